Background: an optimization exercise with open tools, aiming at small area. Do not read the settings as production practice. RTL that was checked went through simulation tests only; none was proved equivalent to the original. Order is by start time. A run may have started before the one above it ended, and the first run may already hold edits. The series may have gaps, and a smaller design here may also do less where the tests do not look. No functional check of the RTL was part of runs 3 and 5. No driver is modelled on the clock port, so clocking that relies on it looks cheaper here than on a real chip. Power and IR drop assume default switching activity.

==> design/flow/design.v <==
module decoder(digit, seg);
  input [3:0] digit;
  output [6:0] seg;
  reg [6:0] seg;
  always@(digit) begin  
    case(digit)
     4'b0000 : seg = 7'b1000000;
     4'b0001 : seg = 7'b1111001;
     4'b0010 : seg = 7'b0100100;
     4'b0011 : seg = 7'b0110000;
     4'b0100 : seg = 7'b0011001;
     4'b0101 : seg = 7'b0010010;
     4'b0110 : seg = 7'b0000010;
     4'b0111 : seg = 7'b1111000;
     4'b1000 : seg = 7'b0000000;
     4'b1001 : seg = 7'b0010000;
     default : seg = 7'b1111111;
    endcase
  end
endmodule
module digits_small(value, out100, out10, out1, len);
    input [6:0] value;
    output [3:0] out100, out10, out1;
    output [1:0] len;
    assign out100 = value / 100;
    assign out10 = (value % 100) / 10;
    assign out1 = value % 10;
    assign len = (out100 == 4'b0000) ? ( (out10 == 4'b0000) ? 2'b01 : 2'b10 ) : 2'b11;
endmodule
module digits_large(value, out1000, out100, out10, out1, len);
    input [9:0] value;
    output [3:0] out1000, out100, out10, out1;
    output [2:0] len;
    assign out1000 = value / 1000;
    assign out100 = (value % 1000) / 100;
    assign out10 = (value % 100) / 10;
    assign out1 = value % 10;
    assign len = (out1000 == 4'b0000) ? ( (out100 == 4'b0000) ? ( (out10 == 4'b0000) ? 3'b001 : 3'b010 ) : 3'b011 ) : 3'b100;
endmodule
module digits_immense(value, out100000, out10000, out1000, out100, out10, out1, len);
    input [16:0] value;
    output [3:0] out100000, out10000, out1000, out100, out10, out1;
    output [2:0] len;
    assign out100000 = value / 100000;
    assign out10000 = (value % 100000) / 10000;
    assign out1000 = (value % 10000) / 1000;
    assign out100 = (value % 1000) / 100;
    assign out10 = (value % 100) / 10;
    assign out1 = value % 10;
    assign len = (out100000 == 4'b0000) ? ( (out10000 == 4'b0000) ? ( (out1000 == 4'b0000) ? ( (out100 == 4'b0000) ? ( (out10 == 4'b0000) ? 3'b001 : 3'b010 ) : 3'b011 ) : 3'b100 ) : 3'b101 ) : 3'b110;
endmodule
module display_mux(mode, cn_now, qty_now, total_sum, seg5, seg4, seg3, seg2, seg1, seg0);
    input [2:0] mode;
    input [9:0] cn_now;
    input [6:0] qty_now;
    input [16:0] total_sum;
    wire [3:0] num_q100, num_q10, num_q1;
    wire [3:0] num_c1000, num_c100, num_c10, num_c1;
    wire [3:0] num_t100000, num_t10000, num_t1000, num_t100, num_t10, num_t1;
    wire [6:0] seg_q100, seg_q10, seg_q1;
    wire [6:0] seg_c1000, seg_c100, seg_c10, seg_c1;
    wire [6:0] seg_t100000, seg_t10000, seg_t1000, seg_t100, seg_t10, seg_t1;
    wire [1:0] len_qty;
    wire [2:0] len_cn, len_total;
    output [6:0] seg5, seg4, seg3, seg2, seg1, seg0;
    parameter [6:0] disp_bar = 7'b0111111,
                    disp_c = 7'b0100111,
                    disp_f = 7'b0001110,
                    disp_h = 7'b0001001,
                    disp_i = 7'b1111001,
                    disp_small_n = 7'b0101011,
                    disp_big_n = 7'b1001000,
                    disp_q = 7'b0011000,
                    disp_s = 7'b0010010,
                    disp_t = 7'b0000111,
                    disp_y = 7'b0010001,
                    disp_null = 7'b1111111;
    digits_small digits_qty(qty_now, num_q100, num_q10, num_q1, len_qty);
    digits_large digits_cn(cn_now, num_c1000, num_c100, num_c10, num_c1, len_cn);
    digits_immense digits_ts(total_sum, num_t100000, num_t10000, num_t1000, num_t100, num_t10, num_t1, len_total);
    decoder dc_q100(num_q100, seg_q100);
    decoder dc_q10(num_q10, seg_q10);
    decoder dc_q1(num_q1, seg_q1);
    decoder dc_c1000(num_c1000, seg_c1000);
    decoder dc_c100(num_c100, seg_c100);
    decoder dc_c10(num_c10, seg_c10);
    decoder dc_c1(num_c1, seg_c1);
    decoder dc_t100000(num_t100000, seg_t100000);
    decoder dc_t10000(num_t10000, seg_t10000);
    decoder dc_t1000(num_t1000, seg_t1000);
    decoder dc_t100(num_t100, seg_t100);
    decoder dc_t10(num_t10, seg_t10);
    decoder dc_t1(num_t1, seg_t1);
    assign seg5 = (mode[2] == 1'b1) ? disp_f
                                    : ( (mode[1] == 1'b1) ? ( (mode[0] == 1'b1) ? ( (len_total == 3'b110) ? seg_t100000 : disp_null ) : disp_q)
                                                        : ( (mode[0] == 1'b1) ? disp_c : disp_bar ) );
    assign seg4 = (mode[2] == 1'b1) ? disp_i
                                    : ( (mode[1] == 1'b1) ? ( (mode[0] == 1'b1) ? ( (len_total == 3'b101 || len_total == 3'b110) ? seg_t10000 : disp_null ) : disp_t)
                                                        : ( (mode[0] == 1'b1) ? disp_small_n : disp_bar ) );
    assign seg3 = (mode[2] == 1'b1) ? disp_big_n
                                    : ( (mode[1] == 1'b1) ? ( (mode[0] == 1'b1) ? ( (len_total == 3'b100 || len_total == 3'b101 || len_total == 3'b110) ? seg_t1000 : disp_null ) : disp_y)
                                                        : ( (mode[0] == 1'b1) ? ( (len_cn == 3'b100) ? seg_c1000 : disp_null ) : disp_bar ) );
    assign seg2 = (mode[2] == 1'b1) ? disp_i
                                    : ( (mode[1] == 1'b1) ? ( (mode[0] == 1'b1) ? ( (len_total == 3'b011 || len_total == 3'b100 || len_total == 3'b101 || len_total == 3'b110) ? seg_t100 : disp_null ) : ( (len_qty == 2'b11) ? seg_q100 : disp_null ) )
                                                        : ( (mode[0] == 1'b1) ? ( (len_cn == 3'b011 || len_cn == 3'b100) ? seg_c100 : disp_null ) : disp_bar ) );
    assign seg1 = (mode[2] == 1'b1) ? disp_s
                                    : ( (mode[1] == 1'b1) ? ( (mode[0] == 1'b1) ? ( (len_total == 3'b010 || len_total == 3'b011 || len_total == 3'b100 || len_total == 3'b101 || len_total == 3'b110) ? seg_t10 : disp_null ) : ( (len_qty == 2'b10 || len_qty == 2'b11) ? seg_q10 : disp_null ) )
                                                        : ( (mode[0] == 1'b1) ? ( (len_cn == 3'b010 || len_cn == 3'b011 || len_cn == 3'b100) ? seg_c10 : disp_null ) : disp_bar ) );
    assign seg0 = (mode[2] == 1'b1) ? disp_h
                                    : ( (mode[1] == 1'b1) ? ( (mode[0] == 1'b1) ? seg_t1 : seg_q1)
                                                        : ( (mode[0] == 1'b1) ? seg_c1 : disp_bar ) );
endmodule
module item_dic(cn, price);
    input [9:0] cn;
    output [16:0] price;
    reg [16:0] price;
    always@(cn) begin
        if(cn < 256) price <= 100;
        else if(cn < 512) price <= 500;
        else price <= 1000;
    end
endmodule
module vud_small(clk, ctrl, value);
    input clk;
    input [3:0] ctrl;
    parameter [3:0] idx_upper_bound = 6;
    parameter [idx_upper_bound:0] min = 0, max = 127;
    output [idx_upper_bound:0] value;
    reg [idx_upper_bound:0] value;
    wire rst, lock, flag_dir;
    wire flag_delta;
    assign {rst, lock, flag_dir, flag_delta} = ctrl;
    reg [idx_upper_bound:0] delta;
    always@(*) begin
        if(flag_delta == 1'b1) delta = 10;
        else delta = 1;
    end
    always@(posedge clk) begin
        if(!lock) ;
        else begin
            if(!rst) begin
                value <= 0;
            end
            else begin
                if(flag_dir == 1'b1) begin
                    if(value <= max - delta)
						      value <= value + delta;
                end
                else begin
                    if(value >= min + delta)
						      value <= value - delta;
                end
            end
        end
    end
endmodule
module vud_large(clk, ctrl, value);
    input clk;
    input [4:0] ctrl;
    parameter [3:0] idx_upper_bound = 9;
    parameter [idx_upper_bound:0] min = 0, max = 1023;
    output [idx_upper_bound:0] value;
    reg [idx_upper_bound:0] value;
    wire rst, lock, flag_dir;
    wire [1:0] flag_delta;
    assign {rst, lock, flag_dir, flag_delta} = ctrl;
    reg [idx_upper_bound:0] delta;
    always@(*) begin
        if(flag_delta == 2'b11) delta = 1000;
        else if(flag_delta == 2'b10) delta = 100;
        else if(flag_delta == 2'b01) delta = 10;
        else delta = 1;
    end
    always@(posedge clk) begin
        if(!lock) ;
        else begin
            if(!rst) begin
                value <= 0;
            end
            else begin
                if(flag_dir == 1'b1) begin
                    if(value > max - delta) ;
                    else value <= value + delta;
                end
                else begin
                    if(value < min + delta) ;
                    else value <= value - delta;
                end
            end
        end
    end
endmodule
module vm_control(clk, ctrl_cn, ctrl_qty, fix, switches, cn_now, qty_now, total_sum, mode);
    input clk;
    input [4:0] ctrl_cn;
    input [3:0] ctrl_qty;
    input fix;
    input [3:0] switches;
    output [2:0] mode;
    assign mode = m;
    wire [9:0] c;
    wire [16:0] item_price;
    output [9:0] cn_now;
    assign cn_now = c;
    output [6:0] qty_now;
    output [16:0] total_sum;
    reg [16:0] total_sum;
    reg [2:0] m;
    reg [3:0] switches_prev;
    always@(posedge clk) begin
        switches_prev <= switches;
        if(switches == 4'b0111) m <= 3'b000;
        else if(switches == 4'b1011) m <= 3'b001;
        else if(switches == 4'b1101) m <= 3'b010;
        else if(switches == 4'b1110) begin
            if(fix == 1'b1) m <= 3'b100;
            else begin
                if(switches_prev != 4'b1110) total_sum <= total_sum + (item_price * qty_now);
                m <= 3'b011;
            end
        end
		  if(m == 3'b000) total_sum <= 0;
    end
    vud_large vud_cn(clk, ctrl_cn, c);
    vud_small vud_qty(clk, ctrl_qty, qty_now);
    item_dic dic(c, item_price);
endmodule
module top_book_vending(clk, sw9, sw8, sw7, sw6, sw5, sw4, sw3, sw2, sw1 , sw0, btn3, btn2, btn1, btn0 , seg5, seg4, seg3, seg2, seg1, seg0);
    input sw0, sw1, sw2, sw3, sw4, sw5, sw6, sw7, sw8, sw9;
    input btn0, btn1, btn2, btn3;
    input clk;
    output [6:0] seg0, seg1, seg2, seg3, seg4, seg5;
    wire [9:0] cn_now;
    wire [6:0] qty_now;
    wire [16:0] total_sum;
    wire [2:0] mode;
    vm_control ctrl(clk, { sw9, sw8, sw7, sw6, sw5 }, { sw4, sw3, sw2, sw1 }, sw0, { btn3, btn2, btn1, btn0 }, cn_now, qty_now, total_sum, mode);
    display_mux mux(mode, cn_now, qty_now, total_sum, seg5, seg4, seg3, seg2, seg1, seg0);
endmodule
==> design/flow/run.sh <==
#!/bin/bash
# synth_recipe.tcl (not shown) runs the flow's synth.tcl, then flattens the netlist and writes it again
# the make line also repeats each setting of config.mk as NAME=value (left out here)
make -C /OpenROAD-flow-scripts/flow DESIGN_CONFIG=/design/flow/config.mk WORK_HOME=/design/flow/orfs CLKGATE_MAP_FILE= SYNTH_SCRIPT=/design/flow/synth_recipe.tcl finish
==> design/flow/config.mk <==
export PLATFORM = sky130hd
export DESIGN_NAME = top_book_vending
export DESIGN_NICKNAME = top_book_vending
export VERILOG_FILES = /design/flow/design.v
export SDC_FILE = /design/flow/constraint.sdc
export NUM_CORES = 4
export LEC_CHECK = 0
export CAP_MARGIN = 20
export CORE_MARGIN = 2
export CORE_UTILIZATION = 40
export SLEW_MARGIN = 20
==> design/flow/constraint.sdc <==
create_clock -name core_clock -period 20.0 [get_ports {clk}]
set_input_delay 4.0000 -clock core_clock [delete_from_list [all_inputs] [get_ports {clk}]]
set_output_delay 4.0000 -clock core_clock [all_outputs]
set_load 0.01 [all_outputs]
==> results of run 1 <==
==> metal layers <==
layer  routed length [um]  part of all wire [%]  up-vias
li1                     -                     -    11009
met1                30400                    46    10712
met2                30200                    46      761
met3                 3770                   5.7      118
met4                 1540                   2.3        4
met5                   22                 0.033        -
==> sequential cells by signal (all words and copies together), names as in the netlist <==
signal,count
ctrl.vud_cn.value,10
ctrl.vud_qty.value,7
ctrl.m,3
ctrl.switches_prev,4
ctrl.total_sum,15
==> cell type report <==
type	instances	area [um2]	area share (%)
Multi-Input combinational cell	2622	18200	84.5
Sequential cell	39	951	4.42
Tap cell	672	841	3.91
Timing Repair Buffer	92	831	3.86
Inverter	147	552	2.57
Clock buffer	6	150	0.698
Clock inverter	2	13.8	0.0640
==> worst max-delay path by stage <==
| stage | from | end |
|---|---|---|
| final | ctrl.total_sum[8]$_SDFFE_PN0P_ | seg2[2] |
| after global routing | ctrl.total_sum[8]$_SDFFE_PN0P_ | seg2[2] |
| after CTS | ctrl.total_sum[8]$_SDFFE_PN0P_ | seg2[2] |
| after detailed placement | ctrl.total_sum[8]$_SDFFE_PN0P_ | seg2[2] |
| after floorplan | ctrl.total_sum[5]$_SDFFE_PN0P_ | seg2[2] |
| after global placement | ctrl.total_sum[8]$_SDFFE_PN0P_ | seg2[2] |
==> critical path, delay by kind of cell (launching register included) <==
family,cells,cell delay (ns)
fa+ha+maj,2,0.60
simple gates,7,1.95
compound gates,22,6.85
flops,1,0.34
mux,2,0.53
xor+xnor,2,0.56
buf+inv,4,1.73
==> placed cells by master, fill, tap and decap left out, types with 18 or more instances in the layout <==
cell / instances
sky130_fd_sc_hd__o22ai_1: 32
sky130_fd_sc_hd__o2111ai_1: 18
sky130_fd_sc_hd__a211o_1: 23
sky130_fd_sc_hd__o211ai_1: 47
sky130_fd_sc_hd__nand2b_1: 27
sky130_fd_sc_hd__mux2_2: 34
sky130_fd_sc_hd__nand2_1: 254
sky130_fd_sc_hd__mux2i_1: 47
sky130_fd_sc_hd__nor2_1: 304
sky130_fd_sc_hd__o21ai_1: 27
sky130_fd_sc_hd__buf_4: 36
sky130_fd_sc_hd__and3_1: 28
sky130_fd_sc_hd__or2_2: 24
sky130_fd_sc_hd__and2_1: 66
sky130_fd_sc_hd__fa_1: 44
sky130_fd_sc_hd__dfxtp_1: 22
sky130_fd_sc_hd__inv_1: 135
sky130_fd_sc_hd__ha_1: 128
sky130_fd_sc_hd__a211oi_1: 26
sky130_fd_sc_hd__nor3_1: 94
sky130_fd_sc_hd__maj3_1: 18
sky130_fd_sc_hd__o31ai_1: 32
sky130_fd_sc_hd__o21ai_0: 194
sky130_fd_sc_hd__o21a_1: 34
sky130_fd_sc_hd__xor2_1: 31
sky130_fd_sc_hd__or3_1: 27
sky130_fd_sc_hd__o21bai_1: 33
sky130_fd_sc_hd__nor2b_1: 41
sky130_fd_sc_hd__nand3_1: 90
sky130_fd_sc_hd__nand4_1: 26
sky130_fd_sc_hd__a21oi_1: 226
sky130_fd_sc_hd__a31oi_1: 64
sky130_fd_sc_hd__clkdlybuf4s50_1: 56
sky130_fd_sc_hd__a22oi_1: 19
sky130_fd_sc_hd__o211a_1: 20
sky130_fd_sc_hd__nor4_1: 24
sky130_fd_sc_hd__xnor2_1: 122
sky130_fd_sc_hd__a21o_1: 42
==> cell families (layout without fill, tap and decap cells) <==
| logic type | Yosys count | in the layout | share of synthesized area [%] |
|---|---|---|---|
| other cells | 1 | 2 | 0.0184 |
| buf+inv | 309 | 247 | 6.20 |
| mux | 87 | 87 | 4.75 |
| compound gates | 1102 | 1102 | 38.1 |
| xor+xnor | 155 | 155 | 6.77 |
| simple gates | 1085 | 1085 | 26.4 |
| fa+ha+maj | 191 | 191 | 13.1 |
| flops | 39 | 39 | 4.67 |
==> through the flow <==
stage,util [%],instances
floorplan,-,2970
global placement,42.5,3572
detailed placement,42.5,3572
CTS,42.8,3580
global route,42.9,3580
finish,42.9,3580
==> flow_metrics.tcl, run 1 <==
set metrics [dict create \
    outcome "finished clean" \
    tritoncts "done" \
    synthDominantAreaCellType "sky130_fd_sc_hd__ha_1" \
    synth-async-reset-ratio_pct 0 \
    clock_latency_ns 0.31 \
    syn2layout_area_growth_pct 5.58 \
    post_cts_resized 0 \
    critical_path.most_common_cell "sky130_fd_sc_hd__a21oi_1" \
    drt-vias-per-instance 6.31 \
    post_drt_wl_per_cell_um 18.4 \
    worst_stage_delay_on_the_critical_path_ns 0.77 \
    detail-route-antenna-nets 0 \
    netlist.area_leader.share_pct 7.86 \
    kind_of_launch_point_of_the_worst_setup_path "register" \
    num_rows 82 \
    syn-instance-count 2969 \
    worst_setup_path_end_kind "output pin" \
    antenna_found_initial 3 \
    ff2ff_setup_slack_ns 13.91 \
    grt_setup_unrepaired "no" \
    place_ws_ns 3.57 \
    source_of_the_worst_hold_timing_path "ctrl.total_sum[15]$_SDFFE_PN0P_" \
    io_pins 57 \
    detailedRoute.firstIterationViolations 2068 \
    synth_cell_types 134 \
    floorplan.initialDensity_pct 40.6 \
    fin_clk_skew_ns 0.0153 \
    yosys-top-cells-count "sky130_fd_sc_hd__nor2_1 (304), sky130_fd_sc_hd__nand2_1 (254), sky130_fd_sc_hd__a21oi_1 (227), sky130_fd_sc_hd__o21ai_0 (194), sky130_fd_sc_hd__inv_1 (135)" \
    cts_max_level 2 \
    ys_ff_latch 39 \
    grt_start_max_net_pins 48 \
    mappedNetlistArea_um2 20400 \
    grt.total_usage_pct 24.2 \
    first_pass_iters 6 \
    use_met1_pct 32.4 \
    r2r_cells 23 \
    worstReg2RegStart "ctrl.vud_cn.value[8]$_SDFFCE_PN0P_" \
    setup_viol 0 \
    met2_usage_pct 40.9 \
    hold_buffers 0 \
    routed-via-count 22604 \
    post_layout_inst_area_um2 21500 \
    layout-drive-gt1-share_pct 7.02 \
    max-cap-violations 0 \
    worst_hold_path_type "register to register" \
    ys_dominant_reg_cell "sky130_fd_sc_hd__dfxtp_1" \
    cp.arrival_ns 12.91 \
    grt_util_met3_pct 2.55 \
    clk_root_buffer_cell "sky130_fd_sc_hd__clkbuf_16" \
    maxSlewViolCount 0 \
    synth_sequential_area_ratio_pct 4.67 \
    fp.dieArea_um2 52700 \
    hold_path_end "ctrl.total_sum[15]$_SDFFE_PN0P_" \
    max_freq_mhz 59.1 \
    final_hold_fails 0 \
    remaining_global_route_overflow 0 \
    ys_warn_count 5 \
    port-buffer-count 56 \
    synth_edf_count 17 \
    post_syn_area_per_cell_um2 6.86 \
    cts-buffers-inserted 5 \
    grt_busiest_layer "met2" \
    clock_sinks 39 \
    period_share_pct 84.6 \
    n_antenna_cell 0 \
    cp_data_required_time_ns 16.00 \
    totalWireLength_mm 66.0 \
    clkTransAtPathRegs_ns 0.07 \
    fin_nets 3094 \
    holdPathStages 2 \
    final.setup.tns_ns 0 \
    critPathMaxFanout 25 \
    filler_cell_count 5223 \
    die_height_um 230 \
    synth_most_common_cell "sky130_fd_sc_hd__nor2_1" \
    synth.top_cells.by_area "sky130_fd_sc_hd__ha_1 (7.9%), sky130_fd_sc_hd__nor2_1 (5.6%), sky130_fd_sc_hd__a21oi_1 (5.6%), sky130_fd_sc_hd__xnor2_1 (5.2%), sky130_fd_sc_hd__o21ai_0 (4.8%)" \
    worstReg2RegEnd "ctrl.total_sum[16]$_SDFFE_PN0P_" \
    first_global_vias 21356 \
    critical_path_class "register to output pin" \
    cts.repair_timing.setup_buffer_count 0 \
    core-area_um2 50200 \
    tightest_slew_ns 1.12 \
    grt_pass1_wl_mm 108 \
    total_half_perimeter_wirelength_after_legalization_and_detailed_placement_mm 50.9 \
    setup_slack_ns 3.09 \
    worst_slew_margin_rel_pct 25.5 \
    die_w_um 230 \
    drc 0 \
    worst_path_max_delay_cell "sky130_fd_sc_hd__clkinv_1" \
    post_dp_cell_area_um2 21300 \
    period_needed_ns 16.91 \
    clk_path_buf_depth 2 \
    place.gp.congestion 0.904 \
    hold_ws_ns 0.548 \
]
Power of run 1 is not shown: the default activity estimate is doubtful for this run.
==> run 2, diff against run 1 <==
==> design/flow/design.v (replaced) <==
module top_book_vending(clk, sw9, sw8, sw7, sw6, sw5, sw4, sw3, sw2, sw1 , sw0, btn3, btn2, btn1, btn0 , seg5, seg4, seg3, seg2, seg1, seg0);
    input sw0, sw1, sw2, sw3, sw4, sw5, sw6, sw7, sw8, sw9;
    input btn0, btn1, btn2, btn3;
    input clk;
    output [6:0] seg0, seg1, seg2, seg3, seg4, seg5;
    reg       c3;             
    reg [3:0] c2, c1, c0;
    reg       q2;             
    reg [3:0] q1, q0;
    reg       t5;             
    reg [3:0] t4, t3, t2, t1, t0;
    reg [2:0] m;              
    reg       prev_buy;       
    wire [3:0] B = {btn3, btn2, btn1, btn0};
    wire [1:0] ck = {sw6, sw5};
    wire c_up = sw7;
    reg c_blk;
    always @* begin
        if (c_up) begin
            case (ck)
                2'd0: c_blk = c3 & c1[1] & (c0 == 4'd3);                        
                2'd1: c_blk = c3 & (c1[1] | (c1[0] & (c0 >= 4'd4)));            
                2'd2: c_blk = c3 | ((c2 == 4'd9) & ((c1 >= 4'd3) | ((c1 == 4'd2) & (c0 >= 4'd4))));  
                default: c_blk = c3 | (c2 != 4'd0) | (c1 >= 4'd3) | ((c1 == 4'd2) & (c0 >= 4'd4));  
            endcase
        end else begin
            case (ck)
                2'd0: c_blk = ~c3 & (c2 == 4'd0) & (c1 == 4'd0) & (c0 == 4'd0);
                2'd1: c_blk = ~c3 & (c2 == 4'd0) & (c1 == 4'd0);
                2'd2: c_blk = ~c3 & (c2 == 4'd0);
                default: c_blk = ~c3;
            endcase
        end
    end
    wire [3:0] cw = c_up ? 4'd9 : 4'd0;       
    wire ca0 = (ck == 2'd0);
    wire ca1 = (ck == 2'd1) | (ca0 & (c0 == cw));
    wire ca2 = (ck == 2'd2) | (ca1 & (c1 == cw));
    wire ca3 = (ck == 2'd3) | (ca2 & (c2 == cw));
    wire [3:0] c0s = c_up ? ((c0 == 4'd9) ? 4'd0 : c0 + 4'd1) : ((c0 == 4'd0) ? 4'd9 : c0 - 4'd1);
    wire [3:0] c1s = c_up ? ((c1 == 4'd9) ? 4'd0 : c1 + 4'd1) : ((c1 == 4'd0) ? 4'd9 : c1 - 4'd1);
    wire [3:0] c2s = c_up ? ((c2 == 4'd9) ? 4'd0 : c2 + 4'd1) : ((c2 == 4'd0) ? 4'd9 : c2 - 4'd1);
    always @(posedge clk) begin
        if (sw8) begin
            if (!sw9) begin
                c3 <= 1'b0; c2 <= 4'd0; c1 <= 4'd0; c0 <= 4'd0;
            end else if (!c_blk) begin
                if (ca0) c0 <= c0s;
                if (ca1) c1 <= c1s;
                if (ca2) c2 <= c2s;
                if (ca3) c3 <= ~c3;
            end
        end
    end
    wire qk = sw1;
    wire q_up = sw2;
    reg q_blk;
    always @* begin
        if (q_up) begin
            if (!qk) q_blk = q2 & q1[1] & (q0 == 4'd7);                        
            else     q_blk = q2 & (q1[1] | (q1[0] & (q0 >= 4'd8)));             
        end else begin
            if (!qk) q_blk = ~q2 & (q1 == 4'd0) & (q0 == 4'd0);
            else     q_blk = ~q2 & (q1 == 4'd0);
        end
    end
    wire [3:0] qw = q_up ? 4'd9 : 4'd0;
    wire qa0 = ~qk;
    wire qa1 = qk | (q0 == qw);
    wire qa2 = (qa1 & (q1 == qw));
    wire [3:0] q0s = q_up ? ((q0 == 4'd9) ? 4'd0 : q0 + 4'd1) : ((q0 == 4'd0) ? 4'd9 : q0 - 4'd1);
    wire [3:0] q1s = q_up ? ((q1 == 4'd9) ? 4'd0 : q1 + 4'd1) : ((q1 == 4'd0) ? 4'd9 : q1 - 4'd1);
    always @(posedge clk) begin
        if (sw3) begin
            if (!sw4) begin
                q2 <= 1'b0; q1 <= 4'd0; q0 <= 4'd0;
            end else if (!q_blk) begin
                if (qa0) q0 <= q0s;
                if (qa1) q1 <= q1s;
                if (qa2) q2 <= ~q2;
            end
        end
    end
    wire lt256 = ~c3 & ((c2 <= 4'd1) | ((c2 == 4'd2) & ((c1 <= 4'd4) | ((c1 == 4'd5) & (c0 <= 4'd5)))));
    wire lt512 = ~c3 & ((c2 <= 4'd4) | ((c2 == 4'd5) & ((c1 == 4'd0) | ((c1 == 4'd1) & (c0 <= 4'd1)))));
    reg [3:0] a2, a3, a4;
    reg       a5;
    always @* begin
        if (lt256) begin             
            a2 = q0; a3 = q1; a4 = {3'd0, q2}; a5 = 1'b0;
        end else if (lt512) begin    
            a2 = q0[0] ? 4'd5 : 4'd0;
            a3 = {1'b0, q0[3:1]} + (q1[0] ? 4'd5 : 4'd0);
            a4 = {1'b0, q1[3:1]} + (q2 ? 4'd5 : 4'd0);
            a5 = 1'b0;
        end else begin               
            a2 = 4'd0; a3 = q0; a4 = q1; a5 = q2;
        end
    end
    wire [4:0] z2 = t2 + a2;
    wire k2 = z2 > 5'd9;
    wire [3:0] s2 = k2 ? z2 - 5'd10 : z2;
    wire [4:0] z3 = t3 + a3 + k2;
    wire k3 = z3 > 5'd9;
    wire [3:0] s3 = k3 ? z3 - 5'd10 : z3;
    wire [4:0] z4 = t4 + a4 + k3;
    wire k4 = z4 > 5'd9;
    wire [3:0] s4 = k4 ? z4 - 5'd10 : z4;
    wire [1:0] s5 = t5 + a5 + k4;             
    wire [4:0] d0x = {1'b0, t0} - 5'd2;
    wire b0 = d0x[4];
    wire [3:0] d0 = b0 ? d0x + 5'd10 : d0x;
    wire [4:0] d1x = {1'b0, t1} - 5'd7 - b0;
    wire b1 = d1x[4];
    wire [3:0] d1 = b1 ? d1x + 5'd10 : d1x;
    wire [4:0] d2x = {1'b0, s2} - 5'd0 - b1;
    wire b2 = d2x[4];
    wire [3:0] d2 = b2 ? d2x + 5'd10 : d2x;
    wire [4:0] d3x = {1'b0, s3} - 5'd1 - b2;
    wire b3 = d3x[4];
    wire [3:0] d3 = b3 ? d3x + 5'd10 : d3x;
    wire [4:0] d4x = {1'b0, s4} - 5'd3 - b3;
    wire b4 = d4x[4];
    wire [3:0] d4 = b4 ? d4x + 5'd10 : d4x;
    wire [2:0] d5x = {1'b0, s5} - 3'd1 - b4;
    wire wrap = ~d5x[2];                      
    wire buy = (B == 4'b1110) & ~sw0 & ~prev_buy;
    always @(posedge clk) begin
        prev_buy <= (B == 4'b1110);
        if (B == 4'b0111) m <= 3'd0;
        else if (B == 4'b1011) m <= 3'd1;
        else if (B == 4'b1101) m <= 3'd2;
        else if (B == 4'b1110) m <= sw0 ? 3'd4 : 3'd3;
        if (m == 3'd0) begin
            t5 <= 1'b0; t4 <= 4'd0; t3 <= 4'd0; t2 <= 4'd0; t1 <= 4'd0; t0 <= 4'd0;
        end else if (buy) begin
            if (wrap) begin
                t5 <= d5x[0]; t4 <= d4; t3 <= d3; t2 <= d2; t1 <= d1; t0 <= d0;
            end else begin
                t5 <= s5[0]; t4 <= s4; t3 <= s3; t2 <= s2;
            end
        end
    end
    localparam [111:0] DEC7 = {7'b1111111, 7'b1111111, 7'b1111111, 7'b1111111, 7'b1111111, 7'b1111111, 7'b0010000, 7'b0000000, 7'b1111000, 7'b0000010, 7'b0010010, 7'b0011001, 7'b0110000, 7'b0100100, 7'b1111001, 7'b1000000};
    localparam [6:0] BAR = 7'b0111111, BLANK = 7'b1111111,
                     L_C = 7'b0100111, L_N = 7'b0101011, L_Q = 7'b0011000,
                     L_T = 7'b0000111, L_Y = 7'b0010001, L_F = 7'b0001110,
                     L_I = 7'b1111001, L_BN = 7'b1001000, L_S = 7'b0010010,
                     L_H = 7'b0001001;
    wire m1 = (m == 3'd1), m2 = (m == 3'd2), m3 = (m == 3'd3), m0 = (m == 3'd0), m4 = m[2];
    wire cz2 = ~c3 & (c2 == 4'd0);
    wire cz1 = cz2 & (c1 == 4'd0);
    wire qz1 = ~q2 & (q1 == 4'd0);
    wire tz4 = ~t5 & (t4 == 4'd0);
    wire tz3 = tz4 & (t3 == 4'd0);
    wire tz2 = tz3 & (t2 == 4'd0);
    wire tz1 = tz2 & (t1 == 4'd0);
    wire [3:0] dd0 = m1 ? c0 : m2 ? q0 : t0;
    wire [3:0] dd1 = m1 ? (cz1 ? 4'd10 : c1) : m2 ? (qz1 ? 4'd10 : q1) : (tz1 ? 4'd10 : t1);
    wire [3:0] dd2 = m1 ? (cz2 ? 4'd10 : c2) : m2 ? (q2 ? 4'd1 : 4'd10) : (tz2 ? 4'd10 : t2);
    wire [3:0] dd3 = m1 ? (c3 ? 4'd1 : 4'd10) : (tz3 ? 4'd10 : t3);
    wire [3:0] dd4 = tz4 ? 4'd10 : t4;
    wire [3:0] dd5 = t5 ? 4'd1 : 4'd10;
    assign seg0 = m0 ? BAR : m4 ? L_H : DEC7[7*dd0 +: 7];
    assign seg1 = m0 ? BAR : m4 ? L_S : DEC7[7*dd1 +: 7];
    assign seg2 = m0 ? BAR : m4 ? L_I : DEC7[7*dd2 +: 7];
    assign seg3 = m0 ? BAR : m4 ? L_BN : m2 ? L_Y : DEC7[7*dd3 +: 7];
    assign seg4 = m0 ? BAR : m4 ? L_I : m2 ? L_T : m1 ? L_N : DEC7[7*dd4 +: 7];
    assign seg5 = m0 ? BAR : m4 ? L_F : m2 ? L_Q : m1 ? L_C : DEC7[7*dd5 +: 7];
endmodule
--- a/design/flow/config.mk
+++ b/design/flow/config.mk
@@ -6,6 +6,7 @@
 export NUM_CORES = 4
 export LEC_CHECK = 0
+export ABC_AREA = 1
 export CAP_MARGIN = 20
 export CORE_MARGIN = 2
-export CORE_UTILIZATION = 40
+export CORE_UTILIZATION = 60
 export SLEW_MARGIN = 20
==> flow_metrics.tcl, run 2 <==
set metrics [dict create \
    outcome "finished clean" \
    clock_latency_ns 0.30 \
    die_height_um 103 \
    detailedRoute.firstIterationViolations 363 \
    worst_path_max_delay_cell "sky130_fd_sc_hd__edfxtp_1" \
    totalWireLength_mm 16.0 \
    critical_path.most_common_cell "sky130_fd_sc_hd__nand2_1" \
    grt_busiest_layer "met2" \
    synthDominantAreaCellType "sky130_fd_sc_hd__ha_1" \
    detail-route-antenna-nets 0 \
    final_common_cell "sky130_fd_sc_hd__nand2_1" \
    maxSlewViolCount 0 \
    synth_cell_types 61 \
    remaining_global_route_overflow 0 \
    setup_slack_ns 12.05 \
    met2_usage_pct 53.6 \
    fin_cells 1095 \
    num_rows 36 \
    fin_clk_skew_ns 0.00761 \
    grt_pass1_wl_mm 25.9 \
    worstReg2RegEnd "t0[1]$_SDFFE_PP0P_" \
    n_antenna_cell 0 \
    mappedNetlistArea_um2 5900 \
    kind_of_launch_point_of_the_worst_setup_path "register" \
    syn-instance-count 917 \
    adder_cell_fraction_of_synth_area_pct 14.3 \
    clk_root_buffer_cell "sky130_fd_sc_hd__clkbuf_8" \
    ys_ff_latch 46 \
    clock_sinks 46 \
    synth.top_cells.by_area "sky130_fd_sc_hd__ha_1 (12%), sky130_fd_sc_hd__edfxtp_1 (11%), sky130_fd_sc_hd__nand2_1 (11%), sky130_fd_sc_hd__inv_1 (9.4%), sky130_fd_sc_hd__dfxtp_1 (8.1%)" \
    clkTransAtPathRegs_ns 0.09 \
    setup_viol 0 \
    cp_data_required_time_ns 20.17 \
    final_hold_fails 0 \
    core-area_um2 9640 \
    netlist.area_leader.share_pct 12.3 \
    leakagePower_nw 3.22 \
    hold_ws_ns 0.516 \
    sw_frac_of_total_pct 52.0 \
    final.setup.tns_ns 0 \
    layout.core_utilization_pct 68.7 \
    post_drt_wl_per_cell_um 14.6 \
    drc 0 \
    die_w_um 103 \
    cts_max_level 2 \
    combinational_family_with_the_most_area_after_synthesis "simple AND/OR/NAND/NOR gates" \
    worst_stage_delay_on_the_critical_path_ns 0.49 \
    post_syn_area_per_cell_um2 6.43 \
    placed_cells 1087 \
    drt-vias-per-instance 5.69 \
    critPathMaxFanout 14 \
    source_of_the_worst_hold_timing_path "t1[1]$_SDFFE_PP0P_" \
    mux_cell_area_share_after_synthesis_pct 0 \
    period_share_pct 39.8 \
    holdPathStages 2 \
    worst_setup_path_end_kind "register" \
    synthXorXnorAreaFrac_pct 2.48 \
    grt.total_usage_pct 30.7 \
    synth_most_common_cell "sky130_fd_sc_hd__nand2_1" \
    ys_warn_count 1 \
    first_global_vias 5547 \
    grt_setup_unrepaired "no" \
    critical_path_class "register to register" \
    synth-async-reset-ratio_pct 0 \
    antenna_found_initial 0 \
    place.gp.congestion 0.927 \
    post_cts_resized 0 \
    synth_compound_area_share_pct 21.0 \
    period_needed_ns 7.95 \
    syn2layout_area_growth_pct 12.2 \
    ff2ff_setup_slack_ns 12.05 \
    cp.arrival_ns 8.12 \
    tritoncts "done" \
    worst_slew_margin_rel_pct 49.2 \
    tightest_slew_ns 0.761 \
    place_ws_ns 12.15 \
    cts-buffers-inserted 5 \
    synth_edf_count 22 \
    fp.dieArea_um2 10600 \
    hold_buffers 0 \
    grt_start_max_net_pins 27 \
    clk_path_buf_depth 2 \
    routed-via-count 6234 \
    max-cap-violations 0 \
    total_half_perimeter_wirelength_after_legalization_and_detailed_placement_mm 12.8 \
    ys_dominant_reg_cell "sky130_fd_sc_hd__dfxtp_1" \
    worst_hold_path_type "register to register" \
    synth_sequential_area_ratio_pct 19.3 \
    clock_power_share_pct 8.0 \
    max_freq_mhz 126 \
    worstReg2RegStart "c1[1]$_SDFFCE_PN0P_" \
    r2r_cells 43 \
    most-common-layout-cells "sky130_fd_sc_hd__nand2_1 (174), sky130_fd_sc_hd__inv_1 (148), sky130_fd_sc_hd__nor2_1 (104)" \
    layout-drive-gt1-share_pct 7.48 \
    vdd_drop_max_v 0.000113 \
    use_met1_pct 40.0 \
    total_switching_power_mw 0.403 \
    first_pass_iters 5 \
    yosys-top-cells-count "sky130_fd_sc_hd__nand2_1 (174), sky130_fd_sc_hd__inv_1 (148), sky130_fd_sc_hd__nor2_1 (104), sky130_fd_sc_hd__o21ai_0 (73), sky130_fd_sc_hd__a21oi_1 (66)" \
    seqPwrFrac_pct 16.1 \
    post_synth_simple_gate_area_pct 30.2 \
    io_pins 57 \
    filler_cell_count 873 \
    cts.repair_timing.setup_buffer_count 0 \
    fin_nets 1040 \
    hold_path_end "t1[1]$_SDFFE_PP0P_" \
    port-buffer-count 56 \
    power.combinational.fraction_pct 75.9 \
    floorplan.initialDensity_pct 61.2 \
    power_per_cell_area_nw_per_um2 117 \
    grt_util_met3_pct 2.51 \
    p_int_mw 0.373 \
]
[run 2: cell count changes after synthesis, moves of 41 or more]
cell / before / now
sky130_fd_sc_hd__xnor2_1: 122 / 6
sky130_fd_sc_hd__a21o_1: 42 / 0
sky130_fd_sc_hd__nor3_1: 94 / 9
sky130_fd_sc_hd__nor2_1: 304 / 104
sky130_fd_sc_hd__ha_1: 128 / 58
sky130_fd_sc_hd__and2_1: 66 / 1
sky130_fd_sc_hd__nand2_1: 254 / 174
sky130_fd_sc_hd__clkbuf_1: 105 / 10
sky130_fd_sc_hd__nor2b_1: 41 / 0
sky130_fd_sc_hd__mux2i_1: 47 / 0
sky130_fd_sc_hd__a31oi_1: 64 / 15
sky130_fd_sc_hd__o21ai_0: 194 / 73
sky130_fd_sc_hd__a21oi_1: 227 / 66
[run 2: through the flow]
stage	instance area (um2)	power [mW]
2_1_floorplan	5900	0.531
3_3_place_gp	6530	0.690
3_5_place_dp	6530	0.710
4_1_cts	6620	0.774
5_1_grt	6620	0.861
6_report	6620	0.776
[run 2: worst max-delay path, delay by kind of cell (launching register included)]
kind                     cells  cell delay, ns
AND/OR/NAND/NOR             20            2.76
buffers and inverters        7            0.73
AO/OA/AOI/OAI                4            0.49
adder cells (fa/ha/maj)      9            2.81
flip-flops                   1            0.49
XOR/XNOR                     3            0.52
[run 2: cells by family (layout without fill, tap and decap cells)]
| group | Yosys count | in the layout |
|---|---|---|
| fa+ha+maj | 64 | 64 |
| buf+inv | 190 | 235 |
| xor+xnor | 15 | 15 |
| flops | 46 | 46 |
| simple gates | 392 | 392 |
| compound gates | 210 | 210 |
[run 2: metal layers]
metal | up-vias | share of wire [%]
met3 | 26 | 5.5
met2 | 203 | 49
met1 | 2902 | 42
li1 | 3103 | -
met5 | - | 0
met4 | 0 | 2.7
[run 2: power by group through the flow]
stage	sequential (mW)	combinational, mW	clock, mW
2_1_floorplan	0.119	0.412	0
3_3_place_gp	0.126	0.564	0
3_5_place_dp	0.126	0.584	0
4_1_cts	0.124	0.587	0.0631
5_1_grt	0.126	0.669	0.0664
6_report	0.125	0.589	0.0624
[run 2: worst max path at each step]
stage	startpoint	endpoint	cells after the start
after floorplan	c1[1]$_SDFFCE_PN0P_	t2[3]$_SDFFE_PP0P_	43
after global placement	c1[1]$_SDFFCE_PN0P_	t0[1]$_SDFFE_PP0P_	42
after detailed placement	c1[1]$_SDFFCE_PN0P_	t0[1]$_SDFFE_PP0P_	42
after CTS	c1[1]$_SDFFCE_PN0P_	t0[1]$_SDFFE_PP0P_	42
after global routing	c1[1]$_SDFFCE_PN0P_	t0[1]$_SDFFE_PP0P_	44
final	c1[1]$_SDFFCE_PN0P_	t0[1]$_SDFFE_PP0P_	43
[run 2: layout make-up]
class                   instances  area, um2  share of cell area (%)
well taps                     133        166                    2.51
repair buffers                 57        568                    8.58
inverters                     170        643                    9.71
flip-flops and latches         46       1140                    17.2
multi-input cells             681       4010                    60.6
clock buffers                   7       87.6                    1.32
clock inverters                 1       5.00                  0.0756
==> run 3, diff against run 2 <==
==> design/flow/design.v (replaced) <==
module bcd_step(d, up, n);
    input [3:0] d;
    input up;
    output [3:0] n;
    wire nz = d[3] | d[2] | d[1];
    assign n[0] = ~d[0];
    assign n[1] = up ? ((d[1] ^ d[0]) & ~d[3]) : ((d[1] ^ ~d[0]) & nz);
    assign n[2] = up ? (d[2] ^ (d[1] & d[0])) : (d[2] ? (d[1] | d[0]) : (d[3] & ~d[0]));
    assign n[3] = up ? ((d[3] & ~d[0]) | (d[2] & d[1] & d[0])) : ((d[3] & d[0]) | ~(nz | d[0]));
endmodule
module seg7(d, s);
    input [3:0] d;
    output [6:0] s;
    assign s[0] = (d[0] & ~d[1] & ~d[2] & ~d[3]) | (d[2] & d[3]) | (~d[0] & ~d[1] & d[2]);
    assign s[1] = (~d[0] & d[1] & d[2]) | (d[1] & d[3]) | (d[0] & ~d[1] & d[2]);
    assign s[2] = (d[1] & d[3]) | (~d[0] & d[1] & ~d[2]);
    assign s[3] = (~d[0] & ~d[1] & d[2]) | (d[0] & ~d[1] & ~d[2] & ~d[3]) | (d[0] & d[1] & d[2]);
    assign s[4] = (~d[1] & d[2]) | d[0];
    assign s[5] = (d[1] & ~d[2]) | (d[0] & ~d[2] & ~d[3]) | (d[0] & d[1]);
    assign s[6] = (~d[1] & ~d[2] & ~d[3]) | (d[0] & d[1] & d[2]);
endmodule
module bcd_add(t, a, ci, s, co);
    input [3:0] t, a;
    input ci;
    output [3:0] s;
    output co;
    wire [4:0] z = t + a + ci;
    assign co = z[4] | (z[3] & (z[2] | z[1]));
    assign s = z[3:0] + {1'b0, co, co, 1'b0};
endmodule
module top_book_vending(clk, sw9, sw8, sw7, sw6, sw5, sw4, sw3, sw2, sw1 , sw0, btn3, btn2, btn1, btn0 , seg5, seg4, seg3, seg2, seg1, seg0);
    input sw0, sw1, sw2, sw3, sw4, sw5, sw6, sw7, sw8, sw9;
    input btn0, btn1, btn2, btn3;
    input clk;
    output [6:0] seg0, seg1, seg2, seg3, seg4, seg5;
    reg       c3;             
    reg [3:0] c2, c1, c0;
    reg       q2;             
    reg [3:0] q1, q0;
    reg       t5;             
    reg [3:0] t4, t3, t2, t1, t0;
    reg [2:0] m;              
    reg       prev_buy;       
    wire [3:0] B = {btn3, btn2, btn1, btn0};
    wire [1:0] ck = {sw6, sw5};
    wire c_up = sw7;
    wire cz2 = ~c3 & (c2 == 4'd0);
    wire cz1 = cz2 & (c1 == 4'd0);
    wire c1ge24 = (c1 >= 4'd3) | ((c1 == 4'd2) & (c0 >= 4'd4));
    reg c_blk;
    always @* begin
        if (c_up) begin
            case (ck)
                2'd0: c_blk = c3 & c1[1] & (c0 == 4'd3);                        
                2'd1: c_blk = c3 & (c1[1] | (c1[0] & (c0 >= 4'd4)));            
                2'd2: c_blk = c3 | ((c2 == 4'd9) & c1ge24);                     
                default: c_blk = ~cz2 | c1ge24;                                 
            endcase
        end else begin
            case (ck)
                2'd0: c_blk = cz1 & (c0 == 4'd0);
                2'd1: c_blk = cz1;
                2'd2: c_blk = cz2;
                default: c_blk = ~c3;
            endcase
        end
    end
    wire [3:0] cw = c_up ? 4'd9 : 4'd0;       
    wire ca0 = (ck == 2'd0);
    wire ca1 = (ck == 2'd1) | (ca0 & (c0 == cw));
    wire ca2 = (ck == 2'd2) | (ca1 & (c1 == cw));
    wire ca3 = (ck == 2'd3) | (ca2 & (c2 == cw));
    wire [3:0] c0s, c1s, c2s;
    bcd_step st_c0(c0, c_up, c0s);
    bcd_step st_c1(c1, c_up, c1s);
    bcd_step st_c2(c2, c_up, c2s);
    wire c_go = ~sw9 | ~c_blk;
    always @(posedge clk) begin
        if (sw8 & c_go & (~sw9 | ca0)) c0 <= sw9 ? c0s : 4'd0;
        if (sw8 & c_go & (~sw9 | ca1)) c1 <= sw9 ? c1s : 4'd0;
        if (sw8 & c_go & (~sw9 | ca2)) c2 <= sw9 ? c2s : 4'd0;
        if (sw8 & c_go & (~sw9 | ca3)) c3 <= sw9 & ~c3;
    end
    wire qk = sw1;
    wire q_up = sw2;
    wire qz1 = ~q2 & (q1 == 4'd0);
    reg q_blk;
    always @* begin
        if (q_up) begin
            if (!qk) q_blk = q2 & q1[1] & (q0 == 4'd7);                        
            else     q_blk = q2 & (q1[1] | (q1[0] & (q0 >= 4'd8)));             
        end else begin
            if (!qk) q_blk = qz1 & (q0 == 4'd0);
            else     q_blk = qz1;
        end
    end
    wire [3:0] qw = q_up ? 4'd9 : 4'd0;
    wire qa0 = ~qk;
    wire qa1 = qk | (q0 == qw);
    wire qa2 = qa1 & (q1 == qw);
    wire [3:0] q0s, q1s;
    bcd_step st_q0(q0, q_up, q0s);
    bcd_step st_q1(q1, q_up, q1s);
    wire q_go = ~sw4 | ~q_blk;
    always @(posedge clk) begin
        if (sw3 & q_go & (~sw4 | qa0)) q0 <= sw4 ? q0s : 4'd0;
        if (sw3 & q_go & (~sw4 | qa1)) q1 <= sw4 ? q1s : 4'd0;
        if (sw3 & q_go & (~sw4 | qa2)) q2 <= sw4 & ~q2;
    end
    wire lt256 = ~c3 & ((c2 <= 4'd1) | ((c2 == 4'd2) & ((c1 <= 4'd4) | ((c1 == 4'd5) & (c0 <= 4'd5)))));
    wire lt512 = ~c3 & ((c2 <= 4'd4) | ((c2 == 4'd5) & ((c1 == 4'd0) | ((c1 == 4'd1) & (c0 <= 4'd1)))));
    reg [3:0] a2, a3, a4;
    reg       a5;
    always @* begin
        if (lt256) begin             
            a2 = q0; a3 = q1; a4 = {3'd0, q2}; a5 = 1'b0;
        end else if (lt512) begin    
            a2 = {1'b0, q0[0], 1'b0, q0[0]};
            a3 = {1'b0, q0[3:1]} + {1'b0, q1[0], 1'b0, q1[0]};
            a4 = {1'b0, q1[3:1]} + {1'b0, q2, 1'b0, q2};
            a5 = 1'b0;
        end else begin               
            a2 = 4'd0; a3 = q0; a4 = q1; a5 = q2;
        end
    end
    wire [3:0] s2, s3, s4;
    wire k2, k3, k4;
    bcd_add ad2(t2, a2, 1'b0, s2, k2);
    bcd_add ad3(t3, a3, k2, s3, k3);
    bcd_add ad4(t4, a4, k3, s4, k4);
    wire [1:0] s5 = t5 + a5 + k4;             
    wire lge72 = (t1 >= 4'd8) | ((t1 == 4'd7) & (t0 >= 4'd2));
    wire wrap = s5[1] | (s5[0] & ((s4 >= 4'd4) | ((s4 == 4'd3) & ((s3 >= 4'd2) | ((s3 == 4'd1) & ((s2 != 4'd0) | lge72))))));
    wire [3:0] w0 = (t0 >= 4'd2) ? t0 - 4'd2 : t0 + 4'd8;
    wire [3:0] w1x = t1 + 4'd2 + (t0 >= 4'd2);
    wire [3:0] w1 = (w1x >= 4'd10) ? w1x - 4'd10 : w1x;
    wire b2 = ~lge72;
    wire [4:0] w2x = {1'b0, s2} - b2;
    wire b3 = w2x[4];
    wire [3:0] w2 = b3 ? w2x + 5'd10 : w2x;
    wire [4:0] w3x = {1'b0, s3} - 5'd1 - b3;
    wire b4 = w3x[4];
    wire [3:0] w3 = b4 ? w3x + 5'd10 : w3x;
    wire [4:0] w4x = {1'b0, s4} - 5'd3 - b4;
    wire b5 = w4x[4];
    wire [3:0] w4 = b5 ? w4x + 5'd10 : w4x;
    wire w5 = s5[1] & ~s5[0] & ~b5;            
    wire m0 = (m == 3'd0);
    wire buy = (B == 4'b1110) & ~sw0 & ~prev_buy;
    always @(posedge clk) begin
        prev_buy <= (B == 4'b1110);
        if (B == 4'b0111) m <= 3'd0;
        else if (B == 4'b1011) m <= 3'd1;
        else if (B == 4'b1101) m <= 3'd2;
        else if (B == 4'b1110) m <= sw0 ? 3'd4 : 3'd3;
        if (m0 | buy) begin
            t5 <= ~m0 & (wrap ? w5 : s5[0]);
            t4 <= m0 ? 4'd0 : wrap ? w4 : s4;
            t3 <= m0 ? 4'd0 : wrap ? w3 : s3;
            t2 <= m0 ? 4'd0 : wrap ? w2 : s2;
        end
        if (m0 | (buy & wrap)) begin
            t1 <= m0 ? 4'd0 : w1;
            t0 <= m0 ? 4'd0 : w0;
        end
    end
    localparam [6:0] BAR = 7'b0111111,
                     L_C = 7'b0100111, L_N = 7'b0101011, L_Q = 7'b0011000,
                     L_T = 7'b0000111, L_Y = 7'b0010001, L_F = 7'b0001110,
                     L_I = 7'b1111001, L_BN = 7'b1001000, L_S = 7'b0010010,
                     L_H = 7'b0001001;
    wire m1 = ~m[2] & ~m[1] & m[0];
    wire m2 = ~m[2] & m[1] & ~m[0];
    wire m4 = m[2];
    wire tz4 = ~t5 & (t4 == 4'd0);
    wire tz3 = tz4 & (t3 == 4'd0);
    wire tz2 = tz3 & (t2 == 4'd0);
    wire tz1 = tz2 & (t1 == 4'd0);
    wire [3:0] dd0 = m1 ? c0 : m2 ? q0 : t0;
    wire [3:0] dd1 = m1 ? (cz1 ? 4'd15 : c1) : m2 ? (qz1 ? 4'd15 : q1) : (tz1 ? 4'd15 : t1);
    wire [3:0] dd2 = m1 ? (cz2 ? 4'd15 : c2) : m2 ? (q2 ? 4'd1 : 4'd15) : (tz2 ? 4'd15 : t2);
    wire [3:0] dd3 = m1 ? (c3 ? 4'd1 : 4'd15) : (tz3 ? 4'd15 : t3);
    wire [3:0] dd4 = tz4 ? 4'd15 : t4;
    wire [3:0] dd5 = t5 ? 4'd1 : 4'd15;
    wire [6:0] e0, e1, e2, e3, e4, e5;
    seg7 dc0(dd0, e0);
    seg7 dc1(dd1, e1);
    seg7 dc2(dd2, e2);
    seg7 dc3(dd3, e3);
    seg7 dc4(dd4, e4);
    seg7 dc5(dd5, e5);
    assign seg0 = m0 ? BAR : m4 ? L_H : e0;
    assign seg1 = m0 ? BAR : m4 ? L_S : e1;
    assign seg2 = m0 ? BAR : m4 ? L_I : e2;
    assign seg3 = m0 ? BAR : m4 ? L_BN : m2 ? L_Y : e3;
    assign seg4 = m0 ? BAR : m4 ? L_I : m2 ? L_T : m1 ? L_N : e4;
    assign seg5 = m0 ? BAR : m4 ? L_F : m2 ? L_Q : m1 ? L_C : e5;
endmodule
==> design/flow/flow/run.sh (new file) <==
#!/bin/bash
# Own layout flow: the standard ORFS flow (standard.sh) with three changes that
# only change how the layout is made:
#  1. synthesis maps the logic with a stronger ABC area script (flow/area.abc);
#     everything else in synthesis, registers included, is the standard synthesis;
#  2. every input and output port is buffered with the smallest buffer (buf_1);
#  3. the clock tree uses small clock buffers and no dummy loads.
# Each tool's output goes to a log file of its own in this folder and in orfs/logs.
set -euo pipefail
W=$(pwd)
F=$W/flow

# 1. synthesis: ORFS's synth.tcl with our ABC script in place of the area/speed one
sed 's#log_cmd abc {\*}$abc_args#log_cmd abc {*}[lreplace $abc_args 1 1 '"$F"'/area.abc]#' \
    "$FLOW_HOME/scripts/synth.tcl" > "$W/own_synth_core.tcl"
grep -q "$F/area.abc" "$W/own_synth_core.tcl"
sed 's#$::env(SCRIPTS_DIR)/synth.tcl#'"$W"'/own_synth_core.tcl#' "$W/synth_recipe.tcl" > "$W/own_synth.tcl"
grep -q own_synth_core "$W/own_synth.tcl"
sed 's#SYNTH_SCRIPT=[^ ]*#SYNTH_SCRIPT='"$W"'/own_synth.tcl#' "$W/standard.sh" > "$W/own_standard.sh"
grep -q own_synth.tcl "$W/own_standard.sh"

# 2. and 3. through ORFS's own variables
export BUFFER_PORTS_ARGS="-buffer_cell sky130_fd_sc_hd__buf_1"
export CTS_ARGS="-sink_clustering_enable -repair_clock_nets -dont_use_dummy_load -buf_list {sky130_fd_sc_hd__clkbuf_2 sky130_fd_sc_hd__clkbuf_4 sky130_fd_sc_hd__clkbuf_8}"

bash "$W/own_standard.sh" finish > "$W/flow_make.log" 2>&1
==> design/flow/flow/area.abc (new file) <==
strash
&get -n
&deepsyn -T 30
&put
dch -f
amap
strash
&get -n
&deepsyn -T 30
&put
dch -f
amap
topo
==> design/flow/standard.sh (new file) <==
#!/bin/bash
# synth_recipe.tcl (not shown) runs the flow's synth.tcl, then flattens the netlist and writes it again
# the make line also repeats each setting of config.mk as NAME=value (left out here)
make -C /OpenROAD-flow-scripts/flow DESIGN_CONFIG=/design/flow/config.mk WORK_HOME=/design/flow/orfs CLKGATE_MAP_FILE= SYNTH_SCRIPT=/design/flow/synth_recipe.tcl "${@:-finish}"
removed: design/flow/run.sh
==> flow_metrics.tcl, run 3 <==
set metrics [dict create \
    synthXorXnorAreaFrac_pct 0.546 \
    totalWireLength_mm 13.6 \
    max-cap-violations 0 \
    clkTransAtPathRegs_ns 0.09 \
    synth.top_cells.by_area "sky130_fd_sc_hd__edfxtp_1 (26%), sky130_fd_sc_hd__ha_1 (13%), sky130_fd_sc_hd__nor2_1 (10%), sky130_fd_sc_hd__clkinv_1 (8.6%), sky130_fd_sc_hd__o21ai_0 (5.8%)" \
    adder_cell_fraction_of_synth_area_pct 16.5 \
    post_syn_area_per_cell_um2 7.42 \
    first_global_vias 4594 \
    netlist.area_leader.share_pct 26.2 \
    die_w_um 93.6 \
    outcome "finished clean" \
    place.gp.congestion 0.937 \
    core-area_um2 7770 \
    critical_path_class "register to register" \
    setup_slack_ns 10.38 \
    clk_root_buffer_cell "sky130_fd_sc_hd__clkbuf_8" \
    placed_cells 807 \
    max_freq_mhz 104 \
    clock_latency_ns 0.30 \
    port-buffer-count 56 \
    drt-vias-per-instance 6.19 \
    setup_viol 0 \
    cts_max_level 2 \
    cts.repair_timing.setup_buffer_count 0 \
    ys_dominant_reg_cell "sky130_fd_sc_hd__edfxtp_1" \
    cp.arrival_ns 9.78 \
    grt_setup_unrepaired "no" \
    worst_slew_margin_rel_pct 48.7 \
    cp_num_cells 40 \
    syn-instance-count 649 \
    mux_cell_area_share_after_synthesis_pct 0 \
    critical-path-top-delay-family "compound AO/OA/AOI/OAI gates" \
    synth-async-reset-ratio_pct 0 \
    synth_cell_types 50 \
    critical_path.most_common_cell "sky130_fd_sc_hd__clkinv_1" \
    combinational_family_with_the_most_area_after_synthesis "compound AO/OA/AOI/OAI gates" \
    period_needed_ns 9.62 \
    antenna_found_initial 0 \
    clock_sinks 46 \
    post_drt_wl_per_cell_um 16.8 \
    total_half_perimeter_wirelength_after_legalization_and_detailed_placement_mm 11.1 \
    detailedRoute.firstIterationViolations 394 \
    syn2layout_area_growth_pct 8.55 \
    fin_nets 785 \
    layout-drive-gt1-share_pct 1.13 \
    detail-route-antenna-nets 0 \
    hold_ws_ns 0.582 \
    drc 0 \
    place_ws_ns 10.60 \
    first_pass_iters 5 \
    n_antenna_cell 0 \
    tritoncts "done" \
    yosys-top-cells-count "sky130_fd_sc_hd__nor2_1 (130), sky130_fd_sc_hd__clkinv_1 (110), sky130_fd_sc_hd__o21ai_0 (56), sky130_fd_sc_hd__ha_1 (49), sky130_fd_sc_hd__nand2_1 (46)" \
    kind_of_launch_point_of_the_worst_setup_path "register" \
    synth_compound_area_share_pct 25.0 \
    final_common_cell "sky130_fd_sc_hd__nor2_1" \
    cp_data_required_time_ns 20.16 \
    grt_start_max_net_pins 17 \
    worst_stage_delay_on_the_critical_path_ns 0.55 \
    floorplan.initialDensity_pct 62.0 \
    cts-buffers-inserted 5 \
    critPathMaxFanout 8 \
    path_buf_inv 10 \
    clk_path_buf_depth 2 \
    num_rows 32 \
    tightest_slew_ns 0.766 \
    worst_path_max_delay_cell "sky130_fd_sc_hd__o21ai_0" \
    maxSlewViolCount 0 \
    worst_hold_path_type "register to register" \
    worst_setup_path_end_kind "register" \
    final.setup.tns_ns 0 \
    fp.dieArea_um2 8750 \
    fin_clk_skew_ns 0.0158 \
    grt_pass1_wl_mm 21.9 \
    die_height_um 93.6 \
    hold_buffers 0 \
    mappedNetlistArea_um2 4810 \
    ys_ff_latch 46 \
    period_share_pct 48.1 \
    ys_warn_count 1 \
    routed-via-count 5029 \
    remaining_global_route_overflow 0 \
    synth_edf_count 42 \
    most-common-layout-cells "sky130_fd_sc_hd__nor2_1 (130), sky130_fd_sc_hd__clkinv_1 (110), sky130_fd_sc_hd__o21ai_0 (56), sky130_fd_sc_hd__buf_1 (56), sky130_fd_sc_hd__ha_1 (49)" \
    synth_sequential_area_ratio_pct 27.9 \
    final_hold_fails 0 \
    synthDominantAreaCellType "sky130_fd_sc_hd__edfxtp_1" \
    fin_cells 812 \
    post_synth_simple_gate_area_pct 21.2 \
    synth_most_common_cell "sky130_fd_sc_hd__nor2_1" \
    io_pins 57 \
    r2r_cells 40 \
    grt.total_usage_pct 31.8 \
    post_cts_resized 0 \
    holdPathStages 1 \
]
-- run 3: routing by layer --
layer	share of wire [%]	global-route usage [%]	wire length, um	vias up
met3	8.8	5.72	1200	33
li1	-	-	-	2444
met1	44	43.9	5980	2300
met5	0	0	0	-
met2	44	49.8	6000	252
met4	3.1	12.1	422	0
-- run 3: area by class of cell --
cell class | count | area, um2
inverters | 110 | 413
well taps | 102 | 128
clock buffers | 5 | 68.8
flip-flops and latches | 46 | 1340
multi-input cells | 491 | 3050
fillers | 666 | 2540
repair buffers | 58 | 225
-- run 3: kinds of logic after synthesis --
family / Yosys count
AND/OR/NAND/NOR: 240
AO/OA/AOI/OAI: 190
buffers and inverters: 112
adder cells (fa/ha/maj): 58
flip-flops: 46
XOR/XNOR: 3
-- run 3: worst reg2reg max path: cells and delay by family (launching register included) --
family	cells	cell delay (ns)
AO/OA/AOI/OAI	14	3.33
adder cells (fa/ha/maj)	8	2.77
buffers and inverters	10	1.44
AND/OR/NAND/NOR	8	1.41
flip-flops	1	0.51
-- run 3: final timing paths --
kind	end	start	slack, ns
setup reg to reg	t2[3]$_SDFFCE_PP0P_	c0[0]$_SDFFCE_PN0P_	10.38
hold / removal	t0[1]$_SDFFCE_PP0P_	t0[1]$_SDFFCE_PP0P_	0.58
setup / recovery	t2[3]$_SDFFCE_PP0P_	c0[0]$_SDFFCE_PN0P_	10.38
hold reg to reg	t0[1]$_SDFFCE_PP0P_	t0[1]$_SDFFCE_PP0P_	0.58
-- run 3: per-stage QoR --
stage               util, %  area, um2
floorplan                 -       4810
global placement       66.4       5160
detailed placement     66.4       5160
CTS                    67.3       5230
global route           67.3       5230
finish                 67.3       5230
Power of run 3 is not shown: the default activity estimate is doubtful for this run.
==> run 4, diff against run 3 <==
--- a/design/flow/design.v
+++ b/design/flow/design.v
@@ -39,5 +39,7 @@
     reg [3:0] q1, q0;
     reg       t5;             
-    reg [3:0] t4, t3, t2, t1, t0;
+    reg [3:0] t4, t3, t2, t1;
+    reg [1:0] t0h;            
+    wire [3:0] t0 = {t0h, t1[0], 1'b0};
     reg [2:0] m;              
     reg       prev_buy;       
@@ -47,12 +49,13 @@
     wire cz2 = ~c3 & (c2 == 4'd0);
     wire cz1 = cz2 & (c1 == 4'd0);
-    wire c1ge24 = (c1 >= 4'd3) | ((c1 == 4'd2) & (c0 >= 4'd4));
+    wire c0ge4 = c0[3] | c0[2];
+    wire c1ge24 = c1[3] | c1[2] | (c1[1] & (c1[0] | c0ge4));
     reg c_blk;
     always @* begin
         if (c_up) begin
             case (ck)
-                2'd0: c_blk = c3 & c1[1] & (c0 == 4'd3);                        
-                2'd1: c_blk = c3 & (c1[1] | (c1[0] & (c0 >= 4'd4)));            
-                2'd2: c_blk = c3 | ((c2 == 4'd9) & c1ge24);                     
+                2'd0: c_blk = c3 & c1[1] & c0[1] & c0[0];                       
+                2'd1: c_blk = c3 & (c1[1] | (c1[0] & c0ge4));           
+                2'd2: c_blk = c3 | (c2[3] & c2[0] & c1ge24);                    
                 default: c_blk = ~cz2 | c1ge24;                                 
             endcase
@@ -66,9 +69,8 @@
         end
     end
-    wire [3:0] cw = c_up ? 4'd9 : 4'd0;       
     wire ca0 = (ck == 2'd0);
-    wire ca1 = (ck == 2'd1) | (ca0 & (c0 == cw));
-    wire ca2 = (ck == 2'd2) | (ca1 & (c1 == cw));
-    wire ca3 = (ck == 2'd3) | (ca2 & (c2 == cw));
+    wire ca1 = (ck == 2'd1) | (ca0 & (c_up ? c0[3] & c0[0] : c0 == 4'd0));
+    wire ca2 = (ck == 2'd2) | (ca1 & (c_up ? c1[3] & c1[0] : c1 == 4'd0));
+    wire ca3 = (ck == 2'd3) | (ca2 & (c_up ? c2[3] & c2[0] : c2 == 4'd0));
     wire [3:0] c0s, c1s, c2s;
     bcd_step st_c0(c0, c_up, c0s);
@@ -88,6 +90,6 @@
     always @* begin
         if (q_up) begin
-            if (!qk) q_blk = q2 & q1[1] & (q0 == 4'd7);                        
-            else     q_blk = q2 & (q1[1] | (q1[0] & (q0 >= 4'd8)));             
+            if (!qk) q_blk = q2 & q1[1] & q0[2] & q0[1] & q0[0];                       
+            else     q_blk = q2 & (q1[1] | (q1[0] & q0[3]));            
         end else begin
             if (!qk) q_blk = qz1 & (q0 == 4'd0);
@@ -95,8 +97,7 @@
         end
     end
-    wire [3:0] qw = q_up ? 4'd9 : 4'd0;
     wire qa0 = ~qk;
-    wire qa1 = qk | (q0 == qw);
-    wire qa2 = qa1 & (q1 == qw);
+    wire qa1 = qk | (q_up ? q0[3] & q0[0] : q0 == 4'd0);
+    wire qa2 = qa1 & (q_up ? q1[3] & q1[0] : q1 == 4'd0);
     wire [3:0] q0s, q1s;
     bcd_step st_q0(q0, q_up, q0s);
@@ -108,6 +109,7 @@
         if (sw3 & q_go & (~sw4 | qa2)) q2 <= sw4 & ~q2;
     end
-    wire lt256 = ~c3 & ((c2 <= 4'd1) | ((c2 == 4'd2) & ((c1 <= 4'd4) | ((c1 == 4'd5) & (c0 <= 4'd5)))));
-    wire lt512 = ~c3 & ((c2 <= 4'd4) | ((c2 == 4'd5) & ((c1 == 4'd0) | ((c1 == 4'd1) & (c0 <= 4'd1)))));
+    wire c1le4 = ~c1[3] & ~(c1[2] & (c1[1] | c1[0]));
+    wire lt256 = ~c3 & ~c2[3] & ~c2[2] & (~c2[1] | (~c2[0] & (c1le4 | (c1 == 4'd5) & ~c0[3] & ~(c0[2] & c0[1]))));
+    wire lt512 = ~c3 & ~c2[3] & (~c2[2] | (~c2[1] & (~c2[0] | ((c1 == 4'd0) | ((c1 == 4'd1) & ~c0[3] & ~c0[2] & ~c0[1])))));
     reg [3:0] a2, a3, a4;
     reg       a5;
@@ -130,9 +132,14 @@
     bcd_add ad4(t4, a4, k3, s4, k4);
     wire [1:0] s5 = t5 + a5 + k4;             
-    wire lge72 = (t1 >= 4'd8) | ((t1 == 4'd7) & (t0 >= 4'd2));
+    wire lge72 = t1[3] | (t1[0] & t1[1] & t1[2]);
     wire wrap = s5[1] | (s5[0] & ((s4 >= 4'd4) | ((s4 == 4'd3) & ((s3 >= 4'd2) | ((s3 == 4'd1) & ((s2 != 4'd0) | lge72))))));
-    wire [3:0] w0 = (t0 >= 4'd2) ? t0 - 4'd2 : t0 + 4'd8;
-    wire [3:0] w1x = t1 + 4'd2 + (t0 >= 4'd2);
-    wire [3:0] w1 = (w1x >= 4'd10) ? w1x - 4'd10 : w1x;
+    wire [1:0] w0h;
+    wire [3:0] w1;
+    assign w0h[0] = t0h[1] | (t1[0] & t0h[0]);
+    assign w0h[1] = ~t1[0] & ~t0h[0] & ~t0h[1];
+    assign w1[0] = t0h[1] | (~t1[0] & t0h[0]);
+    assign w1[1] = (~t1[0] & ~t1[1] & ~t1[3]) | (t1[0] & t1[3]) | (t1[0] & t1[1] & ~t1[2]);
+    assign w1[2] = (t1[0] & ~t1[2] & ~t1[3]) | (t1[1] & ~t1[2]) | (~t1[0] & ~t1[1] & t1[2]);
+    assign w1[3] = (t1[0] & ~t1[1] & t1[2]) | (~t1[0] & t1[1] & t1[2]);
     wire b2 = ~lge72;
     wire [4:0] w2x = {1'b0, s2} - b2;
@@ -162,5 +169,5 @@
         if (m0 | (buy & wrap)) begin
             t1 <= m0 ? 4'd0 : w1;
-            t0 <= m0 ? 4'd0 : w0;
+            t0h <= m0 ? 2'd0 : w0h;
         end
     end
--- a/design/flow/flow/run.sh
+++ b/design/flow/flow/run.sh
@@ -2,5 +2,5 @@
 # Own layout flow: the standard ORFS flow (standard.sh) with three changes that
 # only change how the layout is made:
-#  1. synthesis maps the logic with a stronger ABC area script (flow/area.abc);
+#  1. synthesis maps all the logic with a stronger ABC area script (flow/area.abc);
 #     everything else in synthesis, registers included, is the standard synthesis;
 #  2. every input and output port is buffered with the smallest buffer (buf_1);
@@ -17,10 +17,11 @@
 sed 's#$::env(SCRIPTS_DIR)/synth.tcl#'"$W"'/own_synth_core.tcl#' "$W/synth_recipe.tcl" > "$W/own_synth.tcl"
 grep -q own_synth_core "$W/own_synth.tcl"
-sed 's#SYNTH_SCRIPT=[^ ]*#SYNTH_SCRIPT='"$W"'/own_synth.tcl#' "$W/standard.sh" > "$W/own_standard.sh"
+# (ADDER_MAP_FILE empty: no full/half-adder cells are extracted before ABC, so ABC maps all the logic)
+sed 's#SYNTH_SCRIPT=[^ ]*#SYNTH_SCRIPT='"$W"'/own_synth.tcl ADDER_MAP_FILE=#' "$W/standard.sh" > "$W/own_standard.sh"
 grep -q own_synth.tcl "$W/own_standard.sh"
 
 # 2. and 3. through ORFS's own variables
 export BUFFER_PORTS_ARGS="-buffer_cell sky130_fd_sc_hd__buf_1"
-export CTS_ARGS="-sink_clustering_enable -repair_clock_nets -dont_use_dummy_load -buf_list {sky130_fd_sc_hd__clkbuf_2 sky130_fd_sc_hd__clkbuf_4 sky130_fd_sc_hd__clkbuf_8}"
+export CTS_ARGS="-sink_clustering_enable -repair_clock_nets -dont_use_dummy_load -sink_clustering_size 50 -sink_clustering_max_diameter 300 -root_buf sky130_fd_sc_hd__clkbuf_8 -buf_list {sky130_fd_sc_hd__clkbuf_8 sky130_fd_sc_hd__clkbuf_16}"
 
 bash "$W/own_standard.sh" finish > "$W/flow_make.log" 2>&1
==> flow_metrics.tcl, run 4 <==
set metrics [dict create \
    die_w_um 86.5 \
    cp_data_required_time_ns 20.05 \
    path_buf_inv 5 \
    port-buffer-count 56 \
    num_rows 30 \
    detail-route-antenna-nets 0 \
    synth-async-reset-ratio_pct 0 \
    worst_slew_margin_rel_pct 33.2 \
    floorplan.initialDensity_pct 61.1 \
    setup_slack_ns 10.41 \
    tightest_slew_ns 0.991 \
    clk_path_buf_depth 2 \
    critPathMaxFanout 10 \
    syn2layout_area_growth_pct 9.10 \
    n_antenna_cell 0 \
    antenna_found_initial 0 \
    remaining_global_route_overflow 0 \
    first_global_vias 4109 \
    io_pins 57 \
    mappedNetlistArea_um2 4080 \
    grt_start_max_net_pins 18 \
    totalWireLength_mm 11.5 \
    p_total_mw 0.470 \
    synth_cell_types 42 \
    drc 0 \
    detailedRoute.firstIterationViolations 409 \
    final.setup.tns_ns 0 \
    post_drt_wl_per_cell_um 15.3 \
    syn-instance-count 612 \
    ys_ff_latch 45 \
    layout-drive-gt1-share_pct 0.893 \
    total_half_perimeter_wirelength_after_legalization_and_detailed_placement_mm 9.17 \
    drt-vias-per-instance 6.26 \
    grt_pass1_wl_mm 19.0 \
    critical-path-top-delay-family "compound AO/OA/AOI/OAI gates" \
    place_ws_ns 10.71 \
    most-common-layout-cells "sky130_fd_sc_hd__nor2_1 (151), sky130_fd_sc_hd__clkinv_1 (81), sky130_fd_sc_hd__o21ai_0 (72)" \
    clk_root_buffer_cell "sky130_fd_sc_hd__clkbuf_8" \
    yosys-top-cells-count "sky130_fd_sc_hd__nor2_1 (151), sky130_fd_sc_hd__clkinv_1 (81), sky130_fd_sc_hd__o21ai_0 (73), sky130_fd_sc_hd__nand2_1 (69), sky130_fd_sc_hd__edfxtp_1 (41)" \
    worst_hold_path_type "register to register" \
    routed-via-count 4711 \
    cts.repair_timing.setup_buffer_count 0 \
    die_height_um 86.5 \
    clkTransAtPathRegs_ns 0.09 \
    synth_sequential_area_ratio_pct 32.1 \
    fin_nets 689 \
    setup_viol 0 \
    worst_setup_path_end_kind "register" \
    ys_warn_count 1 \
    grt_setup_unrepaired "no" \
    filler_cell_count 607 \
    critical_path.most_common_cell "sky130_fd_sc_hd__o21ai_0" \
    netlist.area_leader.share_pct 30.2 \
    power_per_cell_area_nw_per_um2 106 \
    kind_of_launch_point_of_the_worst_setup_path "register" \
    final_common_cell "sky130_fd_sc_hd__nor2_1" \
    leakagePower_nw 1.50 \
    synthDominantAreaCellType "sky130_fd_sc_hd__edfxtp_1" \
    fin_cells 752 \
    outcome "finished clean" \
    post_syn_area_per_cell_um2 6.67 \
    tritoncts "done" \
    grt.total_usage_pct 31.5 \
    clock_latency_ns 0.31 \
    max-cap-violations 0 \
    clock_sinks 45 \
    synth_edf_count 41 \
    cts_max_level 2 \
    vdd_drop_max_v 0.0000463 \
    place.gp.congestion 0.979 \
    fin_clk_skew_ns 0.0137 \
    maxSlewViolCount 0 \
    critical_path_class "register to register" \
    worst_path_max_delay_cell "sky130_fd_sc_hd__o21ai_0" \
    cp.arrival_ns 9.65 \
    ys_dominant_reg_cell "sky130_fd_sc_hd__edfxtp_1" \
    core-area_um2 6680 \
    hold_buffers 0 \
    max_freq_mhz 104 \
    cts-buffers-inserted 5 \
    placed_cells 747 \
    fp.dieArea_um2 7480 \
    first_pass_iters 6 \
    period_needed_ns 9.59 \
    post_cts_resized 0 \
    synth.top_cells.by_area "sky130_fd_sc_hd__edfxtp_1 (30%), sky130_fd_sc_hd__nor2_1 (14%), sky130_fd_sc_hd__o21ai_0 (9.0%), sky130_fd_sc_hd__clkinv_1 (7.4%), sky130_fd_sc_hd__nand2_1 (6.3%)" \
    period_share_pct 48.0 \
    final_hold_fails 0 \
    synth_most_common_cell "sky130_fd_sc_hd__nor2_1" \
    worst_stage_delay_on_the_critical_path_ns 0.79 \
]
==> run 4: layout make-up <==
cell class | instances | area (um2) | area share [%]
clock buffers | 5 | 68.8 | 1.55
flip-flops and latches | 45 | 1310 | 29.4
multi-input cells | 484 | 2450 | 55.0
inverters | 81 | 304 | 6.83
well taps | 80 | 100 | 2.25
repair buffers | 57 | 218 | 4.89
==> run 4: through the flow <==
step / utilization, % / hold WS [ns] / cell area (um2)
final: 66.6 / 0.588 / 4450
after global routing: 66.6 / 0.638 / 4450
after CTS: 66.6 / 0.583 / 4450
after detailed placement: 65.6 / 0.566 / 4380
after global placement: 65.6 / 0.570 / 4380
after floorplan: - / 0.532 / 4080
==> run 4: kinds of logic (layout without fill, tap and decap cells) <==
family	Yosys count	count (layout)	share of synthesized area, %
simple gates	275	275	27.8
compound gates	209	209	32.3
buf+inv	83	143	7.82
flops	45	45	32.1
==> run 4: routing by layer <==
layer | vias up | GRT usage (%) | wire length, um
met4 | 0 | 10.1 | 272
met1 | 2109 | 43.7 | 5080
met5 | - | 0 | 0
li1 | 2337 | - | -
met3 | 29 | 5.24 | 956
met2 | 236 | 50.5 | 5220
==> run 4: worst paths after layout <==
check | startpoint | end | slack [ns] | cells after the start
worst max-delay path | c2[0]$_SDFFCE_PN0P_ | t4[3]$_SDFFCE_PP0P_ | 10.41 | 41
worst min-delay path | m[0]$_SDFFE_PP0P_ | m[0]$_SDFFE_PP0P_ | 0.59 | 2
worst max register to register | c2[0]$_SDFFCE_PN0P_ | t4[3]$_SDFFCE_PP0P_ | 10.41 | 41
worst min register to register | m[0]$_SDFFE_PP0P_ | m[0]$_SDFFE_PP0P_ | 0.59 | 2
==> run 4: where the power goes <==
group          total, mW  internal (mW)  switching, mW
Clock             0.0520         0.0226         0.0294
Sequential         0.147          0.128         0.0196
Combinational      0.271         0.0906          0.180
Total              0.470          0.241          0.229
==> run 4: tightest hold or removal path: stages, from the launching register on <==
cell                       delay, ns
sky130_fd_sc_hd__dfxtp_1        0.38
sky130_fd_sc_hd__nor2_1         0.12
sky130_fd_sc_hd__a211oi_1       0.05
==> run 5, diff against run 4 <==
--- a/design/flow/design.v
+++ b/design/flow/design.v
@@ -45,4 +45,13 @@
     reg       prev_buy;       
     wire [3:0] B = {btn3, btn2, btn1, btn0};
+    function [3:0] hold4(input e, input [3:0] n, input [3:0] q);
+        hold4 = ({4{e}} & n) | ({4{~e}} & q);
+    endfunction
+    function [1:0] hold2(input e, input [1:0] n, input [1:0] q);
+        hold2 = ({2{e}} & n) | ({2{~e}} & q);
+    endfunction
+    function hold1(input e, input n, input q);
+        hold1 = (e & n) | (~e & q);
+    endfunction
     wire [1:0] ck = {sw6, sw5};
     wire c_up = sw7;
@@ -79,8 +88,8 @@
     wire c_go = ~sw9 | ~c_blk;
     always @(posedge clk) begin
-        if (sw8 & c_go & (~sw9 | ca0)) c0 <= sw9 ? c0s : 4'd0;
-        if (sw8 & c_go & (~sw9 | ca1)) c1 <= sw9 ? c1s : 4'd0;
-        if (sw8 & c_go & (~sw9 | ca2)) c2 <= sw9 ? c2s : 4'd0;
-        if (sw8 & c_go & (~sw9 | ca3)) c3 <= sw9 & ~c3;
+        c0 <= hold4(sw8 & c_go & (~sw9 | ca0), {4{sw9}} & c0s, c0);
+        c1 <= hold4(sw8 & c_go & (~sw9 | ca1), {4{sw9}} & c1s, c1);
+        c2 <= hold4(sw8 & c_go & (~sw9 | ca2), {4{sw9}} & c2s, c2);
+        c3 <= hold1(sw8 & c_go & (~sw9 | ca3), sw9 & ~c3, c3);
     end
     wire qk = sw1;
@@ -105,7 +114,7 @@
     wire q_go = ~sw4 | ~q_blk;
     always @(posedge clk) begin
-        if (sw3 & q_go & (~sw4 | qa0)) q0 <= sw4 ? q0s : 4'd0;
-        if (sw3 & q_go & (~sw4 | qa1)) q1 <= sw4 ? q1s : 4'd0;
-        if (sw3 & q_go & (~sw4 | qa2)) q2 <= sw4 & ~q2;
+        q0 <= hold4(sw3 & q_go & (~sw4 | qa0), {4{sw4}} & q0s, q0);
+        q1 <= hold4(sw3 & q_go & (~sw4 | qa1), {4{sw4}} & q1s, q1);
+        q2 <= hold1(sw3 & q_go & (~sw4 | qa2), sw4 & ~q2, q2);
     end
     wire c1le4 = ~c1[3] & ~(c1[2] & (c1[1] | c1[0]));
@@ -153,22 +162,18 @@
     wire [3:0] w4 = b5 ? w4x + 5'd10 : w4x;
     wire w5 = s5[1] & ~s5[0] & ~b5;            
-    wire m0 = (m == 3'd0);
+    wire m0 = m[2] & ~m[0];
     wire buy = (B == 4'b1110) & ~sw0 & ~prev_buy;
     always @(posedge clk) begin
         prev_buy <= (B == 4'b1110);
-        if (B == 4'b0111) m <= 3'd0;
-        else if (B == 4'b1011) m <= 3'd1;
-        else if (B == 4'b1101) m <= 3'd2;
-        else if (B == 4'b1110) m <= sw0 ? 3'd4 : 3'd3;
-        if (m0 | buy) begin
-            t5 <= ~m0 & (wrap ? w5 : s5[0]);
-            t4 <= m0 ? 4'd0 : wrap ? w4 : s4;
-            t3 <= m0 ? 4'd0 : wrap ? w3 : s3;
-            t2 <= m0 ? 4'd0 : wrap ? w2 : s2;
-        end
-        if (m0 | (buy & wrap)) begin
-            t1 <= m0 ? 4'd0 : w1;
-            t0h <= m0 ? 2'd0 : w0h;
-        end
+        if (B == 4'b0111) m <= 3'b100;
+        else if (B == 4'b1011) m <= 3'b001;
+        else if (B == 4'b1101) m <= 3'b010;
+        else if (B == 4'b1110) m <= {sw0, 1'b0, sw0};
+        t5 <= hold1(m0 | buy, ~m0 & (wrap ? w5 : s5[0]), t5);
+        t4 <= hold4(m0 | buy, {4{~m0}} & (wrap ? w4 : s4), t4);
+        t3 <= hold4(m0 | buy, {4{~m0}} & (wrap ? w3 : s3), t3);
+        t2 <= hold4(m0 | buy, {4{~m0}} & (wrap ? w2 : s2), t2);
+        t1 <= hold4(m0 | (buy & wrap), {4{~m0}} & w1, t1);
+        t0h <= hold2(m0 | (buy & wrap), {2{~m0}} & w0h, t0h);
     end
     localparam [6:0] BAR = 7'b0111111,
@@ -177,7 +182,7 @@
                      L_I = 7'b1111001, L_BN = 7'b1001000, L_S = 7'b0010010,
                      L_H = 7'b0001001;
-    wire m1 = ~m[2] & ~m[1] & m[0];
-    wire m2 = ~m[2] & m[1] & ~m[0];
-    wire m4 = m[2];
+    wire m1 = m[0];              
+    wire m2 = m[1];
+    wire m4 = m[2];              
     wire tz4 = ~t5 & (t4 == 4'd0);
     wire tz3 = tz4 & (t3 == 4'd0);
==> flow_metrics.tcl, run 5 <==
set metrics [dict create \
    placed_cells 762 \
    core-area_um2 6760 \
    fp.dieArea_um2 7600 \
    most-common-layout-cells "sky130_fd_sc_hd__nor2_1 (145), sky130_fd_sc_hd__clkinv_1 (93), sky130_fd_sc_hd__o21ai_0 (73)" \
    power.combinational.fraction_pct 61.5 \
    cts_max_level 2 \
    clock_sinks 45 \
    port-buffer-count 56 \
    clkTransAtPathRegs_ns 0.09 \
    drc 0 \
    routed-via-count 4812 \
    worst_slew_margin_rel_pct 40.7 \
    remaining_global_route_overflow 0 \
    post_cts_resized 0 \
    power_per_cell_area_nw_per_um2 127 \
    ys_warn_count 1 \
    synth-async-reset-ratio_pct 0 \
    ys_ff_latch 45 \
    antenna_found_initial 0 \
    clk_root_buffer_cell "sky130_fd_sc_hd__clkbuf_8" \
    total_half_perimeter_wirelength_after_legalization_and_detailed_placement_mm 9.34 \
    filler_cell_count 604 \
    num_rows 30 \
    cts.repair_timing.setup_buffer_count 0 \
    fin_clk_skew_ns 0.0197 \
    first_global_vias 4303 \
    period_share_pct 42.5 \
    cp_num_cells 40 \
    synthDominantAreaCellType "sky130_fd_sc_hd__edfxtp_1" \
    worst_stage_delay_on_the_critical_path_ns 0.61 \
    period_needed_ns 8.50 \
    adder_cell_fraction_of_synth_area_pct 0 \
    synth_compound_area_share_pct 32.1 \
    total_switching_power_mw 0.294 \
    seqPwrFrac_pct 29.4 \
    synth.top_cells.by_area "sky130_fd_sc_hd__edfxtp_1 (30%), sky130_fd_sc_hd__nor2_1 (13%), sky130_fd_sc_hd__o21ai_0 (8.8%), sky130_fd_sc_hd__clkinv_1 (8.4%), sky130_fd_sc_hd__nand2_1 (5.4%)" \
    yosys-top-cells-count "sky130_fd_sc_hd__nor2_1 (145), sky130_fd_sc_hd__clkinv_1 (93), sky130_fd_sc_hd__o21ai_0 (73), sky130_fd_sc_hd__nand2_1 (60), sky130_fd_sc_hd__edfxtp_1 (41)" \
    clock_power_share_pct 9.2 \
    mappedNetlistArea_um2 4150 \
    syn2layout_area_growth_pct 9.13 \
    outcome "finished clean" \
    post_synth_simple_gate_area_pct 27.6 \
    register_area_um2 1310 \
    first_pass_iters 5 \
    drt-vias-per-instance 6.27 \
    critical_path_class "register to register" \
    cp_data_required_time_ns 20.06 \
    n_antenna_cell 0 \
    ys_dominant_reg_cell "sky130_fd_sc_hd__edfxtp_1" \
    holdPathStages 1 \
    worst_path_max_delay_cell "sky130_fd_sc_hd__a2111oi_0" \
    synth_most_common_cell "sky130_fd_sc_hd__nor2_1" \
    path_buf_inv 6 \
    maxSlewViolCount 0 \
    die_w_um 87.2 \
    detailedRoute.firstIterationViolations 388 \
    place.gp.congestion 0.955 \
    grt_pass1_wl_mm 19.5 \
    post_drt_wl_per_cell_um 15.6 \
    tritoncts "done" \
    fin_cells 767 \
    totalWireLength_mm 11.9 \
    die_height_um 87.2 \
    mux_cell_area_share_after_synthesis_pct 0 \
    floorplan.initialDensity_pct 61.5 \
    synth_cell_types 45 \
    combinational_family_with_the_most_area_after_synthesis "compound AO/OA/AOI/OAI gates" \
    fin_nets 704 \
    sw_frac_of_total_pct 51.3 \
    worst_setup_path_end_kind "register" \
    critPathMaxFanout 8 \
    detail-route-antenna-nets 0 \
    max-cap-violations 0 \
    synthXorXnorAreaFrac_pct 0 \
    io_pins 57 \
    tightest_slew_ns 0.880 \
    source_of_the_worst_hold_timing_path "m[1]$_SDFFE_PP0P_" \
    critical-path-top-delay-family "compound AO/OA/AOI/OAI gates" \
    synth_edf_count 41 \
    synth_sequential_area_ratio_pct 31.6 \
    final_hold_fails 0 \
    p_int_mw 0.279 \
    syn-instance-count 626 \
    grt.total_usage_pct 32.0 \
    critical_path.most_common_cell "sky130_fd_sc_hd__nor2_1" \
    leakagePower_nw 1.53 \
    grt_setup_unrepaired "no" \
    layout-drive-gt1-share_pct 1.02 \
    setup_viol 0 \
    layout.core_utilization_pct 67.1 \
    r2r_cells 40 \
    grt_start_max_net_pins 19 \
    clock_latency_ns 0.30 \
    hold_buffers 0 \
    worst_hold_path_type "register to register" \
    final.setup.tns_ns 0 \
    final_common_cell "sky130_fd_sc_hd__nor2_1" \
    vdd_drop_max_v 0.0000581 \
    post_syn_area_per_cell_um2 6.64 \
    clk_path_buf_depth 2 \
    cts-buffers-inserted 5 \
    cp.arrival_ns 8.55 \
    kind_of_launch_point_of_the_worst_setup_path "register" \
    area_taken_by_multi_input_logic_gates_um2 2480 \
    netlist.area_leader.share_pct 29.6 \
    max_freq_mhz 118 \
]
-- run 5: final timing paths --
check | end | slack [ns]
worst max-delay path | register | 11.50
worst min register to register | m[1]$_SDFFE_PP0P_ | 0.51
worst max register to register | register | 11.50
worst min-delay path | m[1]$_SDFFE_PP0P_ | 0.51
-- run 5: cells by family after synthesis --
family                 Yosys count
AND/OR/NAND/NOR                272
AO/OA/AOI/OAI                  214
buffers and inverters           95
flip-flops                      45
-- run 5: area by class of cell --
type / instances / area share (%)
multi-input combinational: 486 / 54.7
inverter: 93 / 7.70
sequential: 45 / 28.9
clock buffer: 5 / 1.52
timing repair buffer: 58 / 4.97
tap: 80 / 2.21
-- run 5: power groups by stage --
stage               clock network [mW]  logic (mW)  registers, mW
finish                          0.0526       0.353          0.168
global route                    0.0553       0.401          0.171
CTS                             0.0529       0.346          0.167
detailed placement                   0       0.344          0.169
global placement                     0       0.338          0.168
floorplan                            0       0.264          0.157
-- run 5: stage by stage --
step                      total power [mW]  cell area [um2]  setup slack, ns  hold slack [ns]
after floorplan                      0.422             4150            12.44            0.471
after global placement               0.506             4460            12.29            0.486
after detailed placement             0.513             4460            11.69            0.494
after CTS                            0.566             4530            11.73            0.511
after global routing                 0.627             4530            10.45            0.533
final                                0.574             4530            11.50            0.507
-- run 5: per-layer routing --
layer	vias to the layer above	GRT usage, %	wire, um
met5	-	0	0
met4	0	10.9	261
met3	20	4.08	934
met2	246	53.3	5670
met1	2159	43.0	5070
li1	2387	-	-
-- run 5: worst reg2reg max path, delay by kind of cell (launching register included) --
| kind | cells | cell delay, ns |
|---|---|---|
| AOI/OAI and AO/OA | 16 | 4.08 |
| buffers and inverters | 6 | 0.93 |
| DFF | 1 | 0.49 |
| and+or+nand+nor | 18 | 2.77 |
==> run 6, diff against run 5 <==
==> design/flow/design.v (replaced) <==
module bcd_step(d, up, n);
    input [3:0] d;
    input up;
    output [3:0] n;
    wire nz = d[3] | d[2] | d[1];
    assign n[0] = ~d[0];
    assign n[1] = up ? ((d[1] ^ d[0]) & ~d[3]) : ((d[1] ^ ~d[0]) & nz);
    assign n[2] = up ? (d[2] ^ (d[1] & d[0])) : (d[2] ? (d[1] | d[0]) : (d[3] & ~d[0]));
    assign n[3] = up ? ((d[3] & ~d[0]) | (d[2] & d[1] & d[0])) : ((d[3] & d[0]) | ~(nz | d[0]));
endmodule
module seg7(d, s);
    input [3:0] d;
    output [6:0] s;
    assign s[0] = (d[0] & ~d[1] & ~d[2] & ~d[3]) | (d[2] & d[3]) | (~d[0] & ~d[1] & d[2]);
    assign s[1] = (~d[0] & d[1] & d[2]) | (d[1] & d[3]) | (d[0] & ~d[1] & d[2]);
    assign s[2] = (d[1] & d[3]) | (~d[0] & d[1] & ~d[2]);
    assign s[3] = (~d[0] & ~d[1] & d[2]) | (d[0] & ~d[1] & ~d[2] & ~d[3]) | (d[0] & d[1] & d[2]);
    assign s[4] = (~d[1] & d[2]) | d[0];
    assign s[5] = (d[1] & ~d[2]) | (d[0] & ~d[2] & ~d[3]) | (d[0] & d[1]);
    assign s[6] = (~d[1] & ~d[2] & ~d[3]) | (d[0] & d[1] & d[2]);
endmodule
module seg7_p0(d, s);
    input [3:0] d;
    output [6:0] s;
    assign s[0] = (d[0] & ~d[1] & ~d[2] & ~d[3]) | (d[2] & d[3]) | (~d[0] & ~d[1] & d[2]);
    assign s[1] = ~((~d[0] & ~d[1]) | (d[0] & d[1] & ~d[3]) | (~d[2]));
    assign s[2] = (d[1] & d[3]) | (~d[0] & d[1] & ~d[2]);
    assign s[3] = (~d[0] & ~d[1] & d[2]) | (d[0] & ~d[1] & ~d[2] & ~d[3]) | (d[0] & d[1] & d[2]);
    assign s[4] = (d[0]) | (~d[1] & d[2] & ~d[3]);
    assign s[5] = (d[1] & ~d[2]) | (d[0] & ~d[2] & ~d[3]) | (d[0] & d[1]);
    assign s[6] = (~d[1] & ~d[2] & ~d[3]) | (d[0] & d[1] & d[2] & ~d[3]);
endmodule
module seg7_p1(d, s);
    input [3:0] d;
    output [6:0] s;
    assign s[0] = (d[0] & ~d[1] & ~d[2] & ~d[3]) | (d[1] & d[3]) | (~d[0] & ~d[1] & d[2]);
    assign s[1] = (~d[0] & d[1] & d[2]) | (d[1] & d[3]) | (d[0] & ~d[1] & d[2]);
    assign s[2] = (d[1] & d[3]) | (~d[0] & d[1] & ~d[2]);
    assign s[3] = (d[1] & d[3]) | (~d[0] & ~d[1] & d[2]) | (d[0] & ~d[1] & ~d[2] & ~d[3]) | (d[0] & d[1] & d[2]);
    assign s[4] = (~d[1] & d[2]) | (d[0]);
    assign s[5] = (d[1] & ~d[2]) | (d[0] & ~d[2] & ~d[3]) | (d[0] & d[1]);
    assign s[6] = (~d[1] & ~d[2] & ~d[3]) | (d[0] & d[1] & d[2]);
endmodule
module seg7_p2(d, s);
    input [3:0] d;
    output [6:0] s;
    assign s[0] = (d[0] & ~d[1] & ~d[2] & ~d[3]) | (d[1] & d[3]) | (~d[0] & ~d[1] & d[2]);
    assign s[1] = (~d[0] & d[1] & d[2]) | (d[1] & d[3]) | (d[0] & ~d[1] & d[2]);
    assign s[2] = (d[1] & d[3]) | (~d[0] & d[1] & ~d[2]);
    assign s[3] = (d[1] & d[3]) | (~d[0] & ~d[1] & d[2]) | (d[0] & ~d[1] & ~d[2] & ~d[3]) | (d[0] & d[1] & d[2]);
    assign s[4] = (~d[1] & d[2]) | (d[0]);
    assign s[5] = (d[1] & ~d[2]) | (d[0] & ~d[2] & ~d[3]) | (d[0] & d[1]);
    assign s[6] = (~d[1] & ~d[2] & ~d[3]) | (d[0] & d[1] & d[2]);
endmodule
module seg7_p3(d, s);
    input [3:0] d;
    output [6:0] s;
    assign s[0] = (~d[0] & ~d[1] & d[2]) | (d[0] & ~d[1] & ~d[2] & ~d[3]) | (d[0] & d[1] & d[3]);
    assign s[1] = (d[0] & ~d[1] & d[2]) | (~d[0] & d[1] & d[2] & ~d[3]) | (d[0] & d[1] & d[3]);
    assign s[2] = (d[0] & d[1] & d[3]) | (~d[0] & d[1] & ~d[2]);
    assign s[3] = (d[1] & d[3]) | (~d[0] & ~d[1] & d[2] & ~d[3]) | (d[0] & ~d[1] & ~d[2] & ~d[3]) | (d[0] & d[1] & d[2]);
    assign s[4] = (~d[1] & d[2]) | (d[0]);
    assign s[5] = (d[1] & ~d[2]) | (d[0] & ~d[2] & ~d[3]) | (d[0] & d[1]);
    assign s[6] = (~d[1] & ~d[2] & ~d[3]) | (d[1] & d[2] & d[3]) | (d[0] & d[1] & d[2]);
endmodule
module seg7_p4(d, s);
    input [3:0] d;
    output [6:0] s;
    assign s[0] = (d[0] & ~d[1] & ~d[2] & ~d[3]) | (d[1] & d[3]) | (~d[0] & ~d[1] & d[2]);
    assign s[1] = (~d[0] & d[1] & d[2]) | (d[1] & d[3]) | (d[0] & ~d[1] & d[2]);
    assign s[2] = (~d[0] & d[1] & ~d[2] & ~d[3]) | (d[0] & d[1] & d[3]) | (d[2] & d[3]);
    assign s[3] = (~d[0] & ~d[1] & d[2]) | (d[0] & ~d[1] & ~d[2] & ~d[3]) | (d[1] & ~d[2] & d[3]) | (d[0] & d[1] & d[2]);
    assign s[4] = (~d[1] & d[2]) | (d[0]);
    assign s[5] = (d[1] & ~d[2]) | (d[0] & ~d[2] & ~d[3]) | (d[0] & d[1]);
    assign s[6] = (~d[1] & ~d[2] & ~d[3]) | (d[0] & d[1] & d[2]);
endmodule
module bcd_add(t, a, ci, s, co);
    input [3:0] t, a;
    input ci;
    output [3:0] s;
    output co;
    wire [4:0] z = t + a + ci;
    assign co = z[4] | (z[3] & (z[2] | z[1]));
    assign s = z[3:0] + {1'b0, co, co, 1'b0};
endmodule
module top_book_vending(clk, sw9, sw8, sw7, sw6, sw5, sw4, sw3, sw2, sw1 , sw0, btn3, btn2, btn1, btn0 , seg5, seg4, seg3, seg2, seg1, seg0);
    input sw0, sw1, sw2, sw3, sw4, sw5, sw6, sw7, sw8, sw9;
    input btn0, btn1, btn2, btn3;
    input clk;
    output [6:0] seg0, seg1, seg2, seg3, seg4, seg5;
    reg [3:0] ch;             
    reg [3:0] c1, c0;         
    reg [3:0] qh;             
    reg [3:0] q0;             
    reg [3:0] th;             
    reg [3:0] t3, t2, t1;     
    reg [1:0] t0h;            
    wire [3:0] t0 = {t0h, t1[0], 1'b0};
    reg [2:0] m;              
    reg       prev_buy;       
    wire [3:0] B = {btn3, btn2, btn1, btn0};
    wire c3 = ch[3] & ch[1];                                     
    wire [3:0] c2 = {ch[3] & ~ch[1], ch[2], ch[1] & ~ch[3], ch[0]};
    wire q2 = qh[3] & (qh[2] | qh[1]);                           
    wire [3:0] q1 = q2 ? {2'b00, qh[2], qh[0]} : qh;
    wire t5 = th[3] & (th[2] | th[1]);                           
    wire [3:0] t4 = t5 ? {2'b00, th[2], th[0]} : th;
    wire [1:0] ck = {sw6, sw5};
    wire c_up = sw7;
    wire cz2 = (ch == 4'd0);
    wire cz1 = cz2 & (c1 == 4'd0);
    wire c0ge4 = c0[3] | c0[2];
    wire c1ge24 = c1[3] | c1[2] | (c1[1] & (c1[0] | c0ge4));
    reg c_blk;
    always @* begin
        if (c_up) begin
            case (ck)
                2'd0: c_blk = c3 & c1[1] & c0[1] & c0[0];                   
                2'd1: c_blk = c3 & (c1[1] | (c1[0] & c0ge4));               
                2'd2: c_blk = c3 | (ch[3] & ch[0] & c1ge24);                
                default: c_blk = ~cz2 | c1ge24;                             
            endcase
        end else begin
            case (ck)
                2'd0: c_blk = cz1 & (c0 == 4'd0);
                2'd1: c_blk = cz1;
                2'd2: c_blk = cz2;
                default: c_blk = ~c3;
            endcase
        end
    end
    wire ca0 = (ck == 2'd0);
    wire ca1 = (ck == 2'd1) | (ca0 & (c_up ? c0[3] & c0[0] : c0 == 4'd0));
    wire cah = ck[1] | (ca1 & (c_up ? c1[3] & c1[0] : c1 == 4'd0));
    wire [3:0] c0s, c1s;
    bcd_step st_c0(c0, c_up, c0s);
    bcd_step st_c1(c1, c_up, c1s);
    wire [3:0] chs = (ck == 2'd3) ? {c_up, 1'b0, c_up, 1'b0} : c_up ? ch + 4'd1 : ch - 4'd1;
    wire c_go = ~sw9 | ~c_blk;
    always @(posedge clk) begin
        if (sw8 & c_go & (~sw9 | ca0)) c0 <= sw9 ? c0s : 4'd0;
        if (sw8 & c_go & (~sw9 | ca1)) c1 <= sw9 ? c1s : 4'd0;
        if (sw8 & c_go & (~sw9 | cah)) ch <= sw9 ? chs : 4'd0;
    end
    wire qk = sw1;
    wire q_up = sw2;
    wire qz1 = (qh == 4'd0);
    wire qh12 = qh[3] & qh[2];
    wire qh11 = qh[3] & qh[1] & qh[0];
    reg q_blk;
    always @* begin
        if (q_up) begin
            if (!qk) q_blk = qh12 & q0[2] & q0[1] & q0[0];                 
            else     q_blk = qh12 | (qh11 & q0[3]);                        
        end else begin
            if (!qk) q_blk = qz1 & (q0 == 4'd0);
            else     q_blk = qz1;
        end
    end
    wire qa0 = ~qk;
    wire qah = qk | (q_up ? q0[3] & q0[0] : q0 == 4'd0);
    wire [3:0] q0s;
    bcd_step st_q0(q0, q_up, q0s);
    wire [3:0] qhs = q_up ? qh + 4'd1 : qh - 4'd1;
    wire q_go = ~sw4 | ~q_blk;
    always @(posedge clk) begin
        if (sw3 & q_go & (~sw4 | qa0)) q0 <= sw4 ? q0s : 4'd0;
        if (sw3 & q_go & (~sw4 | qah)) qh <= sw4 ? qhs : 4'd0;
    end
    wire c1le4 = ~c1[3] & ~(c1[2] & (c1[1] | c1[0]));
    wire lt256 = (ch <= 4'd1) | ((ch == 4'd2) & (c1le4 | (c1 == 4'd5) & ~c0[3] & ~(c0[2] & c0[1])));
    wire lt512 = (ch <= 4'd4) | ((ch == 4'd5) & ((c1 == 4'd0) | ((c1 == 4'd1) & ~c0[3] & ~c0[2] & ~c0[1])));
    reg [3:0] a2, a3, ah;
    always @* begin
        if (lt256) begin             
            a2 = q0; a3 = q1; ah = {3'd0, q2};
        end else if (lt512) begin    
            a2 = {1'b0, q0[0], 1'b0, q0[0]};
            a3 = {1'b0, q0[3:1]} + {1'b0, qh[0], 1'b0, qh[0]};
            ah = {1'b0, qh[3:1]};
        end else begin               
            a2 = 4'd0; a3 = q0; ah = qh;
        end
    end
    wire [3:0] s2, s3;
    wire k2, k3;
    bcd_add ad2(t2, a2, 1'b0, s2, k2);
    bcd_add ad3(t3, a3, k2, s3, k3);
    wire [4:0] sh = th + ah + k3;             
    wire lge72 = t1[3] | (t1[0] & t1[1] & t1[2]);
    wire wrap = (sh >= 5'd14) | ((sh == 5'd13) & ((s3 >= 4'd2) | ((s3 == 4'd1) & ((s2 != 4'd0) | lge72))));
    wire [1:0] w0h;
    wire [3:0] w1;
    assign w0h[0] = t0h[1] | (t1[0] & t0h[0]);
    assign w0h[1] = ~t1[0] & ~t0h[0] & ~t0h[1];
    assign w1[0] = t0h[1] | (~t1[0] & t0h[0]);
    assign w1[1] = (~t1[0] & ~t1[1] & ~t1[3]) | (t1[0] & t1[3]) | (t1[0] & t1[1] & ~t1[2]);
    assign w1[2] = (t1[0] & ~t1[2] & ~t1[3]) | (t1[1] & ~t1[2]) | (~t1[0] & ~t1[1] & t1[2]);
    assign w1[3] = (t1[0] & ~t1[1] & t1[2]) | (~t1[0] & t1[1] & t1[2]);
    wire b2 = ~lge72;
    wire [4:0] w2x = {1'b0, s2} - b2;
    wire b3 = w2x[4];
    wire [3:0] w2 = b3 ? w2x + 5'd10 : w2x;
    wire [4:0] w3x = {1'b0, s3} - 5'd1 - b3;
    wire b4 = w3x[4];
    wire [3:0] w3 = b4 ? w3x + 5'd10 : w3x;
    wire [3:0] wh = sh - 5'd13 - b4;           
    wire m0 = m[2] & ~m[0];
    wire buy = (B == 4'b1110) & ~sw0 & ~prev_buy;
    always @(posedge clk) begin
        prev_buy <= (B == 4'b1110);
        if (B == 4'b0111) m <= 3'b100;
        else if (B == 4'b1011) m <= 3'b001;
        else if (B == 4'b1101) m <= 3'b010;
        else if (B == 4'b1110) m <= {sw0, 1'b0, sw0};
        if (m0 | buy) begin
            th <= m0 ? 4'd0 : wrap ? wh : sh[3:0];
            t3 <= m0 ? 4'd0 : wrap ? w3 : s3;
            t2 <= m0 ? 4'd0 : wrap ? w2 : s2;
        end
        if (m0 | (buy & wrap)) begin
            t1 <= m0 ? 4'd0 : w1;
            t0h <= m0 ? 2'd0 : w0h;
        end
    end
    localparam [6:0] BAR = 7'b0111111,
                     L_C = 7'b0100111, L_N = 7'b0101011, L_Q = 7'b0011000,
                     L_T = 7'b0000111, L_Y = 7'b0010001, L_F = 7'b0001110,
                     L_I = 7'b1111001, L_BN = 7'b1001000, L_S = 7'b0010010,
                     L_H = 7'b0001001;
    wire m1 = m[0];              
    wire m2 = m[1];
    wire m4 = m[2];              
    wire tz4 = (th == 4'd0);
    wire tz3 = tz4 & (t3 == 4'd0);
    wire tz2 = tz3 & (t2 == 4'd0);
    wire tz1 = tz2 & (t1 == 4'd0);
    wire [3:0] dd0 = m0 ? 4'd15 : m4 ? 4'd12 : m1 ? c0 : m2 ? q0 : t0;
    wire [3:0] dd1 = m0 ? 4'd11 : m4 ? 4'd5 : m1 ? (cz1 ? 4'd15 : c1) : m2 ? (qz1 ? 4'd15 : q1) : (tz1 ? 4'd15 : t1);
    wire [3:0] dd2 = m0 ? 4'd11 : m4 ? 4'd1 : m1 ? (cz2 ? 4'd15 : c2) : m2 ? (q2 ? 4'd1 : 4'd15) : (tz2 ? 4'd15 : t2);
    wire [3:0] dd3 = m0 ? 4'd11 : m4 ? 4'd14 : m2 ? 4'd12 : m1 ? (c3 ? 4'd1 : 4'd15) : (tz3 ? 4'd15 : t3);
    wire [3:0] dd4 = m0 ? 4'd11 : m4 ? 4'd1 : m2 ? 4'd14 : m1 ? 4'd10 : (tz4 ? 4'd15 : t4);
    seg7_p0 dc0(dd0, seg0);
    seg7_p1 dc1(dd1, seg1);
    seg7_p2 dc2(dd2, seg2);
    seg7_p3 dc3(dd3, seg3);
    seg7_p4 dc4(dd4, seg4);
    assign seg5 = m0 ? BAR : m4 ? L_F : m2 ? L_Q : m1 ? L_C : t5 ? 7'b1111001 : 7'b1111111;
endmodule
==> flow_metrics.tcl, run 6 <==
set metrics [dict create \
    netlist.area_leader.share_pct 30.2 \
    final.setup.tns_ns 0 \
    synth_most_common_cell "sky130_fd_sc_hd__nor2_1" \
    core-area_um2 5990 \
    clk_root_buffer_cell "sky130_fd_sc_hd__clkbuf_8" \
    drt-vias-per-instance 6.36 \
    grt.total_usage_pct 32.9 \
    yosys-top-cells-count "sky130_fd_sc_hd__nor2_1 (126), sky130_fd_sc_hd__clkinv_1 (85), sky130_fd_sc_hd__nand2_1 (67), sky130_fd_sc_hd__o21ai_0 (62), sky130_fd_sc_hd__a21oi_1 (48)" \
    post_drt_wl_per_cell_um 15.8 \
    synthDominantAreaCellType "sky130_fd_sc_hd__edfxtp_1" \
    vdd_drop_max_v 0.000120 \
    detail-route-antenna-nets 0 \
    floorplan.initialDensity_pct 63.0 \
    post_syn_area_per_cell_um2 6.59 \
    cts.repair_timing.setup_buffer_count 0 \
    fp.dieArea_um2 6940 \
    worst_setup_path_end_kind "output pin" \
    ys_warn_count 1 \
    clk_path_buf_depth 2 \
    max_freq_mhz 132 \
    remaining_global_route_overflow 0 \
    clock_latency_ns 0.30 \
    cts_max_level 2 \
    cp.arrival_ns 3.57 \
    first_global_vias 4066 \
    final_hold_fails 0 \
    ys_dominant_reg_cell "sky130_fd_sc_hd__edfxtp_1" \
    leakagePower_nw 1.37 \
    synth-async-reset-ratio_pct 0 \
    setup_viol 0 \
    synth.top_cells.by_area "sky130_fd_sc_hd__edfxtp_1 (30%), sky130_fd_sc_hd__nor2_1 (13%), sky130_fd_sc_hd__clkinv_1 (8.4%), sky130_fd_sc_hd__o21ai_0 (8.2%), sky130_fd_sc_hd__nand2_1 (6.7%)" \
    outcome "finished clean" \
    grt_start_max_net_pins 17 \
    detailedRoute.firstIterationViolations 471 \
    die_w_um 83.3 \
    n_antenna_cell 0 \
    fin_nets 651 \
    mappedNetlistArea_um2 3780 \
    final_common_cell "sky130_fd_sc_hd__nor2_1" \
    worst_slew_margin_rel_pct 50.8 \
    filler_cell_count 539 \
    synth_edf_count 38 \
    tritoncts "done" \
    hold_ws_ns 0.506 \
    most-common-layout-cells "sky130_fd_sc_hd__nor2_1 (126), sky130_fd_sc_hd__clkinv_1 (85), sky130_fd_sc_hd__nand2_1 (67)" \
    period_share_pct 37.9 \
    cts-buffers-inserted 5 \
    layout-drive-gt1-share_pct 1.10 \
    post_cts_resized 0 \
    total_half_perimeter_wirelength_after_legalization_and_detailed_placement_mm 8.99 \
    syn2layout_area_growth_pct 9.87 \
    port-buffer-count 56 \
    tightest_slew_ns 0.735 \
    ys_ff_latch 42 \
    place.gp.congestion 0.954 \
    syn-instance-count 573 \
    cp_data_required_time_ns 16.00 \
    critical_path_class "register to output pin" \
    num_rows 28 \
    routed-via-count 4511 \
    clkTransAtPathRegs_ns 0.07 \
    antenna_found_initial 0 \
    synth_cell_types 36 \
    max-cap-violations 0 \
    maxSlewViolCount 0 \
    period_needed_ns 7.57 \
    power_per_cell_area_nw_per_um2 121 \
    io_pins 57 \
    synth_sequential_area_ratio_pct 32.3 \
    grt_pass1_wl_mm 18.8 \
    die_height_um 83.3 \
    grt_setup_unrepaired "no" \
    drc 0 \
    first_pass_iters 5 \
    layout.core_utilization_pct 69.3 \
    critPathMaxFanout 9 \
    clock_sinks 42 \
    totalWireLength_mm 11.2 \
    hold_buffers 0 \
    worst_hold_path_type "register to register" \
    fin_clk_skew_ns 0.0115 \
    kind_of_launch_point_of_the_worst_setup_path "register" \
]
-- run 6: worst max-delay path: stages, from the launching register on --
cell                       delay (ns)
sky130_fd_sc_hd__edfxtp_1        0.53
sky130_fd_sc_hd__nor3_1          0.31
sky130_fd_sc_hd__clkinv_1        0.14
sky130_fd_sc_hd__nor3_1          0.30
sky130_fd_sc_hd__nand3_1         0.18
sky130_fd_sc_hd__o31ai_1         0.34
sky130_fd_sc_hd__o221a_1         0.25
sky130_fd_sc_hd__o32ai_1         0.13
sky130_fd_sc_hd__nor3_1          0.30
sky130_fd_sc_hd__nor2_1          0.11
sky130_fd_sc_hd__o21ai_0         0.26
sky130_fd_sc_hd__or2_0           0.19
sky130_fd_sc_hd__o21ai_0         0.08
sky130_fd_sc_hd__buf_1           0.15
-- run 6: per-stage QoR --
stage / instance area [um2] / power (mW) / setup slack [ns] / std cells
after floorplan: 3780 / 0.364 / 13.16 / 573
after global placement: 4080 / 0.439 / 12.95 / 704
after detailed placement: 4080 / 0.445 / 12.84 / 704
after CTS: 4150 / 0.496 / 12.51 / 709
after global routing: 4150 / 0.546 / 11.82 / 709
final: 4150 / 0.503 / 12.43 / 709
-- run 6: final timing paths --
kind | cells past startpoint | start | slack, ns | end
hold / removal | 1 | m[1]$_SDFFE_PP0P_ | 0.51 | m[1]$_SDFFE_PP0P_
setup / recovery | 13 | t3[1]$_SDFFCE_PP0P_ | 12.43 | seg1[1]
hold reg to reg | 1 | m[1]$_SDFFE_PP0P_ | 0.51 | m[1]$_SDFFE_PP0P_
setup reg to reg | 39 | c1[1]$_SDFFCE_PN0P_ | 12.78 | t2[2]$_SDFFCE_PP0P_
-- run 6: power breakdown --
group          leakage [nW]  internal (mW)  total (mW)  switching (mW)
registers             0.399          0.124       0.148          0.0244
clock network        0.0359         0.0226      0.0508          0.0282
logic                 0.933         0.0980       0.303           0.205
total                  1.37          0.245       0.503           0.258
-- run 6: cells by family (layout without fill, tap and decap cells) --
logic type | after synthesis | in the layout | synth area share (%)
AOI/OAI and AO/OA | 196 | 196 | 31.6
and+or+nand+nor | 248 | 248 | 27.2
DFF | 42 | 42 | 32.3
buffers and inverters | 87 | 148 | 8.85
-- run 6: layout make-up --
| cell class | count | area [um2] | share of cell area, % |
|---|---|---|---|
| Sequential cell | 42 | 1220 | 29.4 |
| Tap cell | 75 | 93.8 | 2.26 |
| Multi-Input combinational cell | 444 | 2220 | 53.5 |
| Timing Repair Buffer | 58 | 225 | 5.43 |
| Clock buffer | 5 | 68.8 | 1.66 |
| Inverter | 85 | 319 | 7.69 |
-- run 6: per-layer routing --
layer / part of all wire [%] / wire length (um) / GRT usage [%] / up-vias
li1: - / - / - / 2185
met1: 42 / 4700 / 45.0 / 2024
met2: 44 / 4940 / 50.4 / 271
met3: 11 / 1220 / 7.26 / 31
met4: 2.8 / 318 / 13.4 / 0
met5: 0 / 0 / 0 / -
==> run 7, diff against run 6 <==
--- a/design/flow/design.v
+++ b/design/flow/design.v
@@ -97,6 +97,6 @@
     reg [1:0] t0h;            
     wire [3:0] t0 = {t0h, t1[0], 1'b0};
-    reg [2:0] m;              
-    reg       prev_buy;       
+    reg [2:0] m;
+    wire prev_buy = m[2] & m[1];
     wire [3:0] B = {btn3, btn2, btn1, btn0};
     wire c3 = ch[3] & ch[1];                                     
@@ -206,12 +206,12 @@
     wire [3:0] w3 = b4 ? w3x + 5'd10 : w3x;
     wire [3:0] wh = sh - 5'd13 - b4;           
-    wire m0 = m[2] & ~m[0];
+    wire m0 = m[2] & ~m[1] & ~m[0];
     wire buy = (B == 4'b1110) & ~sw0 & ~prev_buy;
     always @(posedge clk) begin
-        prev_buy <= (B == 4'b1110);
         if (B == 4'b0111) m <= 3'b100;
         else if (B == 4'b1011) m <= 3'b001;
         else if (B == 4'b1101) m <= 3'b010;
-        else if (B == 4'b1110) m <= {sw0, 1'b0, sw0};
+        else if (B == 4'b1110) m <= {2'b11, sw0};
+        else if (prev_buy) m <= {m[0], 1'b0, m[0]};
         if (m0 | buy) begin
             th <= m0 ? 4'd0 : wrap ? wh : sh[3:0];
@@ -230,6 +230,6 @@
                      L_H = 7'b0001001;
     wire m1 = m[0];              
-    wire m2 = m[1];
-    wire m4 = m[2];              
+    wire m2 = m[1] & ~m[2];
+    wire m4 = m[2] & m[0];
     wire tz4 = (th == 4'd0);
     wire tz3 = tz4 & (t3 == 4'd0);
==> flow_metrics.tcl, run 7 <==
set metrics [dict create \
    outcome "finished clean" \
    post_syn_area_per_cell_um2 6.47 \
    clock_latency_ns 0.30 \
    p_total_mw 0.665 \
    max_freq_mhz 123 \
    mux_cell_area_share_after_synthesis_pct 0 \
    num_rows 29 \
    grt_start_max_net_pins 17 \
    kind_of_launch_point_of_the_worst_setup_path "register" \
    worstSetupStartpoint "c1[1]$_SDFFCE_PN0P_" \
    totalWireLength_mm 11.0 \
    synthXorXnorAreaFrac_pct 0 \
    holdPathStages 1 \
    synth_edf_count 38 \
    post_drt_wl_per_cell_um 15.0 \
    ys_dominant_reg_cell "sky130_fd_sc_hd__edfxtp_1" \
    floorplan.initialDensity_pct 61.7 \
    combinational_family_with_the_most_area_after_synthesis "simple AND/OR/NAND/NOR gates" \
    fin_nets 675 \
    period_share_pct 40.6 \
    setup_viol 0 \
    worstReg2RegStart "c1[1]$_SDFFCE_PN0P_" \
    remaining_global_route_overflow 0 \
    ys_warn_count 1 \
    ff2ff_setup_slack_ns 11.88 \
    routed-via-count 4525 \
    critPathMaxFanout 8 \
    clk_root_buffer_cell "sky130_fd_sc_hd__clkbuf_8" \
    ys_ff_latch 41 \
    syn2layout_area_growth_pct 9.50 \
    grt_setup_unrepaired "no" \
    placed_cells 730 \
    clkTransAtPathRegs_ns 0.09 \
    max-cap-violations 0 \
    tightest_slew_ns 0.895 \
    worst_slew_margin_rel_pct 39.7 \
    setup.worst_path.end "t2[2]$_SDFFCE_PP0P_" \
    drc 0 \
    detailedRoute.firstIterationViolations 402 \
    n_antenna_cell 0 \
    cp_num_cells 44 \
    cts-buffers-inserted 5 \
    period_needed_ns 8.12 \
    critical-path-top-delay-family "compound AO/OA/AOI/OAI gates" \
    fin_clk_skew_ns 0.0195 \
    worst_hold_path_type "register to register" \
    synth-async-reset-ratio_pct 0 \
    io_pins 57 \
    die_w_um 84.3 \
    yosys-top-cells-count "sky130_fd_sc_hd__nor2_1 (142), sky130_fd_sc_hd__clkinv_1 (90), sky130_fd_sc_hd__nand2_1 (79), sky130_fd_sc_hd__o21ai_0 (71), sky130_fd_sc_hd__edfxtp_1 (38)" \
    grt.total_usage_pct 30.8 \
    port-buffer-count 56 \
    cts_max_level 2 \
    syn-instance-count 598 \
    synth_compound_area_share_pct 29.8 \
    tritoncts "done" \
    core-area_um2 6280 \
    die_height_um 84.3 \
    worst_stage_delay_on_the_critical_path_ns 0.70 \
    detail-route-antenna-nets 0 \
    final_hold_fails 0 \
    synth_most_common_cell "sky130_fd_sc_hd__nor2_1" \
    leakagePower_nw 1.44 \
    critical_path_class "register to register" \
    drt-vias-per-instance 6.16 \
    worst_path_max_delay_cell "sky130_fd_sc_hd__o21ai_0" \
    synth_cell_types 41 \
    layout-drive-gt1-share_pct 0.912 \
    antenna_found_initial 0 \
    path_buf_inv 4 \
    place.gp.congestion 0.971 \
    synthDominantAreaCellType "sky130_fd_sc_hd__edfxtp_1" \
    synth_sequential_area_ratio_pct 31.0 \
    mappedNetlistArea_um2 3870 \
    worst_setup_path_end_kind "register" \
    cts.repair_timing.setup_buffer_count 0 \
    synth.top_cells.by_area "sky130_fd_sc_hd__edfxtp_1 (29%), sky130_fd_sc_hd__nor2_1 (14%), sky130_fd_sc_hd__o21ai_0 (9.2%), sky130_fd_sc_hd__clkinv_1 (8.7%), sky130_fd_sc_hd__nand2_1 (7.7%)" \
    final.setup.tns_ns 0 \
    adder_cell_fraction_of_synth_area_pct 0 \
    post_cts_resized 0 \
    cp.arrival_ns 8.25 \
    netlist.area_leader.share_pct 29.5 \
    post_synth_simple_gate_area_pct 30.1 \
    total_half_perimeter_wirelength_after_legalization_and_detailed_placement_mm 8.83 \
    most-common-layout-cells "sky130_fd_sc_hd__nor2_1 (142), sky130_fd_sc_hd__clkinv_1 (90), sky130_fd_sc_hd__nand2_1 (79)" \
    power_per_cell_area_nw_per_um2 157 \
    fin_cells 735 \
    first_pass_iters 6 \
    clk_path_buf_depth 2 \
    clock_sinks 41 \
    vdd_drop_max_v 0.000156 \
    critical_path.most_common_cell "sky130_fd_sc_hd__nand2_1" \
    hold_buffers 0 \
    maxSlewViolCount 0 \
    worstReg2RegEnd "t2[2]$_SDFFCE_PP0P_" \
    fp.dieArea_um2 7110 \
    cp_data_required_time_ns 20.13 \
    final_common_cell "sky130_fd_sc_hd__nor2_1" \
    grt_pass1_wl_mm 18.1 \
    r2r_cells 44 \
    first_global_vias 3979 \
]
-- run 7: changes by cell type in the layout (fill, tap and decap cells not counted), moves of 9 or more --
cell,previous run,this run
sky130_fd_sc_hd__a21oi_1,48,30
sky130_fd_sc_hd__nor2_1,126,142
sky130_fd_sc_hd__nand2_1,67,79
sky130_fd_sc_hd__a211oi_1,17,7
sky130_fd_sc_hd__o21ai_0,61,71
sky130_fd_sc_hd__a31oi_1,14,5
-- run 7: layout make-up --
cell class | instances | area [um2]
clock buffers | 5 | 68.8
repair buffers | 57 | 218
inverters | 90 | 338
well taps | 77 | 96.3
multi-input cells | 465 | 2320
flip-flops and latches | 41 | 1200
fillers | 567 | 2040
-- run 7: worst reg2reg max path, delay by kind of cell, from the launching register on --
kind                   cells  cell delay (ns)
AO/OA/AOI/OAI             17             4.06
AND/OR/NAND/NOR           23             2.72
buffers and inverters      4             0.72
flip-flops                 1             0.42
-- run 7: power breakdown --
group          internal (mW)  total (mW)  switching (mW)
clock network         0.0226      0.0510          0.0284
registers              0.135       0.165          0.0307
logic                  0.149       0.449           0.300
total                  0.306       0.665           0.359
-- run 7: stage by stage --
| step | util, % | hold WS (ns) | setup slack (ns) | area [um2] |
|---|---|---|---|---|
| global route | 67.5 | 0.667 | 10.96 | 4240 |
| floorplan | - | 0.581 | 13.05 | 3870 |
| finish | 67.5 | 0.636 | 11.88 | 4240 |
| CTS | 67.5 | 0.637 | 12.13 | 4240 |
| detailed placement | 66.4 | 0.625 | 12.16 | 4170 |
| global placement | 66.4 | 0.623 | 12.71 | 4170 |
-- run 7: per-layer routing --
| metal | part of all wire [%] | global-route usage (%) |
|---|---|---|
| met3 | 8.0 | 5.51 |
| met5 | 0 | 0 |
| met1 | 43 | 40.8 |
| met4 | 2.3 | 10.3 |
| met2 | 47 | 51.0 |
-- run 7: logic make-up after synthesis --
logic type,after synthesis
buf+inv,92
flops,41
compound gates,185
simple gates,280
-- run 7: worst min path at each step --
| stage | from | slack [ns] | to |
|---|---|---|---|
| finish | ch[0]$_SDFFCE_PP0P_ | 0.64 | ch[0]$_SDFFCE_PP0P_ |
| detailed placement | ch[0]$_SDFFCE_PP0P_ | 0.62 | ch[0]$_SDFFCE_PP0P_ |
| CTS | ch[0]$_SDFFCE_PP0P_ | 0.64 | ch[0]$_SDFFCE_PP0P_ |
| global placement | ch[0]$_SDFFCE_PP0P_ | 0.62 | ch[0]$_SDFFCE_PP0P_ |
| floorplan | ch[0]$_SDFFCE_PP0P_ | 0.58 | ch[0]$_SDFFCE_PP0P_ |
| global route | ch[0]$_SDFFCE_PP0P_ | 0.67 | ch[0]$_SDFFCE_PP0P_ |
==> run 8, diff against run 7 <==
--- a/design/flow/design.v
+++ b/design/flow/design.v
@@ -137,9 +137,12 @@
     bcd_step st_c1(c1, c_up, c1s);
     wire [3:0] chs = (ck == 2'd3) ? {c_up, 1'b0, c_up, 1'b0} : c_up ? ch + 4'd1 : ch - 4'd1;
-    wire c_go = ~sw9 | ~c_blk;
+    wire c_step = sw8 & sw9 & ~c_blk;    
+    wire c_clr = sw8 & ~sw9;             
     always @(posedge clk) begin
-        if (sw8 & c_go & (~sw9 | ca0)) c0 <= sw9 ? c0s : 4'd0;
-        if (sw8 & c_go & (~sw9 | ca1)) c1 <= sw9 ? c1s : 4'd0;
-        if (sw8 & c_go & (~sw9 | cah)) ch <= sw9 ? chs : 4'd0;
+        c0[2:0] <= (c_step & ca0) ? c0s[2:0] : c0[2:0] & {3{~c_clr}};
+        c1[2:0] <= (c_step & ca1) ? c1s[2:0] : c1[2:0] & {3{~c_clr}};
+        if ((c_step & ca0) | c_clr) c0[3] <= c0s[3] & ~c_clr;
+        if ((c_step & ca1) | c_clr) c1[3] <= c1s[3] & ~c_clr;
+        ch <= (c_step & cah) ? chs : ch & {4{~c_clr}};
     end
     wire qk = sw1;
@@ -163,8 +166,10 @@
     bcd_step st_q0(q0, q_up, q0s);
     wire [3:0] qhs = q_up ? qh + 4'd1 : qh - 4'd1;
-    wire q_go = ~sw4 | ~q_blk;
+    wire q_step = sw3 & sw4 & ~q_blk;    
+    wire q_clr = sw3 & ~sw4;             
     always @(posedge clk) begin
-        if (sw3 & q_go & (~sw4 | qa0)) q0 <= sw4 ? q0s : 4'd0;
-        if (sw3 & q_go & (~sw4 | qah)) qh <= sw4 ? qhs : 4'd0;
+        q0[2:0] <= (q_step & qa0) ? q0s[2:0] : q0[2:0] & {3{~q_clr}};
+        if ((q_step & qa0) | q_clr) q0[3] <= q0s[3] & ~q_clr;
+        qh <= (q_step & qah) ? qhs : qh & {4{~q_clr}};
     end
     wire c1le4 = ~c1[3] & ~(c1[2] & (c1[1] | c1[0]));
@@ -208,4 +213,5 @@
     wire m0 = m[2] & ~m[1] & ~m[0];
     wire buy = (B == 4'b1110) & ~sw0 & ~prev_buy;
+    wire buy_add = buy & ~m0;
     always @(posedge clk) begin
         if (B == 4'b0111) m <= 3'b100;
@@ -213,14 +219,10 @@
         else if (B == 4'b1101) m <= 3'b010;
         else if (B == 4'b1110) m <= {2'b11, sw0};
-        else if (prev_buy) m <= {m[0], 1'b0, m[0]};
-        if (m0 | buy) begin
-            th <= m0 ? 4'd0 : wrap ? wh : sh[3:0];
-            t3 <= m0 ? 4'd0 : wrap ? w3 : s3;
-            t2 <= m0 ? 4'd0 : wrap ? w2 : s2;
-        end
-        if (m0 | (buy & wrap)) begin
-            t1 <= m0 ? 4'd0 : w1;
-            t0h <= m0 ? 2'd0 : w0h;
-        end
+        else m <= m & {~prev_buy | m[0], ~prev_buy, 1'b1};    
+        th <= buy_add ? (wrap ? wh : sh[3:0]) : th & {4{~m0}};
+        t3 <= buy_add ? (wrap ? w3 : s3) : t3 & {4{~m0}};
+        t2 <= buy_add ? (wrap ? w2 : s2) : t2 & {4{~m0}};
+        t1 <= (buy_add & wrap) ? w1 : t1 & {4{~m0}};
+        t0h <= (buy_add & wrap) ? w0h : t0h & {2{~m0}};
     end
     localparam [6:0] BAR = 7'b0111111,
==> design/flow/flow/area.abc (replaced) <==
strash
&get -n
&deepsyn -J 100
&put
dch -f
amap
strash
&get -n
&deepsyn -J 100
&put
dch -f
amap
topo
==> flow_metrics.tcl, run 8 <==
set metrics [dict create \
    leakagePower_nw 1.35 \
    final_common_cell "sky130_fd_sc_hd__nor2_1" \
    drc 0 \
    synth_most_common_cell "sky130_fd_sc_hd__nor2_1" \
    clk_root_buffer_cell "sky130_fd_sc_hd__clkbuf_8" \
    first_pass_iters 8 \
    hold_ws_ns 0.517 \
    layout-drive-gt1-share_pct 0.740 \
    synth_sequential_area_ratio_pct 23.1 \
    ys_warn_count 1 \
    ys_dominant_reg_cell "sky130_fd_sc_hd__dfxtp_1" \
    worst_path_max_delay_cell "sky130_fd_sc_hd__o31ai_1" \
    post_drt_wl_per_cell_um 15.5 \
    drt-vias-per-instance 6.35 \
    cts-buffers-inserted 5 \
    core-area_um2 5920 \
    yosys-top-cells-count "sky130_fd_sc_hd__nor2_1 (150), sky130_fd_sc_hd__clkinv_1 (99), sky130_fd_sc_hd__o21ai_0 (68), sky130_fd_sc_hd__nand2_1 (50), sky130_fd_sc_hd__dfxtp_1 (38)" \
    post_layout_inst_area_um2 4040 \
    max-cap-violations 0 \
    worst_stage_delay_on_the_critical_path_ns 0.65 \
    syn2layout_area_growth_pct 9.71 \
    cp.arrival_ns 8.70 \
    die_w_um 82.4 \
    cts.repair_timing.setup_buffer_count 0 \
    first_global_vias 3964 \
    total_half_perimeter_wirelength_after_legalization_and_detailed_placement_mm 9.34 \
    hold_buffers 0 \
    detail-route-antenna-nets 0 \
    synth_edf_count 3 \
    ys_ff_latch 41 \
    clk_path_buf_depth 2 \
    post_cts_resized 0 \
    critPathMaxFanout 7 \
    period_needed_ns 8.47 \
    grt_setup_unrepaired "no" \
    period_share_pct 42.4 \
    setup_viol 0 \
    outcome "finished clean" \
    routed-via-count 4769 \
    post_dp_cell_area_um2 3980 \
    io_pins 57 \
    final.setup.tns_ns 0 \
    die_height_um 82.4 \
    clkTransAtPathRegs_ns 0.09 \
    tritoncts "done" \
    place.gp.congestion 1.03 \
    worst_slew_margin_rel_pct 42.7 \
    grt_start_max_net_pins 13 \
    totalWireLength_mm 11.7 \
    synthDominantAreaCellType "sky130_fd_sc_hd__dfxtp_1" \
    most-common-layout-cells "sky130_fd_sc_hd__nor2_1 (150), sky130_fd_sc_hd__clkinv_1 (99), sky130_fd_sc_hd__o21ai_0 (68)" \
    final_hold_fails 0 \
    fin_nets 693 \
    floorplan.initialDensity_pct 62.3 \
    netlist.area_leader.share_pct 20.6 \
    remaining_global_route_overflow 0 \
    clock_latency_ns 0.31 \
    fin_clk_skew_ns 0.0193 \
    num_rows 28 \
    detailedRoute.firstIterationViolations 461 \
    kind_of_launch_point_of_the_worst_setup_path "register" \
    synth.top_cells.by_area "sky130_fd_sc_hd__dfxtp_1 (21%), sky130_fd_sc_hd__nor2_1 (15%), sky130_fd_sc_hd__clkinv_1 (10%), sky130_fd_sc_hd__o21ai_0 (9.2%), sky130_fd_sc_hd__nand2_1 (5.1%)" \
    clock_sinks 41 \
    fp.dieArea_um2 6790 \
    n_antenna_cell 0 \
    syn-instance-count 617 \
    grt_pass1_wl_mm 18.2 \
    grt.total_usage_pct 34.1 \
    power_per_cell_area_nw_per_um2 142 \
    antenna_found_initial 0 \
    post_syn_area_per_cell_um2 5.97 \
    worst_hold_path_type "register to register" \
    port-buffer-count 56 \
    worst_setup_path_end_kind "register" \
    critical_path_class "register to register" \
    vdd_drop_max_v 0.000107 \
    synth-async-reset-ratio_pct 0 \
    critical_path.most_common_cell "sky130_fd_sc_hd__clkinv_1" \
    cp_data_required_time_ns 20.23 \
    layout.core_utilization_pct 68.3 \
    mappedNetlistArea_um2 3690 \
    cts_max_level 2 \
    maxSlewViolCount 0 \
    tightest_slew_ns 0.857 \
    max_freq_mhz 118 \
    synth_cell_types 48 \
]
## run 8: changes by cell type after synthesis, sizes merged, moves of 5 or more
cell	previous run	this run
a31oi	5	15
dfxtp	3	38
clkinv	90	99
o32ai	8	13
nor2b	2	10
o22ai	16	24
nor2	142	150
nand2	79	50
edfxtp	38	3
## run 8: cell families after synthesis
family	synth area share [%]
flops	23.1
buf+inv	10.5
simple gates	30.7
compound gates	35.7
## run 8: per-layer routing
metal	vias up	part of all wire [%]	global-route usage (%)
met5	-	0	0
li1	2299	-	-
met2	307	43	52.4
met3	37	11	8.48
met1	2126	43	46.4
met4	0	2.5	11.8
## run 8: final cells by class
| type | count | area [um2] |
|---|---|---|
| repair buffers | 56 | 210 |
| fillers | 549 | 1880 |
| well taps | 75 | 93.8 |
| multi-input cells | 475 | 2450 |
| clock buffers | 5 | 68.8 |
| flip-flops and latches | 41 | 851 |
| inverters | 99 | 372 |
## run 8: report_power, final
part	internal [mW]	switching (mW)
Sequential	0.0954	0.0179
Clock	0.0226	0.0293
Combinational	0.132	0.279
Total	0.250	0.326
## run 8: critical path: cells and delay by family (launching register included)
kind	cells	cell delay, ns
AO/OA/AOI/OAI	17	3.81
AND/OR/NAND/NOR	18	2.56
flip-flops	1	0.46
buffers and inverters	9	1.51
## run 8: worst paths after layout
check                       from        endpoint  slack (ns)  cells after the start
setup / recovery   c1[0]$_DFF_P_   t3[2]$_DFF_P_       11.53                     44
hold / removal    t0h[0]$_DFF_P_  t0h[0]$_DFF_P_        0.52                      2
setup reg to reg   c1[0]$_DFF_P_   t3[2]$_DFF_P_       11.53                     44
hold reg to reg   t0h[0]$_DFF_P_  t0h[0]$_DFF_P_        0.52                      2
## run 8: per-stage QoR
| step | power [mW] | setup slack (ns) | instances |
|---|---|---|---|
| 6_report | 0.576 | 11.53 | 751 |
| 2_1_floorplan | 0.403 | 13.18 | 617 |
| 4_1_cts | 0.564 | 11.74 | 751 |
| 5_1_grt | 0.626 | 10.68 | 751 |
| 3_5_place_dp | 0.513 | 11.79 | 746 |
| 3_3_place_gp | 0.505 | 12.14 | 746 |
==> run 9, diff against run 8 <==
==> design/flow/flow/area.abc (replaced) <==
strash
&get -n
&deepsyn -J 100
&put
dch -f
amap
strash
&get -n
&deepsyn -J 100
&put
dch -f
amap
mfs3 -aez -H 6
mfs3 -ae -H 6
mfs3 -aez -H 6
mfs3 -ae -H 6
topo
==> flow_metrics.tcl, run 9 <==
set metrics [dict create \
    outcome "aborted with a tool error" \
    ys_warn_count 1 \
    outcome.stop_stage "synthesis" \
    tool.error "ERROR: ABC failed with status 6" \
]
==> run 10, diff against run 9 <==
==> design/flow/flow/run.sh (replaced) <==
#!/bin/bash
# Own layout flow: the standard ORFS flow (standard.sh) with three changes that
# only change how the layout is made:
#  1. synthesis maps all the logic with a stronger ABC area script (flow/area.abc,
#     or flow/safe.abc if ABC fails on it); everything before that step,
#     registers and their names included, is the standard synthesis;
#  2. every input and output port is buffered with the smallest buffer (buf_1);
#  3. the clock tree uses no dummy loads.
# Each tool's output goes to a log file of its own in this folder and in orfs/logs.
set -euo pipefail
W=$(pwd)
F=$W/flow

# 1. synthesis: ORFS's synth.tcl with our ABC script in place of the area/speed one
# (ADDER_MAP_FILE empty: no full/half-adder cells are extracted before ABC, so ABC maps all the logic)
core() {
  sed 's#log_cmd abc {\*}$abc_args#log_cmd abc {*}[lreplace $abc_args 1 1 '"$F/$1"']#' \
      "$FLOW_HOME/scripts/synth.tcl" > "$W/own_synth_core.tcl"
  grep -q "$F/$1" "$W/own_synth_core.tcl"
}
core area.abc
sed 's#$::env(SCRIPTS_DIR)/synth.tcl#'"$W"'/own_synth_core.tcl#' "$W/synth_recipe.tcl" > "$W/own_synth.tcl"
grep -q own_synth_core "$W/own_synth.tcl"
sed 's#SYNTH_SCRIPT=[^ ]*#SYNTH_SCRIPT='"$W"'/own_synth.tcl ADDER_MAP_FILE=#' "$W/standard.sh" > "$W/own_standard.sh"
grep -q own_synth.tcl "$W/own_standard.sh"

# 2. and 3. through ORFS's own variables
export BUFFER_PORTS_ARGS="-buffer_cell sky130_fd_sc_hd__buf_1"
export CTS_ARGS="-sink_clustering_enable -repair_clock_nets -dont_use_dummy_load -sink_clustering_size 50 -sink_clustering_max_diameter 300 -root_buf sky130_fd_sc_hd__clkbuf_8 -buf_list {sky130_fd_sc_hd__clkbuf_8 sky130_fd_sc_hd__clkbuf_16}"

if ! bash "$W/own_standard.sh" synth > "$W/flow_synth.log" 2>&1; then
  core safe.abc
  bash "$W/own_standard.sh" synth > "$W/flow_synth_safe.log" 2>&1
fi
bash "$W/own_standard.sh" finish > "$W/flow_make.log" 2>&1
==> design/flow/flow/area.abc (replaced) <==
strash
&get -n
&deepsyn -J 100
&put
dch -f
amap
strash
&get -n
&deepsyn -J 100
&put
dch -f
amap
mfs3 -ae -H 6
mfs3 -ae -H 6
topo
==> design/flow/flow/safe.abc (new file) <==
strash
&get -n
&deepsyn -J 100
&put
dch -f
amap
strash
&get -n
&deepsyn -J 100
&put
dch -f
amap
topo
==> flow_metrics.tcl, run 10 <==
set metrics [dict create \
    worst_stage_delay_on_the_critical_path_ns 0.57 \
    ff2ff_setup_slack_ns 11.75 \
    path_buf_inv 7 \
    clock_sinks 41 \
    hold_buffers 0 \
    most-common-layout-cells "sky130_fd_sc_hd__nor2_1 (134), sky130_fd_sc_hd__clkinv_1 (80), sky130_fd_sc_hd__o21ai_0 (64)" \
    post_syn_area_per_cell_um2 6.13 \
    synth_most_common_cell "sky130_fd_sc_hd__nor2_1" \
    r2r_cells 43 \
    setup_viol 0 \
    cp_data_required_time_ns 20.21 \
    cp.arrival_ns 8.46 \
    n_antenna_cell 0 \
    synth_cell_types 46 \
    post_cts_resized 0 \
    clock_power_share_pct 10.2 \
    core-area_um2 5920 \
    netlist.area_leader.share_pct 20.8 \
    antenna_found_initial 0 \
    die_height_um 82.0 \
    fin_nets 673 \
    totalWireLength_mm 11.3 \
    synth_sequential_area_ratio_pct 23.3 \
    routed-via-count 4582 \
    critPathMaxFanout 8 \
    vdd_drop_max_v 0.000104 \
    io_pins 57 \
    p_int_mw 0.231 \
    ys_warn_count 1 \
    placed_cells 726 \
    worstReg2RegEnd "t3[2]$_DFF_P_" \
    syn2layout_area_growth_pct 10.0 \
    layout-drive-gt1-share_pct 0.915 \
    synth_edf_count 3 \
    fp.dieArea_um2 6730 \
    grt_setup_unrepaired "no" \
    synth.top_cells.by_area "sky130_fd_sc_hd__dfxtp_1 (21%), sky130_fd_sc_hd__nor2_1 (14%), sky130_fd_sc_hd__o21ai_0 (8.8%), sky130_fd_sc_hd__clkinv_1 (8.2%), sky130_fd_sc_hd__nand2_1 (5.5%)" \
    drc 0 \
    grt_pass1_wl_mm 17.9 \
    clk_path_buf_depth 2 \
    clk_root_buffer_cell "sky130_fd_sc_hd__clkbuf_8" \
    first_pass_iters 6 \
    register_area_um2 851 \
    detail-route-antenna-nets 0 \
    synth-async-reset-ratio_pct 0 \
    setup.worst_path.end "t3[2]$_DFF_P_" \
    first_global_vias 3946 \
    fin_clk_skew_ns 0.0312 \
    clkTransAtPathRegs_ns 0.08 \
    area_taken_by_multi_input_logic_gates_um2 2490 \
    tritoncts "done" \
    worstSetupStartpoint "c1[0]$_DFF_P_" \
    num_rows 28 \
    ys_ff_latch 41 \
    die_w_um 82.0 \
    sw_frac_of_total_pct 54.7 \
    maxSlewViolCount 0 \
    port-buffer-count 56 \
    post_drt_wl_per_cell_um 15.4 \
    filler_cell_count 543 \
    synthDominantAreaCellType "sky130_fd_sc_hd__dfxtp_1" \
    post_layout_inst_area_um2 4020 \
    kind_of_launch_point_of_the_worst_setup_path "register" \
    grt.total_usage_pct 34.2 \
    yosys-top-cells-count "sky130_fd_sc_hd__nor2_1 (134), sky130_fd_sc_hd__clkinv_1 (80), sky130_fd_sc_hd__o21ai_0 (64), sky130_fd_sc_hd__nand2_1 (54), sky130_fd_sc_hd__dfxtp_1 (38)" \
    leakagePower_nw 1.38 \
    clock_latency_ns 0.31 \
    detailedRoute.firstIterationViolations 348 \
    power_per_cell_area_nw_per_um2 127 \
    ys_dominant_reg_cell "sky130_fd_sc_hd__dfxtp_1" \
    post_dp_cell_area_um2 3950 \
    tightest_slew_ns 0.820 \
    period_share_pct 41.3 \
    drt-vias-per-instance 6.27 \
    worstReg2RegStart "c1[0]$_DFF_P_" \
    floorplan.initialDensity_pct 61.7 \
    period_needed_ns 8.25 \
    outcome "finished clean" \
    worst_hold_path_type "register to register" \
    p_total_mw 0.510 \
    power.combinational.fraction_pct 67.8 \
    critical_path_class "register to register" \
    cp_num_cells 43 \
    total_switching_power_mw 0.279 \
    fin_cells 731 \
    final_common_cell "sky130_fd_sc_hd__nor2_1" \
    max_freq_mhz 121 \
    max-cap-violations 0 \
    place.gp.congestion 0.961 \
    mappedNetlistArea_um2 3650 \
    critical-path-top-delay-family "compound AO/OA/AOI/OAI gates" \
    worst_path_max_delay_cell "sky130_fd_sc_hd__o31ai_1" \
    final_hold_fails 0 \
    remaining_global_route_overflow 0 \
    cts_max_level 2 \
    worst_setup_path_end_kind "register" \
    cts.repair_timing.setup_buffer_count 0 \
    seqPwrFrac_pct 22.0 \
    syn-instance-count 596 \
    cts-buffers-inserted 5 \
    grt_start_max_net_pins 15 \
    total_half_perimeter_wirelength_after_legalization_and_detailed_placement_mm 8.99 \
    worst_slew_margin_rel_pct 45.3 \
    final.setup.tns_ns 0 \
]
-- run 10: logic make-up (layout without fill, tap and decap cells) --
group	after synthesis	count (layout)	share of synthesized area [%]
DFF	41	41	23.3
buffers and inverters	82	142	8.63
and+or+nand+nor	263	263	31.4
AOI/OAI and AO/OA	210	210	36.7
-- run 10: worst min path at each step --
stage / cells past startpoint / start / endpoint / slack (ns)
after floorplan: 2 / t0h[0]$_DFF_P_ / t0h[0]$_DFF_P_ / 0.45
after global placement: 2 / t0h[0]$_DFF_P_ / t0h[0]$_DFF_P_ / 0.46
after detailed placement: 2 / t0h[0]$_DFF_P_ / t0h[0]$_DFF_P_ / 0.49
after CTS: 2 / t0h[0]$_DFF_P_ / t0h[0]$_DFF_P_ / 0.49
after global routing: 2 / t0h[0]$_DFF_P_ / t0h[0]$_DFF_P_ / 0.54
final: 2 / t0h[0]$_DFF_P_ / t0h[0]$_DFF_P_ / 0.50
-- run 10: through the flow --
step / utilization (%) / hold WS [ns] / setup WS [ns]
3_3_place_gp: 66.7 / 0.465 / 12.43
3_5_place_dp: 66.7 / 0.486 / 11.99
4_1_cts: 67.9 / 0.495 / 11.96
5_1_grt: 67.9 / 0.542 / 10.91
6_report: 67.9 / 0.497 / 11.75
2_1_floorplan: - / 0.452 / 13.15
-- run 10: area by class of cell --
class	instances	area share, %
inverter	80	7.47
tap	75	2.33
multi-input combinational	473	61.9
clock buffer	5	1.71
sequential	41	21.2
timing repair buffer	57	5.42
-- run 10: metal layers --
metal,vias up,GRT usage (%),wire length (um)
met5,-,0,0
met4,0,12.0,255
met3,34,7.69,1070
met2,243,54.4,4980
met1,2057,45.3,4980
li1,2248,-,-
-- run 10: power by group through the flow --
| stage | Sequential, mW | Clock (mW) | Combinational [mW] |
|---|---|---|---|
| 2_1_floorplan | 0.107 | 0 | 0.251 |
| 3_3_place_gp | 0.113 | 0 | 0.333 |
| 3_5_place_dp | 0.113 | 0 | 0.337 |
| 4_1_cts | 0.111 | 0.0518 | 0.339 |
| 5_1_grt | 0.113 | 0.0537 | 0.390 |
| 6_report | 0.112 | 0.0519 | 0.346 |
-- run 10: tightest hold or removal path: stages, from the launching register on --
cell and delay, ns:
sky130_fd_sc_hd__dfxtp_1 0.33, sky130_fd_sc_hd__nand3_1 0.06, sky130_fd_sc_hd__o21ai_0 0.06
==> run 11, diff against run 10 <==
--- a/design/flow/flow/run.sh
+++ b/design/flow/flow/run.sh
@@ -6,5 +6,6 @@
 #     registers and their names included, is the standard synthesis;
 #  2. every input and output port is buffered with the smallest buffer (buf_1);
-#  3. the clock tree uses no dummy loads.
+#  3. the clock tree uses no dummy loads, and its root buffer is downsized
+#     after CTS (flow/post_cts.tcl).
 # Each tool's output goes to a log file of its own in this folder and in orfs/logs.
 set -euo pipefail
@@ -27,4 +28,5 @@
 # 2. and 3. through ORFS's own variables
 export BUFFER_PORTS_ARGS="-buffer_cell sky130_fd_sc_hd__buf_1"
+export POST_CTS_TCL="$F/post_cts.tcl"
 export CTS_ARGS="-sink_clustering_enable -repair_clock_nets -dont_use_dummy_load -sink_clustering_size 50 -sink_clustering_max_diameter 300 -root_buf sky130_fd_sc_hd__clkbuf_8 -buf_list {sky130_fd_sc_hd__clkbuf_8 sky130_fd_sc_hd__clkbuf_16}"
 
==> design/flow/flow/post_cts.tcl (new file) <==
# After CTS: the root clock buffer only drives the few leaf clock buffers, so
# the smallest-but-one clock buffer is enough for it.
foreach inst [get_cells -filter "ref_name =~ sky130_fd_sc_hd__clkbuf_*"] {
  foreach pin [get_pins -of_objects $inst -filter "direction == input"] {
    set net [get_nets -of_objects $pin]
    if { $net ne "" && [get_full_name $net] eq "clk" } {
      puts "post_cts: root clock buffer [get_full_name $inst] -> sky130_fd_sc_hd__clkbuf_2"
      replace_cell $inst sky130_fd_sc_hd__clkbuf_2
    }
  }
}
==> flow_metrics.tcl, run 11 <==
set metrics [dict create \
    netlist.area_leader.share_pct 20.8 \
    worst_hold_path_type "register to register" \
    most-common-layout-cells "sky130_fd_sc_hd__nor2_1 (134), sky130_fd_sc_hd__clkinv_1 (80), sky130_fd_sc_hd__o21ai_0 (64)" \
    period_needed_ns 8.26 \
    p_int_mw 0.228 \
    die_w_um 82.0 \
    grt.total_usage_pct 34.2 \
    clock_latency_ns 0.40 \
    drc 0 \
    mux_cell_area_share_after_synthesis_pct 0 \
    total_half_perimeter_wirelength_after_legalization_and_detailed_placement_mm 8.99 \
    cp_data_required_time_ns 20.30 \
    power.combinational.fraction_pct 68.4 \
    setup_slack_ns 11.74 \
    port-buffer-count 56 \
    num_rows 28 \
    vdd_drop_max_v 0.000104 \
    sw_frac_of_total_pct 55.0 \
    clkTransAtPathRegs_ns 0.07 \
    post_layout_inst_area_um2 4010 \
    worst_path_max_delay_cell "sky130_fd_sc_hd__o31ai_1" \
    synth_sequential_area_ratio_pct 23.3 \
    first_pass_iters 8 \
    die_height_um 82.0 \
    syn2layout_area_growth_pct 9.76 \
    place.gp.congestion 0.961 \
    final.setup.tns_ns 0 \
    clock_sinks 41 \
    maxSlewViolCount 0 \
    max_freq_mhz 121 \
    syn-instance-count 596 \
    synthXorXnorAreaFrac_pct 0 \
    leakagePower_nw 1.37 \
    post_syn_area_per_cell_um2 6.13 \
    kind_of_launch_point_of_the_worst_setup_path "register" \
    routed-via-count 4595 \
    critical_path_class "register to register" \
    setup_viol 0 \
    total_switching_power_mw 0.279 \
    synth_compound_area_share_pct 36.7 \
    r2r_cells 43 \
    n_antenna_cell 0 \
    final_common_cell "sky130_fd_sc_hd__nor2_1" \
    adder_cell_fraction_of_synth_area_pct 0 \
    fin_clk_skew_ns 0.0326 \
    place_ws_ns 11.99 \
    synth_edf_count 3 \
    synth_cell_types 46 \
    mappedNetlistArea_um2 3650 \
    critPathMaxFanout 8 \
    synth.top_cells.by_area "sky130_fd_sc_hd__dfxtp_1 (21%), sky130_fd_sc_hd__nor2_1 (14%), sky130_fd_sc_hd__o21ai_0 (8.8%), sky130_fd_sc_hd__clkinv_1 (8.2%), sky130_fd_sc_hd__nand2_1 (5.5%)" \
    floorplan.initialDensity_pct 61.7 \
    antenna_found_initial 0 \
    post_synth_simple_gate_area_pct 31.4 \
    first_global_vias 3948 \
    io_pins 57 \
    worst_slew_margin_rel_pct 44.8 \
    totalWireLength_mm 11.3 \
    grt_pass1_wl_mm 17.9 \
    worst_stage_delay_on_the_critical_path_ns 0.57 \
    period_share_pct 41.3 \
    yosys-top-cells-count "sky130_fd_sc_hd__nor2_1 (134), sky130_fd_sc_hd__clkinv_1 (80), sky130_fd_sc_hd__o21ai_0 (64), sky130_fd_sc_hd__nand2_1 (54), sky130_fd_sc_hd__dfxtp_1 (38)" \
    filler_cell_count 544 \
    combinational_family_with_the_most_area_after_synthesis "compound AO/OA/AOI/OAI gates" \
    seqPwrFrac_pct 22.1 \
    fp.dieArea_um2 6730 \
    synth_most_common_cell "sky130_fd_sc_hd__nor2_1" \
    synthDominantAreaCellType "sky130_fd_sc_hd__dfxtp_1" \
    grt_start_max_net_pins 15 \
    core-area_um2 5920 \
    max-cap-violations 0 \
    clock_power_share_pct 9.5 \
    post_drt_wl_per_cell_um 15.5 \
    synth-async-reset-ratio_pct 0 \
    tritoncts "done" \
    placed_cells 726 \
    tightest_slew_ns 0.828 \
    worst_setup_path_end_kind "register" \
    final_hold_fails 0 \
    layout-drive-gt1-share_pct 0.915 \
    cp.arrival_ns 8.56 \
    ys_dominant_reg_cell "sky130_fd_sc_hd__dfxtp_1" \
    drt-vias-per-instance 6.29 \
    remaining_global_route_overflow 0 \
    post_dp_cell_area_um2 3950 \
    fin_nets 673 \
    grt_setup_unrepaired "no" \
    fin_cells 731 \
    detailedRoute.firstIterationViolations 421 \
    ys_ff_latch 41 \
    ys_warn_count 1 \
    outcome "finished clean" \
    holdPathStages 2 \
    detail-route-antenna-nets 0 \
    power_per_cell_area_nw_per_um2 126 \
]
## run 11: cell count changes in the layout (fill, tap and decap cells not counted)
cell / previous run / this run
sky130_fd_sc_hd__clkbuf_2: 0 / 1
sky130_fd_sc_hd__clkbuf_8: 5 / 4
## run 11: area by class of cell
type / count / area (um2) / share of cell area [%]
inverter: 80 / 300 / 7.49
clock buffer: 5 / 60.1 / 1.50
timing repair buffer: 57 / 218 / 5.43
multi-input combinational: 473 / 2490 / 62.0
sequential: 41 / 851 / 21.2
tap: 75 / 93.8 / 2.34
## run 11: worst paths after layout
path,from,end,slack (ns)
min,t0h[0]$_DFF_P_,t0h[0]$_DFF_P_,0.50
min reg2reg,t0h[0]$_DFF_P_,t0h[0]$_DFF_P_,0.50
max,c1[0]$_DFF_P_,t3[2]$_DFF_P_,11.74
max reg2reg,c1[0]$_DFF_P_,t3[2]$_DFF_P_,11.74
## run 11: cell families after synthesis
| family | count (synthesis) |
|---|---|
| AO/OA/AOI/OAI | 210 |
| buffers and inverters | 82 |
| flip-flops | 41 |
| AND/OR/NAND/NOR | 263 |
## run 11: power groups by stage
stage          Combinational, mW  Sequential, mW  Clock [mW]
6_report                   0.346           0.112      0.0483
5_1_grt                    0.390           0.113      0.0501
3_5_place_dp               0.337           0.113           0
3_3_place_gp               0.333           0.113           0
2_1_floorplan              0.251           0.107           0
## run 11: per-layer routing
layer	share of wire (%)	track usage, %	up-vias	routed length, um
met2	44	54.4	235	5000
met4	2.2	12.0	0	250
li1	-	-	2251	-
met5	0	0	-	0
met1	44	45.3	2079	4990
met3	9.6	7.69	30	1090
## run 11: worst max-delay path: cells and delay by family (launching register included)
kind / cells / cell delay (ns)
DFF: 1 / 0.41
buffers and inverters: 7 / 1.24
and+or+nand+nor: 17 / 2.60
AOI/OAI and AO/OA: 19 / 3.92
## run 11: through the flow
stage | hold slack [ns] | util (%) | total power [mW]
after floorplan | 0.452 | - | 0.358
after global placement | 0.465 | 66.7 | 0.446
after detailed placement | 0.486 | 66.7 | 0.450
after global routing | 0.542 | 67.8 | 0.553
final | 0.497 | 67.8 | 0.506

-- port drivers added, routing unchanged --
In the flow no input, the clock included, has a driving cell. The finished layouts below were timed again as built, in two steps. Step 1 sets driving cells, clkbuf_16 on the clock port and buf_2 on the other inputs (assumed; they add their load-dependent delay and slew). Step 2 adds t to the input delays and takes it off the output delays; t is the mean of the earliest and latest rising clock arrival at the registers after step 1. Input paths then give back, and output paths get back, about the clock's delay inside the block. a / b / c = ideal ports / drivers / drivers and shift; a / b = the first two.
run | t (ns) | setup WS [ns] | slew at the worst register clock pin (ns) | worst slew at a driven data input, ns
run 1 | 0.344 | 3.086 / 3.040 / 3.384 | 0.07 / 0.07 | 0.03
run 2 | 0.336 | 12.049 / 12.049 / 12.049 | 0.09 / 0.09 | 0.08
run 3 | 0.323 | 10.384 / 10.384 / 10.384 | 0.09 / 0.09 | 0.03
run 4 | 0.330 | 10.409 / 10.409 / 10.409 | 0.09 / 0.09 | 0.03
run 5 | 0.327 | 11.504 / 11.504 / 11.504 | 0.09 / 0.09 | 0.03
run 6 | 0.324 | 12.429 / 12.396 / 12.720 | 0.08 / 0.08 | 0.03
run 7 | 0.320 | 11.881 / 11.881 / 11.881 | 0.09 / 0.09 | 0.03
run 8 | 0.328 | 11.529 / 11.529 / 11.529 | 0.09 / 0.09 | 0.04
run 10 | 0.326 | 11.746 / 11.746 / 11.746 | 0.10 / 0.10 | 0.03
run 11 | 0.415 | 11.737 / 11.737 / 11.737 | 0.10 / 0.10 | 0.03
After both steps setup and hold are still met in every run listed.
